Source: an optimization exercise on an open RTL-to-GDS flow (aim: a short achievable clock period and few clock cycles). Production flows keep margins and buffers that such runs may drop.
Only simulation tests tie the RTL to the original design; equivalence was not proved.
The runs stand in the order in which they began. Some may have run side by side, so a run need not build on the results above it, and the first need not be the original design.
Some runs may be left out. An edit can pass the tests and still lose a function that they never use.
Power and IR drop assume default switching activity.

==> design/flow/run.sh <==
#!/bin/bash
# synth_recipe.tcl (not shown) runs the flow's synth.tcl, then flattens the netlist and writes it again
# the make line also repeats each setting of config.mk as NAME=value (left out here)
make -C /OpenROAD-flow-scripts/flow DESIGN_CONFIG=/design/flow/config.mk WORK_HOME=/design/flow/orfs CLKGATE_MAP_FILE= SYNTH_SCRIPT=/design/flow/synth_recipe.tcl finish
==> design/flow/config.mk <==
export PLATFORM = sky130hd
export DESIGN_NAME = cf_cpu
export DESIGN_NICKNAME = cf_cpu
export VERILOG_FILES = /design/flow/design.v
export SDC_FILE = /design/flow/constraint.sdc
export NUM_CORES = 4
export LEC_CHECK = 0
export CAP_MARGIN = 20
export CORE_MARGIN = 2
export CORE_UTILIZATION = 40
export SLEW_MARGIN = 20
==> design/flow/constraint.sdc <==
create_clock -name core_clock -period 7.5 [get_ports {clk}]
set_input_delay 1.5000 -clock core_clock [delete_from_list [all_inputs] [get_ports {clk}]]
set_output_delay 1.5000 -clock core_clock [all_outputs]
set_load 0.01 [all_outputs]
==> design/flow/design.v <==
`timescale 1ns/1ps
`default_nettype none
module serial_divide
	#(parameter
		BIT_WIDTH=16
	)(
	input wire clk,
	input wire rst_n,
	input wire [BIT_WIDTH-1:0] num,
	input wire [BIT_WIDTH-1:0] denom,
	input wire valid,
	output reg ready,
	output reg [BIT_WIDTH-1:0] quotient,
	output reg [BIT_WIDTH-1:0] remainder);
	reg [BIT_WIDTH-1:0] num_l;
	reg [BIT_WIDTH-1:0] denom_l;
	reg [BIT_WIDTH-1:0] tmp;
	reg [1:0] fsm_state;
	localparam
		FSM_IDLE      = 0,				 
		FSM_DONE      = 1,				 
		FSM_NORMALIZE = 2,				 
		FSM_REDUCE    = 3;				 
	always @(posedge clk) begin
		if (!rst_n) begin
			ready     <= 0;
			fsm_state <= FSM_IDLE;
		end else begin
			case(fsm_state)
				FSM_IDLE:
					begin
						if (valid) begin
							quotient  <= 0;
							remainder <= 0;
							num_l     <= num;
							denom_l   <= denom;
							tmp	      <= 1;
							if (num < denom || denom == 0) begin
								remainder <= denom > 0 ? num : 0;
								ready     <= 1;
								fsm_state <= FSM_DONE;
							end else begin
								fsm_state <= FSM_NORMALIZE;
							end
						end	
					end
				FSM_NORMALIZE:
					begin
						if ({denom_l, 1'b0} <= {1'b0, num_l}) begin
							denom_l <= {denom_l[BIT_WIDTH-2:0], 1'b0};
							tmp     <= {tmp[BIT_WIDTH-2:0], 1'b0};
						end else begin
							fsm_state <= FSM_REDUCE;
						end
					end
				FSM_REDUCE:
					begin
						if (denom_l <= num_l) begin
							quotient <= quotient + tmp;
							num_l    <= num_l - denom_l;
						end else begin
							denom_l  <= {1'b0, denom_l[BIT_WIDTH-1:1]};
							tmp		 <= {1'b0, tmp[BIT_WIDTH-1:1]};
							if (tmp == 1) begin
								remainder <= num_l;
								ready     <= 1;
								fsm_state <= FSM_DONE;
							end
						end
					end
				FSM_DONE:
					begin
						if (!valid) begin
							ready     <= 0;
							fsm_state <= FSM_IDLE;
						end
					end
				default: fsm_state <= FSM_IDLE;
			endcase
		end
	end
endmodule
`default_nettype none
`timescale 1ns/1ps
module cf_cpu #(
	parameter TOP_VER     = 8'h00,
    parameter BOOT_VECTOR = 16'hF000,
    parameter USE_BARREL  = 1            
)(
	input wire clk,
	input wire rst_n,
	output reg [16:0] bus_address,		 
	output reg bus_wr_en,				 
	output reg bus_io_flag,				 
	output reg bus_burst,				 
	output reg [15:0] bus_data_in,		 
	output reg bus_enable,				 
	input wire bus_ready,				 
	input wire [15:0] bus_data_out		 
);
	reg [15:0] reg_ACC;
	reg [15:0] reg_INDEX;
    reg [15:0] reg_R[0:1];
	reg [15:0] reg_SP;
	reg [15:0] reg_PC;
	reg [7:0]  reg_flags;  				 
	reg [15:0] reg_alt;
	reg [7:0]  cur_opcode;				 
    reg [7:0]  cur_opcode2;
	reg [15:0] reg_operand;				 
	reg 	   reg_operand_16;			 
	reg [15:0] switch_table_addr;		 
	reg [15:0] switch_addr;				 
    reg [15:0] cycle_count;              
	localparam
		FLAG_SLT = 0,
		FLAG_SGT = 1,
		FLAG_ULT = 2,
		FLAG_UGT = 3,
		FLAG_EQ  = 4;
	reg [3:0]  fsm_state;
	localparam
		FSM_FETCH_OPCODE                  = 0,
		FSM_FETCH_ALU_OPERAND_00_97       = 1,		 
		FSM_FETCH_ALU_OPERAND2_00_97      = 2,
		FSM_EXECUTE_ALU_OPCODE_00_97      = 3,
		FSM_FETCH_ALU_OPERAND_98_B7       = 4,		 
		FSM_FETCH_ALU_OPERAND_98_B7_STORE = 5,  	 
		FSM_EXECUTE_OPCODE_C8_CF          = 6,		 
		FSM_EXECUTE_OPERAND_D0_D9         = 7,		 
		FSM_OPCODE_D8_1                   = 8,
		FSM_EXECUTE_OPERAND_DA_DF         = 9,		 
		FSM_EXECUTE_OPERAND_E0_FF         = 10,		 
		FSM_SWITCH_LOAD_ADDR              = 11,		 
		FSM_SWITCH_LOAD_VALUE		      = 12;
	reg cf_start_fetch;
	reg [15:0] sd_num;
	reg [15:0] sd_denom;
	reg sd_valid;
	wire sd_ready;
	wire [15:0] sd_quotient;
	wire [15:0] sd_remainder;
	serial_divide divider(
		.clk(clk),
		.rst_n(rst_n),
		.num(sd_num), .denom(sd_denom), .valid(sd_valid),
		.ready(sd_ready), .quotient(sd_quotient), .remainder(sd_remainder));
    reg [31:0] temp_mult;
	always @(posedge clk) begin
		if (!rst_n) begin
			bus_enable   <= 0;
			reg_PC       <= BOOT_VECTOR;
			fsm_state    <= FSM_FETCH_OPCODE;
			sd_valid	 <= 0;
			cf_start_fetch <= 0;
            cycle_count  <= 0;
		end else begin
			cf_start_fetch <= 1'b0;
            cycle_count <= cycle_count + 1'b1;
			case(fsm_state)
				FSM_FETCH_OPCODE:
					begin
						if (!bus_enable) begin
							cf_start_fetch <= 1'b1;
							bus_enable  <= 1'b1;
							bus_wr_en   <= 1'b0;
							bus_io_flag <= 1'b0;
							bus_burst   <= 1'b1;
							bus_address <= {1'b0, reg_PC};
						end else if (bus_enable && bus_ready) begin
							reg_PC      <= reg_PC + 1'b1;
							cur_opcode  <= bus_data_out[7:0];
                            cur_opcode2 <= bus_data_out[15:8];
							bus_enable  <= 1'b0;
                            bus_burst   <= 1'b0;
                            case (1'b1)
                                (bus_data_out[7:0] <= 8'h97): begin
                                    fsm_state      <= FSM_FETCH_ALU_OPERAND_00_97;
                                    reg_operand_16 <= ~bus_data_out[3];
                                end
                                (bus_data_out[7:0] >= 8'h98 && bus_data_out[7:0] <= 8'hB7): begin
                                    fsm_state 		<= FSM_FETCH_ALU_OPERAND_98_B7;
                                    reg_operand_16 	<= (bus_data_out[7:4] == 4'hB) ? 1'b1 : ~bus_data_out[3];  
                                end
                                (bus_data_out[7:0] >= 8'hB8 && bus_data_out[7:0] <= 8'hC7): begin
                                    fsm_state		<= FSM_FETCH_ALU_OPERAND_00_97;
                                    reg_operand_16  <= 0;
                                end
                                (bus_data_out[7:0] >= 8'hC8 && bus_data_out[7:0] <= 8'hCF): begin
                                    fsm_state <= FSM_EXECUTE_OPCODE_C8_CF;
                                end
                                (bus_data_out[7:0] >= 8'hD0 && bus_data_out[7:0] <= 8'hD9): begin
                                    fsm_state <= FSM_EXECUTE_OPERAND_D0_D9;
                                end
                                (bus_data_out[7:0] >= 8'hDA && bus_data_out[7:0] <= 8'hDF): begin
                                    fsm_state <= FSM_EXECUTE_OPERAND_DA_DF;
                                end
                                (bus_data_out[7:0] >= 8'hE0): begin
                                    fsm_state <= FSM_EXECUTE_OPERAND_E0_FF;
                                end 
							endcase
						end
					end
				FSM_FETCH_ALU_OPERAND_00_97:
					begin
						if (!bus_enable) begin
							bus_enable  <= 1'b1;
                            bus_burst   <= 1'b1;
							case(cur_opcode[2:0])
								0:  
									begin
                                        if (reg_operand_16) begin
                                            bus_address <= {1'b0, reg_PC};
                                            reg_PC 		<= reg_PC + 1'b1 + reg_operand_16;
                                            bus_burst   <= reg_operand_16;		 
                                        end else begin
                                            bus_enable  <= 1'b0;
                                            reg_operand <= {8'b0, cur_opcode2};
                                            reg_PC      <= reg_PC + 1'b1;
                                            fsm_state   <= FSM_EXECUTE_ALU_OPCODE_00_97;
                                        end
									end
								1:  
									begin
										bus_address <= {1'b0, reg_PC};		 
										reg_PC 		<= reg_PC + 16'd2;
									end
								2:  
									begin
										bus_address <= {1'b1, reg_INDEX};	 
										bus_burst   <= reg_operand_16;		 
									end
								3:  
									begin
										bus_address <= {1'b1, reg_INDEX + {8'b0, cur_opcode2}};
										bus_burst   <= reg_operand_16;
										fsm_state   <= FSM_FETCH_ALU_OPERAND2_00_97;
                                        reg_PC      <= reg_PC + 1'b1;
									end
								4:  
									begin
										bus_address <= {1'b1, reg_SP + {8'b0, cur_opcode2}};
										bus_burst   <= reg_operand_16;
										fsm_state   <= FSM_FETCH_ALU_OPERAND2_00_97;
                                        reg_PC      <= reg_PC + 1'b1;
									end
								5, 6:  
									begin
										bus_address <= {1'b1, reg_SP};		 
										reg_SP      <= reg_SP + 16'd2;		 
									end
								7:  
									begin
										bus_address <= {1'b1, reg_SP};		 
									end
							endcase
						end else if (bus_enable && bus_ready) begin					 
							bus_enable <= 1'b0;
							case(cur_opcode[2:0])
								0:  
									begin
										reg_operand <= bus_data_out;
										fsm_state   <= FSM_EXECUTE_ALU_OPCODE_00_97;
									end
								1:  
									begin
										bus_address <= {1'b1, bus_data_out};
										bus_burst   <= reg_operand_16;
										fsm_state   <= FSM_FETCH_ALU_OPERAND2_00_97;
									end
								2:  
									begin
										reg_operand <= bus_data_out;
										fsm_state   <= FSM_EXECUTE_ALU_OPCODE_00_97;
									end
								5:  
									begin
										reg_operand <= bus_data_out;
										fsm_state   <= FSM_EXECUTE_ALU_OPCODE_00_97;
									end
								6:  
									begin
										bus_address <= {1'b1, bus_data_out};
										bus_burst   <= reg_operand_16;
										fsm_state   <= FSM_FETCH_ALU_OPERAND2_00_97;
									end
								7:  
									begin
										bus_address <= {1'b1, bus_data_out};
										bus_burst   <= reg_operand_16;
										fsm_state   <= FSM_FETCH_ALU_OPERAND2_00_97;
									end
							endcase
						end
					end
				FSM_FETCH_ALU_OPERAND2_00_97:
					begin
						if (!bus_enable) begin
							bus_enable  <= 1'b1;
						end else if (bus_enable && bus_ready) begin
							bus_enable  <= 1'b0;
							reg_operand <= bus_data_out;					 
							fsm_state   <= FSM_EXECUTE_ALU_OPCODE_00_97;
						end
					end
				FSM_EXECUTE_ALU_OPCODE_00_97:
					begin
						fsm_state <= FSM_FETCH_OPCODE;
						bus_enable  <= 1'b1;
						bus_wr_en   <= 1'b0;
						bus_io_flag <= 1'b0;
						bus_burst   <= 1'b1;
						bus_address <= {1'b0, reg_PC};
						case(cur_opcode[7:4])
							4'h0:  
								begin
									reg_ACC <= reg_operand;
								end
							4'h1:  
								begin
									reg_ACC <= reg_ACC + reg_operand;
								end
							4'h2:  
								begin
									reg_ACC <= reg_ACC - reg_operand;
								end
							4'h3:  
								begin
                                    if (bus_enable == 1'b0) begin
                                        fsm_state <= fsm_state;
                                        temp_mult <= {reg_ACC, reg_operand};
                                    end else begin
                                        {reg_alt,reg_ACC} <= temp_mult[15:0] * temp_mult[31:16];
                                    end
								end
							4'h4:  
								begin
									fsm_state <= fsm_state;			 
                                    sd_valid  <= ~sd_ready;
                                    sd_num   <= reg_ACC;
                                    sd_denom <= reg_operand;
									if (sd_ready) begin
										fsm_state <= FSM_FETCH_OPCODE;
										reg_ACC   <= sd_quotient;						 
										reg_alt   <= sd_remainder;
									end
								end
							4'h5:  
								begin
									reg_ACC <= reg_ACC & reg_operand;
								end
							4'h6:  
								begin
									reg_ACC <= reg_ACC | reg_operand;
								end
							4'h7:  
								begin
									reg_ACC <= reg_ACC ^ reg_operand;
								end
							4'h8:  
								begin
									reg_flags[FLAG_EQ]  <= (reg_ACC == reg_operand) ? 1'b1 : 1'b0;
									reg_ACC             <= (reg_ACC == reg_operand) ? 16'd1 : 16'd0;
									if (reg_operand_16) begin
										reg_flags[FLAG_SLT] <= ($signed(reg_ACC) < $signed(reg_operand)) ? 1'b1 : 1'b0;
										reg_flags[FLAG_SGT] <= ($signed(reg_ACC) > $signed(reg_operand)) ? 1'b1 : 1'b0;
									end else begin
										reg_flags[FLAG_SLT] <= ($signed(reg_ACC[7:0]) < $signed(reg_operand[7:0])) ? 1'b1 : 1'b0;
										reg_flags[FLAG_SGT] <= ($signed(reg_ACC[7:0]) > $signed(reg_operand[7:0])) ? 1'b1 : 1'b0;
									end
									reg_flags[FLAG_ULT] <= (reg_ACC < reg_operand) ? 1'b1 : 1'b0;
									reg_flags[FLAG_UGT] <= (reg_ACC > reg_operand) ? 1'b1 : 1'b0;
								end
							4'h9:  
								begin
									reg_INDEX <= reg_operand;
								end
							default:
								begin
									case(cur_opcode[7:3])
										5'h17:  
											begin
                                                if (USE_BARREL == 1) begin
                                                    if (bus_enable == 1'b0) begin
                                                        fsm_state      <= fsm_state;
                                                        temp_mult[3:0] <= reg_operand[3:0];
                                                    end else begin
                                                        reg_ACC <= reg_ACC >> temp_mult[3:0];
                                                    end
                                                end else begin
                                                    if (reg_operand != 0) begin
                                                        reg_ACC 	<= {1'b0, reg_ACC[15:1]};
                                                        reg_operand <= reg_operand - 1'b1;
                                                        fsm_state 	<= fsm_state;
                                                    end
                                                end
                                            end
										5'h18:  
											begin
                                                if (USE_BARREL == 1) begin
                                                    if (bus_enable == 1'b0) begin
                                                        fsm_state      <= fsm_state;
                                                        temp_mult[3:0] <= reg_operand[3:0];
                                                    end else begin
                                                        reg_ACC <= reg_ACC << temp_mult[3:0];
                                                    end
                                                end else begin
                                                    if (reg_operand != 0) begin
                                                        reg_ACC		<= {reg_ACC[14:0], 1'b0};
                                                        reg_operand <= reg_operand - 1'b1;
                                                        fsm_state   <= fsm_state;
                                                    end
                                                end
											end
										default: begin end
									endcase
								end
						endcase
					end
				FSM_FETCH_ALU_OPERAND_98_B7:								 
					begin
						if (!bus_enable) begin				 
							bus_enable  <= 1'b1;
							bus_wr_en   <= 1'b0;
                            bus_burst   <= 1'b1;
							bus_data_in <= (cur_opcode[7:4] == 4'hA) ? reg_ACC : reg_INDEX;  
							case(cur_opcode[2:0])
								1:  
									begin
										bus_address <= {1'b0, reg_PC};		 
										reg_PC 		<= reg_PC + 16'd2;
									end
								2:  
									begin
										bus_enable  <= 1'b0;
										bus_address <= {1'b0, reg_INDEX};
										fsm_state   <= FSM_FETCH_ALU_OPERAND_98_B7_STORE;
										bus_burst   <= reg_operand_16;									 
									end
								3:  
									begin
										bus_enable  <= 1'b0;
                                        fsm_state   <= FSM_FETCH_ALU_OPERAND_98_B7_STORE;
										bus_address <= {1'b0, reg_INDEX + cur_opcode2};
										reg_PC 		<= reg_PC + 1'b1;
										bus_burst   <= reg_operand_16;									 
									end
								4:  
									begin
										bus_enable  <= 1'b0;
                                        fsm_state   <= FSM_FETCH_ALU_OPERAND_98_B7_STORE;
										bus_address <= {1'b0, reg_SP + cur_opcode2};
										reg_PC 		<= reg_PC + 1'b1;
										bus_burst   <= reg_operand_16;									 
									end
								6:  
									begin
										bus_address <= {1'b1, reg_SP};		 
										if (cur_opcode[7:4] != 4'h9) begin   
											reg_SP <= reg_SP + 16'd2;
										end
									end
								7:  
									begin
										bus_address <= {1'b1, reg_SP};		 
									end
								default:  
									begin end
							endcase
						end else if (bus_enable && bus_ready) begin					 
							bus_enable  <= 1'b0;
							fsm_state   <= FSM_FETCH_ALU_OPERAND_98_B7_STORE;
							bus_burst   <= reg_operand_16;									 
                            bus_address <= {1'b1, bus_data_out};
						end
					end
				FSM_FETCH_ALU_OPERAND_98_B7_STORE:
					begin
						if (!bus_enable) begin
							if (cur_opcode[7:4] == 4'h9) begin  
								reg_INDEX <= bus_address[15:0];
								fsm_state <= FSM_FETCH_OPCODE;
							end else begin						 
								bus_wr_en  <= 1'b1;
								bus_enable <= 1'b1;
							end
						end else if (bus_enable && bus_ready) begin
							bus_wr_en  <= 1'b0;
							bus_enable <= 1'b0;
							fsm_state  <= FSM_FETCH_OPCODE;
						end
					end
				FSM_EXECUTE_OPCODE_C8_CF:  
					begin
						fsm_state <= FSM_FETCH_OPCODE;
						bus_enable  <= 1'b1;
						bus_wr_en   <= 1'b0;
						bus_io_flag <= 1'b0;
						bus_burst   <= 1'b1;
						bus_address <= {1'b0, reg_PC };
						case(cur_opcode[3:0])
							4'h8:  
								reg_ACC <= { 15'b0, reg_flags[FLAG_SLT] };
							4'h9:  
								reg_ACC <= { 15'b0, reg_flags[FLAG_SLT] | reg_flags[FLAG_EQ] };
							4'hA:  
								reg_ACC <= { 15'b0, reg_flags[FLAG_SGT] };
							4'hB:  
								reg_ACC <= { 15'b0, reg_flags[FLAG_SGT] | reg_flags[FLAG_EQ] };
							4'hC:  
								reg_ACC <= { 15'b0, reg_flags[FLAG_ULT] };
							4'hD:  
								reg_ACC <= { 15'b0, reg_flags[FLAG_ULT] | reg_flags[FLAG_EQ] };
							4'hE:  
								reg_ACC <= { 15'b0, reg_flags[FLAG_UGT] };
							4'hF:  
								reg_ACC <= { 15'b0, reg_flags[FLAG_UGT] | reg_flags[FLAG_EQ] };
							default: begin end
						endcase
					end
				FSM_EXECUTE_OPERAND_D0_D9:  
					begin
						if (!bus_enable) begin
							bus_enable  <= 1'b1;
							bus_wr_en   <= 1'b0;
							bus_io_flag <= 1'b0;
                            bus_burst   <= 1'b1;
							case(cur_opcode[3:0])
								4'h0, 4'h1, 4'h2:  
									begin
										bus_address <= {1'b0, reg_PC};
										reg_PC      <= reg_PC + 16'd2;
									end
								4'h3:  
									begin
										reg_PC <= reg_PC + 1'b1 + { {8{cur_opcode2[7]}}, cur_opcode2[7:0] };
                                        bus_enable <= 1'b0;
                                        fsm_state <= FSM_FETCH_OPCODE;
									end
								4'h4:  
									begin
										if (reg_ACC == 0) begin
											reg_PC <= reg_PC + 1'b1 + { {8{cur_opcode2[7]}}, cur_opcode2[7:0] };
										end else begin
                                            reg_PC <= reg_PC + 1'b1;
                                        end
                                        bus_enable <= 1'b0;
                                        fsm_state <= FSM_FETCH_OPCODE;
									end
								4'h5:  
									begin
										if (reg_ACC != 0) begin
											reg_PC <= reg_PC + 1'b1 + { {8{cur_opcode2[7]}}, cur_opcode2[7:0] };
										end	else begin
                                            reg_PC <= reg_PC + 1'b1;
                                        end
                                        bus_enable <= 1'b0;
                                        fsm_state <= FSM_FETCH_OPCODE;
									end
								4'h6:  
									begin
										bus_enable  <= 1'b0;
										reg_PC	    <= reg_ACC;
										fsm_state   <= FSM_FETCH_OPCODE;
									end
								4'h7:  
									begin
										bus_enable        <= 1'b0;
										bus_address 	  <= {1'b0, reg_INDEX};
										switch_table_addr <= reg_INDEX;
										fsm_state   	  <= FSM_SWITCH_LOAD_ADDR;
									end
								4'h8:  
									begin
										bus_address <= {1'b0, reg_PC};
										reg_PC      <= reg_PC + 16'd2;
									end
								4'h9:  
									begin
										bus_address <= {1'b1, reg_SP};
										reg_SP      <= reg_SP + 16'd2;
									end
								default: begin end
							endcase
						end else if (bus_enable && bus_ready) begin							 
							bus_enable <= 1'b0;
							fsm_state  <= FSM_FETCH_OPCODE;
							case(cur_opcode[3:0])
								4'h0:  
									begin
										reg_PC <= bus_data_out;
									end
								4'h1:  
									begin
										if (reg_ACC == 0) begin
											reg_PC <= bus_data_out;
										end
									end
								4'h2:  
									begin
										if (reg_ACC != 0) begin
											reg_PC <= bus_data_out;
										end
									end
								4'h8:  
									begin
										fsm_state <= FSM_OPCODE_D8_1;			 
										bus_address <= {1'b1, reg_SP - 16'd2};
										bus_data_in <= reg_PC;
										bus_wr_en   <= 1'b1;
										reg_SP      <= reg_SP - 16'd2;
										reg_PC      <= bus_data_out;
									end
								4'h9:  
									begin
										reg_PC <= bus_data_out;
									end
								default: begin end  
							endcase
						end
					end
				FSM_OPCODE_D8_1:  
					begin
						if (!bus_enable) begin
							bus_enable <= 1'b1;
						end else if (bus_enable && bus_ready) begin
							bus_enable <= 1'b0;
							bus_wr_en  <= 1'b0;
							fsm_state  <= FSM_FETCH_OPCODE;
						end
					end
				FSM_EXECUTE_OPERAND_DA_DF:  
					begin
						if (!bus_enable) begin
							bus_enable  <= 1'b1;
							bus_wr_en   <= 1'b0;
							bus_io_flag <= 1'b0;
							bus_burst   <= 1'b1;
							case(cur_opcode[3:0])
								4'hA:  
									begin
                                        bus_address <= {1'b0, reg_PC + 1'b1 };
										reg_PC      <= reg_PC + 1'b1;
                                        reg_SP      <= reg_SP - cur_opcode2;
                                        fsm_state   <= FSM_FETCH_OPCODE;
									end
								4'hB:  
									begin
                                        bus_address <= {1'b0, reg_PC + 1'b1 };
										reg_PC      <= reg_PC + 1'b1;
                                        reg_SP      <= reg_SP + cur_opcode2;
                                        fsm_state   <= FSM_FETCH_OPCODE;
									end
								4'hC:  
									begin
										bus_wr_en    <= 1'b1;
										bus_address  <= {1'b1, reg_SP - 16'd2};
										bus_data_in  <= reg_ACC;
										reg_SP	     <= reg_SP - 16'd2;
									end
								4'hD:  
									begin
										bus_wr_en    <= 1'b1;
										bus_address  <= {1'b1, reg_SP - 16'd2};
										bus_data_in  <= reg_INDEX;
										reg_SP	     <= reg_SP - 16'd2;
									end
								4'hE:  
									begin
                                        bus_address  <= {1'b0, reg_PC};
										reg_SP    <= reg_ACC;
										fsm_state <= FSM_FETCH_OPCODE;
									end
								4'hF:  
									begin
                                        bus_address  <= {1'b0, reg_PC};
										reg_ACC   <= reg_SP;
										fsm_state <= FSM_FETCH_OPCODE;
									end
								default: begin end  
							endcase
						end else if (bus_enable && bus_ready) begin
							bus_enable <= 1'b0;
							fsm_state  <= FSM_FETCH_OPCODE;
						end
					end
				FSM_EXECUTE_OPERAND_E0_FF:  
					begin
						if (!bus_enable) begin
							fsm_state <= FSM_FETCH_OPCODE;
							bus_enable  <= 1'b1;
							bus_wr_en   <= 1'b0;
							bus_io_flag <= 1'b0;
							bus_burst   <= 1'b1;
							bus_address <= {1'b0, reg_PC};
							case(cur_opcode[4:0])
								5'h00:  
									reg_ACC <= 0;
								5'h01:  
									reg_ACC <= ~reg_ACC;
								5'h02:  
									reg_ACC <= -reg_ACC;
								5'h03:  
									reg_ACC <= reg_ACC == 0 ? 16'd1 : 16'd0;
								5'h04:  
									reg_ACC <= reg_ACC + 1'b1;
								5'h05:  
									reg_ACC <= reg_ACC - 1'b1;
								5'h06:  
									reg_INDEX <= reg_ACC;
								5'h07:  
									reg_ACC <= reg_INDEX;
								5'h08:  
									reg_INDEX <= reg_INDEX + reg_ACC;
								5'h09:  
									reg_ACC <= reg_alt;
								5'h0A, 5'h0B:  
									begin
                                        fsm_state   <= fsm_state;
                                        bus_io_flag <= 1'b1;
                                        bus_address <= {1'b0, 8'b0, cur_opcode2};
                                        bus_data_in <= reg_ACC;
                                        bus_wr_en   <= cur_opcode[3:0] == 4'hA ? 1'b1 : 1'b0;   
                                        reg_PC      <= reg_PC + 1'b1;
									end
                                5'h0D:  
                                    reg_ACC   <= {TOP_VER, 8'h06};
                                5'h0E:  
                                    begin
                                        reg_ACC     <= cycle_count;
                                        cycle_count <= 16'b0;
                                    end
                                5'h0F:  
                                    reg_R[0] <= reg_ACC;
                                5'h10:  
                                    reg_R[1] <= reg_ACC;
                                5'h11:  
                                    reg_ACC <= reg_R[0];
                                5'h12:  
                                    reg_ACC <= reg_R[1];
                                5'h13:  
                                    begin
                                        reg_ACC <= reg_R[0];
                                        reg_R[0] <= reg_ACC;
                                    end
                                5'h14:  
                                    begin
                                        reg_ACC <= reg_R[1];
                                        reg_R[1] <= reg_ACC;
                                    end
                                5'h15:  
                                    begin
                                        reg_ACC  <= reg_R[0] - 1'b1;
                                        reg_R[0] <= reg_R[0] - 1'b1;
                                    end
                                5'h16:  
                                    begin
                                        reg_ACC  <= reg_R[1] - 1'b1;
                                        reg_R[1] <= reg_R[1] - 1'b1;
                                    end
                                5'h17:  
                                    reg_R[0] <= reg_R[0] + reg_ACC;
                                5'h18:  
                                    reg_R[1] <= reg_R[1] + reg_ACC;
                                5'h19:  
                                    begin
                                        reg_INDEX <= reg_R[0] + 1'b1;
                                        reg_R[0]  <= reg_R[0] + 1'b1;
                                    end
                                5'h1A:  
                                    begin
                                        reg_INDEX <= reg_R[1] + 1'b1;
                                        reg_R[1]  <= reg_R[1] + 1'b1;
                                    end
                                default: begin end
							endcase
						end else if (bus_enable && bus_ready) begin
							if (cur_opcode == 8'hEB || (bus_address[7:2] == 6'b111100)) begin	 
								reg_ACC <= bus_data_out;
							end
							bus_enable  <= 1'b0;
							bus_io_flag <= 1'b0;
                            bus_wr_en   <= 1'b0;
							fsm_state   <= FSM_FETCH_OPCODE;
						end
                    end
				FSM_SWITCH_LOAD_ADDR:  
					begin
						if (!bus_enable) begin
							bus_enable 		  <= 1'b1;
							switch_table_addr <= switch_table_addr + 16'd2;
						end else if (bus_enable && bus_ready) begin
							switch_addr <= bus_data_out;
							bus_enable  <= 1'b0;
							bus_address <= {1'b0, switch_table_addr};
							fsm_state   <= FSM_SWITCH_LOAD_VALUE;
						end
					end
				FSM_SWITCH_LOAD_VALUE:  
					begin
						if (!bus_enable) begin
							bus_enable 		  <= 1'b1;
							switch_table_addr <= switch_table_addr + 16'd2;
						end else if (bus_enable && bus_ready) begin
							bus_enable <= 1'b0;
                            fsm_state  <= FSM_FETCH_OPCODE;
							if (switch_addr == 0) begin				 
								reg_PC    <= bus_data_out;
							end else if (bus_data_out == reg_ACC) begin					 
								reg_PC    <= switch_addr;
							end else begin										 
								bus_address <= {1'b0, switch_table_addr};
								fsm_state   <= FSM_SWITCH_LOAD_ADDR;
							end
						end
					end					
				default:
					fsm_state <= FSM_FETCH_OPCODE;
			endcase
		end
	end
endmodule
==> reports/qor.yml, run 1 <==
vias: 46710
drive_gt1_frac: 0.06763
ios: 56
crit_buf_inv: 4
fmax_ghz: 0.1425
gp_congestion: 1.041
post_cts_resized: 0
cts_buffer_depth: 3
vias_per_cell: 6.681
synth_nets: 6092
p_sw_w: 0.004662
cts_sinks: 387
fp.dieArea_sq_um: 117600
register_area_sq_um: 11220
grt-ovfl-total: 0
internal_power_w: 0.005568
p_leak_nw: 19.42
ys.flop_type: "edfxtp_1"
grt_util_all_layers: 0.3515
port_buffers: 55
h-tree-depth: 2
synth_area_sq_um: 45930
totalWireLength_mm: 212.6
cp_top_family: "adder cells"
tns_ns: 0
arrival_ns: 7.51
slew_viol_final: 0
grt_max_degree: 68
startpoint_type: "flop"
slowest_stage: "a2111oi_0"
antenna_found_initial: 17
finClkSkew_ns: 0.04448
row_count: 124
die_y_um: 342.9
route.detailed.drc: 0
clkTransAtPathRegs_ns: 0.06
netSwitchingFraction: 0.4557
cts_hold_buf: 0
vdd.ir_drop.worst_mv: 0.2022
cts_tree: "done"
reg2regPathDepth: 19
placed_area_sq_um: 48360
worst_pin_slew_ns: 1.189
avgRoutedWirePerCell_um: 30.41
async_flop_share: 0
fin_ws_ns: 0.4835
area_delta_synth_final_pct: 8.951
start_util: 0.4022
fill_cells: 11540
cap_viol_max_count: 0
hpwl_mm: 155.1
core_sq_um: 114200
first_pass_iters: 11
cts_setup_buffers: 0
grt_setup_unrepaired: "false"
finalCriticalPeriod_ns: 7.016
root_buffer: "clkbuf_16"
setup_viol: 0
finalCritPeriodShare: 0.9355
die_w_um: 342.9
multiInputGateArea_sq_um: 31850
status: "complete, no violations"
min_path_type: "flop to flop"
max_slew_margin: 0.2040
yosys_warnings: 3
hold_viol: 0
critical_path.max_stage_delay_ns: 0.92
ys_ff_latch: 387
stdcell_area_sq_um: 50040
numCtsBuffers: 49
grt_first_pass_wirelength_mm: 305.4
crit_type: "flop to flop"
p_comb_frac: 0.440
ant_nets: 0
hold_slack_ns: 0.5095
dr.first_iter.drc_count: 7475
clk_latency_ns: 0.68
pwr-share-clk: 0.247
path_cells: "and2_1 -> fa_1 -> inv_1 -> fa_1 -> inv_1 -> fa_1 -> fa_1 -> fa_1 -> inv_1 -> fa_1 -> inv_1 -> ha_1 -> nand3_1 -> a2111oi_0 -> a22o_1 -> o21a_1 -> o41ai_1 -> and3_1 -> o31ai_1"
crit_fanout: 16
place_ws_ns: 0.6312
power_frac_seq: 0.313
nets: 5981
grt_pass1_vias: 43420
worstPathRequired_ns: 7.99
synth_edf_count: 346
cp_common_cell: "fa_1"
hold_depth: 1
synth_cell_type_count: 101
p_total_w: 0.01023
syn_area_per_cell_sq_um: 8.286
synthesis.instances: 5543
powerDensity_nw_per_um2: 204.4
cp-end-kind: "flop"
cp.depth: 19
yosysSeqAreaShare: 0.2441
path summary, 6_finish.rpt:
| kind | startpoint | end | slack, ns |
|---|---|---|---|
| min | cycle_count[0] | cycle_count[0] | 0.51 |
| max reg2reg | temp_mult[10] | reg_alt[13] | 0.48 |
| min reg2reg | cycle_count[0] | cycle_count[0] | 0.51 |
| max | temp_mult[10] | reg_alt[13] | 0.48 |
placed cells by master (no fill, tap or decap), drive strengths merged, types with 54 or more instances in the layout:
cell type,count
nor3,138
a31oi,59
nor2,414
clkbuf,57
a221oi,80
o21ai,351
clkdlybuf4s50,54
nor2b,67
mux2i,81
xor2,122
or3,55
xnor2,169
nor4,62
o211ai,68
inv,426
o22ai,64
ha,324
a21oi,346
fa,206
a21o,59
a22oi,76
buf,170
edfxtp,346
nand2,540
and2,148
nand3,118
a211oi,75
area by class of cell:
cell class                      count  share of cell area
Antenna cell                        8           0.0004001
Clock buffer                       56             0.02573
Clock inverter                     34            0.007076
Inverter                          426             0.03195
Multi-Input combinational cell   4343              0.6365
Sequential cell                   387              0.2241
Tap cell                         1512             0.03780
Timing Repair Buffer              225             0.03640
power groups by stage:
stage | logic [W] | clock network (W) | registers (W)
6_report | 0.00451 | 0.00252 | 0.00320
5_1_grt | 0.00474 | 0.00262 | 0.00318
4_1_cts | 0.00429 | 0.00255 | 0.00314
3_5_place_dp | 0.00427 | 0 | 0.00318
3_3_place_gp | 0.00427 | 0 | 0.00319
2_1_floorplan | 0.00288 | 0 | 0.00286
Yosys cell counts, drive strengths merged (62+ instances only):
cell type,number,area share
nor3,138,0.015
nor4,62,0.0094
fa,206,0.090
nor2,414,0.034
ha,324,0.088
a221oi,80,0.015
inv,423,0.035
a211oi,75,0.012
clkbuf,336,0.027
o211ai,68,0.011
nand3,118,0.013
edfxtp,346,0.23
o22ai,64,0.0087
nand2,540,0.044
a22oi,76,0.012
mux2i,81,0.018
nor2b,67,0.0091
xor2,122,0.023
and2,148,0.020
xnor2,169,0.032
a21oi,346,0.038
o21ai,351,0.038
worst reg2reg max path, stage by stage, from the launching register on:
cell and delay, ns:
edfxtp_1 0.66, and2_1 0.31, fa_1 0.53, inv_1 0.06, fa_1 0.53, inv_1 0.05, fa_1 0.52, fa_1 0.45
fa_1 0.60, inv_1 0.07, fa_1 0.53, inv_1 0.04, ha_1 0.36, nand3_1 0.17, a2111oi_0 0.92, a22o_1 0.36
o21a_1 0.18, o41ai_1 0.10, and3_1 0.19, o31ai_1 0.19
cells by family after synthesis:
| group | count (synthesis) | share of synthesized area |
|---|---|---|
| and+or+nand+nor | 1788 | 0.1906 |
| xor gates and xnor gates | 291 | 0.05549 |
| muxes | 101 | 0.02354 |
| AOI/OAI and AO/OA | 1633 | 0.2409 |
| DFF | 387 | 0.2441 |
| buffers and inverters | 813 | 0.06731 |
| adders and majority gates | 530 | 0.1780 |
metrics by stage:
step | instances | utilization
final | 6991 | 0.4382
after global routing | 6983 | 0.4381
after CTS | 6982 | 0.4379
after detailed placement | 6892 | 0.4235
after global placement | 6892 | 0.4235
after floorplan | 5543 | -
layer usage:
layer / vias up / wire length (um) / GRT usage / part of all wire
met5: - / 83 / 0 / 0.00039
met4: 10 / 16230 / 0.2163 / 0.076
met3: 786 / 27220 / 0.1006 / 0.13
met2: 3280 / 86900 / 0.5014 / 0.41
met1: 22540 / 82160 / 0.4677 / 0.39
li1: 20090 / - / - / -
Testbench counts, summed over its fixed seeds: cycles 315,103.
==> inputs of run 2 (changes only) <==
==> design/flow/design.v (replaced) <==
`timescale 1ns/1ps
`default_nettype none
module serial_divide(
	input wire clk,
	input wire rst_n,
	input wire start,
	input wire [15:0] num,
	input wire [15:0] denom,
	output wire done,
	output wire [15:0] quotient,
	output wire [15:0] remainder);
	reg [1:0]  st;
	reg [2:0]  cnt;
	reg [15:0] d;
	reg [17:0] d3;
	reg [15:0] r;
	reg [15:0] nq;			 
	localparam
		ST_IDLE = 0,
		ST_RUN  = 1,
		ST_DONE = 2;
	wire [17:0] r4 = {r, nq[15:14]};
	wire [18:0] t1 = {1'b0, r4} - {3'b0, d};
	wire [18:0] t2 = {1'b0, r4} - {2'b0, d, 1'b0};
	wire [18:0] t3 = {1'b0, r4} - {1'b0, d3};
	always @(posedge clk) begin
		if (!rst_n) begin
			st <= ST_IDLE;
		end else begin
			case (st)
				ST_IDLE: if (start) begin
					d  <= denom;
					d3 <= {2'b0, denom} + {1'b0, denom, 1'b0};
					if (denom == 16'd0) begin
						r  <= 16'd0;
						nq <= 16'd0;
						st <= ST_DONE;
					end else if (num < denom) begin
						r  <= num;
						nq <= 16'd0;
						st <= ST_DONE;
					end else if (denom[15:8] != 8'h00 || num[15:8] == 8'h00) begin
						r   <= {8'h00, num[15:8]};
						nq  <= {num[7:0], 8'h00};
						cnt <= 3'd3;
						st  <= ST_RUN;
					end else begin
						r   <= 16'd0;
						nq  <= num;
						cnt <= 3'd7;
						st  <= ST_RUN;
					end
				end
				ST_RUN: begin
					if (!t3[18]) begin
						r  <= t3[15:0];
						nq <= {nq[13:0], 2'd3};
					end else if (!t2[18]) begin
						r  <= t2[15:0];
						nq <= {nq[13:0], 2'd2};
					end else if (!t1[18]) begin
						r  <= t1[15:0];
						nq <= {nq[13:0], 2'd1};
					end else begin
						r  <= r4[15:0];
						nq <= {nq[13:0], 2'd0};
					end
					cnt <= cnt - 3'd1;
					if (cnt == 3'd0) st <= ST_DONE;
				end
				default: st <= ST_IDLE;
			endcase
		end
	end
	assign done      = (st == ST_DONE);
	assign quotient  = nq;
	assign remainder = r;
endmodule
`default_nettype none
`timescale 1ns/1ps
module cf_cpu #(
	parameter TOP_VER     = 8'h00,
    parameter BOOT_VECTOR = 16'hF000,
    parameter USE_BARREL  = 1
)(
	input wire clk,
	input wire rst_n,
	output reg [16:0] bus_address,
	output reg bus_wr_en,
	output reg bus_io_flag,
	output reg bus_burst,
	output reg [15:0] bus_data_in,
	output reg bus_enable,
	input wire bus_ready,
	input wire [15:0] bus_data_out
);
	reg [15:0] reg_ACC;
	reg [15:0] reg_INDEX;
	reg [15:0] reg_R0;
	reg [15:0] reg_R1;
	reg [15:0] reg_SP;
	reg [15:0] reg_PC;					 
	reg [4:0]  reg_flags;				 
	reg [15:0] reg_alt;
	reg [15:0] cycle_count;
	localparam
		FLAG_SLT = 0,
		FLAG_SGT = 1,
		FLAG_ULT = 2,
		FLAG_UGT = 3,
		FLAG_EQ  = 4;
	reg [7:0]  qb0, qb1, qb2, qb3, qb4, qb5, qb6, qb7;
	reg [7:0]  qv;						 
	reg [15:0] fpc;						 
	reg [7:0]  ic_d [0:31];
	reg [2:0]  ic_p [0:31];				 
	reg [10:0] ic_t [0:31];
	reg [31:0] ic_v;
	reg [7:0]  dc_d [0:15];
	reg [11:0] dc_t [0:15];
	reg [15:0] dc_v;
	reg [1:0]  btype;
	localparam
		BT_EXEC  = 0,					 
		BT_FETCH = 1,					 
		BT_DISC  = 2;					 
	reg [3:0]  xs;
	localparam
		X_DEC   = 0,					 
		X_WAITD = 1,					 
		X_WAITP = 2,					 
		X_ALU   = 3,					 
		X_MUL   = 4,
		X_DIV   = 5,
		X_RET   = 6,
		X_SWA   = 7,
		X_SWV   = 8,
		X_IO    = 9;
	reg [7:0]  xop;
	reg [15:0] opnd;
	reg [15:0] sw_tab;
	reg [15:0] sw_addr;
	reg [31:0] macc;
	reg [19:0] mpp;
	reg [15:0] mul_b;
	reg [2:0]  mul_cnt;
	reg        div_start;
	wire       div_done;
	wire [15:0] div_q;
	wire [15:0] div_r;
	serial_divide divider(
		.clk(clk), .rst_n(rst_n),
		.start(div_start), .num(reg_ACC), .denom(opnd),
		.done(div_done), .quotient(div_q), .remainder(div_r));
	wire [7:0] op = qb0;
	wire [7:0] b1 = qb1;
	wire [7:0] b2 = qb2;
	wire [2:0] mode = op[2:0];
	wire       is_alu   = (op <= 8'h97) || (op >= 8'hB8 && op <= 8'hC7);
	wire       is_store = (op >= 8'h98 && op <= 8'hB7);
	wire       wide_imm = (op <= 8'h97) && !op[3];
	function [2:0] predec(input [7:0] o);
		reg [1:0] l;
		reg nb;
		begin
			if (o <= 8'hC7) begin
				case (o[2:0])
					3'd0: l = ((o <= 8'h97) && !o[3]) ? 2'd3 : 2'd2;
					3'd1: l = 2'd3;
					3'd3, 3'd4: l = 2'd2;
					default: l = 2'd1;
				endcase
				if (o >= 8'h98 && o <= 8'hB7)
					nb = (o[7:3] == 5'b10011) ? (o[2:0] == 3'd6 || o[2:0] == 3'd7) : 1'b1;
				else
					nb = (o[2:0] != 3'd0);
			end else begin
				case (o)
					8'hD0, 8'hD1, 8'hD2, 8'hD8: l = 2'd3;
					8'hD3, 8'hD4, 8'hD5, 8'hDA, 8'hDB, 8'hEA, 8'hEB: l = 2'd2;
					default: l = 2'd1;
				endcase
				case (o)
					8'hD7, 8'hD8, 8'hD9, 8'hDC, 8'hDD, 8'hEA, 8'hEB: nb = 1'b1;
					default: nb = 1'b0;
				endcase
			end
			predec = {nb, l};
		end
	endfunction
	reg [2:0] pq0, pq1, pq2, pq3, pq4, pq5, pq6, pq7;
	wire [1:0] ilen = pq0[1:0];
	reg have;
	always @* begin
		case (ilen)
			2'd2: have = qv[1];
			2'd3: have = qv[2];
			default: have = qv[0];
		endcase
	end
	wire [15:0] imm  = wide_imm ? {b2, b1} : {8'h00, b1};
	wire [15:0] sjmp_target = reg_PC + 16'd2 + {{8{b1[7]}}, b1};
	reg [15:0] ea;
	always @* begin
		case (mode)
			3'd1: ea = {b2, b1};
			3'd2: ea = reg_INDEX;
			3'd3: ea = reg_INDEX + {8'h00, b1};
			3'd4: ea = reg_SP + {8'h00, b1};
			default: ea = reg_SP;
		endcase
	end
	wire ea_hi = !(mode == 3'd2 || mode == 3'd3 || mode == 3'd4);
	wire [15:0] dla   = (op == 8'hD9) ? reg_SP : ea;
	wire [15:0] dla1  = dla + 16'd1;
	wire [3:0]  dc_i0 = dla[3:0];
	wire [3:0]  dc_i1 = dla1[3:0];
	wire        dc_h0 = dc_v[dc_i0] && (dc_t[dc_i0] == dla[15:4]);
	wire        dc_h1 = dc_v[dc_i1] && (dc_t[dc_i1] == dla1[15:4]);
	wire [15:0] dc_w  = {dc_d[dc_i1], dc_d[dc_i0]};
	wire        op_byte = !((op <= 8'h97) && !op[3]) && mode != 3'd5;
	wire        dc_hop  = dc_h0 && (op_byte || dc_h1);		 
	wire        dc_hw   = dc_h0 && dc_h1;					 
	wire        in_alu = (xs == X_ALU);
	wire        in_wd  = (xs == X_WAITD);
	wire [7:0]  aop    = (in_alu || in_wd) ? xop : op;
	wire        rd_byte = !((xop <= 8'h97) && !xop[3]) && xop[2:0] != 3'd5;
	wire [15:0] rd_opnd = rd_byte ? {8'h00, bus_data_out[7:0]} : bus_data_out;
	wire [15:0] B      = in_alu ? opnd : in_wd ? rd_opnd : imm;
	wire [15:0] A      = reg_ACC;
	wire        a16    = (aop <= 8'h97) && !aop[3];
	reg [15:0] alu_res;
	always @* begin
		case (aop[7:4])
			4'h0: alu_res = B;
			4'h1: alu_res = A + B;
			4'h2: alu_res = A - B;
			4'h5: alu_res = A & B;
			4'h6: alu_res = A | B;
			4'h7: alu_res = A ^ B;
			4'h8: alu_res = {15'b0, A == B};
			4'hB: alu_res = A >> B[3:0];
			4'hC: alu_res = A << B[3:0];
			default: alu_res = A;
		endcase
	end
	wire [4:0] cmp_flags;
	assign cmp_flags[FLAG_EQ]  = (A == B);
	assign cmp_flags[FLAG_ULT] = (A < B);
	assign cmp_flags[FLAG_UGT] = (A > B);
	assign cmp_flags[FLAG_SLT] = a16 ? ($signed(A) < $signed(B)) : ($signed(A[7:0]) < $signed(B[7:0]));
	assign cmp_flags[FLAG_SGT] = a16 ? ($signed(A) > $signed(B)) : ($signed(A[7:0]) > $signed(B[7:0]));
	reg ftest;
	always @* begin
		case (op[2:0])
			3'd0: ftest = reg_flags[FLAG_SLT];
			3'd1: ftest = reg_flags[FLAG_SLT] | reg_flags[FLAG_EQ];
			3'd2: ftest = reg_flags[FLAG_SGT];
			3'd3: ftest = reg_flags[FLAG_SGT] | reg_flags[FLAG_EQ];
			3'd4: ftest = reg_flags[FLAG_ULT];
			3'd5: ftest = reg_flags[FLAG_ULT] | reg_flags[FLAG_EQ];
			3'd6: ftest = reg_flags[FLAG_UGT];
			default: ftest = reg_flags[FLAG_UGT] | reg_flags[FLAG_EQ];
		endcase
	end
	function [15:0] st_data(input [7:0] o, input [15:0] acc, input [15:0] idx);
		st_data = (o[7:4] == 4'hA) ? acc : idx;
	endfunction
	function st_burst(input [7:0] o);
		st_burst = (o[7:4] == 4'hB) | ~o[3];
	endfunction
	wire [31:0] mul_next = {macc[27:0], 4'b0} + {12'b0, mpp};
	wire [19:0] mul_pp   = reg_ACC * mul_b[15:12];
	wire [4:0]  ic_i0 = fpc[4:0];
	wire [4:0]  ic_i1 = fpc[4:0] + 5'd1;
	wire [15:0] fpc1  = fpc + 16'd1;
	wire        ic_h0 = ic_v[ic_i0] && (ic_t[ic_i0] == fpc[15:5]);
	wire        ic_h1 = ic_v[ic_i1] && (ic_t[ic_i1] == fpc1[15:5]);
	wire        finfl = bus_enable && (btype == BT_FETCH);
	wire bfree  = !bus_enable || bus_ready;
	wire bdone  = bus_enable && bus_ready;
	wire exec_now = have && (!pq0[2] || bfree);
	wire [2:0] pd_lo = predec(bus_data_out[7:0]);
	wire [2:0] pd_hi = predec(bus_data_out[15:8]);
	wire       fapp  = bus_enable && bus_ready && (btype == BT_FETCH);
	wire       capp2 = !finfl && ic_h0 && ic_h1 && !qv[6];
	wire       capp1 = !finfl && ic_h0 && !(ic_h1 && !qv[6]) && !qv[7];
	wire       app2  = fapp || capp2;
	wire       app1  = capp1;
	wire       app   = app2 || app1;
	wire [7:0] a_lo  = finfl ? bus_data_out[7:0]  : ic_d[ic_i0];
	wire [7:0] a_hi  = finfl ? bus_data_out[15:8] : ic_d[ic_i1];
	wire [2:0] a_plo = finfl ? pd_lo : ic_p[ic_i0];
	wire [2:0] a_phi = finfl ? pd_hi : ic_p[ic_i1];
	wire [7:0] lo_pos = ~qv & {qv[6:0], 1'b1};
	wire [7:0] hi_pos = {lo_pos[6:0], 1'b0};
	reg [1:0]  cons;
	reg        flush;
	reg        redir;
	reg [15:0] rtarget;
	reg        xreq;
	reg [16:0] r_addr;
	reg        r_wr, r_io, r_burst;
	reg [15:0] r_din;
	reg        r_wait;
	reg        fetch_ok;
	reg [7:0]  t0, t1, t2, t3, t4, t5, t6, t7, t8, t9;
	reg [2:0]  u0, u1, u2, u3, u4, u5, u6, u7, u8, u9;
	reg [7:0]  qva, qvs;
	reg [15:0] mask_d;
	always @(posedge clk) begin
		if (!rst_n) begin
			bus_enable  <= 1'b0;
			bus_wr_en   <= 1'b0;
			bus_io_flag <= 1'b0;
			reg_PC      <= BOOT_VECTOR;
			fpc         <= BOOT_VECTOR;
			qv          <= 8'h00;
			xs          <= X_DEC;
			btype       <= BT_FETCH;
			div_start   <= 1'b0;
			cycle_count <= 16'd0;
		end else begin
			cycle_count <= cycle_count + 1'b1;
			div_start   <= 1'b0;
			cons    = 2'd0;
			flush   = 1'b0;
			redir   = 1'b0;
			rtarget = 16'h0000;
			xreq    = 1'b0;
			r_addr  = 17'h0;
			r_wr    = 1'b0;
			r_io    = 1'b0;
			r_burst = 1'b1;
			r_din   = reg_ACC;
			r_wait  = 1'b1;
			case (xs)
				X_DEC: if (exec_now) begin
					if (is_alu) begin
						if (mode == 3'd0) begin
							cons = ilen;
							if (op[7:4] == 4'h3 || op[7:4] == 4'h4) begin
								opnd <= imm;
								xop  <= op;
								xs   <= X_ALU;
							end else begin
								if (op[7:4] == 4'h8) reg_flags <= cmp_flags;
								if (op[7:4] == 4'h9) reg_INDEX <= B;
								else reg_ACC <= alu_res;
							end
						end else begin
							cons   = ilen;
							xop    <= op;
							if (mode == 3'd5 || mode == 3'd6) reg_SP <= reg_SP + 16'd2;
							if (mode == 3'd6 || mode == 3'd7) begin
								xreq = 1'b1;
								if (dc_hw) begin
									r_addr = {1'b1, dc_w};
									xs <= X_WAITD;
								end else begin
									r_addr = {1'b1, reg_SP};
									xs <= X_WAITP;
								end
							end else if (dc_hop) begin
								opnd <= op_byte ? {8'h00, dc_w[7:0]} : dc_w;
								xs <= X_ALU;
							end else begin
								xreq   = 1'b1;
								r_addr = {ea_hi, ea};
								xs <= X_WAITD;
							end
						end
					end else if (is_store) begin
						if (op[7:3] == 5'b10011) begin	 
							if (mode == 3'd6 || mode == 3'd7) begin
								cons = 2'd1;
								xop  <= op;
								if (dc_hw) begin
									reg_INDEX <= dc_w;
								end else begin
									xreq   = 1'b1;
									r_addr = {1'b1, reg_SP};
									xs     <= X_WAITP;
								end
							end else begin
								cons = ilen;
								reg_INDEX <= ea;
							end
						end else begin
							cons   = ilen;
							xop    <= op;
							xreq   = 1'b1;
							if ((mode == 3'd6 || mode == 3'd7) && dc_hw) begin
								r_addr  = {1'b1, dc_w};
								r_wr    = 1'b1;
								r_din   = st_data(op, reg_ACC, reg_INDEX);
								r_burst = st_burst(op);
								r_wait  = 1'b0;
								if (mode == 3'd6) reg_SP <= reg_SP + 16'd2;
							end else if (mode == 3'd6 || mode == 3'd7) begin
								r_addr = {1'b1, reg_SP};
								if (mode == 3'd6) reg_SP <= reg_SP + 16'd2;
								xs <= X_WAITP;
							end else begin
								r_addr  = {ea_hi, ea};
								r_wr    = 1'b1;
								r_din   = st_data(op, reg_ACC, reg_INDEX);
								r_burst = st_burst(op);
								r_wait  = 1'b0;
							end
						end
					end else if (op <= 8'hCF) begin
						cons = 2'd1;
						reg_ACC <= {15'b0, ftest};
					end else begin
						case (op)
							8'hD0, 8'hD1, 8'hD2: begin
								cons = 2'd3;
								if (op == 8'hD0 || (op == 8'hD1 && reg_ACC == 16'd0) || (op == 8'hD2 && reg_ACC != 16'd0)) begin
									redir = 1'b1; rtarget = {b2, b1};
								end
							end
							8'hD3, 8'hD4, 8'hD5: begin
								cons = 2'd2;
								if (op == 8'hD3 || (op == 8'hD4 && reg_ACC == 16'd0) || (op == 8'hD5 && reg_ACC != 16'd0)) begin
									redir = 1'b1; rtarget = sjmp_target;
								end
							end
							8'hD6: begin
								cons = 2'd1;
								redir = 1'b1; rtarget = reg_ACC;
							end
							8'hD7: begin	 
								cons   = 2'd1;
								flush  = 1'b1;
								xreq   = 1'b1;
								r_addr = {1'b0, reg_INDEX};
								sw_tab <= reg_INDEX + 16'd2;
								xs     <= X_SWA;
							end
							8'hD8: begin	 
								cons    = 2'd3;
								xreq    = 1'b1;
								r_addr  = {1'b1, reg_SP - 16'd2};
								r_wr    = 1'b1;
								r_din   = reg_PC + 16'd3;
								r_wait  = 1'b0;
								reg_SP  <= reg_SP - 16'd2;
								redir   = 1'b1;
								rtarget = {b2, b1};
							end
							8'hD9: begin	 
								cons   = 2'd1;
								reg_SP <= reg_SP + 16'd2;
								if (dc_hw) begin
									redir   = 1'b1;
									rtarget = dc_w;
								end else begin
									flush  = 1'b1;
									xreq   = 1'b1;
									r_addr = {1'b1, reg_SP};
									xs     <= X_RET;
								end
							end
							8'hDA: begin cons = 2'd2; reg_SP <= reg_SP - {8'h00, b1}; end
							8'hDB: begin cons = 2'd2; reg_SP <= reg_SP + {8'h00, b1}; end
							8'hDC, 8'hDD: begin	 
								cons   = 2'd1;
								xreq   = 1'b1;
								r_addr = {1'b1, reg_SP - 16'd2};
								r_wr   = 1'b1;
								r_din  = op[0] ? reg_INDEX : reg_ACC;
								r_wait = 1'b0;
								reg_SP <= reg_SP - 16'd2;
							end
							8'hDE: begin cons = 2'd1; reg_SP <= reg_ACC; end
							8'hDF: begin cons = 2'd1; reg_ACC <= reg_SP; end
							8'hE0: begin cons = 2'd1; reg_ACC <= 16'd0; end
							8'hE1: begin cons = 2'd1; reg_ACC <= ~reg_ACC; end
							8'hE2: begin cons = 2'd1; reg_ACC <= -reg_ACC; end
							8'hE3: begin cons = 2'd1; reg_ACC <= (reg_ACC == 16'd0) ? 16'd1 : 16'd0; end
							8'hE4: begin cons = 2'd1; reg_ACC <= reg_ACC + 16'd1; end
							8'hE5: begin cons = 2'd1; reg_ACC <= reg_ACC - 16'd1; end
							8'hE6: begin cons = 2'd1; reg_INDEX <= reg_ACC; end
							8'hE7: begin cons = 2'd1; reg_ACC <= reg_INDEX; end
							8'hE8: begin cons = 2'd1; reg_INDEX <= reg_INDEX + reg_ACC; end
							8'hE9: begin cons = 2'd1; reg_ACC <= reg_alt; end
							8'hEA, 8'hEB: begin	 
								cons   = 2'd2;
								xreq   = 1'b1;
								r_addr = {9'b0, b1};
								r_io   = 1'b1;
								r_wr   = (op == 8'hEA);
								r_din  = reg_ACC;
								if (op == 8'hEB || b1[7:2] == 6'b111100) begin
									xs <= X_IO;
								end else begin
									r_wait = 1'b0;
								end
							end
							8'hED: begin cons = 2'd1; reg_ACC <= {TOP_VER, 8'h06}; end
							8'hEE: begin cons = 2'd1; reg_ACC <= cycle_count; cycle_count <= 16'd0; end
							8'hEF: begin cons = 2'd1; reg_R0 <= reg_ACC; end
							8'hF0: begin cons = 2'd1; reg_R1 <= reg_ACC; end
							8'hF1: begin cons = 2'd1; reg_ACC <= reg_R0; end
							8'hF2: begin cons = 2'd1; reg_ACC <= reg_R1; end
							8'hF3: begin cons = 2'd1; reg_ACC <= reg_R0; reg_R0 <= reg_ACC; end
							8'hF4: begin cons = 2'd1; reg_ACC <= reg_R1; reg_R1 <= reg_ACC; end
							8'hF5: begin cons = 2'd1; reg_ACC <= reg_R0 - 16'd1; reg_R0 <= reg_R0 - 16'd1; end
							8'hF6: begin cons = 2'd1; reg_ACC <= reg_R1 - 16'd1; reg_R1 <= reg_R1 - 16'd1; end
							8'hF7: begin cons = 2'd1; reg_R0 <= reg_R0 + reg_ACC; end
							8'hF8: begin cons = 2'd1; reg_R1 <= reg_R1 + reg_ACC; end
							8'hF9: begin cons = 2'd1; reg_INDEX <= reg_R0 + 16'd1; reg_R0 <= reg_R0 + 16'd1; end
							8'hFA: begin cons = 2'd1; reg_INDEX <= reg_R1 + 16'd1; reg_R1 <= reg_R1 + 16'd1; end
							default: cons = 2'd1;		 
						endcase
					end
				end
				X_WAITD: if (bdone) begin
					if (xop[7:4] == 4'h3 || xop[7:4] == 4'h4) begin
						opnd <= rd_opnd;
						xs <= X_ALU;
					end else begin
						if (xop[7:4] == 4'h8) reg_flags <= cmp_flags;
						if (xop[7:4] == 4'h9) reg_INDEX <= B;
						else reg_ACC <= alu_res;
						xs <= X_DEC;
					end
				end
				X_WAITP: if (bdone) begin
					if (xop <= 8'h97 || xop >= 8'hB8) begin		 
						xreq   = 1'b1;
						r_addr = {1'b1, bus_data_out};
						xs     <= X_WAITD;
					end else if (xop[7:3] == 5'b10011) begin	 
						reg_INDEX <= bus_data_out;
						xs <= X_DEC;
					end else begin								 
						xreq    = 1'b1;
						r_addr  = {1'b1, bus_data_out};
						r_wr    = 1'b1;
						r_din   = st_data(xop, reg_ACC, reg_INDEX);
						r_burst = st_burst(xop);
						r_wait  = 1'b0;
						xs <= X_DEC;
					end
				end
				X_ALU: begin
					if (xop[7:4] == 4'h3) begin
						macc    <= 32'd0;
						mpp     <= 20'd0;
						mul_b   <= (opnd[15:8] == 8'h00) ? {opnd[7:0], 8'h00} : opnd;
						mul_cnt <= (opnd[15:8] == 8'h00) ? 3'd2 : 3'd4;
						xs <= X_MUL;
					end else if (xop[7:4] == 4'h4) begin
						div_start <= 1'b1;
						xs <= X_DIV;
					end else begin
						if (xop[7:4] == 4'h8) reg_flags <= cmp_flags;
						if (xop[7:4] == 4'h9) reg_INDEX <= B;
						else reg_ACC <= alu_res;
						xs <= X_DEC;
					end
				end
				X_MUL: begin
					mpp     <= mul_pp;
					macc    <= mul_next;
					mul_b   <= {mul_b[11:0], 4'b0};
					mul_cnt <= mul_cnt - 3'd1;
					if (mul_cnt == 3'd0) begin
						{reg_alt, reg_ACC} <= mul_next;
						xs <= X_DEC;
					end
				end
				X_DIV: if (div_done) begin
					reg_ACC <= div_q;
					reg_alt <= div_r;
					xs <= X_DEC;
				end
				X_RET: if (bdone) begin
					redir   = 1'b1;
					rtarget = bus_data_out;
					xs <= X_DEC;
				end
				X_SWA: if (bdone) begin
					sw_addr <= bus_data_out;
					xreq    = 1'b1;
					r_addr  = {1'b0, sw_tab};
					sw_tab  <= sw_tab + 16'd2;
					xs <= X_SWV;
				end
				X_SWV: if (bdone) begin
					if (sw_addr == 16'd0) begin
						redir = 1'b1; rtarget = bus_data_out;
						xs <= X_DEC;
					end else if (bus_data_out == reg_ACC) begin
						redir = 1'b1; rtarget = sw_addr;
						xs <= X_DEC;
					end else begin
						xreq   = 1'b1;
						r_addr = {1'b0, sw_tab};
						sw_tab <= sw_tab + 16'd2;
						xs <= X_SWA;
					end
				end
				X_IO: if (bdone) begin
					reg_ACC <= bus_data_out;
					xs <= X_DEC;
				end
				default: xs <= X_DEC;
			endcase
			if (redir) flush = 1'b1;
			cons = (xs == X_DEC && exec_now) ? ilen : 2'd0;
			if (xs == X_DEC && exec_now && (op == 8'hD7 || op == 8'hD9)) flush = 1'b1;
			t0 = (app && lo_pos[0]) ? a_lo : qb0;
			t1 = (app && lo_pos[1]) ? a_lo : (app && hi_pos[1]) ? a_hi : qb1;
			t2 = (app && lo_pos[2]) ? a_lo : (app && hi_pos[2]) ? a_hi : qb2;
			t3 = (app && lo_pos[3]) ? a_lo : (app && hi_pos[3]) ? a_hi : qb3;
			t4 = (app && lo_pos[4]) ? a_lo : (app && hi_pos[4]) ? a_hi : qb4;
			t5 = (app && lo_pos[5]) ? a_lo : (app && hi_pos[5]) ? a_hi : qb5;
			t6 = (app && lo_pos[6]) ? a_lo : (app && hi_pos[6]) ? a_hi : qb6;
			t7 = (app && lo_pos[7]) ? a_lo : (app && hi_pos[7]) ? a_hi : qb7;
			t8 = 8'h00; t9 = 8'h00;
			u0 = (app && lo_pos[0]) ? a_plo : pq0;
			u1 = (app && lo_pos[1]) ? a_plo : (app && hi_pos[1]) ? a_phi : pq1;
			u2 = (app && lo_pos[2]) ? a_plo : (app && hi_pos[2]) ? a_phi : pq2;
			u3 = (app && lo_pos[3]) ? a_plo : (app && hi_pos[3]) ? a_phi : pq3;
			u4 = (app && lo_pos[4]) ? a_plo : (app && hi_pos[4]) ? a_phi : pq4;
			u5 = (app && lo_pos[5]) ? a_plo : (app && hi_pos[5]) ? a_phi : pq5;
			u6 = (app && lo_pos[6]) ? a_plo : (app && hi_pos[6]) ? a_phi : pq6;
			u7 = (app && lo_pos[7]) ? a_plo : (app && hi_pos[7]) ? a_phi : pq7;
			u8 = 3'd1; u9 = 3'd1;
			qva = app2 ? {qv[5:0], 2'b11} : app1 ? {qv[6:0], 1'b1} : qv;
			case (cons)
				2'd1: begin
					qb0 <= t1; qb1 <= t2; qb2 <= t3; qb3 <= t4; qb4 <= t5; qb5 <= t6; qb6 <= t7; qb7 <= t8;
					pq0 <= u1; pq1 <= u2; pq2 <= u3; pq3 <= u4; pq4 <= u5; pq5 <= u6; pq6 <= u7; pq7 <= u8;
					qvs = {1'b0, qva[7:1]};
				end
				2'd2: begin
					qb0 <= t2; qb1 <= t3; qb2 <= t4; qb3 <= t5; qb4 <= t6; qb5 <= t7; qb6 <= t8; qb7 <= t9;
					pq0 <= u2; pq1 <= u3; pq2 <= u4; pq3 <= u5; pq4 <= u6; pq5 <= u7; pq6 <= u8; pq7 <= u9;
					qvs = {2'b0, qva[7:2]};
				end
				2'd3: begin
					qb0 <= t3; qb1 <= t4; qb2 <= t5; qb3 <= t6; qb4 <= t7; qb5 <= t8; qb6 <= t9; qb7 <= t9;
					pq0 <= u3; pq1 <= u4; pq2 <= u5; pq3 <= u6; pq4 <= u7; pq5 <= u8; pq6 <= u9; pq7 <= u9;
					qvs = {3'b0, qva[7:3]};
				end
				default: begin
					qb0 <= t0; qb1 <= t1; qb2 <= t2; qb3 <= t3; qb4 <= t4; qb5 <= t5; qb6 <= t6; qb7 <= t7;
					pq0 <= u0; pq1 <= u1; pq2 <= u2; pq3 <= u3; pq4 <= u4; pq5 <= u5; pq6 <= u6; pq7 <= u7;
					qvs = qva;
				end
			endcase
			qv <= flush ? 8'h00 : qvs;
			reg_PC <= redir ? rtarget : reg_PC + {14'b0, cons};
			fetch_ok = (fapp ? !qv[4] : !qv[6]) && !ic_h0 && xs != X_RET && xs != X_SWA && xs != X_SWV;
			if (redir) fpc <= rtarget;
			else if (app && !finfl) fpc <= fpc + (app2 ? 16'd2 : 16'd1);
			if (xreq) begin
				bus_enable  <= 1'b1;
				bus_address <= r_addr;
				bus_wr_en   <= r_wr;
				bus_io_flag <= r_io;
				bus_burst   <= r_burst;
				bus_data_in <= r_din;
				btype       <= BT_EXEC;
			end else if (bfree && !redir && fetch_ok) begin
				bus_enable  <= 1'b1;
				bus_address <= {1'b0, fpc};
				bus_wr_en   <= 1'b0;
				bus_io_flag <= 1'b0;
				bus_burst   <= 1'b1;
				btype       <= BT_FETCH;
				fpc         <= fpc + 16'd2;
			end else begin
				if (bfree) begin
					bus_enable  <= 1'b0;
					bus_wr_en   <= 1'b0;
					bus_io_flag <= 1'b0;
				end else if (redir && btype == BT_FETCH) begin
					btype <= BT_DISC;
				end
			end
		end
	end
	always @(posedge clk) begin
		if (!rst_n) begin
			ic_v <= 32'd0;
		end else if (bus_enable && bus_ready && btype != BT_EXEC) begin
			ic_d[bus_address[4:0]]        <= bus_data_out[7:0];
			ic_p[bus_address[4:0]]        <= pd_lo;
			ic_t[bus_address[4:0]]        <= bus_address[15:5];
			ic_v[bus_address[4:0]]        <= 1'b1;
			ic_d[bus_address[4:0] + 5'd1] <= bus_data_out[15:8];
			ic_p[bus_address[4:0] + 5'd1] <= pd_hi;
			ic_t[bus_address[4:0] + 5'd1] <= bus_addr1[15:5];
			ic_v[bus_address[4:0] + 5'd1] <= 1'b1;
		end
	end
	wire [15:0] bus_addr1 = bus_address[15:0] + 16'd1;
	wire dc_fill = bus_enable && bus_ready && (btype == BT_EXEC) && !bus_wr_en && !bus_io_flag;
	wire dc_wr   = bus_enable && bus_wr_en && !bus_io_flag;
	always @(posedge clk) begin
		if (!rst_n) begin
			dc_v <= 16'd0;
		end else if (dc_fill) begin
			dc_d[bus_address[3:0]] <= bus_data_out[7:0];
			dc_t[bus_address[3:0]] <= bus_address[15:4];
			dc_v[bus_address[3:0]] <= 1'b1;
			if (bus_burst) begin
				dc_d[bus_addr1[3:0]] <= bus_data_out[15:8];
				dc_t[bus_addr1[3:0]] <= bus_addr1[15:4];
				dc_v[bus_addr1[3:0]] <= 1'b1;
			end
		end else if (dc_wr) begin
			if (bus_address[15:0] < 16'hF000) begin
				dc_d[bus_address[3:0]] <= bus_data_in[7:0];
				dc_t[bus_address[3:0]] <= bus_address[15:4];
				dc_v[bus_address[3:0]] <= 1'b1;
			end
			if (bus_burst && bus_addr1 < 16'hF000) begin
				dc_d[bus_addr1[3:0]] <= bus_data_in[15:8];
				dc_t[bus_addr1[3:0]] <= bus_addr1[15:4];
				dc_v[bus_addr1[3:0]] <= 1'b1;
			end
		end
	end
endmodule
--- a/design/flow/config.mk
+++ b/design/flow/config.mk
@@ -7,5 +7,10 @@
 export LEC_CHECK = 0
+export ABC_CLOCK_PERIOD_IN_PS = 4000
 export CAP_MARGIN = 20
+export CELL_PAD_IN_SITES_DETAIL_PLACEMENT = 1
+export CELL_PAD_IN_SITES_GLOBAL_PLACEMENT = 2
 export CORE_MARGIN = 2
-export CORE_UTILIZATION = 40
+export CORE_UTILIZATION = 35
+export PLACE_DENSITY = 0.55
+export SETUP_SLACK_MARGIN = 3.0
 export SLEW_MARGIN = 20
==> run 2 against run 1 <==
Net effect: non-clock buffer count increased by 979; global-route usage decreased by 0.092 points; register-to-register slack improved by 1.1 ns; critical path depth increased by 5; sequential share of layout area increased by 11 points; synthesized cell count increased by 97%; setup slack improved by 1.1 ns; utilization decreased by 1.1 points; fmax increased by 18%; first-iteration DRC count increased by 46%; area after synthesis increased by 140%.
==> reports/qor.yml, run 2 <==
status: "complete, no violations"
tns_ns: 0  # unchanged
synth_most_common_cell: "edfxtp_1"
arrival_ns: 6.50  # -1.01 ns
core_sq_um: 315200  # +180%
ant_nets: 0  # unchanged
finClkSkew_ns: 0.1038  # +0.05936 ns
cts_hold_buf: 0  # unchanged
ys_ff_latch: 1554  # +300%
netlist.top_cell.by_area: "edfxtp_1"
synth_top_family_by_area: "multiplexers"
stdcell_area_sq_um: 134800  # +170%
first_pass_iters: 7  # -4
grt-ovfl-total: 0  # unchanged
dr.first_iter.drc_count: 10910  # +46%
vdd.ir_drop.worst_mv: 0.4809  # +140%
grt_pass1_vias: 97380  # +120%
dp_cells: 14420  # +110%
muxShareOfSynthArea: 0.1707  # +0.1472
fill_cells: 33750  # +190%
numCtsBuffers: 198  # +300%
setup_viol: 0  # unchanged
grt_setup_unrepaired: "true"
startpoint_type: "flop"
syn_area_per_cell_sq_um: 10.18  # +23%
synth_nets: 11290  # +85%
powerDensity_nw_per_um2: 467.2  # +130%
slew_viol_final: 0  # unchanged
synthAdderAreaFrac: 0.04460  # -0.1335
finalCritPeriodShare: 0.7911  # -0.1444
cts_sinks: 1554  # +300%
hold_viol: 0  # unchanged
synthesis.instances: 10900  # +97%
final_util: 0.4276  # -0.01059
avgRoutedWirePerCell_um: 38.12  # +25%
yosysSeqAreaShare: 0.4098  # +0.1657
grt_max_degree: 109  # +60%
min_path_type: "flop to flop"
synth_area_sq_um: 111000  # +140%
place_ws_ns: 0.2839  # -0.3473 ns
synth_cell_type_count: 123  # +22%
die_y_um: 567.3  # +65%
totalWireLength_mm: 584.6  # +170%
p_leak_nw: 47.64  # +150%
vias: 97180  # +110%
fin_ws_ns: 1.567  # +1.083 ns
synth_xor_area_frac: 0.04368  # -0.01181
row_count: 206  # +66%
vias_per_cell: 6.336  # -5.2%
cts_buffer_depth: 4  # +1
fp.dieArea_sq_um: 321800  # +170%
ios: 56  # unchanged
clk_latency_ns: 0.94  # +0.26 ns
drive_gt1_frac: 0.2627  # +0.1951
fin_cells: 15340  # +120%
h-tree-depth: 4  # +2
fmax_ghz: 0.1685  # +18%
worstPathRequired_ns: 8.07  # +0.08 ns
synth_edf_count: 1438  # +320%
route.detailed.drc: 0  # unchanged
yosys_warnings: 2  # -1
port_buffers: 55  # unchanged
yosysTopAreaCellShare: 0.3889  # +0.1626
cts_tree: "done"
synthTopCellsByCount: "edfxtp_1, nand2_1, clkbuf_1"
layout_commonest_cell: "edfxtp_1"
crit_type: "flop to flop"
worst_pin_slew_ns: 1.323  # +0.1334 ns
finalCriticalPeriod_ns: 5.933  # -1.083 ns
crit_fanout: 6  # -10
synth_compound_area_frac: 0.1513  # -0.08970
die_w_um: 567.3  # +65%
gp_congestion: 0.9667  # -7.1%
grt_util_all_layers: 0.3506  # -0.0009188
area_delta_synth_final_pct: 21.39
hpwl_mm: 411.2  # +170%
clkTransAtPathRegs_ns: 0.06  # about the same
cp-end-kind: "flop"
synth_area_leaders: "edfxtp_1, mux4_2, mux2i_1, nand2_1, clkbuf_1"
cap_viol_max_count: 0  # unchanged
nets: 11390  # +90%
yosys.area_share.simple: 0.1222  # -0.06840
final_cell_mix: "edfxtp_1, nand2_1, nor2_1, buf_4, mux2i_1"
start_util: 0.3523  # -0.04995
largest_register_ffs: 352
grt_first_pass_wirelength_mm: 799.9  # +160%
max_slew_margin: 0.1087  # -0.09527
ys.flop_type: "edfxtp_1"
async_flop_share: 0  # unchanged
root_buffer: "clkbuf_16"
antenna_found_initial: 35  # +18
placed_area_sq_um: 117500  # +140%
[run 2: metal layers]
metal	track usage	wire [um]	vias up
li1	-	-	40850
met1	0.4707	246700	51310
met2	0.5595	268700	4038
met3	0.04399	37320	971
met4	0.1695	31890	8
met5	0	49	-
[run 2: area by class of cell]
| cell class | instances | area [sq um] | share of cell area |
|---|---|---|---|
| multi-input combinational | 7720 | 64050 | 0.4752 |
| sequential | 1554 | 45530 | 0.3378 |
| timing repair buffer | 1204 | 12500 | 0.09271 |
| tap | 4160 | 5205 | 0.03861 |
| clock buffer | 243 | 5164 | 0.03831 |
| inverter | 321 | 1235 | 0.009161 |
| clock inverter | 115 | 1066 | 0.007908 |
| antenna | 19 | 47.55 | 0.0003527 |
| timing repair inverter | 1 | 5.005 | 0.00003713 |
[run 2: per-stage QoR]
stage | hold slack [ns] | total power, W
after floorplan | 0.4277 | 0.03096
after global placement | 0.4590 | 0.04426
after detailed placement | 0.4652 | 0.04449
after CTS | 0.4777 | 0.05968
after global routing | 0.5068 | 0.06501
final | 0.4807 | 0.06298
[run 2: worst max-delay path, stage by stage, from the launching register on]
cell and delay (ns):
edfxtp_1 0.53, ha_2 0.27, inv_2 0.04, fa_1 0.51
o22a_1 0.17, o21ai_4 0.09, o21ai_4 0.25, inv_2 0.10
ha_4 0.30, buf_12 0.13, buf_6 0.10, mux4_2 0.31
mux2i_4 0.21, mux2i_1 0.13, xnor2_1 0.28, o21ai_1 0.16
a2111oi_4 0.36, o211ai_1 0.18, nand4b_4 0.24, buf_12 0.19
buf_12 0.14, nand2_8 0.07, mux2i_2 0.35, a221o_1 0.33
a31oi_2 0.13
[run 2: repair_timing]
action	in CTS	in global routing
pin swaps	272	243
resized for setup	855	395
gates cloned	41	15
setup buffers	311	169
setup endpoints to repair	1242	904
hold endpoints to repair	0	0
[run 2: where the power goes]
| group | switching (W) | internal (W) |
|---|---|---|
| combinational | 0.0258 | 0.0159 |
| sequential | 0.000705 | 0.0110 |
| clock | 0.00422 | 0.00535 |
[run 2: worst paths after layout]
kind | from | to | slack, ns | cells after the start
min reg2reg | ic_v[19] | ic_v[19] | 0.48 | 2
max reg2reg | qb1[0] | bus_address[5] | 1.57 | 24
min | ic_v[19] | ic_v[19] | 0.48 | 2
max | qb1[0] | bus_address[5] | 1.57 | 24
[run 2: cells by family (layout without fill, tap and decap cells)]
logic type | after synthesis | after routing
AO/OA/AOI/OAI | 2488 | 2489
XOR/XNOR | 550 | 550
adder cells (fa/ha/maj) | 369 | 369
buffers and inverters | 1632 | 1884
flip-flops | 1554 | 1554
multiplexers | 1282 | 1282
other | 0 | 19
AND/OR/NAND/NOR | 3029 | 3030
Testbench counts for the RTL of run 2, summed over its fixed seeds: cycles 158,327.
==> inputs of run 3 (changes only) <==
--- a/design/flow/design.v
+++ b/design/flow/design.v
@@ -114,6 +114,6 @@
 	reg [15:0] fpc;						 
-	reg [7:0]  ic_d [0:31];
-	reg [2:0]  ic_p [0:31];				 
-	reg [10:0] ic_t [0:31];
-	reg [31:0] ic_v;
+	reg [7:0]  ic_d [0:15];
+	reg [2:0]  ic_p [0:15];				 
+	reg [11:0] ic_tag0, ic_tag1;
+	reg [15:0] ic_v;
 	reg [7:0]  dc_d [0:15];
@@ -126,14 +126,27 @@
 		BT_DISC  = 2;					 
-	reg [3:0]  xs;
+	reg [10:0] xs;
 	localparam
-		X_DEC   = 0,					 
-		X_WAITD = 1,					 
-		X_WAITP = 2,					 
-		X_ALU   = 3,					 
-		X_MUL   = 4,
-		X_DIV   = 5,
-		X_RET   = 6,
-		X_SWA   = 7,
-		X_SWV   = 8,
-		X_IO    = 9;
+		S_DEC = 0,
+		S_WAITD = 1,
+		S_WAITP = 2,
+		S_ALU = 3,
+		S_MUL = 4,
+		S_DIV = 5,
+		S_RET = 6,
+		S_SWA = 7,
+		S_SWV = 8,
+		S_IO = 9,
+		S_RETH = 10;
+	localparam [10:0]
+		X_DEC = 11'd1 << S_DEC,
+		X_WAITD = 11'd1 << S_WAITD,
+		X_WAITP = 11'd1 << S_WAITP,
+		X_ALU = 11'd1 << S_ALU,
+		X_MUL = 11'd1 << S_MUL,
+		X_DIV = 11'd1 << S_DIV,
+		X_RET = 11'd1 << S_RET,
+		X_SWA = 11'd1 << S_SWA,
+		X_SWV = 11'd1 << S_SWV,
+		X_IO = 11'd1 << S_IO,
+		X_RETH = 11'd1 << S_RETH;
 	reg [7:0]  xop;
@@ -201,3 +214,9 @@
 	wire [15:0] imm  = wide_imm ? {b2, b1} : {8'h00, b1};
-	wire [15:0] sjmp_target = reg_PC + 16'd2 + {{8{b1[7]}}, b1};
+	wire [15:0] pc_p1 = reg_PC + 16'd1;
+	wire [15:0] pc_p2 = reg_PC + 16'd2;
+	wire [15:0] pc_p3 = reg_PC + 16'd3;
+	wire [15:0] fpc_p1 = fpc + 16'd1;
+	wire [15:0] fpc_p2 = fpc + 16'd2;
+	reg  [15:0] pc_next;
+	wire [15:0] sjmp_target = pc_p2 + {{8{b1[7]}}, b1};
 	reg [15:0] ea;
@@ -213,9 +232,23 @@
 	wire ea_hi = !(mode == 3'd2 || mode == 3'd3 || mode == 3'd4);
-	wire [15:0] dla   = (op == 8'hD9) ? reg_SP : ea;
-	wire [15:0] dla1  = dla + 16'd1;
-	wire [3:0]  dc_i0 = dla[3:0];
-	wire [3:0]  dc_i1 = dla1[3:0];
-	wire        dc_h0 = dc_v[dc_i0] && (dc_t[dc_i0] == dla[15:4]);
-	wire        dc_h1 = dc_v[dc_i1] && (dc_t[dc_i1] == dla1[15:4]);
-	wire [15:0] dc_w  = {dc_d[dc_i1], dc_d[dc_i0]};
+	wire [15:0] dl_sp = reg_SP;
+	wire [15:0] dl_ix = reg_INDEX;
+	wire [15:0] dl_ab = {b2, b1};
+	wire [15:0] dl_sp1 = dl_sp + 16'd1;
+	wire [15:0] dl_ix1 = dl_ix + 16'd1;
+	wire [15:0] dl_ab1 = dl_ab + 16'd1;
+	wire dh0_sp = dc_v[dl_sp[3:0]]  && (dc_t[dl_sp[3:0]]  == dl_sp[15:4]);
+	wire dh1_sp = dc_v[dl_sp1[3:0]] && (dc_t[dl_sp1[3:0]] == dl_sp1[15:4]);
+	wire dh0_ix = dc_v[dl_ix[3:0]]  && (dc_t[dl_ix[3:0]]  == dl_ix[15:4]);
+	wire dh1_ix = dc_v[dl_ix1[3:0]] && (dc_t[dl_ix1[3:0]] == dl_ix1[15:4]);
+	wire dh0_ab = dc_v[dl_ab[3:0]]  && (dc_t[dl_ab[3:0]]  == dl_ab[15:4]);
+	wire dh1_ab = dc_v[dl_ab1[3:0]] && (dc_t[dl_ab1[3:0]] == dl_ab1[15:4]);
+	wire [15:0] dw_sp = {dc_d[dl_sp1[3:0]], dc_d[dl_sp[3:0]]};
+	wire [15:0] dw_ix = {dc_d[dl_ix1[3:0]], dc_d[dl_ix[3:0]]};
+	wire [15:0] dw_ab = {dc_d[dl_ab1[3:0]], dc_d[dl_ab[3:0]]};
+	wire dl_use_ab = (op != 8'hD9) && (mode == 3'd1);
+	wire dl_use_ix = (op != 8'hD9) && (mode == 3'd2);
+	wire dl_ok = 1'b0;
+	wire        dc_h0 = dl_ok && (dl_use_ab ? dh0_ab : dl_use_ix ? dh0_ix : dh0_sp);
+	wire        dc_h1 = dl_use_ab ? dh1_ab : dl_use_ix ? dh1_ix : dh1_sp;
+	wire [15:0] dc_w  = dl_use_ab ? dw_ab : dl_use_ix ? dw_ix : dw_sp;
 	wire        op_byte = !((op <= 8'h97) && !op[3]) && mode != 3'd5;
@@ -223,4 +256,4 @@
 	wire        dc_hw   = dc_h0 && dc_h1;					 
-	wire        in_alu = (xs == X_ALU);
-	wire        in_wd  = (xs == X_WAITD);
+	wire        in_alu = (xs[S_ALU]);
+	wire        in_wd  = (xs[S_WAITD]);
 	wire [7:0]  aop    = (in_alu || in_wd) ? xop : op;
@@ -273,8 +306,9 @@
 	wire [19:0] mul_pp   = reg_ACC * mul_b[15:12];
-	wire [4:0]  ic_i0 = fpc[4:0];
-	wire [4:0]  ic_i1 = fpc[4:0] + 5'd1;
-	wire [15:0] fpc1  = fpc + 16'd1;
-	wire        ic_h0 = ic_v[ic_i0] && (ic_t[ic_i0] == fpc[15:5]);
-	wire        ic_h1 = ic_v[ic_i1] && (ic_t[ic_i1] == fpc1[15:5]);
-	wire        finfl = bus_enable && (btype == BT_FETCH);
+	wire [3:0]  ic_i0 = fpc[3:0];
+	wire [3:0]  ic_i1 = fpc[3:0] + 4'd1;
+	wire        ic_tm0 = (ic_tag0 == fpc[15:4]);
+	wire        ic_tm1 = (ic_tag1 == fpc[15:4]);
+	wire        ic_h0 = ic_v[ic_i0] && (fpc[3] ? ic_tm1 : ic_tm0);
+	wire        ic_h1 = (fpc[3:0] != 4'd15) && ic_v[ic_i1] && (ic_i1[3] ? ic_tm1 : ic_tm0);
+	wire        finfl = bus_enable && (btype != BT_EXEC);	 
 	wire bfree  = !bus_enable || bus_ready;
@@ -336,4 +370,4 @@
 			r_wait  = 1'b1;
-			case (xs)
-				X_DEC: if (exec_now) begin
+			case (1'b1)
+				xs[S_DEC]: if (exec_now) begin
 					if (is_alu) begin
@@ -445,3 +479,3 @@
 								r_wr    = 1'b1;
-								r_din   = reg_PC + 16'd3;
+								r_din   = pc_p3;
 								r_wait  = 1'b0;
@@ -454,5 +488,6 @@
 								reg_SP <= reg_SP + 16'd2;
+								flush  = 1'b1;
 								if (dc_hw) begin
-									redir   = 1'b1;
-									rtarget = dc_w;
+									opnd <= dc_w;		 
+									xs   <= X_RETH;
 								end else begin
@@ -518,3 +553,3 @@
 				end
-				X_WAITD: if (bdone) begin
+				xs[S_WAITD]: if (bdone) begin
 					if (xop[7:4] == 4'h3 || xop[7:4] == 4'h4) begin
@@ -529,3 +564,3 @@
 				end
-				X_WAITP: if (bdone) begin
+				xs[S_WAITP]: if (bdone) begin
 					if (xop <= 8'h97 || xop >= 8'hB8) begin		 
@@ -547,3 +582,3 @@
 				end
-				X_ALU: begin
+				xs[S_ALU]: begin
 					if (xop[7:4] == 4'h3) begin
@@ -564,3 +599,3 @@
 				end
-				X_MUL: begin
+				xs[S_MUL]: begin
 					mpp     <= mul_pp;
@@ -574,3 +609,3 @@
 				end
-				X_DIV: if (div_done) begin
+				xs[S_DIV]: if (div_done) begin
 					reg_ACC <= div_q;
@@ -579,3 +614,3 @@
 				end
-				X_RET: if (bdone) begin
+				xs[S_RET]: if (bdone) begin
 					redir   = 1'b1;
@@ -584,3 +619,8 @@
 				end
-				X_SWA: if (bdone) begin
+				xs[S_RETH]: begin
+					redir   = 1'b1;
+					rtarget = opnd;
+					xs <= X_DEC;
+				end
+				xs[S_SWA]: if (bdone) begin
 					sw_addr <= bus_data_out;
@@ -591,3 +631,3 @@
 				end
-				X_SWV: if (bdone) begin
+				xs[S_SWV]: if (bdone) begin
 					if (sw_addr == 16'd0) begin
@@ -605,3 +645,3 @@
 				end
-				X_IO: if (bdone) begin
+				xs[S_IO]: if (bdone) begin
 					reg_ACC <= bus_data_out;
@@ -612,4 +652,4 @@
 			if (redir) flush = 1'b1;
-			cons = (xs == X_DEC && exec_now) ? ilen : 2'd0;
-			if (xs == X_DEC && exec_now && (op == 8'hD7 || op == 8'hD9)) flush = 1'b1;
+			cons = (xs[S_DEC] && exec_now) ? ilen : 2'd0;
+			if (xs[S_DEC] && exec_now && (op == 8'hD7 || op == 8'hD9)) flush = 1'b1;
 			t0 = (app && lo_pos[0]) ? a_lo : qb0;
@@ -656,6 +696,12 @@
 			qv <= flush ? 8'h00 : qvs;
-			reg_PC <= redir ? rtarget : reg_PC + {14'b0, cons};
-			fetch_ok = (fapp ? !qv[4] : !qv[6]) && !ic_h0 && xs != X_RET && xs != X_SWA && xs != X_SWV;
+			case (cons)
+				2'd1: pc_next = pc_p1;
+				2'd2: pc_next = pc_p2;
+				2'd3: pc_next = pc_p3;
+				default: pc_next = reg_PC;
+			endcase
+			reg_PC <= redir ? rtarget : pc_next;
+			fetch_ok = (fapp ? !qv[4] : !qv[6]) && !ic_h0 && !xs[S_RET] && !xs[S_RETH] && !xs[S_SWA] && !xs[S_SWV];
 			if (redir) fpc <= rtarget;
-			else if (app && !finfl) fpc <= fpc + (app2 ? 16'd2 : 16'd1);
+			else if (app && !finfl) fpc <= app2 ? fpc_p2 : fpc_p1;
 			if (xreq) begin
@@ -675,3 +721,3 @@
 				btype       <= BT_FETCH;
-				fpc         <= fpc + 16'd2;
+				fpc         <= fpc_p2;
 			end else begin
@@ -687,18 +733,32 @@
 	end
+	wire [15:0] fa0 = bus_address[15:0];
+	wire [15:0] bus_addr1 = bus_address[15:0] + 16'd1;
+	reg  [15:0] icv_n;
 	always @(posedge clk) begin
 		if (!rst_n) begin
-			ic_v <= 32'd0;
-		end else if (bus_enable && bus_ready && btype != BT_EXEC) begin
-			ic_d[bus_address[4:0]]        <= bus_data_out[7:0];
-			ic_p[bus_address[4:0]]        <= pd_lo;
-			ic_t[bus_address[4:0]]        <= bus_address[15:5];
-			ic_v[bus_address[4:0]]        <= 1'b1;
-			ic_d[bus_address[4:0] + 5'd1] <= bus_data_out[15:8];
-			ic_p[bus_address[4:0] + 5'd1] <= pd_hi;
-			ic_t[bus_address[4:0] + 5'd1] <= bus_addr1[15:5];
-			ic_v[bus_address[4:0] + 5'd1] <= 1'b1;
+			ic_v <= 16'd0;
+		end else if (finfl) begin
+			ic_d[fa0[3:0]]       <= bus_data_out[7:0];
+			ic_p[fa0[3:0]]       <= pd_lo;
+			ic_d[bus_addr1[3:0]] <= bus_data_out[15:8];
+			ic_p[bus_addr1[3:0]] <= pd_hi;
+			icv_n = ic_v;
+			if (!fa0[3] || !bus_addr1[3]) begin
+				if (ic_tag0 != (!fa0[3] ? fa0[15:4] : bus_addr1[15:4])) begin
+					ic_tag0 <= !fa0[3] ? fa0[15:4] : bus_addr1[15:4];
+					icv_n[7:0] = 8'd0;
+				end
+			end
+			if (fa0[3] || bus_addr1[3]) begin
+				if (ic_tag1 != (fa0[3] ? fa0[15:4] : bus_addr1[15:4])) begin
+					ic_tag1 <= fa0[3] ? fa0[15:4] : bus_addr1[15:4];
+					icv_n[15:8] = 8'd0;
+				end
+			end
+			icv_n[fa0[3:0]]       = 1'b1;
+			icv_n[bus_addr1[3:0]] = 1'b1;
+			ic_v <= icv_n;
 		end
 	end
-	wire [15:0] bus_addr1 = bus_address[15:0] + 16'd1;
-	wire dc_fill = bus_enable && bus_ready && (btype == BT_EXEC) && !bus_wr_en && !bus_io_flag;
+	wire dc_fill = bus_enable && (btype == BT_EXEC) && !bus_wr_en && !bus_io_flag;
 	wire dc_wr   = bus_enable && bus_wr_en && !bus_io_flag;
@@ -710,3 +770,3 @@
 			dc_t[bus_address[3:0]] <= bus_address[15:4];
-			dc_v[bus_address[3:0]] <= 1'b1;
+			dc_v[bus_address[3:0]] <= bus_ready;
 			if (bus_burst) begin
@@ -714,3 +774,3 @@
 				dc_t[bus_addr1[3:0]] <= bus_addr1[15:4];
-				dc_v[bus_addr1[3:0]] <= 1'b1;
+				dc_v[bus_addr1[3:0]] <= bus_ready;
 			end
--- a/design/flow/config.mk
+++ b/design/flow/config.mk
@@ -7,3 +7,3 @@
 export LEC_CHECK = 0
-export ABC_CLOCK_PERIOD_IN_PS = 4000
+export ABC_CLOCK_PERIOD_IN_PS = 3000
 export CAP_MARGIN = 20
==> run 3 against run 2 <==
Net effect: setup slack better by 1.4 ns; worst hold slack better by 0.031 ns; sequential share of layout area fell by 5.7 points; still clean; cell count down 38%; non-clock buffer count fell by 788; critical path depth fell by 14; routed wire length fell by 41%.
==> reports/qor.yml, run 3 <==
status: "complete, no violations"
yosysSeqAreaShare: 0.3186  # -0.09113
regToRegSetupSlack_ns: 2.92  # +1.35 ns
cts_buffer_depth: 3  # -1
critical_path.max_stage_delay_ns: 0.76  # +0.23 ns
clk_latency_ns: 0.80  # -0.14 ns
vias: 62570  # -36%
syn_area_per_cell_sq_um: 8.847  # -13%
slowest_stage: "or4_1"
synth_most_common_cell: "nor2_1"
final_cell_mix: "nor2_1, edfxtp_1, nand2_1, a21oi_1, o21ai_0"
gp_congestion: 0.9507  # -1.7%
tns_ns: 0  # unchanged
reg2regPathDepth: 10  # -58%
worstHoldStart: "cycle_count[0]"
layout_commonest_cell: "nor2_1"
synth_area_sq_um: 63520  # -43%
dp_cells: 9309  # -35%
vias_per_cell: 6.538  # +3.2%
ys_ff_latch: 704  # -55%
synth_area_leaders: "edfxtp_1, ha_1, a21oi_1, nor2_1, nand2_1"
slew_viol_final: 0  # unchanged
hold_depth: 1  # -1
ios: 56  # unchanged
finClkSkew_ns: 0.06829  # -0.03555 ns
dr.first_iter.drc_count: 6713  # -38%
fp.dieArea_sq_um: 184900  # -43%
worst_pin_slew_ns: 1.254  # -0.06904 ns
numCtsBuffers: 96  # -52%
max_slew_margin: 0.1585  # +0.04974
ys.flop_type: "edfxtp_1"
hold_viol: 0  # unchanged
cap_viol_max_count: 0  # unchanged
drive_gt1_frac: 0.1448  # -0.1179
hpwl_mm: 250.9  # -39%
first_pass_iters: 8  # +1
arrival_ns: 5.24  # -1.26 ns
route.detailed.drc: 0  # unchanged
cts_tree: "done"
synth_nets: 7553  # -33%
grt_setup_unrepaired: "true"
min_path_type: "flop to flop"
avgRoutedWirePerCell_um: 36.31  # -4.8%
synthesis.instances: 7180  # -34%
fin_cells: 9571  # -38%
port_buffers: 55  # unchanged
grt_pass1_vias: 61930  # -36%
final_util: 0.3992  # -0.02847
grt-ovfl-total: 0  # unchanged
grt_first_pass_wirelength_mm: 485.9  # -39%
totalWireLength_mm: 347.5  # -41%
whs_endpoint: "cycle_count[0]"
start_util: 0.3518  # -0.0004724
fmax_ghz: 0.2183  # +30%
async_flop_share: 0  # unchanged
setup_viol: 0  # unchanged
cts_hold_buf: 0  # unchanged
grt_util_all_layers: 0.3639  # +0.01331
path_cells: "or4_1 -> nor2_1 -> buf_4 -> nand2_1 -> a311o_1 -> a22oi_1 -> o22ai_1 -> a21oi_1 -> nand2_1 -> a221o_1"
cp-startpoint: "reg_ACC[8]"
core_sq_um: 180500  # -43%
p_leak_nw: 25.85  # -46%
yosysTopAreaCellShare: 0.2903  # -0.09858
worstPathRequired_ns: 8.16  # +0.09 ns
synth_cell_type_count: 117  # -4.9%
grt_max_degree: 75  # -31%
die_w_um: 430.0  # -24%
ant_nets: 0  # unchanged
r2r_end: "fpc[12]"
nets: 7484  # -34%
finalCritPeriodShare: 0.6107  # -0.1804
synthTopCellsByCount: "nor2_1, edfxtp_1, nand2_1"
vdd.ir_drop.worst_mv: 0.2330  # -52%
crit_type: "flop to flop"
root_buffer: "clkbuf_16"
area_delta_synth_final_pct: 13.46
cp-end-kind: "flop"
netlist.top_cell.by_area: "edfxtp_1"
yosys_warnings: 2  # unchanged
largest_register_ffs: 128  # -64%
clkTransAtPathRegs_ns: 0.06  # about the same
cp_common_cell: "nand2_1"
antenna_found_initial: 14  # -60%
die_y_um: 430.0  # -24%
crit_fanout: 16  # +10
h-tree-depth: 3  # -1
finalCriticalPeriod_ns: 4.580  # -1.353 ns
row_count: 156  # -24%
r2r-start: "reg_ACC[8]"
cts_sinks: 704  # -55%
powerDensity_nw_per_um2: 411.2  # -12%
startpoint_type: "flop"
synth_edf_count: 614  # -57%
[run 3: layout make-up]
| type | count | area [sq um] |
|---|---|---|
| fillers | 20670 | 108500 |
| repair buffers | 416 | 3500 |
| inverters | 241 | 932.1 |
| multi-input cells | 5651 | 40870 |
| diodes | 6 | 15.01 |
| repair inverters | 1 | 5.005 |
| clock inverters | 70 | 1007 |
| clock buffers | 112 | 2512 |
| flip-flops and latches | 704 | 20270 |
| well taps | 2370 | 2965 |
[run 3: timing repair]
item	in CTS	in global routing
setup buffers	39	28
gates resized for setup	78	89
endpoints found under the setup margin	198	133
pin swaps	6	15
cloned	2	2
[run 3: kinds of logic (layout without fill, tap and decap cells)]
kind of cell / count (synthesis) / after routing / synth area share
DFF: 704 / 704 / 0.3186
buffers and inverters: 825 / 840 / 0.05261
adders and majority gates: 355 / 355 / 0.07497
and+or+nand+nor: 2201 / 2201 / 0.1639
xor gates and xnor gates: 398 / 398 / 0.05586
AOI/OAI and AO/OA: 2231 / 2231 / 0.2376
muxes: 466 / 466 / 0.09644
other: 0 / 6 / 0
[run 3: worst max-delay path by stage]
stage                                  to  slack, ns
final                             fpc[12]       2.92
after global routing               pq0[1]       2.94
after CTS                     reg_ACC[14]       2.84
after detailed placement   bus_address[9]       1.61
after global placement    bus_address[16]       1.69
after floorplan               reg_ACC[14]       2.89
[run 3: metal layers]
layer / share of wire / up-vias / global-route usage / wire length [um]
li1: - / 27010 / - / -
met2: 0.45 / 2730 / 0.5762 / 157200
met3: 0.071 / 721 / 0.05409 / 24590
met4: 0.062 / 4 / 0.1945 / 21520
met1: 0.41 / 32110 / 0.4783 / 144200
met5: 0.000078 / - / 0 / 27
[run 3: through the flow]
| step | setup WS [ns] | hold WS [ns] | total power (W) | cell area, sq um |
|---|---|---|---|---|
| after floorplan | 2.887 | 0.4206 | 0.01629 | 63790 |
| after global placement | 1.686 | 0.4835 | 0.02325 | 67210 |
| after detailed placement | 1.610 | 0.4907 | 0.02336 | 67240 |
| after CTS | 2.842 | 0.5040 | 0.02895 | 71430 |
| after global routing | 2.942 | 0.5404 | 0.03076 | 72060 |
| final | 2.920 | 0.5119 | 0.02963 | 72070 |
[run 3: where the power goes]
part / total (W) / internal [W] / switching (W)
Clock: 0.00522 / 0.00306 / 0.00217
Combinational: 0.0183 / 0.00593 / 0.0124
Sequential: 0.00610 / 0.00533 / 0.000769
[run 3: critical path: cells and delay by family, from the launching register on]
kind                   cells  cell delay [ns]
AOI/OAI and AO/OA          5             1.94
buffers and inverters      1             0.29
DFF                        1             0.43
and+or+nand+nor            4             1.82
Testbench counts for the RTL of run 3, summed over its fixed seeds: cycles 171,253.
==> inputs of run 4 (changes only) <==
--- a/design/flow/design.v
+++ b/design/flow/design.v
@@ -21,6 +21,45 @@
 		ST_DONE = 2;
+	function [16:0] ksa(input [15:0] a, input [15:0] b, input cin);
+		reg [15:0] g, p, gk, pk, c;
+		integer i, d;
+		begin
+			g  = a & b;
+			p  = a ^ b;
+			gk = g;
+			pk = p;
+			for (d = 1; d < 16; d = d * 2)
+				for (i = 15; i >= d; i = i - 1) begin
+					gk[i] = gk[i] | (pk[i] & gk[i - d]);
+					pk[i] = pk[i] & pk[i - d];
+				end
+			c[0] = cin;
+			for (i = 1; i < 16; i = i + 1) c[i] = gk[i - 1] | (pk[i - 1] & cin);
+			ksa = {gk[15] | (pk[15] & cin), p ^ c};
+		end
+	endfunction
+	function [32:0] ksa32(input [31:0] a, input [31:0] b, input cin);
+		reg [31:0] g, p, gk, pk, c;
+		integer i, d;
+		begin
+			g  = a & b;
+			p  = a ^ b;
+			gk = g;
+			pk = p;
+			for (d = 1; d < 32; d = d * 2)
+				for (i = 31; i >= d; i = i - 1) begin
+					gk[i] = gk[i] | (pk[i] & gk[i - d]);
+					pk[i] = pk[i] & pk[i - d];
+				end
+			c[0] = cin;
+			for (i = 1; i < 32; i = i + 1) c[i] = gk[i - 1] | (pk[i - 1] & cin);
+			ksa32 = {gk[31] | (pk[31] & cin), p ^ c};
+		end
+	endfunction
 	wire [17:0] r4 = {r, nq[15:14]};
-	wire [18:0] t1 = {1'b0, r4} - {3'b0, d};
-	wire [18:0] t2 = {1'b0, r4} - {2'b0, d, 1'b0};
-	wire [18:0] t3 = {1'b0, r4} - {1'b0, d3};
+	wire [32:0] s1 = ksa32({14'b0, r4}, ~{16'b0, d}, 1'b1);
+	wire [32:0] s2 = ksa32({14'b0, r4}, ~{15'b0, d, 1'b0}, 1'b1);
+	wire [32:0] s3 = ksa32({14'b0, r4}, ~{14'b0, d3}, 1'b1);
+	wire [18:0] t1 = {!s1[32], s1[17:0]};
+	wire [18:0] t2 = {!s2[32], s2[17:0]};
+	wire [18:0] t3 = {!s3[32], s3[17:0]};
 	always @(posedge clk) begin
@@ -118,5 +157,2 @@
 	reg [15:0] ic_v;
-	reg [7:0]  dc_d [0:15];
-	reg [11:0] dc_t [0:15];
-	reg [15:0] dc_v;
 	reg [1:0]  btype;
@@ -126,3 +162,3 @@
 		BT_DISC  = 2;					 
-	reg [10:0] xs;
+	reg [9:0]  xs;
 	localparam
@@ -137,16 +173,14 @@
 		S_SWV = 8,
-		S_IO = 9,
-		S_RETH = 10;
-	localparam [10:0]
-		X_DEC = 11'd1 << S_DEC,
-		X_WAITD = 11'd1 << S_WAITD,
-		X_WAITP = 11'd1 << S_WAITP,
-		X_ALU = 11'd1 << S_ALU,
-		X_MUL = 11'd1 << S_MUL,
-		X_DIV = 11'd1 << S_DIV,
-		X_RET = 11'd1 << S_RET,
-		X_SWA = 11'd1 << S_SWA,
-		X_SWV = 11'd1 << S_SWV,
-		X_IO = 11'd1 << S_IO,
-		X_RETH = 11'd1 << S_RETH;
+		S_IO = 9;
+	localparam [9:0]
+		X_DEC = 10'd1 << S_DEC,
+		X_WAITD = 10'd1 << S_WAITD,
+		X_WAITP = 10'd1 << S_WAITP,
+		X_ALU = 10'd1 << S_ALU,
+		X_MUL = 10'd1 << S_MUL,
+		X_DIV = 10'd1 << S_DIV,
+		X_RET = 10'd1 << S_RET,
+		X_SWA = 10'd1 << S_SWA,
+		X_SWV = 10'd1 << S_SWV,
+		X_IO = 10'd1 << S_IO;
 	reg [7:0]  xop;
@@ -156,3 +190,3 @@
 	reg [31:0] macc;
-	reg [19:0] mpp;
+	reg [17:0] mpa, mpb;
 	reg [15:0] mul_b;
@@ -167,2 +201,38 @@
 		.done(div_done), .quotient(div_q), .remainder(div_r));
+	function [16:0] ksa(input [15:0] a, input [15:0] b, input cin);
+		reg [15:0] g, p, gk, pk, c;
+		integer i, d;
+		begin
+			g  = a & b;
+			p  = a ^ b;
+			gk = g;
+			pk = p;
+			for (d = 1; d < 16; d = d * 2)
+				for (i = 15; i >= d; i = i - 1) begin
+					gk[i] = gk[i] | (pk[i] & gk[i - d]);
+					pk[i] = pk[i] & pk[i - d];
+				end
+			c[0] = cin;
+			for (i = 1; i < 16; i = i + 1) c[i] = gk[i - 1] | (pk[i - 1] & cin);
+			ksa = {gk[15] | (pk[15] & cin), p ^ c};
+		end
+	endfunction
+	function [32:0] ksa32(input [31:0] a, input [31:0] b, input cin);
+		reg [31:0] g, p, gk, pk, c;
+		integer i, d;
+		begin
+			g  = a & b;
+			p  = a ^ b;
+			gk = g;
+			pk = p;
+			for (d = 1; d < 32; d = d * 2)
+				for (i = 31; i >= d; i = i - 1) begin
+					gk[i] = gk[i] | (pk[i] & gk[i - d]);
+					pk[i] = pk[i] & pk[i - d];
+				end
+			c[0] = cin;
+			for (i = 1; i < 32; i = i + 1) c[i] = gk[i - 1] | (pk[i - 1] & cin);
+			ksa32 = {gk[31] | (pk[31] & cin), p ^ c};
+		end
+	endfunction
 	wire [7:0] op = qb0;
@@ -214,9 +284,17 @@
 	wire [15:0] imm  = wide_imm ? {b2, b1} : {8'h00, b1};
-	wire [15:0] pc_p1 = reg_PC + 16'd1;
-	wire [15:0] pc_p2 = reg_PC + 16'd2;
-	wire [15:0] pc_p3 = reg_PC + 16'd3;
-	wire [15:0] fpc_p1 = fpc + 16'd1;
-	wire [15:0] fpc_p2 = fpc + 16'd2;
+	wire [16:0] pc_s1 = ksa(reg_PC, 16'd1, 1'b0);
+	wire [16:0] pc_s2 = ksa(reg_PC, 16'd2, 1'b0);
+	wire [16:0] pc_s3 = ksa(reg_PC, 16'd3, 1'b0);
+	wire [16:0] fpc_s1 = ksa(fpc, 16'd1, 1'b0);
+	wire [16:0] fpc_s2 = ksa(fpc, 16'd2, 1'b0);
+	wire [15:0] pc_p1 = pc_s1[15:0];
+	wire [15:0] pc_p2 = pc_s2[15:0];
+	wire [15:0] pc_p3 = pc_s3[15:0];
+	wire [15:0] fpc_p1 = fpc_s1[15:0];
+	wire [15:0] fpc_p2 = fpc_s2[15:0];
 	reg  [15:0] pc_next;
-	wire [15:0] sjmp_target = pc_p2 + {{8{b1[7]}}, b1};
+	wire [16:0] sjmp_sum    = ksa(pc_p2, {{8{b1[7]}}, b1}, 1'b0);
+	wire [15:0] sjmp_target = sjmp_sum[15:0];
+	wire [16:0] ea_ix = ksa(reg_INDEX, {8'h00, b1}, 1'b0);
+	wire [16:0] ea_sp = ksa(reg_SP, {8'h00, b1}, 1'b0);
 	reg [15:0] ea;
@@ -226,4 +304,4 @@
 			3'd2: ea = reg_INDEX;
-			3'd3: ea = reg_INDEX + {8'h00, b1};
-			3'd4: ea = reg_SP + {8'h00, b1};
+			3'd3: ea = ea_ix[15:0];
+			3'd4: ea = ea_sp[15:0];
 			default: ea = reg_SP;
@@ -232,55 +310,50 @@
 	wire ea_hi = !(mode == 3'd2 || mode == 3'd3 || mode == 3'd4);
-	wire [15:0] dl_sp = reg_SP;
-	wire [15:0] dl_ix = reg_INDEX;
-	wire [15:0] dl_ab = {b2, b1};
-	wire [15:0] dl_sp1 = dl_sp + 16'd1;
-	wire [15:0] dl_ix1 = dl_ix + 16'd1;
-	wire [15:0] dl_ab1 = dl_ab + 16'd1;
-	wire dh0_sp = dc_v[dl_sp[3:0]]  && (dc_t[dl_sp[3:0]]  == dl_sp[15:4]);
-	wire dh1_sp = dc_v[dl_sp1[3:0]] && (dc_t[dl_sp1[3:0]] == dl_sp1[15:4]);
-	wire dh0_ix = dc_v[dl_ix[3:0]]  && (dc_t[dl_ix[3:0]]  == dl_ix[15:4]);
-	wire dh1_ix = dc_v[dl_ix1[3:0]] && (dc_t[dl_ix1[3:0]] == dl_ix1[15:4]);
-	wire dh0_ab = dc_v[dl_ab[3:0]]  && (dc_t[dl_ab[3:0]]  == dl_ab[15:4]);
-	wire dh1_ab = dc_v[dl_ab1[3:0]] && (dc_t[dl_ab1[3:0]] == dl_ab1[15:4]);
-	wire [15:0] dw_sp = {dc_d[dl_sp1[3:0]], dc_d[dl_sp[3:0]]};
-	wire [15:0] dw_ix = {dc_d[dl_ix1[3:0]], dc_d[dl_ix[3:0]]};
-	wire [15:0] dw_ab = {dc_d[dl_ab1[3:0]], dc_d[dl_ab[3:0]]};
-	wire dl_use_ab = (op != 8'hD9) && (mode == 3'd1);
-	wire dl_use_ix = (op != 8'hD9) && (mode == 3'd2);
-	wire dl_ok = 1'b0;
-	wire        dc_h0 = dl_ok && (dl_use_ab ? dh0_ab : dl_use_ix ? dh0_ix : dh0_sp);
-	wire        dc_h1 = dl_use_ab ? dh1_ab : dl_use_ix ? dh1_ix : dh1_sp;
-	wire [15:0] dc_w  = dl_use_ab ? dw_ab : dl_use_ix ? dw_ix : dw_sp;
-	wire        op_byte = !((op <= 8'h97) && !op[3]) && mode != 3'd5;
-	wire        dc_hop  = dc_h0 && (op_byte || dc_h1);		 
-	wire        dc_hw   = dc_h0 && dc_h1;					 
-	wire        in_alu = (xs[S_ALU]);
-	wire        in_wd  = (xs[S_WAITD]);
-	wire [7:0]  aop    = (in_alu || in_wd) ? xop : op;
-	wire        rd_byte = !((xop <= 8'h97) && !xop[3]) && xop[2:0] != 3'd5;
-	wire [15:0] rd_opnd = rd_byte ? {8'h00, bus_data_out[7:0]} : bus_data_out;
-	wire [15:0] B      = in_alu ? opnd : in_wd ? rd_opnd : imm;
+	wire        in_alu = xs[S_ALU];
 	wire [15:0] A      = reg_ACC;
-	wire        a16    = (aop <= 8'h97) && !aop[3];
-	reg [15:0] alu_res;
-	always @* begin
-		case (aop[7:4])
-			4'h0: alu_res = B;
-			4'h1: alu_res = A + B;
-			4'h2: alu_res = A - B;
-			4'h5: alu_res = A & B;
-			4'h6: alu_res = A | B;
-			4'h7: alu_res = A ^ B;
-			4'h8: alu_res = {15'b0, A == B};
-			4'hB: alu_res = A >> B[3:0];
-			4'hC: alu_res = A << B[3:0];
-			default: alu_res = A;
+	function [15:0] alu(input [3:0] f, input [15:0] a, input [15:0] b);
+		reg [16:0] sa, ss;
+		begin
+		sa = ksa(a, b, 1'b0);
+		ss = ksa(a, ~b, 1'b1);
+		case (f)
+			4'h0: alu = b;
+			4'h1: alu = sa[15:0];
+			4'h2: alu = ss[15:0];
+			4'h5: alu = a & b;
+			4'h6: alu = a | b;
+			4'h7: alu = a ^ b;
+			4'h8: alu = {15'b0, a == b};
+			4'hB: alu = a >> b[3:0];
+			4'hC: alu = a << b[3:0];
+			default: alu = a;
 		endcase
-	end
-	wire [4:0] cmp_flags;
-	assign cmp_flags[FLAG_EQ]  = (A == B);
-	assign cmp_flags[FLAG_ULT] = (A < B);
-	assign cmp_flags[FLAG_UGT] = (A > B);
-	assign cmp_flags[FLAG_SLT] = a16 ? ($signed(A) < $signed(B)) : ($signed(A[7:0]) < $signed(B[7:0]));
-	assign cmp_flags[FLAG_SGT] = a16 ? ($signed(A) > $signed(B)) : ($signed(A[7:0]) > $signed(B[7:0]));
+		end
+	endfunction
+	function [4:0] cmpf(input [15:0] a, input [15:0] b, input w);
+		reg [16:0] u1, u2, s1, s2, t1, t2;
+		reg [15:0] as, bs;
+		begin
+			as = {a[15] ^ w, a[14:8], a[7] ^ !w, a[6:0]};
+			bs = {b[15] ^ w, b[14:8], b[7] ^ !w, b[6:0]};
+			u1 = ksa(a, ~b, 1'b1);
+			u2 = ksa(b, ~a, 1'b1);
+			s1 = ksa(as, ~bs, 1'b1);
+			s2 = ksa(bs, ~as, 1'b1);
+			t1 = ksa({8'h00, as[7:0]}, ~{8'h00, bs[7:0]}, 1'b1);
+			t2 = ksa({8'h00, bs[7:0]}, ~{8'h00, as[7:0]}, 1'b1);
+			cmpf[FLAG_EQ]  = (a == b);
+			cmpf[FLAG_ULT] = !u1[16];
+			cmpf[FLAG_UGT] = !u2[16];
+			cmpf[FLAG_SLT] = w ? !s1[16] : !t1[16];
+			cmpf[FLAG_SGT] = w ? !s2[16] : !t2[16];
+		end
+	endfunction
+	wire [15:0] B_d      = imm;
+	wire [15:0] alu_d    = alu(op[7:4], A, B_d);
+	wire [4:0]  cmp_d    = cmpf(A, B_d, wide_imm);
+	reg         xa16, xbyte;
+	wire [15:0] rd_opnd  = xbyte ? {8'h00, bus_data_out[7:0]} : bus_data_out;
+	wire [15:0] B_x      = in_alu ? opnd : rd_opnd;
+	wire [15:0] alu_x    = alu(xop[7:4], A, B_x);
+	wire [4:0]  cmp_x    = cmpf(A, B_x, xa16);
 	reg ftest;
@@ -304,4 +377,11 @@
 	endfunction
-	wire [31:0] mul_next = {macc[27:0], 4'b0} + {12'b0, mpp};
-	wire [19:0] mul_pp   = reg_ACC * mul_b[15:12];
+	wire [31:0] mx = {macc[27:0], 4'b0};
+	wire [31:0] my = {14'b0, mpa};
+	wire [31:0] mz = {12'b0, mpb, 2'b0};
+	wire [32:0] mul_sum  = ksa32(mx ^ my ^ mz, {(mx[30:0] & my[30:0]) | (mx[30:0] & mz[30:0]) | (my[30:0] & mz[30:0]), 1'b0}, 1'b0);
+	wire [31:0] mul_next = mul_sum[31:0];
+	wire [32:0] mul_sa   = ksa32({13'b0, mul_b[13] ? reg_ACC : 16'd0, 3'b0} >> 2, {16'b0, mul_b[12] ? reg_ACC : 16'd0}, 1'b0);
+	wire [32:0] mul_sb   = ksa32({13'b0, mul_b[15] ? reg_ACC : 16'd0, 3'b0} >> 2, {16'b0, mul_b[14] ? reg_ACC : 16'd0}, 1'b0);
+	wire [17:0] mul_pa   = mul_sa[17:0];
+	wire [17:0] mul_pb   = mul_sb[17:0];
 	wire [3:0]  ic_i0 = fpc[3:0];
@@ -372,2 +452,5 @@
 				xs[S_DEC]: if (exec_now) begin
+					xop   <= op;
+					xa16  <= wide_imm;
+					xbyte <= !wide_imm && mode != 3'd5;
 					if (is_alu) begin
@@ -380,5 +463,5 @@
 							end else begin
-								if (op[7:4] == 4'h8) reg_flags <= cmp_flags;
-								if (op[7:4] == 4'h9) reg_INDEX <= B;
-								else reg_ACC <= alu_res;
+								if (op[7:4] == 4'h8) reg_flags <= cmp_d;
+								if (op[7:4] == 4'h9) reg_INDEX <= B_d;
+								else reg_ACC <= alu_d;
 							end
@@ -388,19 +471,5 @@
 							if (mode == 3'd5 || mode == 3'd6) reg_SP <= reg_SP + 16'd2;
-							if (mode == 3'd6 || mode == 3'd7) begin
-								xreq = 1'b1;
-								if (dc_hw) begin
-									r_addr = {1'b1, dc_w};
-									xs <= X_WAITD;
-								end else begin
-									r_addr = {1'b1, reg_SP};
-									xs <= X_WAITP;
-								end
-							end else if (dc_hop) begin
-								opnd <= op_byte ? {8'h00, dc_w[7:0]} : dc_w;
-								xs <= X_ALU;
-							end else begin
-								xreq   = 1'b1;
-								r_addr = {ea_hi, ea};
-								xs <= X_WAITD;
-							end
+							xreq   = 1'b1;
+							r_addr = {ea_hi, ea};
+							xs <= (mode == 3'd6 || mode == 3'd7) ? X_WAITP : X_WAITD;
 						end
@@ -411,9 +480,5 @@
 								xop  <= op;
-								if (dc_hw) begin
-									reg_INDEX <= dc_w;
-								end else begin
-									xreq   = 1'b1;
-									r_addr = {1'b1, reg_SP};
-									xs     <= X_WAITP;
-								end
+								xreq   = 1'b1;
+								r_addr = {1'b1, reg_SP};
+								xs     <= X_WAITP;
 							end else begin
@@ -426,10 +491,3 @@
 							xreq   = 1'b1;
-							if ((mode == 3'd6 || mode == 3'd7) && dc_hw) begin
-								r_addr  = {1'b1, dc_w};
-								r_wr    = 1'b1;
-								r_din   = st_data(op, reg_ACC, reg_INDEX);
-								r_burst = st_burst(op);
-								r_wait  = 1'b0;
-								if (mode == 3'd6) reg_SP <= reg_SP + 16'd2;
-							end else if (mode == 3'd6 || mode == 3'd7) begin
+							if (mode == 3'd6 || mode == 3'd7) begin
 								r_addr = {1'b1, reg_SP};
@@ -489,11 +547,5 @@
 								flush  = 1'b1;
-								if (dc_hw) begin
-									opnd <= dc_w;		 
-									xs   <= X_RETH;
-								end else begin
-									flush  = 1'b1;
-									xreq   = 1'b1;
-									r_addr = {1'b1, reg_SP};
-									xs     <= X_RET;
-								end
+								xreq   = 1'b1;
+								r_addr = {1'b1, reg_SP};
+								xs     <= X_RET;
 							end
@@ -558,5 +610,5 @@
 					end else begin
-						if (xop[7:4] == 4'h8) reg_flags <= cmp_flags;
-						if (xop[7:4] == 4'h9) reg_INDEX <= B;
-						else reg_ACC <= alu_res;
+						if (xop[7:4] == 4'h8) reg_flags <= cmp_x;
+						if (xop[7:4] == 4'h9) reg_INDEX <= B_x;
+						else reg_ACC <= alu_x;
 						xs <= X_DEC;
@@ -585,3 +637,4 @@
 						macc    <= 32'd0;
-						mpp     <= 20'd0;
+						mpa     <= 18'd0;
+						mpb     <= 18'd0;
 						mul_b   <= (opnd[15:8] == 8'h00) ? {opnd[7:0], 8'h00} : opnd;
@@ -593,5 +646,5 @@
 					end else begin
-						if (xop[7:4] == 4'h8) reg_flags <= cmp_flags;
-						if (xop[7:4] == 4'h9) reg_INDEX <= B;
-						else reg_ACC <= alu_res;
+						if (xop[7:4] == 4'h8) reg_flags <= cmp_x;
+						if (xop[7:4] == 4'h9) reg_INDEX <= B_x;
+						else reg_ACC <= alu_x;
 						xs <= X_DEC;
@@ -600,3 +653,4 @@
 				xs[S_MUL]: begin
-					mpp     <= mul_pp;
+					mpa     <= mul_pa;
+					mpb     <= mul_pb;
 					macc    <= mul_next;
@@ -619,7 +673,2 @@
 				end
-				xs[S_RETH]: begin
-					redir   = 1'b1;
-					rtarget = opnd;
-					xs <= X_DEC;
-				end
 				xs[S_SWA]: if (bdone) begin
@@ -703,3 +752,3 @@
 			reg_PC <= redir ? rtarget : pc_next;
-			fetch_ok = (fapp ? !qv[4] : !qv[6]) && !ic_h0 && !xs[S_RET] && !xs[S_RETH] && !xs[S_SWA] && !xs[S_SWV];
+			fetch_ok = (fapp ? !qv[4] : !qv[6]) && !ic_h0 && !xs[S_RET] && !xs[S_SWA] && !xs[S_SWV];
 			if (redir) fpc <= rtarget;
@@ -761,29 +810,2 @@
 		end
-	end
-	wire dc_fill = bus_enable && (btype == BT_EXEC) && !bus_wr_en && !bus_io_flag;
-	wire dc_wr   = bus_enable && bus_wr_en && !bus_io_flag;
-	always @(posedge clk) begin
-		if (!rst_n) begin
-			dc_v <= 16'd0;
-		end else if (dc_fill) begin
-			dc_d[bus_address[3:0]] <= bus_data_out[7:0];
-			dc_t[bus_address[3:0]] <= bus_address[15:4];
-			dc_v[bus_address[3:0]] <= bus_ready;
-			if (bus_burst) begin
-				dc_d[bus_addr1[3:0]] <= bus_data_out[15:8];
-				dc_t[bus_addr1[3:0]] <= bus_addr1[15:4];
-				dc_v[bus_addr1[3:0]] <= bus_ready;
-			end
-		end else if (dc_wr) begin
-			if (bus_address[15:0] < 16'hF000) begin
-				dc_d[bus_address[3:0]] <= bus_data_in[7:0];
-				dc_t[bus_address[3:0]] <= bus_address[15:4];
-				dc_v[bus_address[3:0]] <= 1'b1;
-			end
-			if (bus_burst && bus_addr1 < 16'hF000) begin
-				dc_d[bus_addr1[3:0]] <= bus_data_in[15:8];
-				dc_t[bus_addr1[3:0]] <= bus_addr1[15:4];
-				dc_v[bus_addr1[3:0]] <= 1'b1;
-			end
-		end
 	end
--- a/design/flow/config.mk
+++ b/design/flow/config.mk
@@ -14,3 +14,3 @@
 export PLACE_DENSITY = 0.55
-export SETUP_SLACK_MARGIN = 3.0
+export SETUP_SLACK_MARGIN = 4.0
 export SLEW_MARGIN = 20
==> run 4 against run 3 <==
Net effect: clock-buffer cell count increased by 16; area after synthesis increased by 6.1%; power increased by 11%; clock power decreased by 3%; critical path type unchanged; critical endpoint is now reg_ACC[13]; largest power group unchanged; highest routed layer unchanged.
==> reports/qor.yml, run 4 <==
powerDensity_nw_per_um2: 377.5  # -8.2%
antenna_found_initial: 17  # +3
dr.first_iter.drc_count: 8083  # +20%
port_buffers: 55  # unchanged
grt-busiest-layer: "met2"
largest_register_ffs: 128  # unchanged
place_ws_ns: 1.444  # -0.1660 ns
crit_type: "flop to flop"
hold_viol: 0  # unchanged
ys.flop_type: "edfxtp_1"
clk_latency_ns: 0.82  # +0.02 ns
max_slew_margin: 0.1594  # +0.0009630
avgRoutedWirePerCell_um: 36.51  # +0.57%
cap_viol_max_count: 0  # unchanged
drive_gt1_frac: 0.2790  # +0.1342
slowest_stage: "edfxtp_1"
synth_area_sq_um: 67390  # +6.1%
critical_path.max_stage_delay_ns: 0.46  # -0.30 ns
tns_ns: 0  # unchanged
cts_sinks: 719  # +2.1%
status: "complete, no violations"
finalCritPeriodShare: 0.5605  # -0.05024
start_util: 0.3510  # -0.0007825
min_path_type: "flop to flop"
arrival_ns: 4.73  # -0.51 ns
yosysSeqAreaShare: 0.3070  # -0.01161
synth_edf_count: 629  # +2.4%
yosys_warnings: 2  # unchanged
crit_buf_inv: 8  # +7
final_cell_mix: "buf_4, nand2_1, nor2_1, edfxtp_1, a21oi_1"
grt_first_pass_wirelength_mm: 542.6  # +12%
netlist.top_cell.by_area: "edfxtp_1"
vias: 70700  # +13%
cts_buffer_depth: 3  # unchanged
fin_ws_ns: 3.296  # +0.3768 ns
cp-end-kind: "flop"
slew_viol_final: 0  # unchanged
first_pass_iters: 9  # +1
cts_hold_buf: 0  # unchanged
fp.dieArea_sq_um: 196100  # +6.0%
fill_cells: 21380  # +3.4%
die_w_um: 442.8  # +3.0%
finalCriticalPeriod_ns: 4.204  # -0.3768 ns
yosysTopAreaCellShare: 0.2803  # -0.009986
layout_commonest_cell: "buf_4"
finClkSkew_ns: 0.08897  # +0.02068 ns
synth_nets: 8217  # +8.8%
setup_viol: 0  # unchanged
clkTransAtPathRegs_ns: 0.07  # about the same
syn_area_per_cell_sq_um: 8.698  # -1.7%
cp_common_cell: "buf_6"
async_flop_share: 0  # unchanged
startpoint_type: "flop"
grt_util_met3: 0.06255  # +0.008468
synth_most_common_cell: "nor2_1"
numCtsBuffers: 98  # +2.1%
fmax_ghz: 0.2379  # +9.0%
synth_area_leaders: "edfxtp_1, ha_1, a21oi_1, mux4_2, nor2_1"
ant_nets: 0  # unchanged
totalWireLength_mm: 395.3  # +14%
met1_usage: 0.5037  # +0.02536
die_y_um: 442.8  # +3.0%
grt_util_all_layers: 0.3842  # +0.02024
grt_pass1_vias: 68780  # +11%
cts_tree: "done"
crit_fanout: 5  # -11
synth_cell_type_count: 114  # -2.6%
core_sq_um: 192000  # +6.3%
cp_top_family: "compound AO/OA/AOI/OAI gates"
route.detailed.drc: 0  # unchanged
ys_ff_latch: 719  # +2.1%
ios: 56  # unchanged
grtUsageMet2: 0.6079  # +0.03165
worstPathRequired_ns: 8.03  # -0.13 ns
root_buffer: "clkbuf_16"
grt_setup_unrepaired: "true"
p_leak_nw: 32.01  # +24%
vdd.ir_drop.worst_mv: 0.2431  # +4.4%
h-tree-depth: 3  # unchanged
grt_max_degree: 67  # -11%
gp_congestion: 0.9656  # +1.6%
synthTopCellsByCount: "nor2_1, nand2_1, a21oi_1"
area_delta_synth_final_pct: 29.55
vias_per_cell: 6.531  # -0.10%
row_count: 161  # +3.2%
synthesis.instances: 7748  # +7.9%
hpwl_mm: 272.4  # +8.5%
worst_pin_slew_ns: 1.261  # +0.006968 ns
nets: 8671  # +16%
path_cells: "buf_6 -> buf_6 -> buf_6 -> nor2b_4 -> nand3_2 -> buf_6 -> nor3_4 -> buf_12 -> buf_6 -> buf_6 -> buf_8 -> ha_4 -> and2_4 -> a22o_1 -> a311oi_2 -> a21oi_2 -> a31oi_4 -> xnor2_2 -> a221o_1 -> a211o_1"
grt-ovfl-total: 0  # unchanged
[run 4: per-stage QoR]
stage	hold WS (ns)	power, W	instance area (sq um)	instances	utilization
detailed placement	0.5124	0.02284	71780	9990	0.3739
floorplan	0.4376	0.01639	68970	7748	-
CTS	0.5258	0.03051	82530	10560	0.4299
global placement	0.4955	0.02273	71750	9989	0.3737
finish	0.5196	0.03296	87300	10830	0.4548
global route	0.5402	0.03394	87270	10820	0.4546
[run 4: logic make-up after synthesis]
family                     count (synthesis)  synth area share
xor gates and xnor gates                 436           0.05678
muxes                                    415           0.08769
AOI/OAI and AO/OA                       2460            0.2446
adders and majority gates                451           0.08682
DFF                                      719            0.3070
buffers and inverters                    889           0.05186
and+or+nand+nor                         2378            0.1652
[run 4: worst register-to-register path, cell delays in order, from the launching register on]
cell and delay [ns]:
edfxtp_1 0.46, buf_6 0.13, buf_6 0.09, buf_6 0.08
nor2b_4 0.22, nand3_2 0.10, buf_6 0.15, nor3_4 0.22
buf_12 0.15, buf_6 0.10, buf_6 0.09, buf_8 0.13
ha_4 0.22, and2_4 0.16, a22o_1 0.20, a311oi_2 0.26
a21oi_2 0.13, a31oi_4 0.22, xnor2_2 0.08, a221o_1 0.43
a211o_1 0.30
[run 4: final timing paths]
kind	from	endpoint	slack, ns	cells after the start
max reg2reg	qb0[5]	reg_ACC[13]	3.30	20
min reg2reg	ic_v[4]	ic_v[4]	0.52	2
min	ic_v[4]	ic_v[4]	0.52	2
max	qb0[5]	reg_ACC[13]	3.30	20
[run 4: repair_timing]
action | 4_1_cts | 5_1_grt
setup endpoints to repair | 819 | 362
resized for setup | 885 | 573
buffers inserted | 360 | 242
cloned | 21 | 14
pin swaps | 229 | 313
[run 4: report_power, final]
| group | switching [W] | internal (W) |
|---|---|---|
| combinational | 0.0137 | 0.00804 |
| sequential | 0.000758 | 0.00539 |
| clock | 0.00220 | 0.00284 |
[run 4: metal layers]
metal | up-vias | part of all wire
li1 | 30200 | -
met1 | 36150 | 0.41
met2 | 3466 | 0.45
met3 | 878 | 0.077
met4 | 14 | 0.062
met5 | - | 0.00023
[run 4: area by class of cell]
type                            count  area (sq um)  share of cell area
Clock inverter                     57         703.2            0.008055
Antenna cell                       13         32.53           0.0003726
Clock buffer                      128          2665             0.03053
Sequential cell                   719         20760              0.2378
Timing Repair inverter              2         13.76           0.0001577
Inverter                          264          1129             0.01293
Timing Repair Buffer              970          9808              0.1123
Tap cell                         2526          3161             0.03620
Multi-Input combinational cell   6147         49030              0.5616
Testbench counts for the RTL of run 4, summed over its fixed seeds: cycles 171,253.
==> inputs of run 5 (changes only) <==
--- a/design/flow/design.v
+++ b/design/flow/design.v
@@ -193,3 +193,3 @@
 	reg [2:0]  mul_cnt;
-	reg        div_start;
+	wire       div_start = xs[S_ALU] && (xop[7:4] == 4'h4);
 	wire       div_done;
@@ -298,2 +298,17 @@
 	wire [16:0] ea_ix = ksa(reg_INDEX, {8'h00, b1}, 1'b0);
+	wire [16:0] sp_s_p2 = ksa(reg_SP, 16'd2, 1'b0);
+	wire [16:0] sp_s_m2 = ksa(reg_SP, 16'hFFFE, 1'b0);
+	wire [16:0] sp_s_mb = ksa(reg_SP, ~{8'h00, b1}, 1'b1);
+	wire [16:0] ix_s_pa = ksa(reg_INDEX, reg_ACC, 1'b0);
+	wire [16:0] r0_s_pa = ksa(reg_R0, reg_ACC, 1'b0);
+	wire [16:0] r1_s_pa = ksa(reg_R1, reg_ACC, 1'b0);
+	wire [16:0] r0_s_p1 = ksa(reg_R0, 16'd1, 1'b0);
+	wire [16:0] r1_s_p1 = ksa(reg_R1, 16'd1, 1'b0);
+	wire [16:0] r0_s_m1 = ksa(reg_R0, 16'hFFFF, 1'b0);
+	wire [16:0] r1_s_m1 = ksa(reg_R1, 16'hFFFF, 1'b0);
+	wire [16:0] ac_s_p1 = ksa(reg_ACC, 16'd1, 1'b0);
+	wire [16:0] ac_s_m1 = ksa(reg_ACC, 16'hFFFF, 1'b0);
+	wire [16:0] ac_s_ng = ksa(~reg_ACC, 16'd0, 1'b1);
+	wire [15:0] sp_p2 = sp_s_p2[15:0];
+	wire [15:0] sp_m2 = sp_s_m2[15:0];
 	wire [16:0] ea_sp = ksa(reg_SP, {8'h00, b1}, 1'b0);
@@ -382,4 +397,6 @@
 	wire [31:0] mul_next = mul_sum[31:0];
-	wire [32:0] mul_sa   = ksa32({13'b0, mul_b[13] ? reg_ACC : 16'd0, 3'b0} >> 2, {16'b0, mul_b[12] ? reg_ACC : 16'd0}, 1'b0);
-	wire [32:0] mul_sb   = ksa32({13'b0, mul_b[15] ? reg_ACC : 16'd0, 3'b0} >> 2, {16'b0, mul_b[14] ? reg_ACC : 16'd0}, 1'b0);
+	wire [15:0] mul_b0   = (opnd[15:8] == 8'h00) ? {opnd[7:0], 8'h00} : opnd;
+	wire [3:0]  mul_nib  = xs[S_ALU] ? mul_b0[15:12] : mul_b[15:12];
+	wire [32:0] mul_sa   = ksa32({13'b0, mul_nib[1] ? reg_ACC : 16'd0, 3'b0} >> 2, {16'b0, mul_nib[0] ? reg_ACC : 16'd0}, 1'b0);
+	wire [32:0] mul_sb   = ksa32({13'b0, mul_nib[3] ? reg_ACC : 16'd0, 3'b0} >> 2, {16'b0, mul_nib[2] ? reg_ACC : 16'd0}, 1'b0);
 	wire [17:0] mul_pa   = mul_sa[17:0];
@@ -434,3 +451,2 @@
 			btype       <= BT_FETCH;
-			div_start   <= 1'b0;
 			cycle_count <= 16'd0;
@@ -438,3 +454,2 @@
 			cycle_count <= cycle_count + 1'b1;
-			div_start   <= 1'b0;
 			cons    = 2'd0;
@@ -470,3 +485,3 @@
 							xop    <= op;
-							if (mode == 3'd5 || mode == 3'd6) reg_SP <= reg_SP + 16'd2;
+							if (mode == 3'd5 || mode == 3'd6) reg_SP <= sp_p2;
 							xreq   = 1'b1;
@@ -493,3 +508,3 @@
 								r_addr = {1'b1, reg_SP};
-								if (mode == 3'd6) reg_SP <= reg_SP + 16'd2;
+								if (mode == 3'd6) reg_SP <= sp_p2;
 								xs <= X_WAITP;
@@ -535,3 +550,3 @@
 								xreq    = 1'b1;
-								r_addr  = {1'b1, reg_SP - 16'd2};
+								r_addr  = {1'b1, sp_m2};
 								r_wr    = 1'b1;
@@ -539,3 +554,3 @@
 								r_wait  = 1'b0;
-								reg_SP  <= reg_SP - 16'd2;
+								reg_SP  <= sp_m2;
 								redir   = 1'b1;
@@ -545,3 +560,3 @@
 								cons   = 2'd1;
-								reg_SP <= reg_SP + 16'd2;
+								reg_SP <= sp_p2;
 								flush  = 1'b1;
@@ -551,4 +566,4 @@
 							end
-							8'hDA: begin cons = 2'd2; reg_SP <= reg_SP - {8'h00, b1}; end
-							8'hDB: begin cons = 2'd2; reg_SP <= reg_SP + {8'h00, b1}; end
+							8'hDA: begin cons = 2'd2; reg_SP <= sp_s_mb[15:0]; end
+							8'hDB: begin cons = 2'd2; reg_SP <= ea_sp[15:0]; end
 							8'hDC, 8'hDD: begin	 
@@ -556,3 +571,3 @@
 								xreq   = 1'b1;
-								r_addr = {1'b1, reg_SP - 16'd2};
+								r_addr = {1'b1, sp_m2};
 								r_wr   = 1'b1;
@@ -560,3 +575,3 @@
 								r_wait = 1'b0;
-								reg_SP <= reg_SP - 16'd2;
+								reg_SP <= sp_m2;
 							end
@@ -566,9 +581,9 @@
 							8'hE1: begin cons = 2'd1; reg_ACC <= ~reg_ACC; end
-							8'hE2: begin cons = 2'd1; reg_ACC <= -reg_ACC; end
+							8'hE2: begin cons = 2'd1; reg_ACC <= ac_s_ng[15:0]; end
 							8'hE3: begin cons = 2'd1; reg_ACC <= (reg_ACC == 16'd0) ? 16'd1 : 16'd0; end
-							8'hE4: begin cons = 2'd1; reg_ACC <= reg_ACC + 16'd1; end
-							8'hE5: begin cons = 2'd1; reg_ACC <= reg_ACC - 16'd1; end
+							8'hE4: begin cons = 2'd1; reg_ACC <= ac_s_p1[15:0]; end
+							8'hE5: begin cons = 2'd1; reg_ACC <= ac_s_m1[15:0]; end
 							8'hE6: begin cons = 2'd1; reg_INDEX <= reg_ACC; end
 							8'hE7: begin cons = 2'd1; reg_ACC <= reg_INDEX; end
-							8'hE8: begin cons = 2'd1; reg_INDEX <= reg_INDEX + reg_ACC; end
+							8'hE8: begin cons = 2'd1; reg_INDEX <= ix_s_pa[15:0]; end
 							8'hE9: begin cons = 2'd1; reg_ACC <= reg_alt; end
@@ -595,8 +610,8 @@
 							8'hF4: begin cons = 2'd1; reg_ACC <= reg_R1; reg_R1 <= reg_ACC; end
-							8'hF5: begin cons = 2'd1; reg_ACC <= reg_R0 - 16'd1; reg_R0 <= reg_R0 - 16'd1; end
-							8'hF6: begin cons = 2'd1; reg_ACC <= reg_R1 - 16'd1; reg_R1 <= reg_R1 - 16'd1; end
-							8'hF7: begin cons = 2'd1; reg_R0 <= reg_R0 + reg_ACC; end
-							8'hF8: begin cons = 2'd1; reg_R1 <= reg_R1 + reg_ACC; end
-							8'hF9: begin cons = 2'd1; reg_INDEX <= reg_R0 + 16'd1; reg_R0 <= reg_R0 + 16'd1; end
-							8'hFA: begin cons = 2'd1; reg_INDEX <= reg_R1 + 16'd1; reg_R1 <= reg_R1 + 16'd1; end
+							8'hF5: begin cons = 2'd1; reg_ACC <= r0_s_m1[15:0]; reg_R0 <= r0_s_m1[15:0]; end
+							8'hF6: begin cons = 2'd1; reg_ACC <= r1_s_m1[15:0]; reg_R1 <= r1_s_m1[15:0]; end
+							8'hF7: begin cons = 2'd1; reg_R0 <= r0_s_pa[15:0]; end
+							8'hF8: begin cons = 2'd1; reg_R1 <= r1_s_pa[15:0]; end
+							8'hF9: begin cons = 2'd1; reg_INDEX <= r0_s_p1[15:0]; reg_R0 <= r0_s_p1[15:0]; end
+							8'hFA: begin cons = 2'd1; reg_INDEX <= r1_s_p1[15:0]; reg_R1 <= r1_s_p1[15:0]; end
 							default: cons = 2'd1;		 
@@ -637,9 +652,8 @@
 						macc    <= 32'd0;
-						mpa     <= 18'd0;
-						mpb     <= 18'd0;
-						mul_b   <= (opnd[15:8] == 8'h00) ? {opnd[7:0], 8'h00} : opnd;
-						mul_cnt <= (opnd[15:8] == 8'h00) ? 3'd2 : 3'd4;
+						mpa     <= mul_pa;
+						mpb     <= mul_pb;
+						mul_b   <= {mul_b0[11:0], 4'b0};
+						mul_cnt <= (opnd[15:8] == 8'h00) ? 3'd1 : 3'd3;
 						xs <= X_MUL;
 					end else if (xop[7:4] == 4'h4) begin
-						div_start <= 1'b1;
 						xs <= X_DIV;
==> run 5 against run 4 <==
Net effect: utilization rose by 1.6 points; area after synthesis fell by 1.1%; flip-flop and latch count fell by 5; clock-buffer cell count did not move; first-iteration DRC count fell by 3.2%; combinational power barely moved; global-route usage rose by 0.58 points; non-clock buffer count rose by 145; setup slack got worse by 0.0069 ns; power fell by 0.78%; die area fell by 1.1%; largest power group unchanged.
==> reports/qor.yml, run 5 <==
final_util: 0.4708  # +0.01605
ys.flop_type: "edfxtp_1"
antenna_found_initial: 24  # +7
arrival_ns: 4.76  # +0.03 ns
synth_area_leaders: "edfxtp_1, ha_1, a21oi_1, nor2_1, xnor2_1"
cp-startpoint: "opnd[10]"
final_cell_mix: "buf_4, nor2_1, edfxtp_1, nand2_1, a21oi_1"
tns_ns: 0  # unchanged
slowest_stage: "edfxtp_1"
route.detailed.drc: 0  # unchanged
netlist.top_cell.by_area: "edfxtp_1"
yosysTopAreaCellShare: 0.2816  # +0.001334
finalCriticalPeriod_ns: 4.210  # +0.006910 ns
worstPathRequired_ns: 8.05  # +0.02 ns
core_sq_um: 189600  # -1.2%
port_buffers: 55  # unchanged
ys_ff_latch: 714  # -0.70%
cts_buffer_depth: 3  # unchanged
area_delta_synth_final_pct: 33.93
r2r-start: "opnd[10]"
grt-ovfl-total: 0  # unchanged
drive_gt1_frac: 0.3149  # +0.03595
powerDensity_nw_per_um2: 366.4  # -3.0%
die_w_um: 440.4  # -0.55%
cp_top_family: "buffers and inverters"
synth_cell_type_count: 106  # -7.0%
root_buffer: "clkbuf_16"
synth_nets: 8100  # -1.4%
startpoint_type: "flop"
dr.first_iter.drc_count: 7827  # -3.2%
dp_cells: 9897  # -0.93%
syn_area_per_cell_sq_um: 8.710  # +0.15%
synth_area_sq_um: 66640  # -1.1%
cap_viol_max_count: 0  # unchanged
cp-end-kind: "flop"
largest_register_ffs: 128  # unchanged
cp_common_cell: "buf_6"
status: "complete, no violations"
grtUsageMet2: 0.6060  # -0.001861
yosysSeqAreaShare: 0.3084  # +0.001333
vias: 71220  # +0.74%
synth_edf_count: 625  # -0.64%
fp.dieArea_sq_um: 193900  # -1.1%
worstHoldStart: "ic_v[14]"
numCtsBuffers: 96  # -2.0%
ant_nets: 0  # unchanged
setup_viol: 0  # unchanged
hpwl_mm: 265.3  # -2.6%
max_slew_margin: 0.1949  # +0.03548
vdd.ir_drop.worst_mv: 0.2681  # +10%
async_flop_share: 0  # unchanged
hold_viol: 0  # unchanged
met1_usage: 0.5121  # +0.008431
fin_cells: 10870  # +0.41%
cts_tree: "done"
grt_max_degree: 118  # +76%
synthTopCellsByCount: "nor2_1, a21oi_1, edfxtp_1"
grt_first_pass_wirelength_mm: 542.6  # about the same
grt_util_met3: 0.06572  # +0.003165
first_pass_iters: 8  # -1
grt_util_all_layers: 0.3900  # +0.005811
synth_most_common_cell: "nor2_1"
finClkSkew_ns: 0.08055  # -0.008423 ns
crit_buf_inv: 20  # +12
p_leak_nw: 32.59  # +1.8%
slew_viol_final: 0  # unchanged
cts_sinks: 714  # -0.70%
finalCritPeriodShare: 0.5614  # +0.0009213
row_count: 160  # -0.62%
fill_cells: 20880  # -2.3%
min_path_type: "flop to flop"
grt_pass1_vias: 69180  # +0.58%
die_y_um: 440.4  # -0.55%
gp_congestion: 0.9563  # -0.96%
vias_per_cell: 6.552  # +0.33%
grt-busiest-layer: "met2"
synthesis.instances: 7651  # -1.3%
worst_pin_slew_ns: 1.208  # -0.05322 ns
start_util: 0.3515  # +0.0004984
crit_fanout: 8  # +3
ios: 56  # unchanged
layout_commonest_cell: "buf_4"
h-tree-depth: 3  # unchanged
nets: 8705  # +0.39%
clkTransAtPathRegs_ns: 0.06  # about the same
avgRoutedWirePerCell_um: 36.49  # about the same
yosys_warnings: 2  # unchanged
grt_setup_unrepaired: "true"
clk_latency_ns: 0.82  # about the same
critical_path.max_stage_delay_ns: 0.51  # +0.05 ns
crit_type: "flop to flop"
fmax_ghz: 0.2375  # -0.16%
totalWireLength_mm: 396.6  # +0.34%
==> run 5: cell types whose count changed in the layout (fill, tap and decap cells not counted), moves of 30 or more <==
cell / delta
mux2i_1: +45
buf_4: +81
nand2_1: -112
buf_6: +63
o21ai_0: -36
mux2_2: +39
ha_4: +30
ha_1: -43
==> run 5: tightest hold or removal path, delay by kind of cell, from the launching register on <==
| kind | cells | cell delay (ns) |
|---|---|---|
| flops | 1 | 0.32 |
| simple gates | 1 | 0.06 |
| compound gates | 1 | 0.05 |
==> run 5: power by group <==
| group | leakage [nW] | internal, W | total (W) | switching (W) |
|---|---|---|---|---|
| clock network | 1.57 | 0.00273 | 0.00490 | 0.00217 |
| logic | 24.6 | 0.00822 | 0.0218 | 0.0135 |
| registers | 6.46 | 0.00532 | 0.00604 | 0.000718 |
| total | 32.6 | 0.0163 | 0.0327 | 0.0164 |
==> run 5: path summary, 6_finish.rpt <==
check	cells past startpoint	endpoint	slack, ns
max reg2reg	28	divider.nq[0]	3.29
max	28	divider.nq[0]	3.29
min	2	ic_v[14]	0.48
min reg2reg	2	ic_v[14]	0.48
==> run 5: stage by stage <==
| step | setup WS (ns) | instance area [sq um] | total power [W] | hold slack, ns |
|---|---|---|---|---|
| 2_1_floorplan | 3.117 | 68670 | 0.01576 | 0.4244 |
| 3_3_place_gp | 1.545 | 71480 | 0.02176 | 0.4585 |
| 3_5_place_dp | 1.510 | 71520 | 0.02185 | 0.4657 |
| 4_1_cts | 3.398 | 84260 | 0.03020 | 0.4736 |
| 5_1_grt | 3.244 | 89240 | 0.03356 | 0.5008 |
| 6_report | 3.290 | 89260 | 0.03270 | 0.4760 |
==> run 5: cell families after synthesis <==
family          Yosys count  share of synthesized area
compound gates         2428                     0.2438
xor+xnor                446                    0.05922
fa+ha+maj               431                    0.08381
buf+inv                 895                    0.05204
flops                   714                     0.3084
mux                     465                    0.09138
simple gates           2272                     0.1614
==> run 5: final cells by class <==
| class | instances | area (sq um) | share of cell area |
|---|---|---|---|
| inverter | 278 | 1196 | 0.01340 |
| tap | 2511 | 3142 | 0.03520 |
| timing repair buffer | 1115 | 11220 | 0.1257 |
| clock inverter | 49 | 575.6 | 0.006448 |
| multi-input combinational | 6048 | 49760 | 0.5575 |
| sequential | 714 | 20600 | 0.2308 |
| antenna | 24 | 60.06 | 0.0006729 |
| timing repair inverter | 3 | 28.78 | 0.0003224 |
| clock buffer | 128 | 2664 | 0.02984 |
==> run 5: timing repair <==
action                                  in CTS  in global routing
endpoints found under the setup margin     739                422
gates cloned                                30                 13
pin swaps                                  347                401
hold buffers                                 0                  0
buffers inserted                           489                238
resized for setup                         1067                571
==> run 5: layer usage <==
metal,wire [um],vias up
met5,156,-
met4,29170,18
met3,32270,981
met2,174300,3538
met1,160700,36520
li1,-,30170
Testbench counts for the RTL of run 5, summed over its fixed seeds: cycles 168,808.
==> inputs of run 6 (changes only) <==
--- a/design/flow/design.v
+++ b/design/flow/design.v
@@ -153,6 +153,6 @@
 	reg [15:0] fpc;						 
-	reg [7:0]  ic_d [0:15];
-	reg [2:0]  ic_p [0:15];				 
-	reg [11:0] ic_tag0, ic_tag1;
-	reg [15:0] ic_v;
+	reg [7:0]  ic_d [0:31];
+	reg [2:0]  ic_p [0:31];				 
+	reg [10:0] ic_tag0, ic_tag1;
+	reg [31:0] ic_v;
 	reg [1:0]  btype;
@@ -398,13 +398,24 @@
 	wire [15:0] mul_b0   = (opnd[15:8] == 8'h00) ? {opnd[7:0], 8'h00} : opnd;
-	wire [3:0]  mul_nib  = xs[S_ALU] ? mul_b0[15:12] : mul_b[15:12];
-	wire [32:0] mul_sa   = ksa32({13'b0, mul_nib[1] ? reg_ACC : 16'd0, 3'b0} >> 2, {16'b0, mul_nib[0] ? reg_ACC : 16'd0}, 1'b0);
-	wire [32:0] mul_sb   = ksa32({13'b0, mul_nib[3] ? reg_ACC : 16'd0, 3'b0} >> 2, {16'b0, mul_nib[2] ? reg_ACC : 16'd0}, 1'b0);
-	wire [17:0] mul_pa   = mul_sa[17:0];
-	wire [17:0] mul_pb   = mul_sb[17:0];
-	wire [3:0]  ic_i0 = fpc[3:0];
-	wire [3:0]  ic_i1 = fpc[3:0] + 4'd1;
-	wire        ic_tm0 = (ic_tag0 == fpc[15:4]);
-	wire        ic_tm1 = (ic_tag1 == fpc[15:4]);
-	wire        ic_h0 = ic_v[ic_i0] && (fpc[3] ? ic_tm1 : ic_tm0);
-	wire        ic_h1 = (fpc[3:0] != 4'd15) && ic_v[ic_i1] && (ic_i1[3] ? ic_tm1 : ic_tm0);
+	function [17:0] pp2(input [1:0] m, input [15:0] a);
+		reg [32:0] t;
+		begin
+			t = ksa32({15'b0, m[1] ? a : 16'd0, 1'b0}, {16'b0, m[0] ? a : 16'd0}, 1'b0);
+			pp2 = t[17:0];
+		end
+	endfunction
+	wire [17:0] pa_r = pp2(mul_b[13:12], reg_ACC);
+	wire [17:0] pb_r = pp2(mul_b[15:14], reg_ACC);
+	wire [17:0] pa_h = pp2(opnd[13:12], reg_ACC);
+	wire [17:0] pb_h = pp2(opnd[15:14], reg_ACC);
+	wire [17:0] pa_l = pp2(opnd[5:4], reg_ACC);
+	wire [17:0] pb_l = pp2(opnd[7:6], reg_ACC);
+	wire        op_hz = (opnd[15:8] == 8'h00);
+	wire [17:0] mul_pa   = xs[S_ALU] ? (op_hz ? pa_l : pa_h) : pa_r;
+	wire [17:0] mul_pb   = xs[S_ALU] ? (op_hz ? pb_l : pb_h) : pb_r;
+	wire [4:0]  ic_i0 = fpc[4:0];
+	wire [4:0]  ic_i1 = fpc[4:0] + 5'd1;
+	wire        ic_tm0 = (ic_tag0 == fpc[15:5]);
+	wire        ic_tm1 = (ic_tag1 == fpc[15:5]);
+	wire        ic_h0 = ic_v[ic_i0] && (fpc[4] ? ic_tm1 : ic_tm0);
+	wire        ic_h1 = (fpc[4:0] != 5'd31) && ic_v[ic_i1] && (ic_i1[4] ? ic_tm1 : ic_tm0);
 	wire        finfl = bus_enable && (btype != BT_EXEC);	 
@@ -798,26 +809,26 @@
 	wire [15:0] bus_addr1 = bus_address[15:0] + 16'd1;
-	reg  [15:0] icv_n;
+	reg  [31:0] icv_n;
 	always @(posedge clk) begin
 		if (!rst_n) begin
-			ic_v <= 16'd0;
+			ic_v <= 32'd0;
 		end else if (finfl) begin
-			ic_d[fa0[3:0]]       <= bus_data_out[7:0];
-			ic_p[fa0[3:0]]       <= pd_lo;
-			ic_d[bus_addr1[3:0]] <= bus_data_out[15:8];
-			ic_p[bus_addr1[3:0]] <= pd_hi;
+			ic_d[fa0[4:0]]       <= bus_data_out[7:0];
+			ic_p[fa0[4:0]]       <= pd_lo;
+			ic_d[bus_addr1[4:0]] <= bus_data_out[15:8];
+			ic_p[bus_addr1[4:0]] <= pd_hi;
 			icv_n = ic_v;
-			if (!fa0[3] || !bus_addr1[3]) begin
-				if (ic_tag0 != (!fa0[3] ? fa0[15:4] : bus_addr1[15:4])) begin
-					ic_tag0 <= !fa0[3] ? fa0[15:4] : bus_addr1[15:4];
-					icv_n[7:0] = 8'd0;
+			if (!fa0[4] || !bus_addr1[4]) begin
+				if (ic_tag0 != (!fa0[4] ? fa0[15:5] : bus_addr1[15:5])) begin
+					ic_tag0 <= !fa0[4] ? fa0[15:5] : bus_addr1[15:5];
+					icv_n[15:0] = 16'd0;
 				end
 			end
-			if (fa0[3] || bus_addr1[3]) begin
-				if (ic_tag1 != (fa0[3] ? fa0[15:4] : bus_addr1[15:4])) begin
-					ic_tag1 <= fa0[3] ? fa0[15:4] : bus_addr1[15:4];
-					icv_n[15:8] = 8'd0;
+			if (fa0[4] || bus_addr1[4]) begin
+				if (ic_tag1 != (fa0[4] ? fa0[15:5] : bus_addr1[15:5])) begin
+					ic_tag1 <= fa0[4] ? fa0[15:5] : bus_addr1[15:5];
+					icv_n[31:16] = 16'd0;
 				end
 			end
-			icv_n[fa0[3:0]]       = 1'b1;
-			icv_n[bus_addr1[3:0]] = 1'b1;
+			icv_n[fa0[4:0]]       = 1'b1;
+			icv_n[bus_addr1[4:0]] = 1'b1;
 			ic_v <= icv_n;
==> run 6 against run 5 <==
Net effect: critical path depth fell by 18; register-to-register slack better by 0.09 ns; highest routed layer unchanged; power grew 19%; worst hold slack better by 0.010 ns; still clean on timing, DRC and antenna; non-clock buffer count increased by 7; combinational power is 17% higher; sequential share of layout area increased by 1.6 points.
==> reports/qor.yml, run 6 <==
yosysTopAreaCellShare: 0.2953  # +0.01370
finalCriticalPeriod_ns: 4.118  # -0.09198 ns
finalCritPeriodShare: 0.5491  # -0.01226
gp_congestion: 0.9642  # +0.83%
register_area_sq_um: 26140  # +27%
h-tree-depth: 3  # unchanged
final_cell_mix: "nor2_1, edfxtp_1, buf_4, a21oi_1, nand2_1"
clkTransAtPathRegs_ns: 0.06  # about the same
largest_register_ffs: 256  # +100%
row_count: 176  # +10%
dr.first_iter.drc_count: 9177  # +17%
clk_latency_ns: 0.91  # +0.09 ns
synth_most_common_cell: "nor2_1"
ys.flop_type: "edfxtp_1"
syn_area_per_cell_sq_um: 9.026  # +3.6%
ant_nets: 0  # unchanged
synth_area_leaders: "edfxtp_1, ha_1, mux4_2, a21oi_1, nor2_1"
cts_tree: "done"
port_buffers: 55  # unchanged
yosys_warnings: 2  # unchanged
ios: 56  # unchanged
tns_ns: 0  # unchanged
cp-startpoint: "fpc[12]"
r2r_end: "pq5[1]"
regToRegSetupSlack_ns: 3.38  # +0.09 ns
grt_first_pass_wirelength_mm: 647.3  # +19%
powerDensity_nw_per_um2: 368.6  # +0.61%
cts_hold_buf: 0  # unchanged
slew_viol_final: 0  # unchanged
core_sq_um: 230300  # +21%
multiInputGateArea_sq_um: 58680  # +18%
reg2regPathDepth: 10  # -64%
antenna_found_initial: 23  # -4.2%
totalWireLength_mm: 471.0  # +19%
worst_pin_slew_ns: 1.378  # +0.1703 ns
min_path_type: "flop to flop"
hold_viol: 0  # unchanged
endpoint: "pq5[1]"
root_buffer: "clkbuf_16"
yosysSeqAreaShare: 0.3212  # +0.01284
synthesis.instances: 9001  # +18%
status: "complete, no violations"
fin_cells: 12650  # +16%
cts_buffer_depth: 3  # unchanged
grt_util_all_layers: 0.3810  # -0.008992
crit_fanout: 7  # -1
numCtsBuffers: 119  # +24%
arrival_ns: 4.67  # -0.09 ns
hold_slack_ns: 0.4860  # +0.01001 ns
grt-ovfl-total: 0  # unchanged
r2r-start: "fpc[12]"
crit_type: "flop to flop"
worstPathRequired_ns: 8.05  # about the same
hpwl_mm: 313.8  # +18%
vias_per_cell: 6.591  # +0.58%
cts_sinks: 904  # +27%
die_w_um: 485.8  # +10%
synth_area_sq_um: 81240  # +22%
grt_pass1_vias: 82000  # +19%
setup_viol: 0  # unchanged
vdd.ir_drop.worst_mv: 0.2612  # -2.6%
async_flop_share: 0  # unchanged
start_util: 0.3527  # +0.001188
first_pass_iters: 9  # +1
synth_nets: 9522  # +18%
layout_commonest_cell: "nor2_1"
fill_cells: 25310  # +21%
ys_ff_latch: 904  # +27%
avgRoutedWirePerCell_um: 37.25  # +2.1%
p_leak_nw: 37.53  # +15%
cap_viol_max_count: 0  # unchanged
drive_gt1_frac: 0.3047  # -0.01028
finClkSkew_ns: 0.1478  # +0.06722 ns
area_delta_synth_final_pct: 30.45
die_y_um: 485.8  # +10%
dp_cells: 11670  # +18%
grt_setup_unrepaired: "true"
synth_edf_count: 799  # +28%
cp-end-kind: "flop"
route.detailed.drc: 0  # unchanged
fmax_ghz: 0.2428  # +2.2%
synth_cell_type_count: 115  # +8.5%
netlist.top_cell.by_area: "edfxtp_1"
fp.dieArea_sq_um: 236000  # +22%
grt_max_degree: 60  # -49%
vias: 83340  # +17%
startpoint_type: "flop"
nets: 10020  # +15%
synthTopCellsByCount: "nor2_1, a21oi_1, edfxtp_1"
max_slew_margin: 0.08137  # -0.1135
==> run 6: worst min-delay path by stage <==
stage | startpoint | end | slack [ns] | depth (start not counted)
after floorplan | qb0[4] | xop[4] | 0.42 | 0
after global placement | ic_v[15] | ic_v[15] | 0.47 | 2
after detailed placement | cycle_count[0] | cycle_count[0] | 0.48 | 1
after CTS | xs[9] | xs[9] | 0.49 | 2
after global routing | xs[9] | xs[9] | 0.51 | 2
final | xs[9] | xs[9] | 0.49 | 2
==> run 6: cell families (layout without fill, tap and decap cells) <==
| group | after synthesis | after routing | synth area share |
|---|---|---|---|
| and+or+nand+nor | 2666 | 2670 | 0.1516 |
| xor gates and xnor gates | 495 | 495 | 0.05346 |
| AOI/OAI and AO/OA | 2790 | 2790 | 0.2262 |
| muxes | 630 | 630 | 0.1161 |
| buffers and inverters | 1013 | 1609 | 0.05125 |
| other | 0 | 18 | 0 |
| DFF | 904 | 904 | 0.3212 |
| adders and majority gates | 503 | 503 | 0.08021 |
==> run 6: worst max-delay path, stage by stage, from the launching register on <==
cell and delay [ns]:
dfxtp_1 0.77, xnor2_1 0.19, nand4_1 0.14, nor3_1 0.62, nand3_1 0.32, a21oi_1 0.44
nor2_1 0.12, nor2_1 0.53, mux2i_4 0.36, nor3_1 0.06, a221o_1 0.26
==> run 6: layout make-up <==
| class | instances | area share |
|---|---|---|
| diodes | 18 | 0.0004250 |
| clock buffers | 152 | 0.03003 |
| clock inverters | 74 | 0.008630 |
| inverters | 259 | 0.01072 |
| multi-input cells | 7088 | 0.5537 |
| flip-flops and latches | 904 | 0.2467 |
| well taps | 3026 | 0.03572 |
| repair buffers | 1122 | 0.1139 |
| repair inverters | 2 | 0.0001417 |
==> run 6: what timing repair did <==
action,in CTS,in global routing
gates cloned,36,13
buffers inserted,456,224
pin swaps,302,371
gates resized for setup,1228,647
endpoints found under the setup margin,1224,492
==> run 6: layer usage <==
metal	wire length, um	GRT usage	share of wire	up-vias
met2	212500	0.6030	0.45	4030
met4	31110	0.2082	0.066	16
met3	36900	0.06129	0.078	1129
li1	-	-	-	35160
met1	190400	0.4964	0.40	43000
met5	119	0	0.00025	-
==> run 6: power breakdown <==
part           total (W)  switching, W  internal, W
sequential       0.00739      0.000837      0.00656
combinational     0.0255        0.0160      0.00948
clock            0.00622       0.00272      0.00350
==> run 6: through the flow <==
stage | total power [W] | instance area [sq um] | utilization | setup WS [ns]
finish | 0.03907 | 106000 | 0.4601 | 3.382
floorplan | 0.01866 | 82730 | - | 3.323
detailed placement | 0.02595 | 86120 | 0.3739 | 1.857
global route | 0.04014 | 105900 | 0.4600 | 3.366
global placement | 0.02583 | 86120 | 0.3739 | 1.819
CTS | 0.03634 | 100700 | 0.4370 | 3.541
Testbench counts for the RTL of run 6, summed over its fixed seeds: cycles 166,442.
==> inputs of run 7 (changes only) <==
--- a/design/flow/design.v
+++ b/design/flow/design.v
@@ -8,5 +8,8 @@
 	input wire [15:0] denom,
-	output wire done,
+	output wire done,					 
+	output wire last,					 
 	output wire [15:0] quotient,
-	output wire [15:0] remainder);
+	output wire [15:0] remainder,
+	output wire [15:0] quotient_n,
+	output wire [15:0] remainder_n);
 	reg [1:0]  st;
@@ -64,2 +67,18 @@
 	wire [18:0] t3 = {!s3[32], s3[17:0]};
+	reg  [15:0] r_step, nq_step;
+	always @* begin
+		if (!t3[18]) begin
+			r_step  = t3[15:0];
+			nq_step = {nq[13:0], 2'd3};
+		end else if (!t2[18]) begin
+			r_step  = t2[15:0];
+			nq_step = {nq[13:0], 2'd2};
+		end else if (!t1[18]) begin
+			r_step  = t1[15:0];
+			nq_step = {nq[13:0], 2'd1};
+		end else begin
+			r_step  = r4[15:0];
+			nq_step = {nq[13:0], 2'd0};
+		end
+	end
 	always @(posedge clk) begin
@@ -93,15 +112,4 @@
 				ST_RUN: begin
-					if (!t3[18]) begin
-						r  <= t3[15:0];
-						nq <= {nq[13:0], 2'd3};
-					end else if (!t2[18]) begin
-						r  <= t2[15:0];
-						nq <= {nq[13:0], 2'd2};
-					end else if (!t1[18]) begin
-						r  <= t1[15:0];
-						nq <= {nq[13:0], 2'd1};
-					end else begin
-						r  <= r4[15:0];
-						nq <= {nq[13:0], 2'd0};
-					end
+					r   <= r_step;
+					nq  <= nq_step;
 					cnt <= cnt - 3'd1;
@@ -114,2 +122,5 @@
 	assign done      = (st == ST_DONE);
+	assign last      = (st == ST_RUN) && (cnt == 3'd0);
+	assign quotient_n  = nq_step;
+	assign remainder_n = r_step;
 	assign quotient  = nq;
@@ -151,2 +162,3 @@
 	reg [7:0]  qb0, qb1, qb2, qb3, qb4, qb5, qb6, qb7;
+	reg [3:0]  pq0, pq1, pq2, pq3, pq4, pq5, pq6, pq7;	 
 	reg [7:0]  qv;						 
@@ -154,3 +166,3 @@
 	reg [7:0]  ic_d [0:31];
-	reg [2:0]  ic_p [0:31];				 
+	reg [3:0]  ic_p [0:31];				 
 	reg [10:0] ic_tag0, ic_tag1;
@@ -194,5 +206,5 @@
 	wire       div_start = xs[S_ALU] && (xop[7:4] == 4'h4);
-	wire       div_done;
-	wire [15:0] div_q;
-	wire [15:0] div_r;
+	wire       div_done, div_last;
+	wire [15:0] div_q, div_qn;
+	wire [15:0] div_r, div_rn;
 	serial_divide divider(
@@ -200,3 +212,4 @@
 		.start(div_start), .num(reg_ACC), .denom(opnd),
-		.done(div_done), .quotient(div_q), .remainder(div_r));
+		.done(div_done), .last(div_last), .quotient(div_q), .remainder(div_r),
+		.quotient_n(div_qn), .remainder_n(div_rn));
 	function [16:0] ksa(input [15:0] a, input [15:0] b, input cin);
@@ -243,4 +256,4 @@
 	wire       is_store = (op >= 8'h98 && op <= 8'hB7);
-	wire       wide_imm = (op <= 8'h97) && !op[3];
-	function [2:0] predec(input [7:0] o);
+	wire       wide_imm = pq0[3];
+	function [3:0] predec(input [7:0] o);
 		reg [1:0] l;
@@ -270,6 +283,5 @@
 			end
-			predec = {nb, l};
+			predec = {(o <= 8'h97) && !o[3], nb, l};
 		end
 	endfunction
-	reg [2:0] pq0, pq1, pq2, pq3, pq4, pq5, pq6, pq7;
 	wire [1:0] ilen = pq0[1:0];
@@ -418,4 +430,5 @@
 	wire        ic_tm1 = (ic_tag1 == fpc[15:5]);
+	wire [31:0] ic_vr  = {ic_v[0], ic_v[31:1]};		 
 	wire        ic_h0 = ic_v[ic_i0] && (fpc[4] ? ic_tm1 : ic_tm0);
-	wire        ic_h1 = (fpc[4:0] != 5'd31) && ic_v[ic_i1] && (ic_i1[4] ? ic_tm1 : ic_tm0);
+	wire        ic_h1 = (fpc[4:0] != 5'd31) && ic_vr[ic_i0] && ((fpc[4] ^ (fpc[3:0] == 4'hF)) ? ic_tm1 : ic_tm0);
 	wire        finfl = bus_enable && (btype != BT_EXEC);	 
@@ -424,4 +437,4 @@
 	wire exec_now = have && (!pq0[2] || bfree);
-	wire [2:0] pd_lo = predec(bus_data_out[7:0]);
-	wire [2:0] pd_hi = predec(bus_data_out[15:8]);
+	wire [3:0] pd_lo = predec(bus_data_out[7:0]);
+	wire [3:0] pd_hi = predec(bus_data_out[15:8]);
 	wire       fapp  = bus_enable && bus_ready && (btype == BT_FETCH);
@@ -434,4 +447,4 @@
 	wire [7:0] a_hi  = finfl ? bus_data_out[15:8] : ic_d[ic_i1];
-	wire [2:0] a_plo = finfl ? pd_lo : ic_p[ic_i0];
-	wire [2:0] a_phi = finfl ? pd_hi : ic_p[ic_i1];
+	wire [3:0] a_plo = finfl ? pd_lo : ic_p[ic_i0];
+	wire [3:0] a_phi = finfl ? pd_hi : ic_p[ic_i1];
 	wire [7:0] lo_pos = ~qv & {qv[6:0], 1'b1};
@@ -449,3 +462,3 @@
 	reg [7:0]  t0, t1, t2, t3, t4, t5, t6, t7, t8, t9;
-	reg [2:0]  u0, u1, u2, u3, u4, u5, u6, u7, u8, u9;
+	reg [3:0]  u0, u1, u2, u3, u4, u5, u6, u7, u8, u9;
 	reg [7:0]  qva, qvs;
@@ -666,3 +679,3 @@
 						mul_b   <= {mul_b0[11:0], 4'b0};
-						mul_cnt <= (opnd[15:8] == 8'h00) ? 3'd1 : 3'd3;
+						mul_cnt <= op_hz ? 3'd1 : 3'd3;
 						xs <= X_MUL;
@@ -688,5 +701,5 @@
 				end
-				xs[S_DIV]: if (div_done) begin
-					reg_ACC <= div_q;
-					reg_alt <= div_r;
+				xs[S_DIV]: if (div_done || div_last) begin
+					reg_ACC <= div_done ? div_q : div_qn;
+					reg_alt <= div_done ? div_r : div_rn;
 					xs <= X_DEC;
@@ -745,3 +758,3 @@
 			u7 = (app && lo_pos[7]) ? a_plo : (app && hi_pos[7]) ? a_phi : pq7;
-			u8 = 3'd1; u9 = 3'd1;
+			u8 = 4'd1; u9 = 4'd1;
 			qva = app2 ? {qv[5:0], 2'b11} : app1 ? {qv[6:0], 1'b1} : qv;
==> run 7 against run 6 <==
Net effect: largest power group unchanged; area after synthesis grew 5.1%; first-iteration DRC count rose by 6.0%; via count grew 5.4%; critical path type unchanged; largest cell class unchanged; design area up 5.4%.
==> reports/qor.yml, run 7 <==
cap_viol_max_count: 0  # unchanged
worstPathRequired_ns: 8.04  # about the same
numCtsBuffers: 133  # +12%
drive_gt1_frac: 0.3025  # -0.002151
yosysSeqAreaShare: 0.3198  # -0.001371
totalWireLength_mm: 500.1  # +6.2%
synth_edf_count: 839  # +5.0%
synth_nets: 9911  # +4.1%
ys_ff_latch: 944  # +4.4%
yosys_warnings: 2  # unchanged
die_w_um: 497.8  # +2.5%
async_flop_share: 0  # unchanged
fp.dieArea_sq_um: 247800  # +5.0%
syn_area_per_cell_sq_um: 9.087  # +0.68%
vias: 87800  # +5.4%
netlist.top_cell.by_area: "edfxtp_1"
clk_latency_ns: 0.87  # -0.04 ns
dr.first_iter.drc_count: 9725  # +6.0%
ios: 56  # unchanged
p_total_w: 0.03972  # +1.7%
port_buffers: 55  # unchanged
finalCritPeriodShare: 0.5359  # -0.01321
max_slew_margin: 0.1642  # +0.08287
die_y_um: 497.8  # +2.5%
slowest_stage: "edfxtp_1"
layout_commonest_cell: "edfxtp_1"
dp_cells: 12140  # +4.0%
cp_top_family: "compound AO/OA/AOI/OAI gates"
synth_most_common_cell: "nor2_1"
synthesis.instances: 9392  # +4.3%
crit_type: "flop to flop"
ant_nets: 0  # unchanged
avgRoutedWirePerCell_um: 37.90  # +1.8%
min_path_type: "flop to flop"
register_area_sq_um: 27360  # +4.6%
status: "complete, no violations"
largest_register_ffs: 256  # unchanged
first_pass_iters: 7  # -2
start_util: 0.3516  # -0.001157
ys.flop_type: "edfxtp_1"
cp_common_cell: "nand2_1"
p_leak_nw: 39.18  # +4.4%
critical_path.max_stage_delay_ns: 0.70  # -0.07 ns
row_count: 181  # +2.8%
powerDensity_nw_per_um2: 355.6  # -3.5%
cts_buffer_depth: 3  # unchanged
hold_viol: 0  # unchanged
cts_sinks: 944  # +4.4%
arrival_ns: 4.56  # -0.11 ns
area_delta_synth_final_pct: 30.86
synth_cell_type_count: 117  # +1.7%
grt-ovfl-total: 0  # unchanged
grt_setup_unrepaired: "true"
grt_max_degree: 74  # +23%
hpwl_mm: 332.3  # +5.9%
multiInputGateArea_sq_um: 62020  # +5.7%
clkTransAtPathRegs_ns: 0.06  # about the same
fill_cells: 26530  # +4.8%
worst_pin_slew_ns: 1.250  # -0.1283 ns
cts_tree: "done"
setup_viol: 0  # unchanged
synth_area_leaders: "edfxtp_1, ha_1, mux4_2, a21oi_1, nor2_1"
grt_pass1_vias: 85950  # +4.8%
yosysTopAreaCellShare: 0.2952  # about the same
fmax_ghz: 0.2488  # +2.5%
cp-end-kind: "flop"
slew_viol_final: 0  # unchanged
gp_congestion: 0.9574  # -0.71%
h-tree-depth: 4  # +1
nets: 10400  # +3.8%
final_cell_mix: "edfxtp_1, nor2_1, buf_4, nand2_1, a21oi_1"
core_sq_um: 242800  # +5.4%
tns_ns: 0  # unchanged
finClkSkew_ns: 0.1005  # -0.04724 ns
synthTopCellsByCount: "nor2_1, edfxtp_1, nand2_1"
crit_buf_inv: 0  # unchanged
grt_util_all_layers: 0.3834  # +0.002429
vdd.ir_drop.worst_mv: 0.2367  # -9.4%
finalCriticalPeriod_ns: 4.019  # -0.09907 ns
grt_first_pass_wirelength_mm: 683.8  # +5.6%
route.detailed.drc: 0  # unchanged
crit_fanout: 7  # unchanged
path_cells: "nand2_1 -> ha_1 -> nor4_4 -> nand2_1 -> o211ai_4 -> a21boi_1 -> a2111o_1 -> a41oi_1 -> o2111ai_1"
synth_area_sq_um: 85350  # +5.1%
fin_cells: 13190  # +4.3%
root_buffer: "clkbuf_16"
startpoint_type: "flop"
antenna_found_initial: 27  # +17%
vias_per_cell: 6.655  # +0.98%
run 7: cell types whose count changed after synthesis, moves of 50 or more:
cell,change
nor2_1,-125
clkbuf_1,+69
nand2_1,+125
mux2i_1,+115
a21oi_1,-153
a2bb2oi_1,+52
nor3_1,+50
run 7: stage by stage:
stage | hold WS, ns | setup WS, ns | instance area, sq um | utilization
CTS | 0.4871 | 3.546 | 106000 | 0.4367
floorplan | 0.4206 | 3.075 | 87510 | -
global placement | 0.4647 | 1.492 | 90520 | 0.3729
global route | 0.5038 | 3.427 | 111700 | 0.4599
finish | 0.4883 | 3.481 | 111700 | 0.4600
detailed placement | 0.4729 | 1.496 | 90540 | 0.3729
run 7: path summary, 6_finish.rpt:
kind / startpoint / endpoint / slack [ns] / cells after the start
worst min register to register: ic_v[13] / ic_v[13] / 0.49 / 1
worst max-delay path: qb2[3] / reg_ACC[15] / 3.48 / 9
worst max register to register: qb2[3] / reg_ACC[15] / 3.48 / 9
worst min-delay path: ic_v[13] / ic_v[13] / 0.49 / 1
run 7: layout make-up:
cell class | instances | area share
diodes | 11 | 0.0002465
clock buffers | 170 | 0.03169
clock inverters | 69 | 0.008660
inverters | 275 | 0.01114
multi-input cells | 7355 | 0.5553
flip-flops and latches | 944 | 0.2449
well taps | 3202 | 0.03587
repair buffers | 1163 | 0.1119
repair inverters | 4 | 0.0003137
run 7: per-layer routing:
layer,track usage,vias up,routed length (um)
met3,0.07001,1190,40670
met4,0.2137,22,34600
met5,0,-,138
li1,-,36920,-
met2,0.6125,4218,226500
met1,0.4880,45450,198200
run 7: cells by family after synthesis:
kind of cell	Yosys count	synth area share
compound gates	2856	0.2291
mux	727	0.1206
simple gates	2787	0.1534
xor+xnor	469	0.04822
buf+inv	1106	0.05260
flops	944	0.3198
fa+ha+maj	503	0.07631
run 7: worst reg2reg max path, stage by stage (launching register included):
cell	delay, ns
edfxtp_1	0.70
nand2_1	0.48
ha_1	0.61
nor4_4	0.40
nand2_1	0.14
o211ai_4	0.37
a21boi_1	0.21
a2111o_1	0.45
a41oi_1	0.29
o2111ai_1	0.13
run 7: power by group:
group          switching [W]  leakage [nW]  internal (W)
clock                0.00295          2.16       0.00379
sequential          0.000805          8.51       0.00686
combinational         0.0160          28.5       0.00931
total                 0.0198          39.2        0.0200
run 7: repair_timing:
item,CTS,global route
setup endpoints to repair,1279,486
gates resized for setup,1202,649
hold buffers,0,0
endpoints found under the hold margin,0,0
buffers inserted,480,273
pin swaps,323,381
cloned,41,10
Testbench counts for the RTL of run 7, summed over its fixed seeds: cycles 166,072.
==> inputs of run 8 (changes only) <==
--- a/design/flow/design.v
+++ b/design/flow/design.v
@@ -167,2 +167,4 @@
 	reg [3:0]  ic_p [0:31];				 
+	reg [7:0]  ic_dr [0:31];			 
+	reg [3:0]  ic_pr [0:31];
 	reg [10:0] ic_tag0, ic_tag1;
@@ -446,5 +448,5 @@
 	wire [7:0] a_lo  = finfl ? bus_data_out[7:0]  : ic_d[ic_i0];
-	wire [7:0] a_hi  = finfl ? bus_data_out[15:8] : ic_d[ic_i1];
+	wire [7:0] a_hi  = finfl ? bus_data_out[15:8] : ic_dr[ic_i0];
 	wire [3:0] a_plo = finfl ? pd_lo : ic_p[ic_i0];
-	wire [3:0] a_phi = finfl ? pd_hi : ic_p[ic_i1];
+	wire [3:0] a_phi = finfl ? pd_hi : ic_pr[ic_i0];
 	wire [7:0] lo_pos = ~qv & {qv[6:0], 1'b1};
@@ -738,2 +740,6 @@
 			endcase
+			if (xs[S_DEC] && have && is_alu && mode == 3'd0 && op[7:4] != 4'h3 && op[7:4] != 4'h4 && op[7:4] != 4'h9)
+				reg_ACC <= alu_d;
+			if ((xs[S_ALU] || (xs[S_WAITD] && bdone)) && xop[7:4] != 4'h3 && xop[7:4] != 4'h4 && xop[7:4] != 4'h9)
+				reg_ACC <= alu_x;
 			if (redir) flush = 1'b1;
@@ -831,2 +837,6 @@
 			ic_p[bus_addr1[4:0]] <= pd_hi;
+			ic_dr[fa0[4:0] - 5'd1] <= bus_data_out[7:0];
+			ic_pr[fa0[4:0] - 5'd1] <= pd_lo;
+			ic_dr[fa0[4:0]]        <= bus_data_out[15:8];
+			ic_pr[fa0[4:0]]        <= pd_hi;
 			icv_n = ic_v;
==> run 8 against run 7 <==
Net effect: non-clock buffer count rose by 156; flip-flop and latch count rose by 384; first-iteration DRC count rose by 17%; routed wire length rose by 17%; synthesized cell count rose by 16%; clock power rose by about 20%; cell count rose by 17%; register-to-register slack improved by 0.12 ns; clock skew fell by 0.013 ns; global-route usage fell by 0.66 points.
==> reports/qor.yml, run 8 <==
synthTopCellsByCount: "edfxtp_1, nand2_1, nor2_1"
die_w_um: 544.5  # +9.4%
fin_cells: 15460  # +17%
hold_depth: 2  # +1
core_sq_um: 290800  # +20%
dp_cells: 14330  # +18%
ios: 56  # unchanged
crit_fanout: 7  # unchanged
netSwitchingFraction: 0.4848  # -0.01278
route.detailed.drc: 0  # unchanged
fmax_ghz: 0.2564  # +3.1%
slew_viol_final: 0  # unchanged
setup_viol: 0  # unchanged
gp_congestion: 0.9665  # +0.95%
arrival_ns: 4.47  # -0.09 ns
yosysTopAreaCellShare: 0.3591  # +0.06395
yosys_warnings: 2  # unchanged
vias_per_cell: 6.494  # -2.4%
r2r-start: "fpc[0]"
nets: 11950  # +15%
fp.dieArea_sq_um: 296500  # +20%
start_util: 0.3516  # about the same
first_pass_iters: 9  # +2
syn_area_per_cell_sq_um: 9.370  # +3.1%
final_cell_mix: "edfxtp_1, nand2_1, nor2_1, buf_4, a21oi_1"
synth_most_common_cell: "edfxtp_1"
grt-ovfl-total: 0  # unchanged
r2r_end: "qb3[1]"
totalWireLength_mm: 583.3  # +17%
path_cells: "buf_12 -> buf_12 -> buf_16 -> buf_4 -> mux4_2 -> a22o_4 -> a2111oi_4 -> a211o_4 -> buf_6 -> a22oi_2 -> o22a_1 -> a222oi_1 -> a21oi_1"
cts_sinks: 1328  # +41%
ys_ff_latch: 1328  # +41%
whs_endpoint: "ic_v[23]"
finClkSkew_ns: 0.08759  # -0.01295 ns
placed_area_sq_um: 108600  # +20%
ant_nets: 0  # unchanged
numCtsBuffers: 172  # +29%
ys.flop_type: "edfxtp_1"
clkTransAtPathRegs_ns: 0.06  # about the same
reg2regPathDepth: 13  # +4
worstHoldStart: "ic_v[23]"
fin_ws_ns: 3.600  # +0.1197 ns
hold_viol: 0  # unchanged
async_flop_share: 0  # unchanged
crit_buf_inv: 5  # +5
synth_edf_count: 1223  # +46%
cp_common_cell: "buf_12"
p_total_w: 0.04671  # +18%
hpwl_mm: 389.0  # +17%
status: "complete, no violations"
area_delta_synth_final_pct: 28.01
port_buffers: 55  # unchanged
worst_pin_slew_ns: 1.250  # +0.00003296 ns
netlist.top_cell.by_area: "edfxtp_1"
cts_tree: "done"
die_y_um: 544.5  # +9.4%
grt_first_pass_wirelength_mm: 795.5  # +16%
layout_commonest_cell: "edfxtp_1"
power_frac_seq: 0.215  # +0.022
synth_nets: 11430  # +15%
synth_cell_type_count: 113  # -3.4%
cap_viol_max_count: 0  # unchanged
cp-end-kind: "flop"
worstPathRequired_ns: 8.07  # +0.03 ns
dr.first_iter.drc_count: 11370  # +17%
root_buffer: "clkbuf_16"
drive_gt1_frac: 0.2956  # -0.006946
place_ws_ns: 1.769  # +0.2733 ns
min_path_type: "flop to flop"
synthesis.instances: 10910  # +16%
grt_setup_unrepaired: "true"
row_count: 198  # +9.4%
cp_top_family: "compound AO/OA/AOI/OAI gates"
startpoint_type: "flop"
synth_area_leaders: "edfxtp_1, ha_1, mux2_2, mux4_2, nand2_1"
finalCritPeriodShare: 0.5200  # -0.01596
p_comb_frac: 0.612  # -0.025
critical_path.max_stage_delay_ns: 0.54  # -0.16 ns
crit_type: "flop to flop"
stdcell_area_sq_um: 130900  # +17%
h-tree-depth: 4  # unchanged
p_leak_nw: 46.11  # +18%
slowest_stage: "mux4_2"
grt_max_degree: 65  # -12%
vdd.ir_drop.worst_mv: 0.9860  # +320%
cts_hold_buf: 0  # unchanged
p_sw_w: 0.02265  # +15%
cts_buffer_depth: 4  # +1
antenna_found_initial: 36  # +33%
max_slew_margin: 0.1669  # +0.002620
internal_power_w: 0.02407  # +21%
avgRoutedWirePerCell_um: 37.72  # -0.48%
yosysSeqAreaShare: 0.3797  # +0.05988
grt_pass1_vias: 98760  # +15%
regToRegSetupSlack_ns: 3.60  # +0.12 ns
grt_util_all_layers: 0.3768  # -0.006634
vias: 100400  # +14%
cp-startpoint: "fpc[0]"
synth_area_sq_um: 102300  # +20%
powerDensity_nw_per_um2: 356.9  # +0.35%
pwr-share-clk: 0.173  # +0.003
finalCriticalPeriod_ns: 3.900  # -0.1197 ns
clk_latency_ns: 0.91  # +0.04 ns
tns_ns: 0  # unchanged
run 8: cell count changes after synthesis, sizes merged, moves of 88 or more:
cell    before   now
edfxtp     839  1223
nand2      770  1045
o21ai      501   769
mux2       249   423
clkbuf     643   799
nor2       863  1012
a22oi      132   243
mux2i      264   173
a21oi      676   764
run 8: per-layer routing:
layer | part of all wire | up-vias | global-route usage
li1 | - | 42400 | -
met1 | 0.40 | 52010 | 0.4899
met2 | 0.45 | 4692 | 0.5941
met3 | 0.075 | 1307 | 0.05748
met4 | 0.071 | 12 | 0.2188
met5 | 0.00012 | - | 0
run 8: worst min-delay path, delay by kind of cell, from the launching register on:
kind	cells	cell delay [ns]
simple gates	1	0.05
compound gates	1	0.05
flops	1	0.32
run 8: through the flow:
stage                 util  hold slack (ns)
floorplan                -           0.4244
global placement    0.3732           0.4599
detailed placement  0.3734           0.4606
CTS                 0.4299           0.4690
global route        0.4500           0.4917
finish              0.4501           0.4701
run 8: how the worst max path moves through the flow:
stage,to,slack [ns],cells past startpoint
2_1_floorplan,reg_ACC[15],3.07,14
3_3_place_gp,fpc[14],1.75,12
3_5_place_dp,pq1[1],1.77,11
4_1_cts,reg_ACC[15],3.53,12
5_1_grt,qb1[3],3.50,13
6_report,qb3[1],3.60,13
run 8: area by class of cell:
type                    count  area, sq um
fillers                 31770       159900
diodes                     12        30.03
clock buffers             222         4564
multi-input cells        8325        66800
well taps                3900         4880
inverters                 284         1234
clock inverters            72        568.0
flip-flops and latches   1328        38890
repair inverters            1        8.758
repair buffers           1319        13930
run 8: cells by family after synthesis:
kind of cell / synth area share
buffers and inverters: 0.04958
DFF: 0.3797
muxes: 0.1051
xor gates and xnor gates: 0.03911
AOI/OAI and AO/OA: 0.2166
and+or+nand+nor: 0.1462
adders and majority gates: 0.06370
run 8: power by group through the flow:
| stage | sequential (W) | combinational (W) | clock, W |
|---|---|---|---|
| 6_report | 0.0101 | 0.0286 | 0.00806 |
| 5_1_grt | 0.0101 | 0.0295 | 0.00837 |
| 4_1_cts | 0.0100 | 0.0257 | 0.00816 |
| 3_5_place_dp | 0.0103 | 0.0215 | 0 |
| 3_3_place_gp | 0.0103 | 0.0214 | 0 |
| 2_1_floorplan | 0.00989 | 0.0128 | 0 |
run 8: what timing repair did:
action                                   CTS  global route
pin swaps                                322           419
buffers inserted                         520           254
gates cloned                              39            12
gates resized for setup                 1233           768
endpoints found under the setup margin  1661           895
Testbench counts for the RTL of run 8, summed over its fixed seeds: cycles 166,072.
==> inputs of run 9 (changes only) <==
--- a/design/flow/design.v
+++ b/design/flow/design.v
@@ -740,2 +740,4 @@
 			endcase
+			if (xs[S_MUL] && mul_cnt == 3'd0)
+				{reg_alt, reg_ACC} <= mul_next;
 			if (xs[S_DEC] && have && is_alu && mode == 3'd0 && op[7:4] != 4'h3 && op[7:4] != 4'h4 && op[7:4] != 4'h9)
==> run 9 against run 8 <==
Net effect: register-to-register slack better by 0.03 ns; combinational power down 2%; clock power up 6.7%; critical path depth up 2; still clean; highest routed layer unchanged; largest cell class unchanged; non-clock buffer count down 26; worst hold slack better by 0.017 ns; cell count down 0.87%.
==> reports/qor.yml, run 9 <==
drive_gt1_frac: 0.3036  # +0.008016
synthTopCellsByCount: "edfxtp_1, nor2_1, nand2_1"
grt_pass1_vias: 97840  # -0.93%
route.detailed.drc: 0  # unchanged
synth_edf_count: 1223  # unchanged
worst_pin_slew_ns: 1.182  # -0.06776 ns
clk_latency_ns: 0.93  # +0.02 ns
grt-ovfl-total: 0  # unchanged
yosysSeqAreaShare: 0.3789  # -0.0007928
fmax_ghz: 0.2581  # +0.65%
totalWireLength_mm: 579.5  # -0.65%
crit_type: "flop to flop"
layout_commonest_cell: "edfxtp_1"
dp_cells: 14140  # -1.4%
avgRoutedWirePerCell_um: 37.81  # +0.22%
startpoint_type: "flop"
clkTransAtPathRegs_ns: 0.06  # about the same
async_flop_share: 0  # unchanged
p_leak_nw: 46.10  # about the same
tns_ns: 0  # unchanged
slew_viol_final: 0  # unchanged
grt_setup_unrepaired: "true"
final_util: 0.4527  # +0.002630
dr.first_iter.drc_count: 11350  # -0.12%
worstPathRequired_ns: 8.01  # -0.06 ns
crit_fanout: 6  # -1
nets: 11800  # -1.3%
root_buffer: "clkbuf_16"
cts_hold_buf: 0  # unchanged
core_sq_um: 291100  # about the same
h-tree-depth: 4  # unchanged
grt_first_pass_wirelength_mm: 792.6  # -0.36%
finalCritPeriodShare: 0.5166  # -0.003376
vdd.ir_drop.worst_mv: 0.2138  # -78%
cap_viol_max_count: 0  # unchanged
ys_ff_latch: 1328  # unchanged
numCtsBuffers: 174  # +1.2%
cp-end-kind: "flop"
status: "complete, no violations"
synth_cell_type_count: 112  # -0.88%
hpwl_mm: 382.7  # -1.6%
die_y_um: 545.1  # +0.10%
arrival_ns: 4.38  # -0.09 ns
finalCriticalPeriod_ns: 3.874  # -0.02532 ns
synth_most_common_cell: "edfxtp_1"
yosysTopAreaCellShare: 0.3584  # -0.0007499
cts_buffer_depth: 4  # unchanged
synth_nets: 11310  # -1.1%
start_util: 0.3520  # +0.0004358
yosys_warnings: 2  # unchanged
first_pass_iters: 10  # +1
area_delta_synth_final_pct: 28.60
p_total_w: 0.04675  # about the same
netlist.top_cell.by_area: "edfxtp_1"
synth_area_sq_um: 102500  # +0.21%
hold_slack_ns: 0.4871  # +0.01695 ns
vias: 99110  # -1.3%
die_w_um: 545.1  # +0.10%
vias_per_cell: 6.465  # -0.45%
ios: 56  # unchanged
gp_congestion: 0.9496  # -1.7%
port_buffers: 55  # unchanged
syn_area_per_cell_sq_um: 9.499  # +1.4%
grt_util_all_layers: 0.3760  # -0.0008316
finClkSkew_ns: 0.08001  # -0.007577 ns
max_slew_margin: 0.2073  # +0.04042
antenna_found_initial: 41  # +14%
fill_cells: 31400  # -1.2%
fp.dieArea_sq_um: 297100  # +0.21%
ys.flop_type: "edfxtp_1"
min_path_type: "flop to flop"
final_cell_mix: "edfxtp_1, nor2_1, buf_4, nand2_1, a21oi_1"
ant_nets: 0  # unchanged
grt_max_degree: 83  # +28%
cts_tree: "done"
synth_area_leaders: "edfxtp_1, ha_1, mux2_2, mux4_2, nor2_1"
row_count: 198  # unchanged
fin_cells: 15330  # -0.87%
hold_viol: 0  # unchanged
cts_sinks: 1328  # unchanged
synthesis.instances: 10790  # -1.2%
setup_viol: 0  # unchanged
powerDensity_nw_per_um2: 354.7  # -0.60%
==> run 9: worst paths after layout <==
kind	from	end	slack, ns	cells after the start
min reg2reg	ic_v[9]	ic_v[9]	0.49	2
max reg2reg	qb1[0]	bus_address[12]	3.63	15
max	qb1[0]	bus_address[12]	3.63	15
min	ic_v[9]	ic_v[9]	0.49	2
==> run 9: timing repair <==
| action | 4_1_cts | 5_1_grt |
|---|---|---|
| setup endpoints to repair | 1666 | 619 |
| cloned | 49 | 13 |
| gates resized for setup | 1254 | 608 |
| buffers inserted | 589 | 213 |
| pin swaps | 335 | 370 |
==> run 9: per-stage QoR <==
| stage | setup slack, ns | area [sq um] |
|---|---|---|
| final | 3.626 | 131800 |
| after detailed placement | 2.061 | 108700 |
| after CTS | 3.686 | 126800 |
| after global placement | 2.067 | 108700 |
| after global routing | 3.588 | 131700 |
| after floorplan | 3.208 | 104700 |
==> run 9: worst max-delay path, stage by stage, from the launching register on <==
cell and delay, ns:
edfxtp_1 0.42, buf_12 0.17, ha_4 0.17, fa_2 0.35, a21o_1 0.19, a21oi_2 0.19, o21bai_2 0.11, a2111oi_4 0.32
or2_4 0.21, buf_4 0.11, buf_6 0.09, nor3_4 0.03, xnor2_2 0.14, o221ai_2 0.14, o211ai_1 0.46, o211ai_1 0.37
==> run 9: cell families after synthesis <==
logic type      Yosys count  share of synthesized area
compound gates         3164                     0.2055
mux                     996                     0.1248
buf+inv                1291                    0.05018
simple gates           3018                     0.1351
fa+ha+maj               506                    0.06391
flops                  1328                     0.3789
xor+xnor                484                    0.04151
==> run 9: routing by layer <==
metal / GRT usage / vias to the layer above / share of wire
met3: 0.05980 / 1164 / 0.079
met5: 0 / - / 0.00013
met4: 0.1902 / 12 / 0.061
li1: - / 41760 / -
met2: 0.5904 / 4543 / 0.45
met1: 0.4996 / 51620 / 0.41
==> run 9: layout make-up <==
cell class,instances,area (sq um),share of cell area
repair inverters,1,8.758,0.00006646
repair buffers,1293,14390,0.1092
inverters,304,1315,0.009979
multi-input cells,8177,66640,0.5057
clock inverters,99,1013,0.007691
diodes,15,37.54,0.0002848
flip-flops and latches,1328,38900,0.2952
well taps,3900,4880,0.03703
clock buffers,212,4588,0.03482
==> run 9: power by group <==
part | leakage, nW | internal (W) | switching (W)
clock | 2.73 | 0.00491 | 0.00369
sequential | 11.9 | 0.00935 | 0.000676
combinational | 31.4 | 0.0101 | 0.0180
total | 46.1 | 0.0244 | 0.0224
Testbench counts for the RTL of run 9, summed over its fixed seeds: cycles 166,072.

## afterwards: timing with drivers on the ports
Ports are ideal in the flow. The routed layouts listed here were re-timed in OpenROAD. Step 1 assumes that a clkbuf_16 drives the clock port and a buf_2 every other input. Step 2 times the ports against the registers' clock, not the clock port: input delays grow and output delays shrink by t, the midpoint of the rising clock arrivals with the driver on. a / b / c = ideal / step 1 / step 2; a / b = the first two.
run	t (ns)	setup slack, ns	worst setup path at the end	worst slew at a driven data input, ns
run 1	0.732	0.484 / 0.484 / 0.484	register to register	0.08
run 2	0.995	1.567 / 1.567 / 1.038	input to register	0.18
run 3	0.855	2.920 / 2.920 / 2.177	input to register	0.12
run 4	0.864	3.296 / 3.296 / 2.645	input to register	0.07
run 5	0.877	3.290 / 3.290 / 2.775	input to register	0.27
run 6	0.938	3.382 / 3.382 / 2.569	input to register	0.45
run 7	0.930	3.481 / 3.481 / 2.717	input to register	0.19
run 8	0.962	3.600 / 3.412 / 2.451	input to register	0.37
run 9	0.976	3.626 / 3.626 / 2.678	input to register	0.19
After both steps setup and hold are still met in every run listed. The setup slack of run 8, which loses most, moves by -0.188 ns with the drivers and by -1.149 ns with both steps.
